What follows belongs to an exercise in optimizing a design on an open flow for small area; a production flow would make more cautious choices.
At most, simulation tests tie the RTL to the original design; equivalence was not proved.
Runs are listed by start time; runs that overlapped did not see each other's results, and the first one shown may already differ from the original design.
Some runs may be left out. An edit can pass the tests and still lose a function that they never use.
Only the layout flow was run in runs 5 to 10; the RTL was not checked for function there.

===== flow/design.v =====
module  ultrasound_ctrl
#(
    parameter   CNT_10US_MAX    =   9'd500          ,
    parameter   CNT_100MS_MAX   =   23'd5000_000    
)
(
    input   wire                sys_clk             , 
    input   wire                sys_rst_n           ,
    input   wire                echo                , 
    output  reg                 trig                ,
    output  reg                 fall_flag_r1        , 
    output  reg     [12:0]      data_bin             
);
reg                 echo_r1             ;
reg                 echo_r2             ;
wire                raise_flag          ; 
wire                fall_flag           ; 
reg     [20:0]      cnt_pulse           ; 
reg     [20:0]      temp_pulse          ;
reg     [22:0]      cnt_100ms           ;
wire                cnt_100ms_flag      ;
assign raise_flag = ((~echo_r2) && (echo_r1)) ? 1'b1 : 1'b0 ;
assign fall_flag  = ((echo_r2) && (~echo_r1)) ? 1'b1 : 1'b0 ;
always @ (posedge sys_clk or negedge sys_rst_n) begin
    if(!sys_rst_n) begin
        echo_r1<=1'b0;
        echo_r2<=1'b0;
    end
    else begin
        echo_r1<=echo;
        echo_r2<=echo_r1;
    end
end
always @ (posedge sys_clk or negedge sys_rst_n) begin
    if(!sys_rst_n)
        cnt_pulse<=21'd0;
    else if(raise_flag)
        cnt_pulse<=21'd1; 
    else if(echo_r2)
        cnt_pulse<=cnt_pulse+1'b1;
    else
        cnt_pulse<=cnt_pulse; 
end
always @ (posedge sys_clk or negedge sys_rst_n ) begin
    if(!sys_rst_n)
        temp_pulse<=21'd0;
    else if(fall_flag)
        temp_pulse<=cnt_pulse;
    else
        temp_pulse<=temp_pulse;     
end
always @ (posedge sys_clk or negedge sys_rst_n ) begin
    if(!sys_rst_n)
        fall_flag_r1<=1'b0;
    else
        fall_flag_r1<=fall_flag;
end
always @ (posedge sys_clk or negedge sys_rst_n ) begin
    if(!sys_rst_n)
        data_bin<=1'b0;
    else if(fall_flag_r1)
        data_bin<=temp_pulse*34/10000;
    else
        data_bin<=data_bin;
end
assign  cnt_100ms_flag  =   cnt_100ms==CNT_100MS_MAX - 1'B1 ;
always @ (posedge sys_clk or negedge sys_rst_n) begin
    if(!sys_rst_n)
        cnt_100ms<=23'd0;
    else if(cnt_100ms_flag)
        cnt_100ms<=23'd0;
    else
        cnt_100ms<=cnt_100ms+1'b1;
end
always @ (posedge sys_clk or negedge sys_rst_n) begin
    if(!sys_rst_n)
        trig<=1'b0;
    else if(cnt_100ms<CNT_10US_MAX)
        trig<=1'b1;
    else
        trig<=1'b0;
end
endmodule
module  filter
(
    input   wire                sys_clk             ,
    input   wire                sys_rst_n           ,
    input   wire    [12:0]      data_bin            ,
    input   wire                fall_flag_r1        ,
    output  wire    [12:0]      data_ave             
);
reg     [12:0]      data_temp   [7:0]           ;
reg     [15:0]      data_sum                    ;
always @ (posedge sys_clk or negedge sys_rst_n) begin
    if(!sys_rst_n) begin
        data_temp[0]<=13'd0;
        data_temp[1]<=13'd0;
        data_temp[2]<=13'd0;
        data_temp[3]<=13'd0;
        data_temp[4]<=13'd0;
        data_temp[5]<=13'd0;
        data_temp[6]<=13'd0;
        data_temp[7]<=13'd0;
    end
    else if(fall_flag_r1) begin
        data_temp[0]<=data_bin  ;
        data_temp[1]<=data_temp[0] ;
        data_temp[2]<=data_temp[1] ;
        data_temp[3]<=data_temp[2] ;
        data_temp[4]<=data_temp[3] ;
        data_temp[5]<=data_temp[4] ;
        data_temp[6]<=data_temp[5] ;
        data_temp[7]<=data_temp[6] ;
    end
end
always @ (posedge sys_clk or negedge sys_rst_n ) begin
    if(!sys_rst_n)
        data_sum<=1'd0;
    else
        data_sum<=data_temp[0]+data_temp[1]+data_temp[2]+data_temp[3]+data_temp[4]+data_temp[5]+data_temp[6]+data_temp[7];
end
assign  data_ave    =   data_sum[15:3]      ; 
endmodule
module  beep_led_alarm
(
    input   wire                sys_clk             ,
    input   wire                sys_rst_n           ,
    input   wire    [12:0]      data_ave            , 
    output  reg                 beep_out            ,
    output  reg                 led_out              
);
parameter CNT_1KHZ_MAX  =   15'd25_000      ;
parameter CNT_500HZ_MAX =   16'd50_000      ;
reg     [14:0]          cnt_1khz            ;
wire                    cnt_1khz_flag       ;
reg     [15:0]          cnt_500hz           ;
wire                    cnt_500hz_flag      ;
reg                     beep_da             ; 
reg                     beep_di             ; 
always @ (posedge sys_clk or negedge sys_rst_n) begin
    if(!sys_rst_n) begin
        led_out<=1'b0;
        beep_out<=1'b0;
    end
    else if(data_ave<=13'd200) begin 
        led_out<=1'b1;
        if(data_ave<=13'd50) 
            beep_out<=beep_da ;
        else if(data_ave<=13'd30) 
            beep_out<=beep_di ;
    end
    else begin
        led_out<=1'b0;
        beep_out<=1'b0;
    end
end
assign  cnt_1khz_flag =cnt_1khz==CNT_1KHZ_MAX-1'B1;
always @ (posedge sys_clk or negedge sys_rst_n) begin
    if(!sys_rst_n)
        cnt_1khz<=15'd0;
    else if(cnt_1khz_flag)
        cnt_1khz<=15'd0;
    else
        cnt_1khz<=cnt_1khz+1'b1;
end
always @ (posedge sys_clk or negedge sys_rst_n) begin
    if(!sys_rst_n)
        beep_da<=1'b0;
    else if(cnt_1khz_flag)
        beep_da<=~beep_da;
    else
        beep_da<=beep_da;
end
assign cnt_500hz_flag=cnt_500hz==CNT_500HZ_MAX-1'B1;
always @ (posedge sys_clk or negedge sys_rst_n ) begin
    if(!sys_rst_n)
        cnt_500hz<=16'd0;
    else if(cnt_500hz_flag)
        cnt_500hz<=16'd0;
    else
        cnt_500hz<=cnt_500hz+1'b1;
end
always @ (posedge sys_clk or negedge sys_rst_n) begin
    if(!sys_rst_n)
        beep_di<=1'b0;
    else if(cnt_500hz_flag)
        beep_di<=~beep_di;
    else
        beep_di<=beep_di;
end
endmodule
module  bin_to_bcd
(
    input   wire                sys_clk             , 
    input   wire                sys_rst_n           ,
    input   wire    [12:0]      data_ave            ,
    output  reg     [15:0]      data_bcd             
);
parameter   SHIFT_CNT_MAX   =   5'd14       ; 
reg                 shift_flag              ;
reg     [4:0]       shift_cnt               ;
reg     [28:0]      data_shift              ;
wire                complete_flag           ;
always @ (posedge sys_clk or negedge sys_rst_n ) begin
    if(!sys_rst_n)
        shift_flag<=1'b0;
    else
        shift_flag<=~shift_flag;
end
wire                shift_cnt_flag          ;
assign  shift_cnt_flag  =   shift_cnt==SHIFT_CNT_MAX    ;
always @ (posedge sys_clk or negedge sys_rst_n) begin
    if(!sys_rst_n)
        shift_cnt<=5'd0;
    else if(shift_flag) begin
        if(shift_cnt_flag)
            shift_cnt<=5'd0;
        else
            shift_cnt<=shift_cnt+1'b1;
    end
    else
        shift_cnt<=shift_cnt        ;
end
always @ (posedge sys_clk or negedge sys_rst_n ) begin
    if(!sys_rst_n)
        data_shift<=29'd0;
    else if((!shift_cnt) && (shift_flag))
        data_shift<={16'b0,data_ave} ; 
    else if((shift_cnt>=1'b1)  && (shift_cnt<=5'd13)) begin
        if(!shift_flag) begin  
            data_shift[16:13]<=(data_shift[16:13] > 4'd4) ? (data_shift[16:13]+4'd3) : data_shift[16:13] ;
            data_shift[20:17]<=(data_shift[20:17] > 4'd4) ? (data_shift[20:17]+4'd3) : data_shift[20:17] ;
            data_shift[24:21]<=(data_shift[24:21] > 4'd4) ? (data_shift[24:21]+4'd3) : data_shift[24:21] ;
            data_shift[28:25]<=(data_shift[28:25] > 4'd4) ? (data_shift[28:25]+4'd3) : data_shift[28:25] ;
        end
        else begin 
            data_shift<=data_shift<<1'b1;
        end
    end
    else
        data_shift<=data_shift;
end
assign  complete_flag   =   (shift_cnt_flag && shift_flag) ? 1'b1: 1'b0 ;
always @(posedge sys_clk or negedge sys_rst_n) begin
    if(!sys_rst_n)
        data_bcd<=16'd0;
    else if(complete_flag)
        data_bcd<=data_shift[28:13] ;
    else
        data_bcd<=data_bcd;
end
endmodule
module  nixie_display
#(
    parameter   CNT_1MS_MAX     =   16'd50_000      
)
(
    input   wire                sys_clk             , 
    input   wire                sys_rst_n           ,
    input   wire    [15:0]      data_bcd            ,
    output  reg     [3:0]       nixie_cs            , 
    output  reg     [7:0]       nixie_seg             
);
localparam  _0 = 8'b0011_1111   ,
            _1 = 8'b0000_0110   ,
            _2 = 8'b0101_1011   ,
            _3 = 8'b0100_1111   ,
            _4 = 8'b0110_0110   ,
            _5 = 8'b0110_1101   ,
            _6 = 8'b0111_1101   ,
            _7 = 8'b0000_0111   ,
            _8 = 8'b0111_1111   ,
            _9 = 8'b0110_1111   ;
parameter   CNT_1S_MAX =   26'd50_000_000       ;
reg     [15:0]          cnt_1ms             ;
wire                    cnt_1ms_flag        ;
reg     [3:0]           disp_num            ; 
assign cnt_1ms_flag =  cnt_1ms==CNT_1MS_MAX-1'B1;
always @ (posedge sys_clk or negedge sys_rst_n) begin
    if(!sys_rst_n)
        cnt_1ms<=16'd0;
    else if(cnt_1ms_flag)
        cnt_1ms<=16'd0;
    else
        cnt_1ms<=cnt_1ms+1'b1;
end
always @ (posedge sys_clk or negedge sys_rst_n) begin
    if(!sys_rst_n)
        nixie_cs<=4'b0000; 
    else if(cnt_1ms_flag) begin
        if(nixie_cs==4'b0000)
            nixie_cs<=4'b0001;
        else
            nixie_cs<={nixie_cs[2:0],nixie_cs[3]};
    end
    else
        nixie_cs<=nixie_cs;
end
always @ (nixie_cs,data_bcd) begin
    case(nixie_cs)
        4'b0001:disp_num<=data_bcd[3:0];
        4'b0010:disp_num<=data_bcd[7:4];
        4'b0100:disp_num<=data_bcd[11:8];
        4'b1000:disp_num<=data_bcd[15:12];
        default:disp_num<=4'd0;
    endcase
end
always @ (disp_num) begin
    case(disp_num)
        4'd0:nixie_seg<=_0  ;
        4'd1:nixie_seg<=_1  ;
        4'd2:nixie_seg<=_2  ;
        4'd3:nixie_seg<=_3  ;
        4'd4:nixie_seg<=_4  ;
        4'd5:nixie_seg<=_5  ;
        4'd6:nixie_seg<=_6  ;
        4'd7:nixie_seg<=_7  ;
        4'd8:nixie_seg<=_8  ;
        4'd9:nixie_seg<=_9  ;
        default:nixie_seg<=_0;
    endcase
end
endmodule
module  distance_meter
(
    input   wire                sys_clk             ,
    input   wire                sys_rst_n           ,
    input   wire                echo                ,
    output  wire                trig                ,
    output  wire    [3:0]       nixie_cs            , 
    output  wire    [7:0]       nixie_seg           , 
    output  wire                led_out             ,
    output  wire                beep_out             
);
wire                fall_flag_r1            ;
wire    [12:0]      data_bin                ; 
wire    [12:0]      data_ave                ; 
wire    [15:0]      data_bcd                ; 
ultrasound_ctrl
#(
    . CNT_10US_MAX    (   9'd500        )  ,
    . CNT_100MS_MAX   (   23'd5000_000  )  
)
ultrasound_ctrl_inst_1
(
    . sys_clk         ( sys_clk      )    , 
    . sys_rst_n       ( sys_rst_n    )    ,
    . echo            ( echo         )    , 
    . trig            ( trig         )    ,
    . fall_flag_r1    ( fall_flag_r1 )    , 
    . data_bin        ( data_bin     )     
);
filter filter_inst_1
(
    . sys_clk        ( sys_clk      )     ,
    . sys_rst_n      ( sys_rst_n    )     ,
    . data_bin       ( data_bin     )     ,
    . fall_flag_r1   ( fall_flag_r1 )     ,
    . data_ave       ( data_ave     )      
);
beep_led_alarm beep_led_alarm_inst_1
(
    . sys_clk       ( sys_clk   )      ,
    . sys_rst_n     ( sys_rst_n )      ,
    . data_ave      ( data_ave  )      , 
    . beep_out      ( beep_out  )      ,
    . led_out       ( led_out   )       
);
bin_to_bcd bin_to_bcd_inst_1
(
    . sys_clk      ( sys_clk   )       , 
    . sys_rst_n    ( sys_rst_n )       ,
    . data_ave     ( data_ave  )       ,
    . data_bcd     ( data_bcd  )        
);
nixie_display
#(
    . CNT_1MS_MAX     (   16'd50_000      )
)
nixie_display_inst_1
(
    .  sys_clk       (sys_clk   )      , 
    .  sys_rst_n     (sys_rst_n )      ,
    .  data_bcd      (data_bcd  )      ,
    .  nixie_cs      (nixie_cs  )      , 
    .  nixie_seg     (nixie_seg )        
);
endmodule

===== flow/run.sh =====
#!/bin/bash
# synth_recipe.tcl (not shown) runs the flow's synth.tcl, then flattens the netlist and writes it again
# the make line also repeats each setting of config.mk as NAME=value (left out here)
make -C /OpenROAD-flow-scripts/flow DESIGN_CONFIG=/design/flow/config.mk WORK_HOME=/design/flow/orfs CLKGATE_MAP_FILE= SYNTH_SCRIPT=/design/flow/synth_recipe.tcl finish

===== flow/config.mk =====
export PLATFORM = sky130hd
export DESIGN_NAME = distance_meter
export DESIGN_NICKNAME = distance_meter
export VERILOG_FILES = /design/flow/design.v
export SDC_FILE = /design/flow/constraint.sdc
export NUM_CORES = 4
export LEC_CHECK = 0
export CAP_MARGIN = 20
export CORE_MARGIN = 2
export CORE_UTILIZATION = 40
export SLEW_MARGIN = 20

===== flow/constraint.sdc =====
create_clock -name core_clock -period 20.0 [get_ports {sys_clk}]
set_input_delay 4.0000 -clock core_clock [delete_from_list [all_inputs] [get_ports {sys_clk}]]
set_output_delay 4.0000 -clock core_clock [all_outputs]
set_load 0.01 [all_outputs]

==> impl_results.md, run 1 <==
* R2R cell count at 48
* RSZ-0062 raised after global routing: false
* Vias in the first global route at 15.7k
* Critical path's top delay family: compound AO/OA/AOI/OAI gates
* CP max stage cell: a311oi_2
* Via/cell ratio at 5.52
* Worst Path Buf+Inv at 1
* CP Max Fanout at 20
* Xor and xnor area share after synthesis at 0.0609
* Worst Skew at 0.0315 ns
* PortBufs at 16
* Post-route ant nets at 0
* Max-slew violation count at 0
* Worst path required time at 20.41 ns
* Post-synthesis sequential area ratio at 0.353
* Syn nets at 2,313
* Setup bufs post-CTS at 0
* CTS tree: done
* Sequential Area at 7210 um2
* Antenna violations before repair at 0
* HPWL Detailed at 30,900 um
* Status: timing/DRC/antenna clean
* Initial cell density of the core at 0.406
* Max clock buf depth at 3
* Simple logic cell fraction of the synthesized area at 0.167
* Slew Limit Headroom at 0.331
* Post-Syn Area at 20,400 um2
* Worst Path Arrival at 16.65 ns
* Row Count at 82
* Area after DPL at 21,100 um2
* Skew-Pair Late Insertion Delay at 0.55 ns
* Distinct cell type count after synthesis at 109
* GR Overflow Total at 0
* Layout area overhead at 9.73%
* Adder-cell share of the synthesized area at 0.120
* WL/cell at 15.0 um
* Post-synth EDFFs at 0
* All-Layer GR Usage at 0.164
* Fin crit period at 16.24 ns
* Slew @ Worst Pin at 1.00 ns
* Clk root buf: clkbuf_16
* Hold buffer count at cts at 0
* Clk slew on worst S/H paths at 0.06 ns
* CP peak stage delay at 0.84 ns
* Synthesis Warnings at 6
* Syn Area/Cell at 9.45 um2
* Synth Area in Compound Gates at 0.187
* Initial DRC count at 1,076
* Nets@finish at 2,297
* PostCTS Resize Cnt at 0
* H-tree Lvls at 2
* Critical path class: reg -> reg
* Final setup violation count at 0
* Ys flop type: dfrtp_1
* Largest family of logic cells by synthesized area: compound AO/OA/AOI/OAI gates
* # DRC at 0
* IO Count at 18
* Die Height at 230 um
* Fin crit share at 0.812
* Max cap viols at 0
* Crit start category: flip-flop
* Routability cong. at 0.861
* Fillers at 4,833
* HP Class: reg -> reg
* Synthesized flop and latch total at 288
* Diodes inserted at 0
* Hold Path Depth at 1
* Fin area at 22,400 um2
* Die area at 52,800 um2
* Total routed wirelength at 42,700 um
* Largest net degree at the start of global routing at 161
* Final-report hold violation count at 0
* Layout cell share with drive strength beyond 1 at 0.110
* CTS Buf Count at 36
* Levels on crit path at 48
* Fmax at 0.0616 GHz
* First-pass GRT wire length at 75,000 um
* Core area at 50,300 um2
* Fraction of registers with async set/reset at 1.00
* Chip Width at 230 um
* DR vias at 15.7k
* Synthesized netlist cell count at 2,159
* Mux share of post-synthesis cell area at 0.0730
* TritonRoute pass-1 iters at 5
* Fin Setup TNS at 0 ns
* CP endpoint kind: flip-flop
* Clock sink count at 288
* Most frequent CP cell: xnor2_1
* Area of the multi-input gates at 12,400 um2
-- final cells by class --
| cell class | count | share of cell area |
|---|---|---|
| clock buffer | 49 | 0.0461 |
| tap | 672 | 0.0376 |
| inverter | 119 | 0.0200 |
| clock inverter | 14 | 0.00861 |
| multi-input combinational | 1674 | 0.555 |
| timing repair buffer | 24 | 0.0106 |
| sequential | 288 | 0.322 |
-- layer usage --
metal / wire (um) / GRT usage / up-vias
met5: 0 / 0 / -
met4: 751 / 0.0423 / 0
met3: 1260 / 0.0238 / 61
met2: 20600 / 0.280 / 197
met1: 20100 / 0.220 / 7707
li1: - / - / 7723
-- state kept, by name, summed over array words and instances (netlist names) --
name,cells
filter_inst_1.data_temp,104
bin_to_bcd_inst_1.data_shift,29
ultrasound_ctrl_inst_1.cnt_100ms,23
ultrasound_ctrl_inst_1.cnt_pulse,21
ultrasound_ctrl_inst_1.temp_pulse,21
bin_to_bcd_inst_1.data_bcd,16
nixie_display_inst_1.cnt_1ms,16
beep_led_alarm_inst_1.cnt_1khz,15
filter_inst_1.data_sum,13
ultrasound_ctrl_inst_1.data_bin,13
bin_to_bcd_inst_1.shift_cnt,5
nixie_display_inst_1.nixie_cs,4
beep_led_alarm_inst_1.beep_da,1
beep_led_alarm_inst_1.beep_out,1
beep_led_alarm_inst_1.led_out,1
bin_to_bcd_inst_1.shift_flag,1
ultrasound_ctrl_inst_1.echo_r1,1
ultrasound_ctrl_inst_1.echo_r2,1
ultrasound_ctrl_inst_1.fall_flag_r1,1
ultrasound_ctrl_inst_1.trig,1
-- logic make-up after synthesis --
| family | after synthesis |
|---|---|
| AO/OA/AOI/OAI | 538 |
| XOR/XNOR | 140 |
| adder cells (fa/ha/maj) | 159 |
| buffers and inverters | 197 |
| flip-flops | 288 |
| multiplexers | 134 |
| other | 1 |
| AND/OR/NAND/NOR | 702 |
-- layout by cell type (no fill, tap or decap), types with 23 or more instances in the layout --
master,instances
dfrtp_1,287
nand2_1,212
nor2_1,164
o21ai_0,120
inv_1,119
mux2_2,113
a21oi_1,96
xnor2_1,89
ha_1,87
nand3_1,74
fa_1,64
nor3_1,57
xor2_1,49
clkbuf_16,37
a31oi_1,33
and2_1,29
o21a_1,27
nand4_1,26
o211ai_1,23
-- worst register-to-register path: cells and delay by family, from the launching register on --
kind,cells,cell delay [ns]
compound gates,26,9.30
simple gates,10,2.66
xor+xnor,6,2.38
fa+ha+maj,3,0.83
mux,2,0.49
flops,1,0.40
buf+inv,1,0.05
-- stage by stage --
stage,utilization,hold WS [ns],cells,worst slack (ns)
after floorplan,-,0.425,2159,7.13
after global placement,0.421,0.448,2777,4.66
after detailed placement,0.421,0.453,2777,3.98
after CTS,0.445,0.469,2840,3.89
after global routing,0.445,0.482,2840,2.29
final,0.445,0.472,2840,3.76
-- synthesized netlist by cell type, types with 13 or more instances --
master	count	area, um2
a211oi_1	13	97.6
a21o_1	20	150
a21oi_1	97	485
a31oi_1	33	206
and2_1	29	181
and3_1	19	119
buf_2	14	70.1
clkbuf_1	55	206
dfrtp_1	288	7210
fa_1	64	1280
ha_1	87	1090
inv_1	119	447
mux2_2	113	1270
mux2i_1	20	200
nand2_1	212	796
nand2b_1	19	119
nand3_1	74	370
nand4_1	26	163
nor2_1	164	616
nor2b_1	21	131
nor3_1	57	285
o211ai_1	23	173
o21a_1	27	203
o21ai_0	120	601
o22ai_1	14	87.6
o31ai_1	19	143
or3_1	14	87.6
xnor2_1	89	780
xor2_1	49	429
-- worst paths after layout --
path | start | end | slack (ns)
setup / recovery | ultrasound_ctrl_inst_1.temp_pulse[5]$_DFFE_PN0P_ | ultrasound_ctrl_inst_1.data_bin[0]$_DFFE_PN0P_ | 3.76
hold / removal | beep_led_alarm_inst_1.beep_da$_DFFE_PN0N_ | beep_led_alarm_inst_1.beep_da$_DFFE_PN0N_ | 0.47
setup reg to reg | ultrasound_ctrl_inst_1.temp_pulse[5]$_DFFE_PN0P_ | ultrasound_ctrl_inst_1.data_bin[0]$_DFFE_PN0P_ | 3.76
hold reg to reg | beep_led_alarm_inst_1.beep_da$_DFFE_PN0N_ | beep_led_alarm_inst_1.beep_da$_DFFE_PN0N_ | 0.47
max in group asynchronous | sys_rst_n | ultrasound_ctrl_inst_1.fall_flag_r1$_DFF_PN0_ | 14.86
min in group asynchronous | sys_rst_n | nixie_display_inst_1.nixie_cs[0]$_DFFE_PN0N_ | 3.54
Power of run 1 is not shown: the default activity estimate is doubtful for this run.
==> run 2: changes to the inputs <==
==> flow/design.v (replaced) <==
module distance_meter
(
    input  wire       sys_clk,
    input  wire       sys_rst_n,
    input  wire       echo,
    output reg        trig,
    output wire [3:0] nixie_cs,
    output wire [7:0] nixie_seg,
    output reg        led_out,
    output reg        beep_out
);
reg e1, e2, ff1, ff2;
wire rise = e1 & ~e2;
wire fall = e2 & ~e1;
always @(posedge sys_clk or negedge sys_rst_n)
    if (!sys_rst_n) begin
        e1 <= 1'b0; e2 <= 1'b0; ff1 <= 1'b0; ff2 <= 1'b0;
    end else begin
        e1 <= echo; e2 <= e1; ff1 <= fall; ff2 <= ff1;
    end
reg [12:0] d;
reg [8:0]  j;
reg [4:0]  s;
wire s_lo = ~|s[4:1];                                    
wire jt   = j[8] & j[5] & j[2] & (s_lo ? j[1] : j[0]);   
wire wrap = d[12] & d[11] & d[9] & d[8] & d[7] & d[6] & d[4] & d[3] & d[1]
          & j[6] & j[4] & j[3] & j[2];
always @(posedge sys_clk or negedge sys_rst_n)
    if (!sys_rst_n) begin
        d <= 13'd0; j <= 9'd0; s <= 5'd0;
    end else if (rise) begin
        d <= 13'd0; j <= 9'd1; s <= 5'd0;
    end else if (e1 & e2) begin
        if (wrap) begin
            d <= 13'd0; j <= 9'd0; s <= 5'd0;
        end else if (jt) begin
            d <= d + 13'd1; j <= 9'd0;
            s <= s_lo ? s + 5'd15 : s - 5'd2;
        end else
            j <= j + 9'd1;
    end
reg [4:0] c;                  
reg       nw, conv;
always @(posedge sys_clk or negedge sys_rst_n)
    if (!sys_rst_n) c <= 5'd0;
    else            c <= (c == 5'd29) ? 5'd0 : c + 5'd1;
reg  [3:0]  ph;               
reg         act;              
reg  [12:0] r0, r1, r2, r3, r4, r5, r6;
reg  [9:0]  acc;              
reg  [2:0]  cy;               
wire [12:0] nxt = {cy, acc};  
wire dbit = d[ph];
wire [3:0] tot = r0[0] + r1[0] + r2[0] + r3[0] + r4[0] + r5[0] + r6[0] + dbit
               + (act && ph != 4'd0 ? cy : 3'd0);
wire start = conv & (ph == 4'd12) & (c >= 5'd2) & (c <= 5'd14);
always @(posedge sys_clk or negedge sys_rst_n)
    if (!sys_rst_n) begin
        ph <= 4'd0; act <= 1'b0;
    end else begin
        ph  <= (ph == 4'd12) ? 4'd0 : ph + 4'd1;
        if (ph == 4'd12) act <= start;
    end
always @(posedge sys_clk or negedge sys_rst_n)
    if (!sys_rst_n) begin
        r0 <= 13'd0; r1 <= 13'd0; r2 <= 13'd0; r3 <= 13'd0;
        r4 <= 13'd0; r5 <= 13'd0; r6 <= 13'd0;
    end else if (act) begin
        r0 <= {dbit,  r0[12:1]};
        r1 <= {r0[0], r1[12:1]};
        r2 <= {r1[0], r2[12:1]};
        r3 <= {r2[0], r3[12:1]};
        r4 <= {r3[0], r4[12:1]};
        r5 <= {r4[0], r5[12:1]};
        r6 <= {r5[0], r6[12:1]};
    end else begin
        r0 <= {r0[0], r0[12:1]};
        r1 <= {r1[0], r1[12:1]};
        r2 <= {r2[0], r2[12:1]};
        r3 <= {r3[0], r3[12:1]};
        r4 <= {r4[0], r4[12:1]};
        r5 <= {r5[0], r5[12:1]};
        r6 <= {r6[0], r6[12:1]};
    end
always @(posedge sys_clk or negedge sys_rst_n)
    if (!sys_rst_n) begin
        acc <= 10'd0; cy <= 3'd0;
    end else if (act) begin
        acc <= {tot[0], acc[9:1]};
        cy  <= tot[3:1];
    end
reg gt200, gt50;
always @(posedge sys_clk or negedge sys_rst_n)
    if (!sys_rst_n) begin
        gt200 <= 1'b0; gt50 <= 1'b0;
    end else if (ff2) begin
        gt200 <= nxt > 13'd200;
        gt50  <= nxt > 13'd50;
    end
reg  [12:0] bin;
reg  [14:0] w;                
reg  [14:0] bcd;
function [3:0] add3(input [3:0] x);
    add3 = (x > 4'd4) ? x + 4'd3 : x;
endfunction
wire [14:0] wa = {w[14:12], add3(w[11:8]), add3(w[7:4]), add3(w[3:0])};
always @(posedge sys_clk or negedge sys_rst_n)
    if (!sys_rst_n) begin
        nw <= 1'b0; conv <= 1'b0;
    end else begin
        if (ff2) nw <= 1'b1;
        else if (c == 5'd1) nw <= 1'b0;
        if (c == 5'd1) conv <= nw;
        else if (c == 5'd29) conv <= 1'b0;
    end
always @(posedge sys_clk or negedge sys_rst_n)
    if (!sys_rst_n) begin
        bin <= 13'd0; w <= 15'd0;
    end else if (c == 5'd1) begin
        bin <= nxt; w <= 15'd0;
    end else if (c[0] && c >= 5'd3 && c <= 5'd27) begin
        bin <= {bin[11:0], 1'b0};
        w   <= {wa[13:0], bin[12]};
    end
always @(posedge sys_clk or negedge sys_rst_n)
    if (!sys_rst_n) bcd <= 15'd0;
    else if (c == 5'd29 && conv) bcd <= w;
reg [8:0] tb;                 
reg [5:0] ta;                 
reg       tt;                 
reg [6:0] tc;                 
wire bt = &{tb[8:4], tb[1:0]};           
wire at = ta[5] & ta[4] & ta[0];         
wire ct = tc[6] & tc[5] & tc[1] & tc[0]; 
wire tick = bt & at & tt;                
always @(posedge sys_clk or negedge sys_rst_n)
    if (!sys_rst_n) begin
        tb <= 9'd0; ta <= 6'd0; tt <= 1'b0; tc <= 7'd0; trig <= 1'b0;
    end else begin
        tb <= bt ? 9'd0 : tb + 9'd1;
        if (bt) ta <= at ? 6'd0 : ta + 6'd1;
        if (bt & at) tt <= ~tt;
        if (tick) tc <= ct ? 7'd0 : tc + 7'd1;
        trig <= ~|{tc, tt, ta};
    end
always @(posedge sys_clk or negedge sys_rst_n)
    if (!sys_rst_n) begin
        led_out <= 1'b0; beep_out <= 1'b0;
    end else if (!gt200) begin
        led_out <= 1'b1;
        if (!gt50) beep_out <= tt;
    end else begin
        led_out <= 1'b0; beep_out <= 1'b0;
    end
reg       on;
reg [1:0] pos;
always @(posedge sys_clk or negedge sys_rst_n)
    if (!sys_rst_n) begin
        on <= 1'b0; pos <= 2'd0;
    end else if (tick) begin
        on <= 1'b1;
        if (on) pos <= pos + 2'd1;
    end
assign nixie_cs = {on & (pos == 2'd3), on & (pos == 2'd2),
                   on & (pos == 2'd1), on & (pos == 2'd0)};
reg [3:0] dg;
always @(*)
    case (pos)
        2'd0: dg = bcd[3:0];
        2'd1: dg = bcd[7:4];
        2'd2: dg = bcd[11:8];
        default: dg = {1'b0, bcd[14:12]};
    endcase
wire [3:0] D = on ? dg : 4'd0;
assign nixie_seg[0] = D[3] | D[1] | ~(D[2] ^ D[0]);
assign nixie_seg[1] = ~D[2] | ~(D[1] ^ D[0]);
assign nixie_seg[2] = D[2] | ~D[1] | D[0];
assign nixie_seg[3] = D[3] | (~D[2] & ~D[0]) | (D[1] & ~D[0]) | (~D[2] & D[1])
                    | (D[2] & ~D[1] & D[0]);
assign nixie_seg[4] = (~D[2] & ~D[0]) | (D[1] & ~D[0]);
assign nixie_seg[5] = D[3] | (~D[1] & ~D[0]) | (D[2] & ~D[1]) | (D[2] & ~D[0]);
assign nixie_seg[6] = D[3] | (D[2] ^ D[1]) | (D[1] & ~D[0]);
assign nixie_seg[7] = 1'b0;
endmodule
==> impl_results.md, run 2 <==
* DR top layer: met4 (unchanged)
* Vias in the first global route at 5,715 (was 15.7k)
* Reg2reg setup slack at 16.25 ns (was 3.76 ns)
* Largest regs: bcd x15, w x15 (was filter_inst_1.data_temp x104, bin_to_bcd_inst_1.data_shift x29, ultrasound_ctrl_inst_1.cnt_100ms x23)
* Fraction of registers with async set/reset at 1.00 (unchanged)
* Xor and xnor area share after synthesis at 0.0179 (was 0.0609)
* Met2 WL at 7300 um (was 20,600 um)
* Ys flop type: dfrtp_1 (unchanged)
* Post-synth EDFFs at 0 (unchanged)
* Final setup violation count at 0 (unchanged)
* Via/cell ratio at 5.04 (was 5.52)
* Reg-to-Reg End: cy[0]$_DFFE_PN0P_ (was ultrasound_ctrl_inst_1.data_bin[0]$_DFFE_PN0P_)
* Layout cell share with drive strength beyond 1 at 0.113 (was 0.110)
* Most frequent cells in the layout: dfrtp_1 (221), nand2_1 (81), o21ai_0 (63) (was dfrtp_1 (287), nand2_1 (212), nor2_1 (164))
* Fin Setup TNS at 0 ns (unchanged)
* CP endpoint kind: primary output (was flip-flop)
* Post-route ant nets at 0 (unchanged)
* Fmax at 0.138 GHz (was 0.0616 GHz)
* Hold buffer count at cts at 0 (unchanged)
* Skew-Pair Late Insertion Delay at 0.52 ns (was 0.55 ns)
* Die area at 24,500 um2 (was 52,800 um2)
* Mux share of post-synthesis cell area at 0.0599 (was 0.0730)
* Clk slew on worst S/H paths at 0.06 ns (about the same)
* Largest net degree at the start of global routing at 101 (was 161)
* Diodes inserted at 0 (unchanged)
* PostCTS Resize Cnt at 0 (unchanged)
* Worst Hold End: r2[5]$_DFF_PN0_ (was beep_led_alarm_inst_1.beep_da$_DFFE_PN0N_)
* Synth top cells by count: dfrtp_1 (221), nand2_1 (81), o21ai_0 (63) (was dfrtp_1 (288), nand2_1 (212), nor2_1 (164))
* Commonest non-fill, non-tap cell in the layout: dfrtp_1 (unchanged)
* Post-synthesis sequential area ratio at 0.593 (was 0.353)
* M1 WL at 8240 um (was 20,100 um)
* R2R cell count at 8 (was 48)
* Setup bufs post-CTS at 0 (unchanged)
* HP Class: reg -> reg (unchanged)
* Chip Width at 157 um (was 230 um)
* Slew Limit Headroom at 0.370 (was 0.331)
* Synth area leader: dfrtp_1 (unchanged)
* Synth Area in Compound Gates at 0.116 (was 0.187)
* Critical path class: reg -> out (was reg -> reg)
* Syn nets at 843 (was 2,313)
* Share of the synthesized area in the top cell type at 0.593 (was 0.353)
* Total routed wirelength at 16,400 um (was 42,700 um)
* Distinct cell type count after synthesis at 73 (was 109)
* GR Overflow Total at 0 (unchanged)
* Fin crit share at 0.361 (was 0.812)
* TritonRoute pass-1 iters at 4 (was 5)
* Synthesized flop and latch total at 221 (was 288)
* Slew @ Worst Pin at 0.945 ns (was 1.00 ns)
* Crit start category: flip-flop (unchanged)
* HPWL Detailed at 10,300 um (was 30,900 um)
* DR vias at 5,783 (was 15.7k)
* Clk root buf: clkbuf_16 (unchanged)
* Count leader, synth: dfrtp_1 (unchanged)
* Die Height at 157 um (was 230 um)
* Adder-cell share of the synthesized area at 0.0591 (was 0.120)
* Max-slew violation count at 0 (unchanged)
* Layout area overhead at 13.7% (was 9.73%)
* Initial cell density of the core at 0.409 (was 0.406)
* CTS tree: done (unchanged)
* Met3 WL post-DR at 458 um (was 1260 um)
* Worst Skew at 0.0111 ns (was 0.0315 ns)
* Fin crit period at 7.23 ns (was 16.24 ns)
* RR Startpoint: act$_DFFE_PN0N_ (was ultrasound_ctrl_inst_1.temp_pulse[5]$_DFFE_PN0P_)
* Simple logic cell fraction of the synthesized area at 0.124 (was 0.167)
* Worst path required time at 16.00 ns (was 20.41 ns)
* IO Count at 18 (unchanged)
* Core area at 22,800 um2 (was 50,300 um2)
* Row Count at 55 (was 82)
* Post-Syn Area at 9320 um2 (was 20,400 um2)
* Hold Path Depth at 0 (was 1)
* Dominant cells by area after synthesis: dfrtp_1 (59%), ha_1 (4.8%), o21ai_0 (3.4%) (was dfrtp_1 (35%), fa_1 (6.3%), mux2_2 (6.2%))
* Hold wc startpoint: r2[6]$_DFF_PN0_ (was beep_led_alarm_inst_1.beep_da$_DFFE_PN0N_)
* PortBufs at 16 (unchanged)
* WL/cell at 14.3 um (was 15.0 um)
* Nets@finish at 860 (was 2,297)
* Worst Path Arrival at 3.23 ns (was 16.65 ns)
* CTS Buf Count at 24 (was 36)
* Antenna violations before repair at 0 (unchanged)
* Max cap viols at 0 (unchanged)
* Synthesis Warnings at 1 (was 6)
* All-Layer GR Usage at 0.141 (was 0.164)
* # DRC at 0 (unchanged)
* Clock sink count at 221 (was 288)
* Largest family of logic cells by synthesized area: simple AND/OR/NAND/NOR gates (was compound AO/OA/AOI/OAI gates)
* Routability cong. at 0.763 (was 0.861)
* Synthesized netlist cell count at 799 (was 2,159)
* RSZ-0062 raised after global routing: false (unchanged)
* CP Max Fanout at 5 (was 20)
* Syn Area/Cell at 11.7 um2 (was 9.45 um2)
* First-pass GRT wire length at 28,500 um (was 75,000 um)
* Initial DRC count at 339 (was 1,076)
* Final-report hold violation count at 0 (unchanged)
* H-tree Lvls at 1 (was 2)
* Max clock buf depth at 3 (unchanged)
* Status: timing/DRC/antenna clean (unchanged)
run 2: metrics by stage:
stage               instance area, um2  cells   util  worst slack, ns  hold WS [ns]
floorplan                         9320    799      -            13.96         0.331
global placement                  9770   1103  0.429            13.38         0.331
detailed placement                9780   1103  0.429            13.31         0.335
CTS                              10600   1147  0.465            12.76         0.346
global route                     10600   1147  0.465            12.65         0.348
finish                           10600   1147  0.465            12.77         0.344
run 2: per-layer routing:
layer,up-vias,GRT usage
met3,32,0.0227
met4,0,0.0424
met2,81,0.220
li1,2838,-
met1,2832,0.204
met5,-,0
run 2: worst max-delay path, cell delays in order, from the launching register on:
cell and delay (ns):
dfrtp_1 0.44, inv_1 0.09, ha_1 0.28, a222oi_1 0.37
o21ai_0 0.13, and2_1 0.21, ha_1 0.20, or4_1 0.51
clkdlybuf4s50_1 0.49
run 2: area by class of cell:
| type | count | area (um2) |
|---|---|---|
| sequential | 221 | 5530 |
| multi-input combinational | 510 | 3520 |
| timing repair buffer | 20 | 195 |
| clock inverter | 13 | 159 |
| inverter | 39 | 146 |
| tap | 313 | 392 |
| fill | 2080 | 12200 |
| clock buffer | 31 | 657 |
run 2: how the worst max path moves through the flow:
stage | startpoint | endpoint | cells after the start
after floorplan | pos[0]$_DFFE_PN0P_ | nixie_seg[3] | 9
after global placement | pos[0]$_DFFE_PN0P_ | nixie_seg[3] | 10
after detailed placement | pos[0]$_DFFE_PN0P_ | nixie_seg[5] | 8
after CTS | pos[0]$_DFFE_PN0P_ | nixie_seg[5] | 8
after global routing | pos[0]$_DFFE_PN0P_ | nixie_seg[3] | 10
final | pos[0]$_DFFE_PN0P_ | nixie_seg[5] | 8
run 2: logic make-up (layout without fill, tap and decap cells):
group           count (synthesis)  after routing
mux                            48             48
fa+ha+maj                      41             41
simple gates                  235            235
other cells                     1              1
compound gates                166            166
flops                         221            221
buf+inv                        68            103
xor+xnor                       19             19
Power of run 2 is not shown: the default activity estimate is doubtful for this run.
==> run 3: changes to the inputs <==
--- a/flow/design.v
+++ b/flow/design.v
@@ -26,8 +26,6 @@
 wire wrap = d[12] & d[11] & d[9] & d[8] & d[7] & d[6] & d[4] & d[3] & d[1]
           & j[6] & j[4] & j[3] & j[2];
-always @(posedge sys_clk or negedge sys_rst_n)
-    if (!sys_rst_n) begin
-        d <= 13'd0; j <= 9'd0; s <= 5'd0;
-    end else if (rise) begin
+always @(posedge sys_clk)
+    if (rise) begin
         d <= 13'd0; j <= 9'd1; s <= 5'd0;
     end else if (e1 & e2) begin
@@ -62,9 +60,10 @@
         if (ph == 4'd12) act <= start;
     end
+reg clr;
 always @(posedge sys_clk or negedge sys_rst_n)
-    if (!sys_rst_n) begin
-        r0 <= 13'd0; r1 <= 13'd0; r2 <= 13'd0; r3 <= 13'd0;
-        r4 <= 13'd0; r5 <= 13'd0; r6 <= 13'd0;
-    end else if (act) begin
+    if (!sys_rst_n)       clr <= 1'b0;
+    else if (ph == 4'd12) clr <= 1'b1;
+always @(posedge sys_clk)
+    if (act) begin
         r0 <= {dbit,  r0[12:1]};
         r1 <= {r0[0], r1[12:1]};
@@ -75,11 +74,11 @@
         r6 <= {r5[0], r6[12:1]};
     end else begin
-        r0 <= {r0[0], r0[12:1]};
-        r1 <= {r1[0], r1[12:1]};
-        r2 <= {r2[0], r2[12:1]};
-        r3 <= {r3[0], r3[12:1]};
-        r4 <= {r4[0], r4[12:1]};
-        r5 <= {r5[0], r5[12:1]};
-        r6 <= {r6[0], r6[12:1]};
+        r0 <= {r0[0] & clr, r0[12:1]};
+        r1 <= {r1[0] & clr, r1[12:1]};
+        r2 <= {r2[0] & clr, r2[12:1]};
+        r3 <= {r3[0] & clr, r3[12:1]};
+        r4 <= {r4[0] & clr, r4[12:1]};
+        r5 <= {r5[0] & clr, r5[12:1]};
+        r6 <= {r6[0] & clr, r6[12:1]};
     end
 always @(posedge sys_clk or negedge sys_rst_n)
@@ -114,8 +113,6 @@
         else if (c == 5'd29) conv <= 1'b0;
     end
-always @(posedge sys_clk or negedge sys_rst_n)
-    if (!sys_rst_n) begin
-        bin <= 13'd0; w <= 15'd0;
-    end else if (c == 5'd1) begin
+always @(posedge sys_clk)
+    if (c == 5'd1) begin
         bin <= nxt; w <= 15'd0;
     end else if (c[0] && c >= 5'd3 && c <= 5'd27) begin
@@ -130,5 +127,5 @@
 reg       tt;                 
 reg [6:0] tc;                 
-wire bt = &{tb[8:4], tb[1:0]};           
+wire bt = tb[0] & ~tb[1] & ~tb[2] & tb[3] & tb[4] & tb[6] & ~tb[7] & ~tb[8];
 wire at = ta[5] & ta[4] & ta[0];         
 wire ct = tc[6] & tc[5] & tc[1] & tc[0]; 
@@ -136,7 +133,7 @@
 always @(posedge sys_clk or negedge sys_rst_n)
     if (!sys_rst_n) begin
-        tb <= 9'd0; ta <= 6'd0; tt <= 1'b0; tc <= 7'd0; trig <= 1'b0;
+        tb <= 9'd178; ta <= 6'd0; tt <= 1'b0; tc <= 7'd0; trig <= 1'b0;
     end else begin
-        tb <= bt ? 9'd0 : tb + 9'd1;
+        tb <= {tb[7:6], tb[5] & ~bt, tb[4:0], ~(tb[8] ^ tb[4])};
         if (bt) ta <= at ? 6'd0 : ta + 6'd1;
         if (bt & at) tt <= ~tt;
==> impl_results.md, run 3 <==
* CTS Buf Count at 23 (was 24)
* CP cell instances: inv_1 > ha_1 > a222oi_1 > o21ai_0 > and2_1 > ha_1 > or2_2 > nor3_1 > o21ai_0 > clkdlybuf4s50_1 (was inv_1 > ha_1 > a222oi_1 > o21ai_0 > and2_1 > ha_1 > or4_1 > clkdlybuf4s50_1)
* HPWL Detailed at 9170 um (was 10,300 um)
* IO Count at 18 (unchanged)
* Row Count at 53 (was 55)
* Slew Limit Headroom at 0.344 (was 0.370)
* Chip Width at 150 um (was 157 um)
* Syn Area/Cell at 10.9 um2 (was 11.7 um2)
* Crit start category: flip-flop (unchanged)
* Xor and xnor area share after synthesis at 0.0215 (was 0.0179)
* Most frequent cells in the layout: dfxtp_1 (133), nand2_1 (87), dfrtp_1 (72) (was dfrtp_1 (221), nand2_1 (81), o21ai_0 (63))
* Largest net degree at the start of global routing at 77 (was 101)
* Synthesized flop and latch total at 222 (was 221)
* Total routed wirelength at 14,100 um (was 16,400 um)
* Die Height at 150 um (was 157 um)
* Worst path required time at 16.00 ns (about the same)
* Place WS at 13.40 ns (was 13.31 ns)
* CP Max Fanout at 5 (unchanged)
* Synthesized netlist cell count at 781 (was 799)
* Clk slew on worst S/H paths at 0.06 ns (about the same)
* Fin worst setup slack at 12.87 ns (was 12.77 ns)
* Skew-Pair Late Insertion Delay at 0.50 ns (was 0.52 ns)
* Fin crit period at 7.13 ns (was 7.23 ns)
* Final-report hold violation count at 0 (unchanged)
* # DRC at 0 (unchanged)
* Final setup violation count at 0 (unchanged)
* Fmax at 0.140 GHz (was 0.138 GHz)
* Synth area leader: dfxtp_1 (was dfrtp_1)
* Layout cell share with drive strength beyond 1 at 0.0936 (was 0.113)
* CP max stage cell: clkdlybuf4s50_1 (was or4_1)
* Antenna violations before repair at 0 (unchanged)
* Commonest non-fill, non-tap cell in the layout: dfxtp_1 (was dfrtp_1)
* Nets@finish at 839 (was 860)
* Diodes inserted at 0 (unchanged)
* Simple logic cell fraction of the synthesized area at 0.145 (was 0.124)
* RSZ-0062 raised after global routing: false (unchanged)
* Distinct cell type count after synthesis at 66 (was 73)
* Slew @ Worst Pin at 0.984 ns (was 0.945 ns)
* Count leader, synth: dfxtp_1 (was dfrtp_1)
* H-tree Lvls at 1 (unchanged)
* Synthesis Warnings at 1 (unchanged)
* Hold buffer count at cts at 0 (unchanged)
* Critical path's top delay family: simple AND/OR/NAND/NOR gates (unchanged)
* Fraction of registers with async set/reset at 0.342 (was 1.00)
* Adder-cell share of the synthesized area at 0.0630 (was 0.0591)
* TritonRoute pass-1 iters at 4 (unchanged)
* HP Class: reg -> reg (unchanged)
* Reg2reg setup slack at 16.21 ns (was 16.25 ns)
* CP peak stage delay at 0.48 ns (was 0.51 ns)
* PortBufs at 16 (unchanged)
* Mux share of post-synthesis cell area at 0.0527 (was 0.0599)
* Worst Skew at 0.00944 ns (was 0.0111 ns)
* Clk root buf: clkbuf_16 (unchanged)
* Via/cell ratio at 4.96 (was 5.04)
* Routability cong. at 0.770 (was 0.763)
* Post-synth EDFFs at 13 (was 0)
* Post-route ant nets at 0 (unchanged)
* Levels on crit path at 10 (was 8)
* Largest family of logic cells by synthesized area: simple AND/OR/NAND/NOR gates (unchanged)
* GR Overflow Total at 0 (unchanged)
* Syn nets at 824 (was 843)
* WL/cell at 13.0 um (was 14.3 um)
* CP endpoint kind: primary output (unchanged)
* Setup bufs post-CTS at 0 (unchanged)
* Max cap viols at 0 (unchanged)
* Fillers at 1,959 (was 2,080)
* Share of the synthesized area in the top cell type at 0.312 (was 0.593)
* Crit path capture: nixie_seg[3] (was nixie_seg[5])
* Post-Syn Area at 8540 um2 (was 9320 um2)
* Post-synthesis sequential area ratio at 0.581 (was 0.593)
* Max-slew violation count at 0 (unchanged)
* Status: timing/DRC/antenna clean (unchanged)
* Vias in the first global route at 5,262 (was 5,715)
* PostCTS Resize Cnt at 0 (unchanged)
* Critical path class: reg -> out (unchanged)
* Fin crit share at 0.357 (was 0.361)
* Fin Setup TNS at 0 ns (unchanged)
* Core area at 21,000 um2 (was 22,800 um2)
* Reg-to-Reg End: cy[1]$_DFFE_PN0P_ (was cy[0]$_DFFE_PN0P_)
* All-Layer GR Usage at 0.131 (was 0.141)
* Origin of the worst setup path: pos[0]$_DFFE_PN0P_ (unchanged)
* Die area at 22,500 um2 (was 24,500 um2)
* Layout area overhead at 13.8% (was 13.7%)
* Worst Path Buf+Inv at 2 (unchanged)
* Synth Area in Compound Gates at 0.102 (was 0.116)
* Ys flop type: dfxtp_1 (was dfrtp_1)
* Synth top cells by count: dfxtp_1 (133), nand2_1 (87), dfrtp_1 (72) (was dfrtp_1 (221), nand2_1 (81), o21ai_0 (63))
* R2R cell count at 8 (unchanged)
* CTS tree: done (unchanged)
* RR Startpoint: act$_DFFE_PN0N_ (unchanged)
* First-pass GRT wire length at 24,900 um (was 28,500 um)
* Max clock buf depth at 3 (unchanged)
* Dominant cells by area after synthesis: dfxtp_1 (31%), dfrtp_1 (21%), ha_1 (5.1%) (was dfrtp_1 (59%), ha_1 (4.8%), o21ai_0 (3.4%))
* Largest regs: bcd x15, w x15 (unchanged)
* DR vias at 5,391 (was 5,783)
* Initial cell density of the core at 0.406 (was 0.409)
* Clock sink count at 222 (was 221)
* Initial DRC count at 295 (was 339)
* Worst Path Arrival at 3.13 ns (was 3.23 ns)
run 3: cell type report:
| class | instances | area [um2] | share of cell area |
|---|---|---|---|
| clock buffers | 30 | 632 | 0.0650 |
| clock inverters | 11 | 110 | 0.0113 |
| inverters | 47 | 176 | 0.0182 |
| multi-input cells | 485 | 3330 | 0.342 |
| flip-flops and latches | 222 | 4960 | 0.510 |
| well taps | 275 | 344 | 0.0354 |
| repair buffers | 17 | 169 | 0.0174 |
run 3: stage by stage:
stage | area [um2] | cells | hold slack, ns | util
finish | 9720 | 1087 | 0.320 | 0.462
global route | 9720 | 1087 | 0.330 | 0.462
CTS | 9690 | 1087 | 0.325 | 0.461
detailed placement | 8950 | 1046 | 0.312 | 0.426
global placement | 8950 | 1046 | 0.310 | 0.426
floorplan | 8540 | 781 | 0.310 | -
run 3: worst register-to-register path, stage by stage (launching register included):
cell and delay, ns:
dfrtp_1 0.99, a21boi_0 0.40, nand2_1 0.12, fa_1 0.52, fa_1 0.44, fa_1 0.42
fa_1 0.40, xnor2_1 0.13, mux2_2 0.25
run 3: cell families (layout without fill, tap and decap cells):
| logic type | after synthesis | after routing |
|---|---|---|
| other | 1 | 1 |
| flip-flops | 222 | 222 |
| AND/OR/NAND/NOR | 244 | 244 |
| adder cells (fa/ha/maj) | 40 | 40 |
| buffers and inverters | 74 | 105 |
| XOR/XNOR | 21 | 21 |
| multiplexers | 40 | 40 |
| AO/OA/AOI/OAI | 139 | 139 |
run 3: worst min path at each step:
stage               endpoint  cells past startpoint           from
2_1_floorplan  r0[0]$_DFF_P_                      0  r0[1]$_DFF_P_
3_3_place_gp   r3[2]$_DFF_P_                      0  r3[3]$_DFF_P_
3_5_place_dp   r0[0]$_DFF_P_                      0  r0[1]$_DFF_P_
4_1_cts        r3[3]$_DFF_P_                      0  r3[4]$_DFF_P_
5_1_grt        r3[2]$_DFF_P_                      0  r3[3]$_DFF_P_
6_report       r5[1]$_DFF_P_                      0  r5[2]$_DFF_P_
run 3: metal layers:
metal	part of all wire	track usage	vias to the layer above
met2	0.44	0.210	61
met1	0.51	0.183	2561
li1	-	-	2742
met4	0.026	0.0401	0
met5	0	0	-
met3	0.032	0.0233	27
Power of run 3 is not shown: the default activity estimate is doubtful for this run.
==> run 4: changes to the inputs <==
--- a/flow/config.mk
+++ b/flow/config.mk
@@ -6,6 +6,8 @@
 export NUM_CORES = 4
 export LEC_CHECK = 0
+export ABC_AREA = 1
 export CAP_MARGIN = 20
 export CORE_MARGIN = 2
 export CORE_UTILIZATION = 40
+export CTS_BUF_LIST = sky130_fd_sc_hd__clkbuf_4
 export SLEW_MARGIN = 20
==> impl_results.md, run 4 <==
* Antenna violations before repair at 1 (was 0)
* Synthesis Warnings at 1 (unchanged)
* Synth top cells by count: nand2_1 (219), inv_1 (135), dfxtp_1 (133) (was dfxtp_1 (133), nand2_1 (87), dfrtp_1 (72))
* Largest net degree at the start of global routing at 77 (unchanged)
* Synthesized flop and latch total at 222 (unchanged)
* Slew @ Worst Pin at 0.830 ns (was 0.984 ns)
* Most frequent CP cell: inv_1
* PortBufs at 16 (unchanged)
* Worst Path Buf+Inv at 4 (was 2)
* Reg2reg setup slack at 16.24 ns (was 16.21 ns)
* TritonRoute pass-1 iters at 4 (unchanged)
* Row Count at 54 (was 53)
* Max cap viols at 0 (unchanged)
* Synth area leader: dfxtp_1 (unchanged)
* CTS Buf Count at 57 (was 23)
* Die area at 23,400 um2 (was 22,500 um2)
* Fin crit share at 0.359 (was 0.357)
* CTS tree: done (unchanged)
* Synthesized netlist cell count at 997 (was 781)
* Total routed wirelength at 15,600 um (was 14,100 um)
* Count leader, synth: nand2_1 (was dfxtp_1)
* Skew-Pair Late Insertion Delay at 0.68 ns (was 0.50 ns)
* GR Overflow Total at 0 (unchanged)
* Fraction of registers with async set/reset at 0.342 (unchanged)
* Syn Area/Cell at 8.89 um2 (was 10.9 um2)
* Initial cell density of the core at 0.407 (was 0.406)
* Max clock buf depth at 3 (unchanged)
* CP Max Fanout at 5 (unchanged)
* Hold buffer count at cts at 0 (unchanged)
* Largest regs: bcd x15, w x15 (unchanged)
* Clk root buf: clkbuf_4 (was clkbuf_16)
* CP cell instances: inv_1 > ha_1 > a22o_1 > inv_1 > a31oi_1 > inv_1 > ha_1 > or2_2 > nor2_1 > nand3_1 > clkdlybuf4s50_1 (was inv_1 > ha_1 > a222oi_1 > o21ai_0 > and2_1 > ha_1 > or2_2 > nor3_1 > o21ai_0 > clkdlybuf4s50_1)
* First-pass GRT wire length at 27,500 um (was 24,900 um)
* Status: timing/DRC/antenna clean (unchanged)
* IO Count at 18 (unchanged)
* All-Layer GR Usage at 0.138 (was 0.131)
* Fin crit period at 7.19 ns (was 7.13 ns)
* Max-slew violation count at 0 (unchanged)
* Post-synth EDFFs at 13 (unchanged)
* RSZ-0062 raised after global routing: false (unchanged)
* Fin Setup TNS at 0 ns (unchanged)
* Clock sink count at 222 (unchanged)
* Ys flop type: dfxtp_1 (unchanged)
* Layout area overhead at 13.2% (was 13.8%)
* Slew Limit Headroom at 0.445 (was 0.344)
* Final setup violation count at 0 (unchanged)
* DR vias at 6,403 (was 5,391)
* Distinct cell type count after synthesis at 45 (was 66)
* Crit start category: flip-flop (unchanged)
* Critical path's top delay family: buffers and inverters (was simple AND/OR/NAND/NOR gates)
* Clk slew on worst S/H paths at 0.07 ns (was 0.06 ns)
* Worst Path Arrival at 3.19 ns (was 3.13 ns)
* Core area at 21,800 um2 (was 21,000 um2)
* CP max stage cell: clkdlybuf4s50_1 (unchanged)
* Setup bufs post-CTS at 0 (unchanged)
* Post-route ant nets at 0 (unchanged)
* Routability cong. at 0.832 (was 0.770)
* WL/cell at 11.3 um (was 13.0 um)
* Worst path required time at 16.00 ns (about the same)
* Die Height at 153 um (was 150 um)
* HPWL Detailed at 10,100 um (was 9170 um)
* CP endpoint kind: primary output (unchanged)
* Fmax at 0.139 GHz (was 0.140 GHz)
* H-tree Lvls at 2 (was 1)
* Post-Syn Area at 8860 um2 (was 8540 um2)
* Chip Width at 153 um (was 150 um)
* Post-synthesis sequential area ratio at 0.560 (was 0.581)
* Vias in the first global route at 6,161 (was 5,262)
* Final-report hold violation count at 0 (unchanged)
* Fillers at 2,168 (was 1,959)
* Via/cell ratio at 4.64 (was 4.96)
* CP peak stage delay at 0.48 ns (about the same)
* Nets@finish at 1,096 (was 839)
* # DRC at 0 (unchanged)
* Most frequent cells in the layout: nand2_1 (219), inv_1 (135), dfxtp_1 (133) (was dfxtp_1 (133), nand2_1 (87), dfrtp_1 (72))
* Initial DRC count at 355 (was 295)
* Worst Skew at 0.0473 ns (was 0.00944 ns)
* Sequential Area at 4960 um2 (unchanged)
* Critical path class: reg -> out (unchanged)
* Area of the multi-input gates at 3260 um2 (was 3330 um2)
* Share of the synthesized area in the top cell type at 0.301 (was 0.312)
* Syn nets at 1,040 (was 824)
* HP Class: reg -> reg (unchanged)
* Layout cell share with drive strength beyond 1 at 0.115 (was 0.0936)
* Dominant cells by area after synthesis: dfxtp_1 (30%), dfrtp_1 (20%), nand2_1 (9.3%) (was dfxtp_1 (31%), dfrtp_1 (21%), ha_1 (5.1%))
* PostCTS Resize Cnt at 0 (unchanged)
* Commonest non-fill, non-tap cell in the layout: nand2_1 (was dfxtp_1)
-- run 4: final timing paths --
kind,from,endpoint,cells after the start
min,r0[3]$_DFF_P_,r0[2]$_DFF_P_,0
max reg2reg,act$_DFFE_PN0N_,cy[1]$_DFFE_PN0P_,9
max,pos[0]$_DFFE_PN0P_,nixie_seg[3],11
max in group asynchronous,sys_rst_n,tc[4]$_DFFE_PN0P_,1
min in group asynchronous,sys_rst_n,c[2]$_DFF_PN0_,1
min reg2reg,r0[3]$_DFF_P_,r0[2]$_DFF_P_,0
-- run 4: cell type report --
cell class / count / area share
flip-flops and latches: 222 / 0.495
multi-input cells: 614 / 0.325
clock buffers: 91 / 0.0681
inverters: 141 / 0.0528
well taps: 280 / 0.0349
repair buffers: 17 / 0.0168
clock inverters: 14 / 0.00749
diodes: 1 / 0.000250
-- run 4: logic make-up after synthesis --
logic type	synth area share
AOI/OAI and AO/OA	0.0725
DFF	0.560
adders and majority gates	0.0607
other	0.000423
and+or+nand+nor	0.219
xor gates and xnor gates	0.0148
buffers and inverters	0.0724
-- run 4: metal layers --
layer,up-vias,global-route usage,wire length [um]
met4,0,0.0547,347
met5,-,0,0
met1,2919,0.182,7660
met3,39,0.0369,673
li1,3333,-,-
met2,112,0.216,6950
-- run 4: worst register-to-register path, delay by kind of cell, from the launching register on --
family / cells / cell delay, ns
and+or+nand+nor: 1 / 0.11
AOI/OAI and AO/OA: 2 / 0.40
adders and majority gates: 4 / 1.79
xor gates and xnor gates: 1 / 0.17
DFF: 1 / 0.76
buffers and inverters: 1 / 0.39
-- run 4: through the flow --
stage          hold slack [ns]  setup slack [ns]  instance area (um2)  cells  utilization
2_1_floorplan            0.310             14.06                 8860    997            -
3_5_place_dp             0.312             13.46                 9260   1274        0.426
4_1_cts                  0.316             12.74                10000   1379        0.461
6_report                 0.314             12.81                10000   1380        0.461
5_1_grt                  0.327             12.57                10000   1380        0.461
3_3_place_gp             0.310             13.55                 9260   1274        0.426
Power of run 4 is not shown: the default activity estimate is doubtful for this run.
==> run 5: changes to the inputs <==
--- a/flow/design.v
+++ b/flow/design.v
@@ -97,5 +97,4 @@
         gt50  <= nxt > 13'd50;
     end
-reg  [12:0] bin;
 reg  [14:0] w;                
 reg  [14:0] bcd;
@@ -104,4 +103,6 @@
 endfunction
 wire [14:0] wa = {w[14:12], add3(w[11:8]), add3(w[7:4]), add3(w[3:0])};
+wire [3:0]  bi = ~c[3:0];     
+wire        nb = nxt[bi];
 always @(posedge sys_clk or negedge sys_rst_n)
     if (!sys_rst_n) begin
@@ -114,9 +115,9 @@
     end
 always @(posedge sys_clk)
-    if (c == 5'd1) begin
-        bin <= nxt; w <= 15'd0;
-    end else if (c[0] && c >= 5'd3 && c <= 5'd27) begin
-        bin <= {bin[11:0], 1'b0};
-        w   <= {wa[13:0], bin[12]};
+    if (!conv) begin
+        if (c == 5'd2)
+            w <= 15'd0;
+        else if (c >= 5'd3 && c <= 5'd15)
+            w <= {wa[13:0], nb};
     end
 always @(posedge sys_clk or negedge sys_rst_n)
--- a/flow/config.mk
+++ b/flow/config.mk
@@ -6,8 +6,8 @@
 export NUM_CORES = 4
 export LEC_CHECK = 0
-export ABC_AREA = 1
 export CAP_MARGIN = 20
 export CORE_MARGIN = 2
 export CORE_UTILIZATION = 40
-export CTS_BUF_LIST = sky130_fd_sc_hd__clkbuf_4
+export CTS_CLUSTER_DIAMETER = 100
+export CTS_CLUSTER_SIZE = 30
 export SLEW_MARGIN = 20
==> impl_results.md, run 5 <==
* Synthesized flop and latch total at 209 (was 222)
* Chip Width at 148 um (was 153 um)
* First-pass GRT wire length at 24,800 um (was 27,500 um)
* Synth top cells by count: dfxtp_1 (118), dfrtp_1 (72), nand2_1 (61) (was nand2_1 (219), inv_1 (135), dfxtp_1 (133))
* Clk slew on worst S/H paths at 0.11 ns (was 0.07 ns)
* Crit start category: flip-flop (unchanged)
* Worst Path Arrival at 3.15 ns (was 3.19 ns)
* HPWL Detailed at 9620 um (was 10,100 um)
* Syn Area/Cell at 11.3 um2 (was 8.89 um2)
* CP endpoint kind: primary output (unchanged)
* Hold WS at 0.319 ns (was 0.314 ns)
* Clock sink count at 209 (was 222)
* Skew-Pair Late Insertion Delay at 0.46 ns (was 0.68 ns)
* Commonest non-fill, non-tap cell in the layout: dfxtp_1 (was nand2_1)
* Post-synthesis sequential area ratio at 0.573 (was 0.560)
* RSZ-0062 raised after global routing: false (unchanged)
* Fillers at 1,876 (was 2,168)
* TritonRoute pass-1 iters at 4 (unchanged)
* # DRC at 0 (unchanged)
* Max clock buf depth at 3 (unchanged)
* Routability cong. at 0.836 (was 0.832)
* Via/cell ratio at 5.17 (was 4.64)
* WL/cell at 13.9 um (was 11.3 um)
* Layout cell share with drive strength beyond 1 at 0.0851 (was 0.115)
* Worst path required time at 16.00 ns (about the same)
* GR Overflow Total at 0 (unchanged)
* Share of the synthesized area in the top cell type at 0.287 (was 0.301)
* Syn nets at 770 (was 1,040)
* Slew Limit Headroom at 0.377 (was 0.445)
* Vias in the first global route at 5,194 (was 6,161)
* Worst Skew at 0.0154 ns (was 0.0473 ns)
* Initial DRC count at 315 (was 355)
* Largest regs: bcd x15, w x15 (unchanged)
* Most frequent cells in the layout: dfxtp_1 (118), dfrtp_1 (72), nand2_1 (61) (was nand2_1 (219), inv_1 (135), dfxtp_1 (133))
* PostCTS Resize Cnt at 0 (unchanged)
* Synthesized netlist cell count at 726 (was 997)
* Fin crit share at 0.357 (was 0.359)
* CTS Buf Count at 10 (was 57)
* Layout area overhead at 8.81% (was 13.2%)
* Post-route ant nets at 0 (unchanged)
* Fraction of registers with async set/reset at 0.364 (was 0.342)
* Antenna violations before repair at 0 (was 1)
* H-tree Lvls at 1 (was 2)
* Critical path class: reg -> out (unchanged)
* Synth area leader: dfxtp_1 (unchanged)
* Dominant cells by area after synthesis: dfxtp_1 (29%), dfrtp_1 (22%), edfxtp_1 (5.5%) (was dfxtp_1 (30%), dfrtp_1 (20%), nand2_1 (9.3%))
* HP Class: reg -> reg (unchanged)
* Clk root buf: clkbuf_16 (was clkbuf_4)
* Fin crit period at 7.15 ns (was 7.19 ns)
* Final setup violation count at 0 (unchanged)
* Post-Syn Area at 8240 um2 (was 8860 um2)
* Count leader, synth: dfxtp_1 (was nand2_1)
* CTS tree: done (unchanged)
* CP Max Fanout at 5 (unchanged)
* Distinct cell type count after synthesis at 70 (was 45)
* Diodes inserted at 0 (was 1)
* Nets@finish at 780 (was 1,096)
* Setup bufs post-CTS at 0 (unchanged)
* Fin Setup TNS at 0 ns (unchanged)
* Largest net degree at the start of global routing at 77 (unchanged)
* Synthesis Warnings at 1 (unchanged)
* IO Count at 18 (unchanged)
* Status: timing/DRC/antenna clean (unchanged)
* All-Layer GR Usage at 0.134 (was 0.138)
* Core area at 20,200 um2 (was 21,800 um2)
* Fmax at 0.140 GHz (was 0.139 GHz)
* Die Height at 148 um (was 153 um)
* Post-synth EDFFs at 15 (was 13)
* Die area at 21,800 um2 (was 23,400 um2)
* Initial cell density of the core at 0.407 (about the same)
* DR vias at 5,218 (was 6,403)
* Hold buffer count at cts at 0 (unchanged)
* Slew @ Worst Pin at 0.934 ns (was 0.830 ns)
* Total routed wirelength at 14,000 um (was 15,600 um)
* Final-report hold violation count at 0 (unchanged)
* Ys flop type: dfxtp_1 (unchanged)
* PortBufs at 16 (unchanged)
* Max cap viols at 0 (unchanged)
* Max-slew violation count at 0 (unchanged)
* Row Count at 52 (was 54)
run 5: cell count changes after synthesis, sizes merged, moves of 29 or more:
cell   change
mux2      +29
nand2    -163
o21ai     -34
nand3     -43
nor2      -68
inv       -96
run 5: critical path: stages, from the launching register on:
cell             delay [ns]
dfrtp_1                0.45
inv_1                  0.09
ha_1                   0.27
a222oi_1               0.30
o21ai_0                0.10
and2_1                 0.21
ha_1                   0.22
or2_2                  0.30
nor3_1                 0.15
o21ai_0                0.11
clkdlybuf4s50_1        0.49
run 5: cells by family after synthesis:
group,after synthesis,share of synthesized area
simple gates,217,0.137
flops,209,0.573
compound gates,131,0.107
buf+inv,65,0.0305
mux,49,0.0715
fa+ha+maj,41,0.0668
xor+xnor,13,0.0138
other cells,1,0.000455
run 5: layout make-up:
class,count,area (um2),area share
clock buffer,16,294,0.0328
inverter,44,165,0.0184
multi-input combinational,452,3270,0.365
sequential,209,4720,0.526
tap,270,338,0.0377
timing repair buffer,19,180,0.0201
run 5: routing by layer:
metal	global-route usage	wire length [um]	vias to the layer above
li1	-	-	2588
met1	0.184	6740	2532
met2	0.226	6640	80
met3	0.0176	429	18
met4	0.0317	222	0
met5	0	0	-
run 5: stage by stage:
stage / utilization / area, um2 / worst slack [ns] / std cells
after detailed placement: 0.429 / 8670 / 13.34 / 994
final: 0.443 / 8960 / 12.85 / 1010
after global routing: 0.443 / 8960 / 12.56 / 1010
after floorplan: - / 8240 / 13.96 / 726
after global placement: 0.429 / 8670 / 13.42 / 994
after CTS: 0.443 / 8960 / 12.83 / 1010
run 5: final timing paths:
check,from,endpoint,slack [ns],depth (start not counted)
max,pos[0]$_DFFE_PN0P_,nixie_seg[3],12.85,10
min,r0[5]$_DFF_P_,r0[4]$_DFF_P_,0.32,0
max reg2reg,act$_DFFE_PN0N_,cy[1]$_DFFE_PN0P_,16.11,10
min reg2reg,r0[5]$_DFF_P_,r0[4]$_DFF_P_,0.32,0
max in group asynchronous,sys_rst_n,acc[9]$_DFFE_PN0P_,15.72,1
min in group asynchronous,sys_rst_n,tc[5]$_DFFE_PN0P_,3.66,1
Power of run 5 is not shown: the default activity estimate is doubtful for this run.
==> run 6: changes to the inputs <==
--- a/flow/config.mk
+++ b/flow/config.mk
@@ -6,4 +6,5 @@
 export NUM_CORES = 4
 export LEC_CHECK = 0
+export ABC_AREA = 1
 export CAP_MARGIN = 20
 export CORE_MARGIN = 2
==> impl_results.md, run 6 <==
* Status: timing/DRC/antenna clean (unchanged)
* Slew @ Worst Pin at 0.931 ns (was 0.934 ns)
* Synthesized netlist cell count at 892 (was 726)
* # DRC at 0 (unchanged)
* Total routed wirelength at 13,600 um (was 14,000 um)
* Initial cell density of the core at 0.409 (was 0.407)
* Setup bufs post-CTS at 0 (unchanged)
* RSZ-0062 raised after global routing: false (unchanged)
* Diodes inserted at 0 (unchanged)
* Worst Path Buf+Inv at 4 (was 2)
* Fmax at 0.142 GHz (was 0.140 GHz)
* Post-Syn Area at 8300 um2 (was 8240 um2)
* Worst Path Arrival at 3.03 ns (was 3.15 ns)
* Vias in the first global route at 5,220 (was 5,194)
* Clk slew on worst S/H paths at 0.11 ns (about the same)
* Skew-Pair Late Insertion Delay at 0.47 ns (was 0.46 ns)
* WL/cell at 11.5 um (was 13.9 um)
* Hold buffer count at cts at 0 (unchanged)
* Worst Skew at 0.0210 ns (was 0.0154 ns)
* TritonRoute pass-1 iters at 4 (unchanged)
* CTS Buf Count at 11 (was 10)
* Distinct cell type count after synthesis at 47 (was 70)
* Count leader, synth: nand2_1 (was dfxtp_1)
* Chip Width at 148 um (about the same)
* Initial DRC count at 231 (was 315)
* Layout area overhead at 8.50% (was 8.81%)
* Post-synth EDFFs at 15 (unchanged)
* Max-slew violation count at 0 (unchanged)
* Critical path class: reg -> out (unchanged)
* Fraction of registers with async set/reset at 0.364 (unchanged)
* DR vias at 5,476 (was 5,218)
* Synth top cells by count: nand2_1 (161), inv_1 (128), dfxtp_1 (118) (was dfxtp_1 (118), dfrtp_1 (72), nand2_1 (61))
* PostCTS Resize Cnt at 0 (unchanged)
* HPWL Detailed at 9380 um (was 9620 um)
* CP max stage cell: clkdlybuf4s50_1 (unchanged)
* Dominant cells by area after synthesis: dfxtp_1 (28%), dfrtp_1 (22%), nand2_1 (7.3%) (was dfxtp_1 (29%), dfrtp_1 (22%), edfxtp_1 (5.5%))
* Final-report hold violation count at 0 (unchanged)
* Routability cong. at 0.828 (was 0.836)
* Most frequent cells in the layout: nand2_1 (161), inv_1 (128), dfxtp_1 (118) (was dfxtp_1 (118), dfrtp_1 (72), nand2_1 (61))
* Max cap viols at 0 (unchanged)
* First-pass GRT wire length at 24,200 um (was 24,800 um)
* IO Count at 18 (unchanged)
* CP Max Fanout at 5 (unchanged)
* Place WS at 13.46 ns (was 13.34 ns)
* Most frequent CP cell: inv_1
* Clock sink count at 209 (unchanged)
* Via/cell ratio at 4.65 (was 5.17)
* Worst Hold End: r2[8]$_DFF_P_ (was r0[4]$_DFF_P_)
* CP endpoint kind: primary output (unchanged)
* Critical path's top delay family: buffers and inverters (was simple AND/OR/NAND/NOR gates)
* Fin worst setup slack at 12.97 ns (was 12.85 ns)
* Ys flop type: dfxtp_1 (unchanged)
* Antenna violations before repair at 0 (unchanged)
* H-tree Lvls at 1 (unchanged)
* Die Height at 148 um (about the same)
* Largest regs: bcd x15, w x15 (unchanged)
* HP Class: reg -> reg (unchanged)
* Row Count at 52 (unchanged)
* Layout cell share with drive strength beyond 1 at 0.0485 (was 0.0851)
* Fin crit period at 7.03 ns (was 7.15 ns)
* Synthesis Warnings at 1 (unchanged)
* R2R cell count at 12 (was 10)
* Post-route ant nets at 0 (unchanged)
* Fin Setup TNS at 0 ns (unchanged)
* CP cell instances: inv_1 > ha_1 > a22o_1 > inv_1 > a31oi_1 > inv_1 > ha_1 > or2_2 > nor2_1 > nand3_1 > clkdlybuf4s50_1 (was inv_1 > ha_1 > a222oi_1 > o21ai_0 > and2_1 > ha_1 > or2_2 > nor3_1 > o21ai_0 > clkdlybuf4s50_1)
* Syn Area/Cell at 9.31 um2 (was 11.3 um2)
* Fin crit share at 0.352 (was 0.357)
* Hold Path Depth at 0 (unchanged)
* CP peak stage delay at 0.48 ns (was 0.49 ns)
* Core area at 20,300 um2 (was 20,200 um2)
* PortBufs at 16 (unchanged)
* Hold WS at 0.319 ns (about the same)
* All-Layer GR Usage at 0.130 (was 0.134)
* Final setup violation count at 0 (unchanged)
* Syn nets at 936 (was 770)
* Hold wc startpoint: r2[9]$_DFF_P_ (was r0[5]$_DFF_P_)
* Largest net degree at the start of global routing at 77 (unchanged)
* Nets@finish at 949 (was 780)
* Crit start category: flip-flop (unchanged)
* GR Overflow Total at 0 (unchanged)
* CTS tree: done (unchanged)
* Worst path required time at 16.00 ns (about the same)
* Slew Limit Headroom at 0.380 (was 0.377)
* RR Startpoint: ph[0]$_DFF_PN0_ (was act$_DFFE_PN0N_)
* Reg-to-Reg End: cy[1]$_DFFE_PN0P_ (unchanged)
* Commonest non-fill, non-tap cell in the layout: nand2_1 (was dfxtp_1)
* Post-synthesis sequential area ratio at 0.569 (was 0.573)
* Share of the synthesized area in the top cell type at 0.285 (was 0.287)
* Synth area leader: dfxtp_1 (unchanged)
* Reg2reg setup slack at 16.39 ns (was 16.11 ns)
* Clk root buf: clkbuf_16 (unchanged)
* Die area at 21,900 um2 (was 21,800 um2)
* Max clock buf depth at 3 (unchanged)
* Synthesized flop and latch total at 209 (unchanged)
## run 6: changes by cell type after synthesis, sizes merged, moves of 11 or more
cell,before,now
nand2,61,170
inv,44,131
o21ai,36,79
nor2,38,74
nand3,24,57
mux2,29,3
mux2i,15,0
nand2b,14,0
and2,14,2
nand4,11,22
## run 6: cells by family after synthesis
kind of cell	synth area share
compound gates	0.0846
xor+xnor	0.0200
fa+ha+maj	0.0663
buf+inv	0.0742
flops	0.569
mux	0.00407
other cells	0.000452
simple gates	0.182
## run 6: per-stage QoR
| stage | std cells | cell area (um2) | util |
|---|---|---|---|
| floorplan | 892 | 8300 | - |
| global placement | 1162 | 8690 | 0.428 |
| detailed placement | 1162 | 8690 | 0.428 |
| CTS | 1178 | 9010 | 0.444 |
| global route | 1178 | 9010 | 0.444 |
| finish | 1178 | 9010 | 0.444 |
## run 6: routing by layer
| layer | share of wire | track usage |
|---|---|---|
| met1 | 0.51 | 0.186 |
| met2 | 0.44 | 0.208 |
| met3 | 0.032 | 0.0196 |
| met4 | 0.012 | 0.0329 |
| met5 | 0 | 0 |
## run 6: final cells by class
cell class                      instances  area [um2]
Clock buffer                           13         283
Inverter                              133         499
Timing Repair Buffer                   17         165
Sequential cell                       209        4720
Tap cell                              270         338
Clock inverter                          3        36.3
Multi-Input combinational cell        533        2970
Fill cell                            2027       11300
## run 6: worst max-delay path by stage
stage,start,cells past startpoint,to,slack (ns)
floorplan,pos[0]$_DFFE_PN0P_,10,nixie_seg[3],14.06
detailed placement,pos[0]$_DFFE_PN0P_,11,nixie_seg[3],13.46
global placement,pos[0]$_DFFE_PN0P_,11,nixie_seg[3],13.54
global route,pos[0]$_DFFE_PN0P_,11,nixie_seg[3],12.71
finish,pos[0]$_DFFE_PN0P_,11,nixie_seg[3],12.97
CTS,pos[0]$_DFFE_PN0P_,11,nixie_seg[3],12.93
Power of run 6 is not shown: the default activity estimate is doubtful for this run.
==> run 7: changes to the inputs <==
--- a/flow/design.v
+++ b/flow/design.v
@@ -63,5 +63,5 @@
 always @(posedge sys_clk or negedge sys_rst_n)
     if (!sys_rst_n)       clr <= 1'b0;
-    else if (ph == 4'd12) clr <= 1'b1;
+    else if (c == 5'd29)  clr <= 1'b1;
 always @(posedge sys_clk)
     if (act) begin
@@ -121,7 +121,6 @@
             w <= {wa[13:0], nb};
     end
-always @(posedge sys_clk or negedge sys_rst_n)
-    if (!sys_rst_n) bcd <= 15'd0;
-    else if (c == 5'd29 && conv) bcd <= w;
+always @(posedge sys_clk)
+    if (c == 5'd29 && (conv || !clr)) bcd <= w;
 reg [8:0] tb;                 
 reg [5:0] ta;                 
==> flow/flow/run.sh (new file) <==
#!/bin/bash
# Standard layout, with two changes: the clock tree is built without dummy
# loads and with larger sink clusters, and the ports get the smallest buffer.
set -euo pipefail
export CTS_ARGS="-sink_clustering_enable -repair_clock_nets -dont_use_dummy_load -sink_clustering_size 30 -sink_clustering_max_diameter 100"
export BUFFER_PORTS_ARGS="-buffer_cell sky130_fd_sc_hd__buf_1"
bash standard.sh > standard.log 2>&1
==> flow/standard.sh (new file) <==
#!/bin/bash
# synth_recipe.tcl (not shown) runs the flow's synth.tcl, then flattens the netlist and writes it again
# the make line also repeats each setting of config.mk as NAME=value (left out here)
make -C /OpenROAD-flow-scripts/flow DESIGN_CONFIG=/design/flow/config.mk WORK_HOME=/design/flow/orfs CLKGATE_MAP_FILE= SYNTH_SCRIPT=/design/flow/synth_recipe.tcl "${@:-finish}"
--- a/flow/config.mk
+++ b/flow/config.mk
@@ -6,9 +6,6 @@
 export NUM_CORES = 4
 export LEC_CHECK = 0
-export ABC_AREA = 1
 export CAP_MARGIN = 20
 export CORE_MARGIN = 2
 export CORE_UTILIZATION = 40
-export CTS_CLUSTER_DIAMETER = 100
-export CTS_CLUSTER_SIZE = 30
 export SLEW_MARGIN = 20
removed: flow/run.sh
==> impl_results.md, run 7 <==
* Fmax at 0.146 GHz (was 0.142 GHz)
* Worst Skew at 0.0648 ns (was 0.0210 ns)
* Max clock buf depth at 3 (unchanged)
* Clock sink count at 209 (unchanged)
* Core area at 19,500 um2 (was 20,300 um2)
* DP Cell Count at 951 (was 1,162)
* Total routed wirelength at 13,000 um (was 13,600 um)
* Initial cell density of the core at 0.409 (about the same)
* Status: timing/DRC/antenna clean (unchanged)
* TritonRoute pass-1 iters at 5 (was 4)
* Slew Limit Headroom at 0.312 (was 0.380)
* Ys flop type: dfxtp_1 (unchanged)
* Final-report hold violation count at 0 (unchanged)
* IO Count at 18 (unchanged)
* HP Class: reg -> reg (unchanged)
* All-Layer GR Usage at 0.127 (was 0.130)
* Met3 Usage GRT at 0.0201 (was 0.0196)
* Routability cong. at 0.779 (was 0.828)
* Fraction of registers with async set/reset at 0.292 (was 0.364)
* Synth top cells by count: dfxtp_1 (118), dfrtp_1 (57), nor2_1 (54) (was nand2_1 (161), inv_1 (128), dfxtp_1 (118))
* CP Max Fanout at 5 (unchanged)
* Setup bufs post-CTS at 0 (unchanged)
* Chip Width at 145 um (was 148 um)
* Hold wc startpoint: r6[11]$_DFF_P_ (was r2[9]$_DFF_P_)
* Vias in the first global route at 4,875 (was 5,220)
* PortBufs at 16 (unchanged)
* Met1 Use GR at 0.177 (was 0.186)
* Final setup violation count at 0 (unchanged)
* Area of the multi-input gates at 2960 um2 (was 2970 um2)
* Simple logic cell fraction of the synthesized area at 0.137 (was 0.182)
* Fin crit period at 6.86 ns (was 7.03 ns)
* Top Usage Layer GRT: met2 (unchanged)
* RR Startpoint: act$_DFFE_PN0N_ (was ph[0]$_DFF_PN0_)
* Hold Path Depth at 0 (unchanged)
* Reg-to-Reg End: cy[1]$_DFFE_PN0P_ (unchanged)
* GR Overflow Total at 0 (unchanged)
* Met2 usage at 0.208 (about the same)
* Fin crit share at 0.343 (was 0.352)
* Mux share of post-synthesis cell area at 0.0426 (was 0.00407)
* WL/cell at 13.5 um (was 11.5 um)
* Xor and xnor area share after synthesis at 0.0220 (was 0.0200)
* Initial DRC count at 307 (was 231)
* Post-route ant nets at 0 (unchanged)
* Largest regs: bcd x15, w x15 (unchanged)
* Sequential Area at 4790 um2 (was 4720 um2)
* Hold buffer count at cts at 0 (unchanged)
* Most frequent cells in the layout: dfxtp_1 (118), dfrtp_1 (57), nor2_1 (54) (was nand2_1 (161), inv_1 (128), dfxtp_1 (118))
* PostCTS Resize Cnt at 0 (unchanged)
* Diodes inserted at 0 (unchanged)
* CTS tree: done (unchanged)
* Slew @ Worst Pin at 1.01 ns (was 0.931 ns)
* Synthesis Warnings at 1 (unchanged)
* Crit start category: flip-flop (unchanged)
* Place WS at 13.63 ns (was 13.46 ns)
* RSZ-0062 raised after global routing: false (unchanged)
* Row Count at 51 (was 52)
* Max cap viols at 0 (unchanged)
* Layout area overhead at 7.98% (was 8.50%)
* Critical path class: reg -> out (unchanged)
* Syn Area/Cell at 11.6 um2 (was 9.31 um2)
* Worst path required time at 16.00 ns (about the same)
* Finished Layout Cells at 962 (was 1,178)
* H-tree Lvls at 1 (unchanged)
* Reg2reg setup slack at 16.09 ns (was 16.39 ns)
* Worst Path Arrival at 2.86 ns (was 3.03 ns)
* Share of the synthesized area in the top cell type at 0.297 (was 0.285)
* Nets@finish at 743 (was 949)
* Via/cell ratio at 5.13 (was 4.65)
* Max-slew violation count at 0 (unchanged)
* Post-synthesis sequential area ratio at 0.603 (was 0.569)
* Post-synth EDFFs at 30 (was 15)
* Clk root buf: clkbuf_16 (unchanged)
* Synthesized flop and latch total at 209 (unchanged)
* Fin Setup TNS at 0 ns (unchanged)
* Largest family of logic cells by synthesized area: simple AND/OR/NAND/NOR gates (unchanged)
* DR vias at 4,933 (was 5,476)
* Util after Layout at 0.441 (was 0.444)
* # DRC at 0 (unchanged)
* First-pass GRT wire length at 23,000 um (was 24,200 um)
* Synth area leader: dfxtp_1 (unchanged)
* CP endpoint kind: primary output (unchanged)
* R2R cell count at 10 (was 12)
* Layout cell share with drive strength beyond 1 at 0.0775 (was 0.0485)
* Antenna violations before repair at 0 (unchanged)
* Worst Hold End: r6[10]$_DFF_P_ (was r2[8]$_DFF_P_)
* Dominant cells by area after synthesis: dfxtp_1 (30%), dfrtp_1 (18%), edfxtp_1 (11%) (was dfxtp_1 (28%), dfrtp_1 (22%), nand2_1 (7.3%))
* Syn nets at 727 (was 936)
* Synth Area in Compound Gates at 0.0994 (was 0.0846)
* Die Height at 145 um (was 148 um)
* Fillers at 1,767 (was 2,027)
* Fin worst setup slack at 13.14 ns (was 12.97 ns)
* Origin of the worst setup path: pos[0]$_DFFE_PN0P_ (unchanged)
* Synthesized netlist cell count at 683 (was 892)
* Die area at 21,000 um2 (was 21,900 um2)
* Skew-Pair Late Insertion Delay at 0.46 ns (was 0.47 ns)
* Commonest non-fill, non-tap cell in the layout: dfxtp_1 (was nand2_1)
* Count leader, synth: dfxtp_1 (was nand2_1)
* HPWL Detailed at 8900 um (was 9380 um)
* Adder-cell share of the synthesized area at 0.0692 (was 0.0663)
* Distinct cell type count after synthesis at 71 (was 47)
* CTS Buf Count at 11 (unchanged)
* Largest net degree at the start of global routing at 62 (was 77)
* Post-Syn Area at 7950 um2 (was 8300 um2)
* Clk slew on worst S/H paths at 0.11 ns (about the same)
[run 7: worst max path at each step]
stage          depth (start not counted)  slack, ns      endpoint
6_report                              10      13.14  nixie_seg[3]
5_1_grt                               10      12.94  nixie_seg[3]
3_5_place_dp                          10      13.63  nixie_seg[3]
2_1_floorplan                          9      13.96  nixie_seg[3]
4_1_cts                               10      13.11  nixie_seg[3]
3_3_place_gp                          10      13.80  nixie_seg[3]
[run 7: per-stage QoR]
step / area, um2 / hold WS [ns]
5_1_grt: 8590 / 0.286
6_report: 8590 / 0.301
3_3_place_gp: 8310 / 0.310
4_1_cts: 8580 / 0.290
3_5_place_dp: 8310 / 0.312
2_1_floorplan: 7950 / 0.310
[run 7: kinds of logic after synthesis]
logic type                 Yosys count
other                                1
muxes                               24
DFF                                209
and+or+nand+nor                    211
adders and majority gates           41
AOI/OAI and AO/OA                  123
buffers and inverters               54
xor gates and xnor gates            20
[run 7: area by class of cell]
| class | count | share of cell area |
|---|---|---|
| sequential | 209 | 0.558 |
| multi-input combinational | 420 | 0.345 |
| tap | 265 | 0.0386 |
| clock buffer | 11 | 0.0321 |
| inverter | 38 | 0.0166 |
| timing repair buffer | 19 | 0.00976 |
[run 7: layer usage]
layer | vias up | routed length [um]
li1 | 2436 | -
met1 | 2392 | 6190
met2 | 92 | 6080
met3 | 13 | 476
met4 | 0 | 225
met5 | - | 0
[run 7: worst max-delay path, cell delays in order, from the launching register on]
cell      delay (ns)
dfrtp_1         0.45
inv_1           0.09
ha_1            0.27
a222oi_1        0.31
o21ai_0         0.11
and2_1          0.21
ha_1            0.23
or2_2           0.29
nor3_1          0.16
o21ai_0         0.14
buf_1           0.15
Power of run 7 is not shown: the default activity estimate is doubtful for this run.
==> run 8: changes to the inputs <==
==> flow/run.sh (new file) <==
#!/bin/bash
# synth_recipe.tcl (not shown) runs the flow's synth.tcl, then flattens the netlist and writes it again
# the make line also repeats each setting of config.mk as NAME=value (left out here)
make -C /OpenROAD-flow-scripts/flow DESIGN_CONFIG=/design/flow/config.mk WORK_HOME=/design/flow/orfs CLKGATE_MAP_FILE= SYNTH_SCRIPT=/design/flow/synth_recipe.tcl finish
--- a/flow/config.mk
+++ b/flow/config.mk
@@ -9,3 +9,5 @@
 export CORE_MARGIN = 2
 export CORE_UTILIZATION = 40
+export CTS_CLUSTER_DIAMETER = 100
+export CTS_CLUSTER_SIZE = 30
 export SLEW_MARGIN = 20
removed: flow/flow/run.sh
removed: flow/standard.sh
==> impl_results.md, run 8 <==
* Worst Skew at 0.0314 ns (was 0.0648 ns)
* PortBufs at 16 (unchanged)
* Synth area leader: dfxtp_1 (unchanged)
* Commonest non-fill, non-tap cell in the layout: dfxtp_1 (unchanged)
* Via/cell ratio at 5.12 (was 5.13)
* Slew @ Worst Pin at 0.972 ns (was 1.01 ns)
* # DRC at 0 (unchanged)
* DR vias at 4,953 (was 4,933)
* Fin crit share at 0.358 (was 0.343)
* First-pass GRT wire length at 23,000 um (about the same)
* Most frequent cells in the layout: dfxtp_1 (118), dfrtp_1 (57), nor2_1 (54) (unchanged)
* GR Overflow Total at 0 (unchanged)
* IO Count at 18 (unchanged)
* Hold buffer count at cts at 0 (unchanged)
* Chip Width at 145 um (unchanged)
* CTS Buf Count at 11 (unchanged)
* Max cap viols at 0 (unchanged)
* Met2 usage at 0.221 (was 0.208)
* Count leader, synth: dfxtp_1 (unchanged)
* WL/cell at 13.7 um (was 13.5 um)
* Initial DRC count at 236 (was 307)
* Largest regs: bcd x15, w x15 (unchanged)
* CP max stage cell: clkdlybuf4s50_1 (was dfrtp_1)
* Die Height at 145 um (unchanged)
* Fin Setup TNS at 0 ns (unchanged)
* CTS tree: done (unchanged)
* Layout cell share with drive strength beyond 1 at 0.0812 (was 0.0775)
* TritonRoute pass-1 iters at 4 (was 5)
* CP cell instances: inv_1 > ha_1 > a222oi_1 > o21ai_0 > and2_1 > ha_1 > or2_2 > nor3_1 > o21ai_0 > clkdlybuf4s50_1 (was inv_1 > ha_1 > a222oi_1 > o21ai_0 > and2_1 > ha_1 > or2_2 > nor3_1 > o21ai_0 > buf_1)
* All-Layer GR Usage at 0.127 (about the same)
* PostCTS Resize Cnt at 0 (unchanged)
* Post-Syn Area at 7950 um2 (unchanged)
* CP peak stage delay at 0.49 ns (was 0.45 ns)
* Fraction of registers with async set/reset at 0.292 (unchanged)
* Die area at 21,000 um2 (unchanged)
* Vias in the first global route at 4,838 (was 4,875)
* Top Usage Layer GRT: met2 (unchanged)
* Met3 Usage GRT at 0.0179 (was 0.0201)
* Distinct cell type count after synthesis at 71 (unchanged)
* Max clock buf depth at 3 (unchanged)
* CP endpoint kind: primary output (unchanged)
* Area of the multi-input gates at 2960 um2 (unchanged)
* Final setup violation count at 0 (unchanged)
* Fin crit period at 7.16 ns (was 6.86 ns)
* Setup bufs post-CTS at 0 (unchanged)
* Clk root buf: clkbuf_16 (unchanged)
* Initial cell density of the core at 0.409 (unchanged)
* Total routed wirelength at 13,200 um (was 13,000 um)
* Routability cong. at 0.757 (was 0.779)
* Syn Area/Cell at 11.6 um2 (unchanged)
* Skew-Pair Late Insertion Delay at 0.46 ns (about the same)
* Post-synth EDFFs at 30 (unchanged)
* Row Count at 51 (unchanged)
* Synthesized flop and latch total at 209 (unchanged)
* Max-slew violation count at 0 (unchanged)
* Fillers at 1,787 (was 1,767)
* Synth top cells by count: dfxtp_1 (118), dfrtp_1 (57), nor2_1 (54) (unchanged)
* CP Max Fanout at 5 (unchanged)
* Crit start category: flip-flop (unchanged)
* Sequential Area at 4790 um2 (unchanged)
* Worst path required time at 16.00 ns (about the same)
* Post-route ant nets at 0 (unchanged)
* Core area at 19,500 um2 (unchanged)
* Synthesis Warnings at 1 (unchanged)
* Post-synthesis sequential area ratio at 0.603 (unchanged)
* Clk slew on worst S/H paths at 0.11 ns (about the same)
* Worst Path Arrival at 3.16 ns (was 2.86 ns)
* Ys flop type: dfxtp_1 (unchanged)
* Status: timing/DRC/antenna clean (unchanged)
* H-tree Lvls at 1 (unchanged)
* Critical path class: reg -> out (unchanged)
* Largest net degree at the start of global routing at 62 (unchanged)
* Slew Limit Headroom at 0.339 (was 0.312)
* Final-report hold violation count at 0 (unchanged)
* Fin area at 8770 um2 (was 8590 um2)
* Layout area overhead at 10.3% (was 7.98%)
* Dominant cells by area after synthesis: dfxtp_1 (30%), dfrtp_1 (18%), edfxtp_1 (11%) (unchanged)
* Fmax at 0.140 GHz (was 0.146 GHz)
* HP Class: reg -> reg (unchanged)
* Area after DPL at 8400 um2 (was 8310 um2)
* Met1 Use GR at 0.167 (was 0.177)
* Syn nets at 727 (unchanged)
* RSZ-0062 raised after global routing: false (unchanged)
* Nets@finish at 743 (unchanged)
* HPWL Detailed at 9100 um (was 8900 um)
* Antenna violations before repair at 0 (unchanged)
* Clock sink count at 209 (unchanged)
* Synthesized netlist cell count at 683 (unchanged)
* Share of the synthesized area in the top cell type at 0.297 (unchanged)
* Diodes inserted at 0 (unchanged)
## run 8: cell counts after synthesis
Identical to the previous run, type by type.
## run 8: cells by family after synthesis
family                   share of synthesized area
multiplexers                                0.0426
flip-flops                                   0.603
XOR/XNOR                                    0.0220
adder cells (fa/ha/maj)                     0.0692
other                                     0.000472
AND/OR/NAND/NOR                              0.137
AO/OA/AOI/OAI                               0.0994
buffers and inverters                       0.0264
## run 8: cell type report
| class | instances | share of cell area |
|---|---|---|
| Clock buffer | 14 | 0.0351 |
| Clock inverter | 2 | 0.00685 |
| Inverter | 38 | 0.0163 |
| Multi-Input combinational cell | 420 | 0.337 |
| Sequential cell | 209 | 0.546 |
| Tap cell | 265 | 0.0378 |
| Timing Repair Buffer | 19 | 0.0203 |
## run 8: metal layers
metal	vias up	part of all wire
met4	0	0.020
met3	19	0.028
met2	58	0.48
met1	2439	0.47
li1	2437	-
met5	-	0
## run 8: worst max-delay path: cells and delay by family (launching register included)
kind | cells | cell delay (ns)
DFF | 1 | 0.45
adders and majority gates | 2 | 0.50
buffers and inverters | 2 | 0.58
AOI/OAI and AO/OA | 3 | 0.54
and+or+nand+nor | 3 | 0.62
## run 8: final timing paths
path / slack, ns / end / cells past startpoint / start
worst min register to register: 0.32 / r2[2]$_DFF_P_ / 0 / r2[3]$_DFF_P_
min in group asynchronous: 3.68 / ta[2]$_DFFE_PN0P_ / 2 / sys_rst_n
worst max register to register: 16.13 / cy[1]$_DFFE_PN0P_ / 10 / act$_DFFE_PN0N_
max in group asynchronous: 15.81 / acc[9]$_DFFE_PN0P_ / 2 / sys_rst_n
worst max-delay path: 12.84 / nixie_seg[3] / 10 / pos[0]$_DFFE_PN0P_
worst min-delay path: 0.32 / r2[2]$_DFF_P_ / 0 / r2[3]$_DFF_P_
## run 8: stage by stage
step	util	hold slack [ns]	std cells	setup slack, ns
floorplan	-	0.310	683	13.96
global placement	0.432	0.310	951	13.45
detailed placement	0.432	0.312	951	13.33
CTS	0.450	0.328	967	12.82
global route	0.451	0.331	967	12.65
finish	0.451	0.320	967	12.84
Power of run 8 is not shown: the default activity estimate is doubtful for this run.
==> run 9: changes to the inputs <==
--- a/flow/design.v
+++ b/flow/design.v
@@ -10,4 +10,15 @@
     output reg        beep_out
 );
+function [15:0] inc(input [15:0] x);
+    integer i;
+    reg     cy;
+    begin
+        cy = 1'b1;
+        for (i = 0; i < 16; i = i + 1) begin
+            inc[i] = x[i] ^ cy;
+            cy     = cy & x[i];
+        end
+    end
+endfunction
 reg e1, e2, ff1, ff2;
 wire rise = e1 & ~e2;
@@ -19,22 +30,24 @@
         e1 <= echo; e2 <= e1; ff1 <= fall; ff2 <= ff1;
     end
+localparam [8:0] J0 = 9'd46, J1 = 9'd93;
 reg [12:0] d;
 reg [8:0]  j;
 reg [4:0]  s;
 wire s_lo = ~|s[4:1];                                    
-wire jt   = j[8] & j[5] & j[2] & (s_lo ? j[1] : j[0]);   
+wire jt   = s_lo ? ((j & 9'b010110111) == 9'b010010101)    
+                 : ((j & 9'b101011011) == 9'b001001010);   
 wire wrap = d[12] & d[11] & d[9] & d[8] & d[7] & d[6] & d[4] & d[3] & d[1]
-          & j[6] & j[4] & j[3] & j[2];
+          & ((j & 9'b100001011) == 9'b100001011);
 always @(posedge sys_clk)
     if (rise) begin
-        d <= 13'd0; j <= 9'd1; s <= 5'd0;
+        d <= 13'd0; j <= J1; s <= 5'd0;
     end else if (e1 & e2) begin
         if (wrap) begin
-            d <= 13'd0; j <= 9'd0; s <= 5'd0;
+            d <= 13'd0; j <= J0; s <= 5'd0;
         end else if (jt) begin
-            d <= d + 13'd1; j <= 9'd0;
+            d <= inc(d); j <= J0;
             s <= s_lo ? s + 5'd15 : s - 5'd2;
         end else
-            j <= j + 9'd1;
+            j <= {j[7:0], ~(j[8] ^ j[4])};
     end
 reg [4:0] c;                  
@@ -42,5 +55,5 @@
 always @(posedge sys_clk or negedge sys_rst_n)
     if (!sys_rst_n) c <= 5'd0;
-    else            c <= (c == 5'd29) ? 5'd0 : c + 5'd1;
+    else            c <= (c == 5'd29) ? 5'd0 : inc(c);
 reg  [3:0]  ph;               
 reg         act;              
@@ -57,5 +70,5 @@
         ph <= 4'd0; act <= 1'b0;
     end else begin
-        ph  <= (ph == 4'd12) ? 4'd0 : ph + 4'd1;
+        ph  <= (ph == 4'd12) ? 4'd0 : inc(ph);
         if (ph == 4'd12) act <= start;
     end
@@ -136,7 +149,7 @@
     end else begin
         tb <= {tb[7:6], tb[5] & ~bt, tb[4:0], ~(tb[8] ^ tb[4])};
-        if (bt) ta <= at ? 6'd0 : ta + 6'd1;
+        if (bt) ta <= at ? 6'd0 : inc(ta);
         if (bt & at) tt <= ~tt;
-        if (tick) tc <= ct ? 7'd0 : tc + 7'd1;
+        if (tick) tc <= ct ? 7'd0 : inc(tc);
         trig <= ~|{tc, tt, ta};
     end
==> flow/flow/run.sh (new file) <==
#!/bin/bash
# Standard layout, with two changes: the clock tree is built without dummy
# loads and with larger sink clusters, and the ports get the smallest buffer.
set -euo pipefail
export CTS_ARGS="-sink_clustering_enable -repair_clock_nets -dont_use_dummy_load -sink_clustering_size 30 -sink_clustering_max_diameter 100"
export BUFFER_PORTS_ARGS="-buffer_cell sky130_fd_sc_hd__buf_1"
bash standard.sh > standard.log 2>&1
==> flow/standard.sh (new file) <==
#!/bin/bash
# synth_recipe.tcl (not shown) runs the flow's synth.tcl, then flattens the netlist and writes it again
# the make line also repeats each setting of config.mk as NAME=value (left out here)
make -C /OpenROAD-flow-scripts/flow DESIGN_CONFIG=/design/flow/config.mk WORK_HOME=/design/flow/orfs CLKGATE_MAP_FILE= SYNTH_SCRIPT=/design/flow/synth_recipe.tcl "${@:-finish}"
--- a/flow/config.mk
+++ b/flow/config.mk
@@ -8,6 +8,5 @@
 export CAP_MARGIN = 20
 export CORE_MARGIN = 2
-export CORE_UTILIZATION = 40
-export CTS_CLUSTER_DIAMETER = 100
-export CTS_CLUSTER_SIZE = 30
+export CORE_UTILIZATION = 65
+export PLACE_DENSITY = 0.8
 export SLEW_MARGIN = 20
removed: flow/run.sh
==> impl_results.md, run 9 <==
* Status: timing/DRC/antenna clean (unchanged)
* Clock sink count at 209 (unchanged)
* Area after DPL at 8000 um2 (was 8400 um2)
* Total routed wirelength at 12,100 um (was 13,200 um)
* CP endpoint kind: primary output (unchanged)
* All-Layer GR Usage at 0.198 (was 0.127)
* Util after Layout at 0.696 (was 0.451)
* First-pass GRT wire length at 21,000 um (was 23,000 um)
* Fmax at 0.149 GHz (was 0.140 GHz)
* Die Height at 114 um (was 145 um)
* Max-slew violation count at 0 (unchanged)
* Distinct cell type count after synthesis at 67 (was 71)
* Layout area overhead at 5.71% (was 10.3%)
* Core area at 11,900 um2 (was 19,500 um2)
* PortBufs at 16 (unchanged)
* CTS tree: done (unchanged)
* Hold wc startpoint: r5[7]$_DFF_P_ (was r2[3]$_DFF_P_)
* Count leader, synth: dfxtp_1 (unchanged)
* Skew-Pair Late Insertion Delay at 0.45 ns (was 0.46 ns)
* Slew Limit Headroom at 0.413 (was 0.339)
* IO Count at 18 (unchanged)
* Fillers at 818 (was 1,787)
* Post-synth EDFFs at 30 (unchanged)
* Largest net degree at the start of global routing at 47 (was 62)
* HPWL Detailed at 8430 um (was 9100 um)
* Max clock buf depth at 3 (unchanged)
* Hold Path Depth at 0 (unchanged)
* # DRC at 0 (unchanged)
* Worst Path Arrival at 2.73 ns (was 3.16 ns)
* Setup bufs post-CTS at 0 (unchanged)
* Layout cell share with drive strength beyond 1 at 0.0775 (was 0.0812)
* Worst Hold End: r5[6]$_DFF_P_ (was r2[2]$_DFF_P_)
* Fin worst setup slack at 13.27 ns (was 12.84 ns)
* TritonRoute pass-1 iters at 5 (was 4)
* Worst Skew at 0.0112 ns (was 0.0314 ns)
* Clk root buf: clkbuf_16 (unchanged)
* Share of the synthesized area in the top cell type at 0.303 (was 0.297)
* Synth area leader: dfxtp_1 (unchanged)
* Place WS at 13.76 ns (was 13.33 ns)
* Diodes inserted at 0 (unchanged)
* WL/cell at 15.5 um (was 13.7 um)
* Final setup violation count at 0 (unchanged)
* Synthesis Warnings at 1 (unchanged)
* Fin Setup TNS at 0 ns (unchanged)
* Reg-to-Reg End: cy[2]$_DFFE_PN0P_ (was cy[1]$_DFFE_PN0P_)
* Slew @ Worst Pin at 0.880 ns (was 0.972 ns)
* Commonest non-fill, non-tap cell in the layout: dfxtp_1 (unchanged)
* Largest regs: bcd x15, w x15 (unchanged)
* Synthesized flop and latch total at 209 (unchanged)
* Post-route ant nets at 0 (unchanged)
* Final-report hold violation count at 0 (unchanged)
* Vias in the first global route at 4,442 (was 4,838)
* DR vias at 4,519 (was 4,953)
* Chip Width at 114 um (was 145 um)
* Critical path class: reg -> out (unchanged)
* Synth top cells by count: dfxtp_1 (118), dfrtp_1 (57), ha_1 (53) (was dfxtp_1 (118), dfrtp_1 (57), nor2_1 (54))
* Area of the multi-input gates at 2810 um2 (was 2960 um2)
* HP Class: reg -> reg (unchanged)
* Synthesized netlist cell count at 619 (was 683)
* Dominant cells by area after synthesis: dfxtp_1 (30%), dfrtp_1 (18%), edfxtp_1 (12%) (was dfxtp_1 (30%), dfrtp_1 (18%), edfxtp_1 (11%))
* Clk slew on worst S/H paths at 0.11 ns (about the same)
* Fraction of registers with async set/reset at 0.292 (unchanged)
* Row Count at 40 (was 51)
* Antenna violations before repair at 0 (unchanged)
* Post-Syn Area at 7810 um2 (was 7950 um2)
* Fin area at 8250 um2 (was 8770 um2)
* H-tree Lvls at 1 (unchanged)
* GR Overflow Total at 0 (unchanged)
* Syn nets at 680 (was 727)
* Most frequent cells in the layout: dfxtp_1 (118), dfrtp_1 (57), ha_1 (53) (was dfxtp_1 (118), dfrtp_1 (57), nor2_1 (54))
* Initial cell density of the core at 0.658 (was 0.409)
* Worst path required time at 16.00 ns (about the same)
* RR Startpoint: act$_DFFE_PN0N_ (unchanged)
* RSZ-0062 raised after global routing: false (unchanged)
* Ys flop type: dfxtp_1 (unchanged)
* Routability cong. at 0.807 (was 0.757)
* Initial DRC count at 297 (was 236)
* PostCTS Resize Cnt at 0 (unchanged)
* Crit start category: flip-flop (unchanged)
* R2R cell count at 10 (unchanged)
* Post-synthesis sequential area ratio at 0.614 (was 0.603)
* Fin crit period at 6.73 ns (was 7.16 ns)
* CP Max Fanout at 5 (unchanged)
* Syn Area/Cell at 12.6 um2 (was 11.6 um2)
* Die area at 12,900 um2 (was 21,000 um2)
* Nets@finish at 695 (was 743)
* CTS Buf Count at 10 (was 11)
* Fin crit share at 0.336 (was 0.358)
* Sequential Area at 4790 um2 (unchanged)
* Max cap viols at 0 (unchanged)
* Hold buffer count at cts at 0 (unchanged)
* Reg2reg setup slack at 16.27 ns (was 16.13 ns)
* Via/cell ratio at 5.80 (was 5.12)
-- run 9: changes by cell type after synthesis, moves of 6 or more --
cell / previous run / this run
a21oi_1: 31 / 22
a22o_1: 4 / 19
a31oi_1: 3 / 10
ha_1: 36 / 53
nand2_1: 51 / 40
nand3_1: 21 / 10
nor2_1: 54 / 41
o211ai_1: 6 / 0
o21ai_0: 39 / 17
o21ai_1: 0 / 11
xor2_1: 8 / 1
-- run 9: layer usage --
metal,GRT usage,share of wire,routed length [um],vias up
met5,0,0,0,-
met2,0.338,0.49,5980,60
met4,0.0390,0.013,155,0
met1,0.279,0.46,5600,2235
li1,-,-,-,2209
met3,0.0244,0.029,353,15
-- run 9: cell type report --
type | count | area share
Clock buffer | 10 | 0.0303
Inverter | 35 | 0.0159
Multi-Input combinational cell | 359 | 0.340
Sequential cell | 209 | 0.581
Tap cell | 147 | 0.0223
Timing Repair Buffer | 19 | 0.0102
-- run 9: kinds of logic (layout without fill, tap and decap cells) --
kind of cell             after synthesis  count (layout)  share of synthesized area
flip-flops                           209             209                      0.614
AND/OR/NAND/NOR                      158             158                      0.107
AO/OA/AOI/OAI                        107             107                     0.0963
adder cells (fa/ha/maj)               58              58                     0.0978
buffers and inverters                 51              64                     0.0276
multiplexers                          22              22                     0.0417
XOR/XNOR                              13              13                     0.0146
other                                  1               1                   0.000480
-- run 9: worst max path at each step --
stage / startpoint / end / slack [ns]
floorplan: pos[0]$_DFFE_PN0P_ / nixie_seg[3] / 13.96
global placement: pos[0]$_DFFE_PN0P_ / nixie_seg[5] / 13.83
detailed placement: pos[0]$_DFFE_PN0P_ / nixie_seg[3] / 13.76
CTS: pos[0]$_DFFE_PN0P_ / nixie_seg[3] / 13.27
global route: pos[0]$_DFFE_PN0P_ / nixie_seg[5] / 13.06
finish: pos[0]$_DFFE_PN0P_ / nixie_seg[6] / 13.27
-- run 9: stage by stage --
step / hold WS, ns / std cells
floorplan: 0.310 / 619
global placement: 0.310 / 769
detailed placement: 0.312 / 769
CTS: 0.334 / 779
global route: 0.340 / 779
finish: 0.327 / 779
-- run 9: critical path: stages, from the launching register on --
cell and delay, ns:
dfrtp_1 0.44, inv_1 0.09, ha_1 0.26, a222oi_1 0.32
o21ai_0 0.11, and2_1 0.21, ha_1 0.28, or3b_2 0.44
buf_1 0.14
Power of run 9 is not shown: the default activity estimate is doubtful for this run.
==> run 10: changes to the inputs <==
--- a/flow/design.v
+++ b/flow/design.v
@@ -30,25 +30,46 @@
         e1 <= echo; e2 <= e1; ff1 <= fall; ff2 <= ff1;
     end
+reg  [3:0]  ph;               
 localparam [8:0] J0 = 9'd46, J1 = 9'd93;
-reg [12:0] d;
+reg [12:0] dr;                
 reg [8:0]  j;
 reg [4:0]  s;
+reg        pend, dcy;         
+reg        zreq, zact;        
+reg        eqa, is7130;       
 wire s_lo = ~|s[4:1];                                    
 wire jt   = s_lo ? ((j & 9'b010110111) == 9'b010010101)    
                  : ((j & 9'b101011011) == 9'b001001010);   
-wire wrap = d[12] & d[11] & d[9] & d[8] & d[7] & d[6] & d[4] & d[3] & d[1]
-          & ((j & 9'b100001011) == 9'b100001011);
+wire wrap = is7130 & ((j & 9'b100001011) == 9'b100001011);
+wire hi   = e1 & e2;
 always @(posedge sys_clk)
     if (rise) begin
-        d <= 13'd0; j <= J1; s <= 5'd0;
-    end else if (e1 & e2) begin
+        j <= J1; s <= 5'd0;
+    end else if (hi) begin
         if (wrap) begin
-            d <= 13'd0; j <= J0; s <= 5'd0;
+            j <= J0; s <= 5'd0;
         end else if (jt) begin
-            d <= inc(d); j <= J0;
+            j <= J0;
             s <= s_lo ? s + 5'd15 : s - 5'd2;
         end else
             j <= {j[7:0], ~(j[8] ^ j[4])};
     end
+wire ph0  = (ph == 4'd0);
+wire ph12 = (ph == 4'd12);
+wire cin  = ph0 ? pend : dcy;
+wire dbit = ~zact & (dr[0] ^ cin);       
+wire k7130 = (ph == 4'd1) | (ph == 4'd3) | (ph == 4'd4) | (ph == 4'd6)
+           | (ph == 4'd7) | (ph == 4'd8) | (ph == 4'd9) | (ph == 4'd11)
+           | ph12;
+wire eqn  = (ph0 | eqa) & (dbit | ~k7130);
+always @(posedge sys_clk) begin
+    dr   <= {dbit, dr[12:1]};
+    dcy  <= cin & dr[0];
+    pend <= (hi & jt & ~wrap & ~rise) | (pend & ~ph0 & ~rise);
+    zreq <= rise | (hi & wrap) | (zreq & ~ph12);
+    if (ph12) zact <= zreq;
+    eqa  <= eqn;
+    if (ph12) is7130 <= eqn;
+end
 reg [4:0] c;                  
 reg       nw, conv;
@@ -56,5 +77,4 @@
     if (!sys_rst_n) c <= 5'd0;
     else            c <= (c == 5'd29) ? 5'd0 : inc(c);
-reg  [3:0]  ph;               
 reg         act;              
 reg  [12:0] r0, r1, r2, r3, r4, r5, r6;
@@ -62,7 +82,16 @@
 reg  [2:0]  cy;               
 wire [12:0] nxt = {cy, acc};  
-wire dbit = d[ph];
-wire [3:0] tot = r0[0] + r1[0] + r2[0] + r3[0] + r4[0] + r5[0] + r6[0] + dbit
-               + (act && ph != 4'd0 ? cy : 3'd0);
+function [1:0] fa(input a, input b, input c);    
+    fa = {(a & b) | (a & c) | (b & c), a ^ b ^ c};
+endfunction
+wire [2:0] cyi = (act && ph != 4'd0) ? cy : 3'd0;
+wire [1:0] f1 = fa(r0[0], r1[0], r2[0]);
+wire [1:0] f2 = fa(r3[0], r4[0], r5[0]);
+wire [1:0] f3 = fa(r6[0], dbit, cyi[0]);
+wire [1:0] f4 = fa(f1[0], f2[0], f3[0]);
+wire [1:0] f5 = fa(f1[1], f2[1], f3[1]);
+wire [1:0] f6 = fa(f5[0], f4[1], cyi[1]);
+wire [1:0] f7 = fa(f5[1], f6[1], cyi[2]);
+wire [3:0] tot = {f7[1], f7[0], f6[0], f4[0]};
 wire start = conv & (ph == 4'd12) & (c >= 5'd2) & (c <= 5'd14);
 always @(posedge sys_clk or negedge sys_rst_n)
@@ -113,5 +142,8 @@
 reg  [14:0] bcd;
 function [3:0] add3(input [3:0] x);
-    add3 = (x > 4'd4) ? x + 4'd3 : x;
+    add3 = {x[3] | (x[2] & x[0]) | (x[2] & x[1]),
+            (x[2] & ~x[1] & ~x[0]) | (x[3] & x[0]),
+            (x[1] & ~x[2]) | (x[1] & x[0]) | (x[3] & ~x[0]),
+            (~x[3] & ~x[2] & x[0]) | (x[2] & x[1] & ~x[0]) | (x[3] & ~x[0])};
 endfunction
 wire [14:0] wa = {w[14:12], add3(w[11:8]), add3(w[7:4]), add3(w[3:0])};
==> flow/flow/run.sh (replaced) <==
#!/bin/bash
# Standard layout, with two changes: the clock tree is built without dummy
# loads and with chosen clusters and buffers, and the ports get the smallest buffer.
set -euo pipefail
export CTS_ARGS="-sink_clustering_enable -repair_clock_nets -dont_use_dummy_load -buf_list sky130_fd_sc_hd__clkbuf_8 -sink_clustering_size 20 -sink_clustering_max_diameter 80"
export BUFFER_PORTS_ARGS="-buffer_cell sky130_fd_sc_hd__buf_1"
bash standard.sh > standard.log 2>&1
--- a/flow/config.mk
+++ b/flow/config.mk
@@ -8,5 +8,4 @@
 export CAP_MARGIN = 20
 export CORE_MARGIN = 2
-export CORE_UTILIZATION = 65
-export PLACE_DENSITY = 0.8
+export CORE_UTILIZATION = 50
 export SLEW_MARGIN = 20
==> impl_results.md, run 10 <==
* Status: timing/DRC/antenna clean (unchanged)
* First-pass GRT wire length at 19,100 um (was 21,000 um)
* All-Layer GR Usage at 0.143 (was 0.198)
* Row Count at 44 (was 40)
* GR Overflow Total at 0 (unchanged)
* Commonest non-fill, non-tap cell in the layout: dfxtp_1 (unchanged)
* Setup bufs post-CTS at 0 (unchanged)
* H-tree Lvls at 1 (unchanged)
* Fin worst setup slack at 13.21 ns (was 13.27 ns)
* Fin crit share at 0.340 (was 0.336)
* Syn Area/Cell at 12.9 um2 (was 12.6 um2)
* Diodes inserted at 0 (unchanged)
* DR top layer: met4 (unchanged)
* IO Count at 18 (unchanged)
* M1 WL at 5400 um (was 5600 um)
* Core area at 14,500 um2 (was 11,900 um2)
* Post-synthesis sequential area ratio at 0.663 (was 0.614)
* HP Class: reg -> reg (unchanged)
* Met3 WL post-DR at 338 um (was 353 um)
* WL/cell at 13.9 um (was 15.5 um)
* Layout cell share with drive strength beyond 1 at 0.0889 (was 0.0775)
* Synthesis Warnings at 1 (unchanged)
* CP endpoint kind: primary output (unchanged)
* Place WS at 13.71 ns (was 13.76 ns)
* Area of the multi-input gates at 2260 um2 (was 2810 um2)
* CTS tree: done (unchanged)
* Initial cell density of the core at 0.512 (was 0.658)
* Sequential Area at 4930 um2 (was 4790 um2)
* Fin Setup TNS at 0 ns (unchanged)
* Syn nets at 620 (was 680)
* TritonRoute pass-1 iters at 4 (was 5)
* Reg-to-Reg End: cy[1]$_DFFE_PN0P_ (was cy[2]$_DFFE_PN0P_)
* Slew Limit Headroom at 0.415 (was 0.413)
* Fillers at 1,235 (was 818)
* Initial DRC count at 297 (unchanged)
* RSZ-0062 raised after global routing: false (unchanged)
* Clk slew on worst S/H paths at 0.11 ns (about the same)
* Count leader, synth: dfxtp_1 (unchanged)
* Largest regs: bcd x15, w x15 (unchanged)
* Routability cong. at 0.774 (was 0.807)
* R2R cell count at 15 (was 10)
* Chip Width at 126 um (was 114 um)
* CTS Buf Count at 14 (was 10)
* RR Startpoint: ph[0]$_DFF_PN0_ (was act$_DFFE_PN0N_)
* Final-report hold violation count at 0 (unchanged)
* HPWL Detailed at 7200 um (was 8430 um)
* Max clock buf depth at 3 (unchanged)
* Via/cell ratio at 5.21 (was 5.80)
* Layout area overhead at 5.95% (was 5.71%)
* Largest net degree at the start of global routing at 62 (was 47)
* Total routed wirelength at 10,900 um (was 12,100 um)
* Crit start category: flip-flop (unchanged)
* Skew-Pair Late Insertion Delay at 0.48 ns (was 0.45 ns)
* Share of the synthesized area in the top cell type at 0.328 (was 0.303)
* Slew @ Worst Pin at 0.878 ns (was 0.880 ns)
* Dominant cells by area after synthesis: dfxtp_1 (33%), dfrtp_1 (19%), edfxtp_1 (13%) (was dfxtp_1 (30%), dfrtp_1 (18%), edfxtp_1 (12%))
* Antenna violations before repair at 0 (unchanged)
* Max-slew violation count at 0 (unchanged)
* PortBufs at 16 (unchanged)
* PostCTS Resize Cnt at 0 (unchanged)
* Clock sink count at 215 (was 209)
* Fin crit period at 6.79 ns (was 6.73 ns)
* Met2 WL at 4850 um (was 5980 um)
* Reg2reg setup slack at 15.60 ns (was 16.27 ns)
* Distinct cell type count after synthesis at 63 (was 67)
* Clk root buf: clkbuf_8 (was clkbuf_16)
* Post-synth EDFFs at 32 (was 30)
* Ys flop type: dfxtp_1 (unchanged)
* Final setup violation count at 0 (unchanged)
* Synthesized netlist cell count at 576 (was 619)
* Synthesized flop and latch total at 215 (was 209)
* Critical path class: reg -> out (unchanged)
* Post-Syn Area at 7450 um2 (was 7810 um2)
* Synth area leader: dfxtp_1 (unchanged)
* Die Height at 126 um (was 114 um)
* Worst Skew at 0.0294 ns (was 0.0112 ns)
* Worst Hold End: r5[5]$_DFF_P_ (was r5[6]$_DFF_P_)
* Most frequent cells in the layout: dfxtp_1 (122), dfrtp_1 (57), inv_1 (47) (was dfxtp_1 (118), dfrtp_1 (57), ha_1 (53))
* # DRC at 0 (unchanged)
* Hold buffer count at cts at 0 (unchanged)
* Synth top cells by count: dfxtp_1 (122), dfrtp_1 (57), inv_1 (47) (was dfxtp_1 (118), dfrtp_1 (57), ha_1 (53))
* Worst Path Arrival at 2.79 ns (was 2.73 ns)
* Fmax at 0.147 GHz (was 0.149 GHz)
* Hold WS at 0.315 ns (was 0.327 ns)
* Vias in the first global route at 4,039 (was 4,442)
* Post-route ant nets at 0 (unchanged)
* Hold Path Depth at 0 (unchanged)
* Nets@finish at 642 (was 695)
* Max cap viols at 0 (unchanged)
* Die area at 15,900 um2 (was 12,900 um2)
* DR vias at 4,064 (was 4,519)
* Hold wc startpoint: r5[6]$_DFF_P_ (was r5[7]$_DFF_P_)
* Fraction of registers with async set/reset at 0.284 (was 0.292)
* CP Max Fanout at 5 (unchanged)
* Worst path required time at 16.00 ns (about the same)
-- run 10: cell types whose count changed after synthesis, moves of 9 or more --
cell and change:
o21ai_0 +14, o21ai_1 -11, a22o_1 -10, nand2_1 -9, nor2_1 -14, ha_1 -19
inv_1 +12
-- run 10: worst max-delay path by stage --
stage | startpoint | endpoint
after detailed placement | pos[0]$_DFFE_PN0P_ | nixie_seg[5]
after CTS | pos[0]$_DFFE_PN0P_ | nixie_seg[5]
after global placement | pos[0]$_DFFE_PN0P_ | nixie_seg[5]
after global routing | pos[0]$_DFFE_PN0P_ | nixie_seg[5]
final | pos[0]$_DFFE_PN0P_ | nixie_seg[5]
after floorplan | pos[0]$_DFFE_PN0P_ | nixie_seg[3]
-- run 10: logic make-up after synthesis --
| kind of cell | share of synthesized area |
|---|---|
| adders and majority gates | 0.0760 |
| other | 0.000504 |
| and+or+nand+nor | 0.0976 |
| DFF | 0.663 |
| muxes | 0.0346 |
| buffers and inverters | 0.0339 |
| AOI/OAI and AO/OA | 0.0840 |
| xor gates and xnor gates | 0.0106 |
-- run 10: per-stage QoR --
step,instances,utilization,area [um2]
5_1_grt,780,0.543,7890
3_3_place_gp,766,0.530,7700
6_report,780,0.543,7890
2_1_floorplan,576,-,7450
3_5_place_dp,766,0.530,7700
4_1_cts,780,0.543,7890
-- run 10: worst max-delay path: stages, from the launching register on --
cell and delay [ns]:
dfrtp_1 0.45, inv_1 0.09, ha_1 0.26, a222oi_1 0.31, o21ai_0 0.13, and2_1 0.21, ha_1 0.21, or4_1 0.52
buf_1 0.14
-- run 10: cell type report --
type                       count  share of cell area
sequential                   215               0.626
inverter                      47              0.0224
multi-input combinational    300               0.287
timing repair buffer          20              0.0116
tap                          184              0.0292
clock buffer                  14              0.0244
-- run 10: metal layers --
layer,track usage,vias up
li1,-,2015
met1,0.207,1975
met2,0.225,55
met3,0.0212,19
met4,0.0433,0
met5,0,-
Power of run 10 is not shown: the default activity estimate is doubtful for this run.
==> run 11: changes to the inputs <==
--- a/flow/design.v
+++ b/flow/design.v
@@ -30,5 +30,7 @@
         e1 <= echo; e2 <= e1; ff1 <= fall; ff2 <= ff1;
     end
-reg  [3:0]  ph;               
+reg  [3:0]  ph;
+wire ph0  = ~|ph[2:0];                    
+wire ph12 = ph[3] & ~ph[2] & ~ph[0];      
 localparam [8:0] J0 = 9'd46, J1 = 9'd93;
 reg [12:0] dr;                
@@ -55,11 +57,7 @@
             j <= {j[7:0], ~(j[8] ^ j[4])};
     end
-wire ph0  = (ph == 4'd0);
-wire ph12 = (ph == 4'd12);
 wire cin  = ph0 ? pend : dcy;
 wire dbit = ~zact & (dr[0] ^ cin);       
-wire k7130 = (ph == 4'd1) | (ph == 4'd3) | (ph == 4'd4) | (ph == 4'd6)
-           | (ph == 4'd7) | (ph == 4'd8) | (ph == 4'd9) | (ph == 4'd11)
-           | ph12;
+wire k7130 = ~((ph == 4'd0) | (ph == 4'd3) | (ph == 4'd13) | (ph == 4'd2));
 wire eqn  = (ph0 | eqa) & (dbit | ~k7130);
 always @(posedge sys_clk) begin
@@ -85,5 +83,5 @@
     fa = {(a & b) | (a & c) | (b & c), a ^ b ^ c};
 endfunction
-wire [2:0] cyi = (act && ph != 4'd0) ? cy : 3'd0;
+wire [2:0] cyi = (act && !ph0) ? cy : 3'd0;
 wire [1:0] f1 = fa(r0[0], r1[0], r2[0]);
 wire [1:0] f2 = fa(r3[0], r4[0], r5[0]);
@@ -94,11 +92,11 @@
 wire [1:0] f7 = fa(f5[1], f6[1], cyi[2]);
 wire [3:0] tot = {f7[1], f7[0], f6[0], f4[0]};
-wire start = conv & (ph == 4'd12) & (c >= 5'd2) & (c <= 5'd14);
+wire start = conv & ph12 & (c >= 5'd2) & (c <= 5'd14);
 always @(posedge sys_clk or negedge sys_rst_n)
     if (!sys_rst_n) begin
         ph <= 4'd0; act <= 1'b0;
     end else begin
-        ph  <= (ph == 4'd12) ? 4'd0 : inc(ph);
-        if (ph == 4'd12) act <= start;
+        ph  <= {ph[2], ph[1] & ~ph12, ph[0], ~(ph[3] ^ ph[2])};
+        if (ph12) act <= start;
     end
 reg clr;
==> impl_results.md, run 11 <==
* Origin of the worst setup path: pos[0]$_DFFE_PN0P_ (unchanged)
* Fin Setup TNS at 0 ns (unchanged)
* Simple logic cell fraction of the synthesized area at 0.103 (was 0.0976)
* Final setup violation count at 0 (unchanged)
* CTS tree: done (unchanged)
* Hold wc startpoint: r6[1]$_DFF_P_ (was r5[6]$_DFF_P_)
* Post-synthesis sequential area ratio at 0.660 (was 0.663)
* First-pass GRT wire length at 19,400 um (was 19,100 um)
* Final-report hold violation count at 0 (unchanged)
* Chip Width at 126 um (about the same)
* RR Startpoint: ph[0]$_DFF_PN0_ (unchanged)
* Share of the synthesized area in the top cell type at 0.327 (was 0.328)
* Post-route ant nets at 0 (unchanged)
* Largest regs: bcd x15, w x15 (unchanged)
* Crit path capture: nixie_seg[3] (was nixie_seg[5])
* Util after Layout at 0.542 (was 0.543)
* HPWL Detailed at 7270 um (was 7200 um)
* R2R cell count at 12 (was 15)
* Status: timing/DRC/antenna clean (unchanged)
* Post-Syn Area at 7470 um2 (was 7450 um2)
* CP endpoint kind: primary output (unchanged)
* Routability cong. at 0.761 (was 0.774)
* IO Count at 18 (unchanged)
* Core area at 14,600 um2 (was 14,500 um2)
* Synth Area in Compound Gates at 0.0851 (was 0.0840)
* TritonRoute pass-1 iters at 4 (unchanged)
* Xor and xnor area share after synthesis at 0.00938 (was 0.0106)
* Crit start category: flip-flop (unchanged)
* Worst Path Arrival at 2.85 ns (was 2.79 ns)
* Layout cell share with drive strength beyond 1 at 0.0941 (was 0.0889)
* Most frequent cells in the layout: dfxtp_1 (122), dfrtp_1 (57), inv_1 (45) (was dfxtp_1 (122), dfrtp_1 (57), inv_1 (47))
* Count leader, synth: dfxtp_1 (unchanged)
* Diodes inserted at 0 (unchanged)
* Max-slew violation count at 0 (unchanged)
* Distinct cell type count after synthesis at 66 (was 63)
* Max clock buf depth at 3 (unchanged)
* Vias in the first global route at 4,048 (was 4,039)
* Clk root buf: clkbuf_8 (unchanged)
* Synthesis Warnings at 1 (unchanged)
* Critical path class: reg -> out (unchanged)
* Via/cell ratio at 5.24 (was 5.21)
* Largest net degree at the start of global routing at 62 (unchanged)
* Worst path required time at 16.00 ns (about the same)
* Fmax at 0.146 GHz (was 0.147 GHz)
* Clk slew on worst S/H paths at 0.12 ns (was 0.11 ns)
* Hold buffer count at cts at 0 (unchanged)
* Nets@finish at 639 (was 642)
* Syn Area/Cell at 13.0 um2 (was 12.9 um2)
* Synthesized netlist cell count at 576 (unchanged)
* DR vias at 4,079 (was 4,064)
* Dominant cells by area after synthesis: dfxtp_1 (33%), dfrtp_1 (19%), edfxtp_1 (13%) (unchanged)
* Setup bufs post-CTS at 0 (unchanged)
* Adder-cell share of the synthesized area at 0.0723 (was 0.0760)
* PostCTS Resize Cnt at 0 (unchanged)
* H-tree Lvls at 1 (unchanged)
* Largest family of logic cells by synthesized area: simple AND/OR/NAND/NOR gates (unchanged)
* Fraction of registers with async set/reset at 0.284 (unchanged)
* Ys flop type: dfxtp_1 (unchanged)
* Slew Limit Headroom at 0.395 (was 0.415)
* Synthesized flop and latch total at 215 (unchanged)
* Layout area overhead at 5.91% (was 5.95%)
* Die Height at 126 um (about the same)
* Fin crit share at 0.342 (was 0.340)
* Hold Path Depth at 0 (unchanged)
* Die area at 15,900 um2 (about the same)
* WL/cell at 14.2 um (was 13.9 um)
* CP Max Fanout at 5 (unchanged)
* Initial cell density of the core at 0.512 (about the same)
* Syn nets at 618 (was 620)
* GR Overflow Total at 0 (unchanged)
* Max cap viols at 0 (unchanged)
* Slew @ Worst Pin at 0.908 ns (was 0.878 ns)
* All-Layer GR Usage at 0.145 (was 0.143)
* PortBufs at 16 (unchanged)
* Skew-Pair Late Insertion Delay at 0.49 ns (was 0.48 ns)
* Initial DRC count at 200 (was 297)
* Fin crit period at 6.85 ns (was 6.79 ns)
* Worst Skew at 0.0248 ns (was 0.0294 ns)
* Synth area leader: dfxtp_1 (unchanged)
* Reg-to-Reg End: cy[1]$_DFFE_PN0P_ (unchanged)
* Post-synth EDFFs at 32 (unchanged)
* Clock sink count at 215 (unchanged)
* Antenna violations before repair at 0 (unchanged)
* Synth top cells by count: dfxtp_1 (122), dfrtp_1 (57), inv_1 (45) (was dfxtp_1 (122), dfrtp_1 (57), inv_1 (47))
* Commonest non-fill, non-tap cell in the layout: dfxtp_1 (unchanged)
* RSZ-0062 raised after global routing: false (unchanged)
* Row Count at 44 (unchanged)
* Reg2reg setup slack at 16.30 ns (was 15.60 ns)
* Total routed wirelength at 11,100 um (was 10,900 um)
* HP Class: reg -> reg (unchanged)
* # DRC at 0 (unchanged)
* CTS Buf Count at 14 (unchanged)
* Mux share of post-synthesis cell area at 0.0358 (was 0.0346)
-- run 11: cell count changes in the layout (fill, tap and decap cells not counted), moves of 3 or more --
| cell | before | now |
|---|---|---|
| nand4_1 | 4 | 8 |
| xnor2_1 | 7 | 4 |
| a21oi_1 | 19 | 22 |
| or3_1 | 2 | 5 |
| o2bb2ai_1 | 0 | 3 |
| nor3b_1 | 4 | 1 |
| nand2_1 | 31 | 26 |
-- run 11: per-stage QoR --
step | instances | setup WS [ns] | hold WS (ns) | area, um2
after detailed placement | 764 | 13.68 | 0.312 | 7710
after floorplan | 576 | 13.96 | 0.310 | 7470
final | 779 | 13.15 | 0.319 | 7910
after global routing | 779 | 12.85 | 0.320 | 7910
after CTS | 778 | 13.12 | 0.318 | 7900
after global placement | 764 | 13.82 | 0.312 | 7710
-- run 11: worst max-delay path, stage by stage (launching register included) --
cell	delay, ns
dfrtp_1	0.46
inv_1	0.10
ha_1	0.27
a222oi_1	0.33
o21ai_0	0.11
and2_1	0.21
ha_1	0.22
or2_2	0.29
nor3_1	0.14
o21ai_0	0.11
buf_1	0.13
-- run 11: cell families (layout without fill, tap and decap cells) --
group                    count (synthesis)  in the layout
AO/OA/AOI/OAI                           95             95
XOR/XNOR                                 8              8
adder cells (fa/ha/maj)                 39             39
buffers and inverters                   60             79
flip-flops                             215            215
multiplexers                            20             20
other                                    1              1
AND/OR/NAND/NOR                        138            138
-- run 11: how the worst min path moves through the flow --
stage | to
global route | r6[0]$_DFF_P_
global placement | r2[0]$_DFF_P_
finish | r6[0]$_DFF_P_
floorplan | dr[0]$_DFF_P_
CTS | r6[0]$_DFF_P_
detailed placement | dr[9]$_DFF_P_
-- run 11: final cells by class --
type                       instances  area (um2)
timing repair buffer              20        88.8
multi-input combinational        301        2300
tap                              184         230
fill                            1237        6680
inverter                          45         169
sequential                       215        4930
clock buffer                      14         193
-- run 11: routing by layer --
| layer | vias up | GRT usage | wire length, um |
|---|---|---|---|
| met5 | - | 0 | 0 |
| met3 | 19 | 0.0229 | 351 |
| met1 | 1970 | 0.206 | 5430 |
| met2 | 61 | 0.235 | 5060 |
| met4 | 0 | 0.0356 | 227 |
| li1 | 2029 | - | - |
Power of run 11 is not shown: the default activity estimate is doubtful for this run.
==> run 12: changes to the inputs <==
==> flow/flow/run.sh (replaced) <==
#!/bin/bash
# Standard layout, with two changes: the clock tree is built without dummy
# loads and with chosen clusters and buffers, and the ports get the smallest buffer.
set -euo pipefail
export CTS_ARGS="-sink_clustering_enable -repair_clock_nets -dont_use_dummy_load -buf_list sky130_fd_sc_hd__clkbuf_4 -sink_clustering_size 10 -sink_clustering_max_diameter 50"
export BUFFER_PORTS_ARGS="-buffer_cell sky130_fd_sc_hd__buf_1"
bash standard.sh > standard.log 2>&1
==> impl_results.md, run 12 <==
* Max cap viols at 0 (unchanged)
* Fin crit period at 6.93 ns (was 6.85 ns)
* Fin crit share at 0.347 (was 0.342)
* Synthesized netlist cell count at 576 (unchanged)
* Status: timing/DRC/antenna clean (unchanged)
* Final setup violation count at 0 (unchanged)
* Core area at 14,600 um2 (unchanged)
* Routability cong. at 0.761 (unchanged)
* Initial DRC count at 207 (was 200)
* Synthesis Warnings at 1 (unchanged)
* HPWL Detailed at 7270 um (unchanged)
* Slew Limit Headroom at 0.400 (was 0.395)
* Clk slew on worst S/H paths at 0.11 ns (was 0.12 ns)
* Hold buffer count at cts at 0 (unchanged)
* Total routed wirelength at 11,200 um (was 11,100 um)
* First-pass GRT wire length at 19,800 um (was 19,400 um)
* Nets@finish at 650 (was 639)
* Clk root buf: clkbuf_4 (was clkbuf_8)
* Fin worst setup slack at 13.07 ns (was 13.15 ns)
* Place WS at 13.68 ns (unchanged)
* Synthesized flop and latch total at 215 (unchanged)
* Post-route ant nets at 0 (unchanged)
* Distinct cell type count after synthesis at 66 (unchanged)
* Critical path class: reg -> out (unchanged)
* DR vias at 4,150 (was 4,079)
* Worst Skew at 0.0594 ns (was 0.0248 ns)
* Largest net degree at the start of global routing at 62 (unchanged)
* Layout area overhead at 5.88% (was 5.91%)
* Share of the synthesized area in the top cell type at 0.327 (unchanged)
* Crit start category: flip-flop (unchanged)
* CP endpoint kind: primary output (unchanged)
* Area of the multi-input gates at 2300 um2 (unchanged)
* Layout cell share with drive strength beyond 1 at 0.111 (was 0.0941)
* Chip Width at 126 um (unchanged)
* HP Class: reg -> reg (unchanged)
* Clock sink count at 215 (unchanged)
* CTS Buf Count at 25 (was 14)
* Post-Syn Area at 7470 um2 (unchanged)
* Skew-Pair Late Insertion Delay at 0.63 ns (was 0.49 ns)
* Slew @ Worst Pin at 0.900 ns (was 0.908 ns)
* Post-synth EDFFs at 32 (unchanged)
* Hold Path Depth at 0 (unchanged)
* Worst Path Arrival at 2.93 ns (was 2.85 ns)
* Vias in the first global route at 4,165 (was 4,048)
* Worst path required time at 16.00 ns (about the same)
* DP Cell Count at 764 (unchanged)
* Synth area leader: dfxtp_1 (unchanged)
* Fmax at 0.144 GHz (was 0.146 GHz)
* Hold WS at 0.302 ns (was 0.319 ns)
* GR Overflow Total at 0 (unchanged)
* RR Startpoint: ph[0]$_DFF_PN0_ (unchanged)
* Syn nets at 618 (unchanged)
* Setup bufs post-CTS at 0 (unchanged)
* # DRC at 0 (unchanged)
* Fraction of registers with async set/reset at 0.284 (unchanged)
* Die area at 15,900 um2 (unchanged)
* Die Height at 126 um (unchanged)
* Most frequent cells in the layout: dfxtp_1 (122), dfrtp_1 (57), inv_1 (45) (unchanged)
* WL/cell at 14.2 um (about the same)
* Dominant cells by area after synthesis: dfxtp_1 (33%), dfrtp_1 (19%), edfxtp_1 (13%) (unchanged)
* Final-report hold violation count at 0 (unchanged)
* Commonest non-fill, non-tap cell in the layout: dfxtp_1 (unchanged)
* CP Max Fanout at 5 (unchanged)
* Max clock buf depth at 3 (unchanged)
* All-Layer GR Usage at 0.148 (was 0.145)
* Max-slew violation count at 0 (unchanged)
* H-tree Lvls at 1 (unchanged)
* PortBufs at 16 (unchanged)
* RSZ-0062 raised after global routing: false (unchanged)
* Synth top cells by count: dfxtp_1 (122), dfrtp_1 (57), inv_1 (45) (unchanged)
* Ys flop type: dfxtp_1 (unchanged)
* Reg-to-Reg End: cy[1]$_DFFE_PN0P_ (unchanged)
* Finished Layout Cells at 791 (was 779)
* Initial cell density of the core at 0.512 (unchanged)
* Hold wc startpoint: r4[10]$_DFF_P_ (was r6[1]$_DFF_P_)
* Fin Setup TNS at 0 ns (unchanged)
* R2R cell count at 12 (unchanged)
* CTS tree: done (unchanged)
* Via/cell ratio at 5.25 (was 5.24)
* Worst Hold End: r4[9]$_DFF_P_ (was r6[0]$_DFF_P_)
* Reg2reg setup slack at 16.29 ns (was 16.30 ns)
* Syn Area/Cell at 13.0 um2 (unchanged)
* TritonRoute pass-1 iters at 4 (unchanged)
* IO Count at 18 (unchanged)
* Post-synthesis sequential area ratio at 0.660 (unchanged)
* PostCTS Resize Cnt at 0 (unchanged)
* Count leader, synth: dfxtp_1 (unchanged)
* Fillers at 1,248 (was 1,237)
* Row Count at 44 (unchanged)
* Antenna violations before repair at 1 (was 0)
* Largest regs: bcd x15, w x15 (unchanged)
* Sequential Area at 4930 um2 (unchanged)
run 12: cell type report:
cell class,count,area share
timing repair buffer,20,0.0112
tap,184,0.0291
antenna,1,0.000316
clock buffer,25,0.0237
sequential,215,0.624
inverter,45,0.0214
multi-input combinational,301,0.291
run 12: per-layer routing:
| metal | wire length (um) | track usage |
|---|---|---|
| met1 | 5420 | 0.205 |
| met4 | 244 | 0.0478 |
| met2 | 5170 | 0.237 |
| met3 | 393 | 0.0302 |
| met5 | 0 | 0 |
run 12: cells by family after synthesis:
kind of cell | count (synthesis) | share of synthesized area
AO/OA/AOI/OAI | 95 | 0.0851
XOR/XNOR | 8 | 0.00938
adder cells (fa/ha/maj) | 39 | 0.0723
buffers and inverters | 60 | 0.0335
flip-flops | 215 | 0.660
multiplexers | 20 | 0.0358
other | 1 | 0.000502
AND/OR/NAND/NOR | 138 | 0.103
run 12: critical path, cell delays in order (launching register included):
cell      delay (ns)
dfrtp_1         0.46
inv_1           0.10
ha_1            0.27
a222oi_1        0.32
o21ai_0         0.11
and2_1          0.21
ha_1            0.22
or2_2           0.29
nor3_1          0.14
o21ai_0         0.11
buf_1           0.13
run 12: how the worst max path moves through the flow:
stage,startpoint,endpoint,slack [ns],cells past startpoint
3_5_place_dp,pos[0]$_DFFE_PN0P_,nixie_seg[3],13.68,10
6_report,pos[0]$_DFFE_PN0P_,nixie_seg[3],13.07,10
4_1_cts,pos[0]$_DFFE_PN0P_,nixie_seg[3],13.00,10
2_1_floorplan,pos[0]$_DFFE_PN0P_,nixie_seg[3],13.96,9
5_1_grt,pos[0]$_DFFE_PN0P_,nixie_seg[3],12.71,10
3_3_place_gp,pos[0]$_DFFE_PN0P_,nixie_seg[5],13.82,8
run 12: metrics by stage:
stage	cell area, um2	util
CTS	7900	0.541
detailed placement	7710	0.528
global route	7910	0.542
global placement	7710	0.528
floorplan	7470	-
finish	7910	0.542
Power of run 12 is not shown: the default activity estimate is doubtful for this run.
==> run 13: changes to the inputs <==
==> flow/flow/run.sh (replaced) <==
#!/bin/bash
# The standard layout (standard.sh), with three changes:
# - synthesis maps no half or full adder cells (ADDER_MAP_FILE empty), so ABC
#   maps the adders as plain gates; registers are the same as the standard's;
# - the clock tree uses clkbuf_8 and larger sink clusters, with no dummy loads;
# - the ports are buffered with the smallest buffer.
set -euo pipefail
export CTS_ARGS="-sink_clustering_enable -repair_clock_nets -dont_use_dummy_load -buf_list sky130_fd_sc_hd__clkbuf_8 -sink_clustering_size 20 -sink_clustering_max_diameter 80"
export BUFFER_PORTS_ARGS="-buffer_cell sky130_fd_sc_hd__buf_1"
bash standard.sh ADDER_MAP_FILE= finish > standard.log 2>&1
==> impl_results.md, run 13 <==
* First-pass GRT wire length at 19,200 um (was 19,800 um)
* Skew-Pair Late Insertion Delay at 0.48 ns (was 0.63 ns)
* Post-synthesis sequential area ratio at 0.682 (was 0.660)
* Synth area leader: dfxtp_1 (unchanged)
* Die Height at 124 um (was 126 um)
* Worst path required time at 16.00 ns (about the same)
* IO Count at 18 (unchanged)
* # DRC at 0 (unchanged)
* PortBufs at 16 (unchanged)
* Diodes inserted at 0 (was 1)
* Clock sink count at 215 (unchanged)
* Core area at 14,000 um2 (was 14,600 um2)
* Distinct cell type count after synthesis at 65 (was 66)
* H-tree Lvls at 1 (unchanged)
* Routability cong. at 0.828 (was 0.761)
* Largest net degree at the start of global routing at 62 (unchanged)
* Met1 Use GR at 0.202 (was 0.205)
* Worst Path Arrival at 2.55 ns (was 2.93 ns)
* Slew @ Worst Pin at 1.02 ns (was 0.900 ns)
* Commonest non-fill, non-tap cell in the layout: dfxtp_1 (unchanged)
* Chip Width at 124 um (was 126 um)
* Fraction of registers with async set/reset at 0.284 (unchanged)
* Synthesized netlist cell count at 606 (was 576)
* Critical path class: reg -> out (unchanged)
* Final setup violation count at 0 (unchanged)
* GR Overflow Total at 0 (unchanged)
* Max cap viols at 0 (unchanged)
* Nets@finish at 622 (was 650)
* Max clock buf depth at 3 (unchanged)
* TritonRoute pass-1 iters at 4 (unchanged)
* Fin crit period at 6.55 ns (was 6.93 ns)
* CTS Buf Count at 14 (was 25)
* Post-route ant nets at 0 (unchanged)
* Crit start category: flip-flop (unchanged)
* Status: timing/DRC/antenna clean (unchanged)
* Clk root buf: clkbuf_8 (was clkbuf_4)
* Clk slew on worst S/H paths at 0.12 ns (was 0.11 ns)
* Final-report hold violation count at 0 (unchanged)
* All-Layer GR Usage at 0.145 (was 0.148)
* Syn nets at 609 (was 618)
* Antenna violations before repair at 0 (was 1)
* Met3 Usage GRT at 0.0241 (was 0.0302)
* Synthesis Warnings at 1 (unchanged)
* Vias in the first global route at 4,118 (was 4,165)
* Fin Setup TNS at 0 ns (unchanged)
* Dominant cells by area after synthesis: dfxtp_1 (34%), dfrtp_1 (20%), edfxtp_1 (13%) (was dfxtp_1 (33%), dfrtp_1 (19%), edfxtp_1 (13%))
* Post-synth EDFFs at 32 (unchanged)
* Share of the synthesized area in the top cell type at 0.338 (was 0.327)
* CTS tree: done (unchanged)
* Total routed wirelength at 10,900 um (was 11,200 um)
* Most frequent cells in the layout: dfxtp_1 (122), nand2_1 (65), dfrtp_1 (57) (was dfxtp_1 (122), dfrtp_1 (57), inv_1 (45))
* Fmax at 0.153 GHz (was 0.144 GHz)
* PostCTS Resize Cnt at 0 (unchanged)
* Initial cell density of the core at 0.517 (was 0.512)
* Row Count at 43 (was 44)
* Post-Syn Area at 7230 um2 (was 7470 um2)
* Count leader, synth: dfxtp_1 (unchanged)
* WL/cell at 13.7 um (was 14.2 um)
* Initial DRC count at 237 (was 207)
* Worst Skew at 0.0190 ns (was 0.0594 ns)
* Synth top cells by count: dfxtp_1 (122), nand2_1 (65), dfrtp_1 (57) (was dfxtp_1 (122), dfrtp_1 (57), inv_1 (45))
* Layout area overhead at 5.83% (was 5.88%)
* CP endpoint kind: primary output (unchanged)
* Hold buffer count at cts at 0 (unchanged)
* Via/cell ratio at 5.31 (was 5.25)
* Layout cell share with drive strength beyond 1 at 0.0729 (was 0.111)
* Max-slew violation count at 0 (unchanged)
* Top Usage Layer GRT: met2 (unchanged)
* Setup bufs post-CTS at 0 (unchanged)
* Slew Limit Headroom at 0.318 (was 0.400)
* HP Class: reg -> reg (unchanged)
* DR vias at 4,230 (was 4,150)
* Syn Area/Cell at 11.9 um2 (was 13.0 um2)
* Fin crit share at 0.327 (was 0.347)
* Ys flop type: dfxtp_1 (unchanged)
* Met2 usage at 0.237 (about the same)
* Synthesized flop and latch total at 215 (unchanged)
* Die area at 15,400 um2 (was 15,900 um2)
* RSZ-0062 raised after global routing: false (unchanged)
* HPWL Detailed at 7060 um (was 7270 um)
* Largest regs: bcd x15, w x15 (unchanged)
* CP Max Fanout at 11 (was 5)
==> run 13: cell types whose count changed after synthesis, sizes merged, moves of 14 or more <==
| cell | previous run | this run |
|---|---|---|
| nand2 | 26 | 65 |
| ha | 32 | 0 |
| inv | 45 | 19 |
| o21ai | 30 | 47 |
| nor2 | 27 | 41 |
| xnor2 | 4 | 18 |
==> run 13: final timing paths <==
| kind | from | end | slack, ns | depth (start not counted) |
|---|---|---|---|---|
| max | pos[0]$_DFFE_PN0P_ | nixie_seg[3] | 13.45 | 6 |
| max reg2reg | act$_DFFE_PN0P_ | cy[2]$_DFFE_PN0P_ | 17.24 | 7 |
| min | r5[6]$_DFF_P_ | r5[5]$_DFF_P_ | 0.33 | 0 |
| min reg2reg | r5[6]$_DFF_P_ | r5[5]$_DFF_P_ | 0.33 | 0 |
| min in group asynchronous | sys_rst_n | ta[5]$_DFFE_PN0P_ | 3.68 | 2 |
| max in group asynchronous | sys_rst_n | e2$_DFF_PN0_ | 15.81 | 2 |
==> run 13: per-layer routing <==
metal / up-vias / share of wire
li1: 2121 / -
met1: 2048 / 0.50
met2: 47 / 0.45
met3: 14 / 0.028
met4: 0 / 0.019
met5: - / 0
==> run 13: cell type report <==
| type | count | area [um2] |
|---|---|---|
| multi-input cells | 351 | 2150 |
| clock buffers | 14 | 193 |
| fillers | 1210 | 6330 |
| inverters | 19 | 71.3 |
| flip-flops and latches | 215 | 4930 |
| well taps | 180 | 225 |
| repair buffers | 18 | 76.3 |
==> run 13: metrics by stage <==
step	hold WS (ns)	cells	cell area, um2	util	setup WS [ns]
floorplan	0.310	606	7230	-	14.10
global placement	0.312	783	7460	0.533	14.05
detailed placement	0.312	783	7460	0.533	13.94
CTS	0.329	797	7650	0.547	13.40
global route	0.335	797	7650	0.547	13.26
finish	0.331	797	7650	0.547	13.45
==> run 13: cell families after synthesis <==
group / Yosys count / share of synthesized area
multiplexers: 19 / 0.0368
XOR/XNOR: 24 / 0.0301
AO/OA/AOI/OAI: 119 / 0.101
other: 1 / 0.000518
adder cells (fa/ha/maj): 1 / 0.00156
buffers and inverters: 40 / 0.0214
AND/OR/NAND/NOR: 187 / 0.126
flip-flops: 215 / 0.682
==> run 13: critical path: stages, from the launching register on <==
cell     delay (ns)
dfrtp_1        0.60
mux4_2         0.58
and2_0         0.25
nor2_1         0.23
nor3b_1        0.08
o21ai_0        0.17
buf_1          0.17
Power of run 13 is not shown: the default activity estimate is doubtful for this run.
==> run 14: changes to the inputs <==
--- a/flow/design.v
+++ b/flow/design.v
@@ -31,4 +31,6 @@
     end
 reg  [3:0]  ph;
+reg         act;              
+reg         clr;              
 wire ph0  = ~|ph[2:0];                    
 wire ph12 = ph[3] & ~ph[2] & ~ph[0];      
@@ -38,5 +40,5 @@
 reg [4:0]  s;
 reg        pend, dcy;         
-reg        zreq, zact;        
+reg        dz;                
 reg        eqa, is7130;       
 wire s_lo = ~|s[4:1];                                    
@@ -58,13 +60,12 @@
     end
 wire cin  = ph0 ? pend : dcy;
-wire dbit = ~zact & (dr[0] ^ cin);       
+wire dbit = (dr[0] & ~dz) ^ cin;         
 wire k7130 = ~((ph == 4'd0) | (ph == 4'd3) | (ph == 4'd13) | (ph == 4'd2));
 wire eqn  = (ph0 | eqa) & (dbit | ~k7130);
 always @(posedge sys_clk) begin
-    dr   <= {dbit, dr[12:1]};
-    dcy  <= cin & dr[0];
-    pend <= (hi & jt & ~wrap & ~rise) | (pend & ~ph0 & ~rise);
-    zreq <= rise | (hi & wrap) | (zreq & ~ph12);
-    if (ph12) zact <= zreq;
+    dr   <= {dbit & clr & ~act, dr[12:1]};
+    dcy  <= cin & dr[0] & ~dz;
+    pend <= (hi & jt & ~wrap) | (pend & ~ph0);
+    dz   <= (hi & wrap) | (dz & ~(ph0 & pend));
     eqa  <= eqn;
     if (ph12) is7130 <= eqn;
@@ -75,11 +76,10 @@
     if (!sys_rst_n) c <= 5'd0;
     else            c <= (c == 5'd29) ? 5'd0 : inc(c);
-reg         act;              
 reg  [12:0] r0, r1, r2, r3, r4, r5, r6;
 reg  [9:0]  acc;              
 reg  [2:0]  cy;               
 wire [12:0] nxt = {cy, acc};  
-function [1:0] fa(input a, input b, input c);    
-    fa = {(a & b) | (a & c) | (b & c), a ^ b ^ c};
+function [1:0] fa(input a, input b, input ci);   
+    fa = {(a & b) | (a & ci) | (b & ci), a ^ b ^ ci};
 endfunction
 wire [2:0] cyi = (act && !ph0) ? cy : 3'd0;
@@ -100,5 +100,4 @@
         if (ph12) act <= start;
     end
-reg clr;
 always @(posedge sys_clk or negedge sys_rst_n)
     if (!sys_rst_n)       clr <= 1'b0;
@@ -166,21 +165,20 @@
 always @(posedge sys_clk)
     if (c == 5'd29 && (conv || !clr)) bcd <= w;
-reg [8:0] tb;                 
-reg [5:0] ta;                 
-reg       tt;                 
-reg [6:0] tc;                 
-wire bt = tb[0] & ~tb[1] & ~tb[2] & tb[3] & tb[4] & tb[6] & ~tb[7] & ~tb[8];
-wire at = ta[5] & ta[4] & ta[0];         
-wire ct = tc[6] & tc[5] & tc[1] & tc[0]; 
-wire tick = bt & at & tt;                
-always @(posedge sys_clk or negedge sys_rst_n)
-    if (!sys_rst_n) begin
-        tb <= 9'd178; ta <= 6'd0; tt <= 1'b0; tc <= 7'd0; trig <= 1'b0;
-    end else begin
-        tb <= {tb[7:6], tb[5] & ~bt, tb[4:0], ~(tb[8] ^ tb[4])};
-        if (bt) ta <= at ? 6'd0 : inc(ta);
-        if (bt & at) tt <= ~tt;
+reg [14:0] tb;
+reg        tt;
+reg [6:0]  tc;
+wire bt  = (tb & 15'b110111111101111) == 15'b100010010100000;   
+wire b0  = (tb & 15'b111101111111111) == 15'b000100101100000;   
+wire b500 = (tb & 15'b000000110001111) == 15'b000000110001011;  
+wire ct  = tc[6] & tc[5] & tc[1] & tc[0]; 
+wire tick = bt & tt;                     
+always @(posedge sys_clk or negedge sys_rst_n)
+    if (!sys_rst_n) begin
+        tb <= 15'b000100101100000; tt <= 1'b0; tc <= 7'd0; trig <= 1'b0;
+    end else begin
+        tb <= {tb[13:5], tb[4] | bt, tb[3:0], ~(tb[14] ^ tb[13])};
+        if (bt) tt <= ~tt;
         if (tick) tc <= ct ? 7'd0 : inc(tc);
-        trig <= ~|{tc, tt, ta};
+        trig <= (b0 & ~tt & ~|tc) | (trig & ~b500);
     end
 always @(posedge sys_clk or negedge sys_rst_n)
==> flow/flow/run.sh (replaced) <==
#!/bin/bash
# The standard layout (standard.sh), with three changes:
# - the half-adder cell is kept out (added to the platform's don't-use list),
#   so synthesis maps only full adders to cells and ABC maps the rest as
#   plain gates; the registers are the same as the standard synthesis's;
# - the clock tree uses clkbuf_8 and larger sink clusters, with no dummy loads;
# - the ports are buffered with the smallest buffer.
set -euo pipefail
export CTS_ARGS="-sink_clustering_enable -repair_clock_nets -dont_use_dummy_load -buf_list sky130_fd_sc_hd__clkbuf_8 -sink_clustering_size 20 -sink_clustering_max_diameter 80"
export BUFFER_PORTS_ARGS="-buffer_cell sky130_fd_sc_hd__buf_1"
DONT_USE="sky130_fd_sc_hd__probe_p_8 sky130_fd_sc_hd__probec_p_8 sky130_fd_sc_hd__lpflow_bleeder_1 sky130_fd_sc_hd__lpflow_clkbufkapwr_1 sky130_fd_sc_hd__lpflow_clkbufkapwr_16 sky130_fd_sc_hd__lpflow_clkbufkapwr_2 sky130_fd_sc_hd__lpflow_clkbufkapwr_4 sky130_fd_sc_hd__lpflow_clkbufkapwr_8 sky130_fd_sc_hd__lpflow_clkinvkapwr_1 sky130_fd_sc_hd__lpflow_clkinvkapwr_16 sky130_fd_sc_hd__lpflow_clkinvkapwr_2 sky130_fd_sc_hd__lpflow_clkinvkapwr_4 sky130_fd_sc_hd__lpflow_clkinvkapwr_8 sky130_fd_sc_hd__lpflow_decapkapwr_12 sky130_fd_sc_hd__lpflow_decapkapwr_3 sky130_fd_sc_hd__lpflow_decapkapwr_4 sky130_fd_sc_hd__lpflow_decapkapwr_6 sky130_fd_sc_hd__lpflow_decapkapwr_8 sky130_fd_sc_hd__lpflow_inputiso0n_1 sky130_fd_sc_hd__lpflow_inputiso0p_1 sky130_fd_sc_hd__lpflow_inputiso1n_1 sky130_fd_sc_hd__lpflow_inputiso1p_1 sky130_fd_sc_hd__lpflow_inputisolatch_1 sky130_fd_sc_hd__lpflow_isobufsrc_1 sky130_fd_sc_hd__lpflow_isobufsrc_16 sky130_fd_sc_hd__lpflow_isobufsrc_2 sky130_fd_sc_hd__lpflow_isobufsrc_4 sky130_fd_sc_hd__lpflow_isobufsrc_8 sky130_fd_sc_hd__lpflow_isobufsrckapwr_16 sky130_fd_sc_hd__lpflow_lsbuf_lh_hl_isowell_tap_1 sky130_fd_sc_hd__lpflow_lsbuf_lh_hl_isowell_tap_2 sky130_fd_sc_hd__lpflow_lsbuf_lh_hl_isowell_tap_4 sky130_fd_sc_hd__lpflow_lsbuf_lh_isowell_4 sky130_fd_sc_hd__lpflow_lsbuf_lh_isowell_tap_1 sky130_fd_sc_hd__lpflow_lsbuf_lh_isowell_tap_2 sky130_fd_sc_hd__lpflow_lsbuf_lh_isowell_tap_4  sky130_fd_sc_hd__ha_1"
bash standard.sh "DONT_USE_CELLS=$DONT_USE" finish > standard.log 2>&1
==> impl_results.md, run 14 <==
* Commonest non-fill, non-tap cell in the layout: dfxtp_1 (unchanged)
* Critical path class: reg -> out (unchanged)
* H-tree Lvls at 1 (unchanged)
* Die area at 15,300 um2 (was 15,400 um2)
* Reg-to-Reg End: cy[1]$_DFFE_PN0P_ (was cy[2]$_DFFE_PN0P_)
* Most frequent cells in the layout: dfxtp_1 (122), dfrtp_1 (57), nand2_1 (31), edfxtp_1 (31), nor2_1 (30) (was dfxtp_1 (122), nand2_1 (65), dfrtp_1 (57))
* Synthesis Warnings at 1 (unchanged)
* Final setup violation count at 0 (unchanged)
* Crit start category: flip-flop (unchanged)
* HP Class: reg -> reg (unchanged)
* Count leader, synth: dfxtp_1 (unchanged)
* WL/cell at 14.7 um (was 13.7 um)
* PostCTS Resize Cnt at 0 (unchanged)
* Slew Limit Headroom at 0.391 (was 0.318)
* Skew-Pair Late Insertion Delay at 0.49 ns (was 0.48 ns)
* Post-synthesis sequential area ratio at 0.687 (was 0.682)
* DP Cell Count at 726 (was 783)
* Hold buffer count at cts at 0 (unchanged)
* Initial cell density of the core at 0.512 (was 0.517)
* Vias in the first global route at 3,856 (was 4,118)
* Max-slew violation count at 0 (unchanged)
* Routability cong. at 0.809 (was 0.828)
* Hold wc startpoint: dr[10]$_DFF_P_ (was r5[6]$_DFF_P_)
* Max clock buf depth at 3 (unchanged)
* Largest regs: bcd x15, tb x15, w x15 (was bcd x15, w x15)
* Dominant cells by area after synthesis: dfxtp_1 (34%), dfrtp_1 (20%), edfxtp_1 (13%) (unchanged)
* CP Max Fanout at 10 (was 11)
* Ys flop type: dfxtp_1 (unchanged)
* CTS Buf Count at 14 (unchanged)
* Hold WS at 0.327 ns (was 0.331 ns)
* Fin crit period at 6.37 ns (was 6.55 ns)
* Final-report hold violation count at 0 (unchanged)
* Diodes inserted at 0 (unchanged)
* Fin Setup TNS at 0 ns (unchanged)
* Worst path required time at 16.00 ns (about the same)
* Max cap viols at 0 (unchanged)
* CTS tree: done (unchanged)
* CP endpoint kind: primary output (unchanged)
* GR Overflow Total at 0 (unchanged)
* Post-synth EDFFs at 31 (was 32)
* Worst Hold End: dr[9]$_DFF_P_ (was r5[5]$_DFF_P_)
* Via/cell ratio at 5.28 (was 5.31)
* DR vias at 3,909 (was 4,230)
* Synthesized flop and latch total at 214 (was 215)
* # DRC at 0 (unchanged)
* Post-route ant nets at 0 (unchanged)
* Clk slew on worst S/H paths at 0.12 ns (about the same)
* Post-Syn Area at 7140 um2 (was 7230 um2)
* Row Count at 43 (unchanged)
* Status: timing/DRC/antenna clean (unchanged)
* R2R cell count at 9 (was 7)
* Share of the synthesized area in the top cell type at 0.342 (was 0.338)
* Worst Skew at 0.0263 ns (was 0.0190 ns)
* Chip Width at 124 um (about the same)
* RSZ-0062 raised after global routing: false (unchanged)
* Synthesized netlist cell count at 545 (was 606)
* Clk root buf: clkbuf_8 (unchanged)
* Slew @ Worst Pin at 0.913 ns (was 1.02 ns)
* Synth top cells by count: dfxtp_1 (122), dfrtp_1 (57), edfxtp_1 (31), nand2_1 (31), nor2_1 (30) (was dfxtp_1 (122), nand2_1 (65), dfrtp_1 (57))
* Syn Area/Cell at 13.1 um2 (was 11.9 um2)
* Clock sink count at 214 (was 215)
* Core area at 13,900 um2 (was 14,000 um2)
* Total routed wirelength at 10,900 um (about the same)
* IO Count at 18 (unchanged)
* Fmax at 0.157 GHz (was 0.153 GHz)
* Fillers at 1,191 (was 1,210)
* Distinct cell type count after synthesis at 73 (was 65)
* Worst Path Arrival at 2.37 ns (was 2.55 ns)
* Layout cell share with drive strength beyond 1 at 0.0893 (was 0.0729)
* Reg2reg setup slack at 16.45 ns (was 17.24 ns)
* Largest net degree at the start of global routing at 62 (unchanged)
* HPWL Detailed at 7110 um (was 7060 um)
* Setup bufs post-CTS at 0 (unchanged)
* TritonRoute pass-1 iters at 6 (was 4)
* Util after Layout at 0.544 (was 0.547)
* PortBufs at 16 (unchanged)
* Initial DRC count at 189 (was 237)
* Synth area leader: dfxtp_1 (unchanged)
* RR Startpoint: ph[2]$_DFF_PN0_ (was act$_DFFE_PN0P_)
* Nets@finish at 572 (was 622)
* Hold Path Depth at 0 (unchanged)
* Syn nets at 555 (was 609)
* Fraction of registers with async set/reset at 0.285 (was 0.284)
* Die Height at 124 um (about the same)
* All-Layer GR Usage at 0.151 (was 0.145)
* Finished Layout Cells at 740 (was 797)
* Fin crit share at 0.318 (was 0.327)
* Antenna violations before repair at 0 (unchanged)
* First-pass GRT wire length at 18,400 um (was 19,200 um)
* Layout area overhead at 6.10% (was 5.83%)
## run 14: cell count changes in the layout (fill, tap and decap cells not counted), sizes merged, moves of 8 or more
| cell | delta |
|---|---|
| a21oi | -8 |
| a31oi | -8 |
| xnor2 | -12 |
| nand2 | -34 |
| nor2 | -11 |
| o21ai | -23 |
| inv | +10 |
## run 14: metrics by stage
stage / area, um2 / worst slack (ns)
after detailed placement: 7380 / 14.14
after CTS: 7570 / 13.58
after floorplan: 7140 / 14.37
after global routing: 7580 / 13.45
final: 7580 / 13.63
after global placement: 7380 / 14.19
## run 14: critical path: stages (launching register included)
cell	delay, ns
dfrtp_1	0.59
mux4_2	0.64
xnor2_1	0.18
or3b_1	0.34
buf_1	0.13
## run 14: how the worst max path moves through the flow
stage,start,to
after CTS,pos[0]$_DFFE_PN0P_,nixie_seg[0]
after detailed placement,pos[0]$_DFFE_PN0P_,nixie_seg[0]
after global placement,pos[0]$_DFFE_PN0P_,nixie_seg[0]
after floorplan,pos[0]$_DFFE_PN0P_,nixie_seg[0]
after global routing,pos[0]$_DFFE_PN0P_,nixie_seg[0]
final,pos[0]$_DFFE_PN0P_,nixie_seg[0]
## run 14: final cells by class
type | instances | area, um2 | area share
sequential | 214 | 4900 | 0.647
clock buffer | 14 | 193 | 0.0254
multi-input combinational | 284 | 2060 | 0.272
inverter | 29 | 109 | 0.0144
timing repair buffer | 19 | 83.8 | 0.0111
tap | 180 | 225 | 0.0297
## run 14: cell families after synthesis
| kind of cell | Yosys count | synth area share |
|---|---|---|
| adders and majority gates | 8 | 0.0210 |
| muxes | 20 | 0.0407 |
| other | 1 | 0.000525 |
| buffers and inverters | 47 | 0.0261 |
| DFF | 214 | 0.687 |
| AOI/OAI and AO/OA | 94 | 0.0876 |
| xor gates and xnor gates | 11 | 0.0135 |
| and+or+nand+nor | 150 | 0.124 |
## run 14: routing by layer
metal  wire length, um  up-vias  global-route usage
met3               359       14              0.0277
met2              5080       46               0.249
met4               187        0              0.0412
li1                  -     1945                   -
met1              5230     1904               0.206
met5                 0        -                   0
Power of run 14 is not shown: the default activity estimate is doubtful for this run.
==> run 15: changes to the inputs <==
--- a/flow/flow/run.sh
+++ b/flow/flow/run.sh
@@ -7,5 +7,5 @@
 # - the ports are buffered with the smallest buffer.
 set -euo pipefail
-export CTS_ARGS="-sink_clustering_enable -repair_clock_nets -dont_use_dummy_load -buf_list sky130_fd_sc_hd__clkbuf_8 -sink_clustering_size 20 -sink_clustering_max_diameter 80"
+export CTS_ARGS="-sink_clustering_enable -repair_clock_nets -dont_use_dummy_load -buf_list sky130_fd_sc_hd__clkbuf_4 -sink_clustering_size 11 -sink_clustering_max_diameter 55"
 export BUFFER_PORTS_ARGS="-buffer_cell sky130_fd_sc_hd__buf_1"
 DONT_USE="sky130_fd_sc_hd__probe_p_8 sky130_fd_sc_hd__probec_p_8 sky130_fd_sc_hd__lpflow_bleeder_1 sky130_fd_sc_hd__lpflow_clkbufkapwr_1 sky130_fd_sc_hd__lpflow_clkbufkapwr_16 sky130_fd_sc_hd__lpflow_clkbufkapwr_2 sky130_fd_sc_hd__lpflow_clkbufkapwr_4 sky130_fd_sc_hd__lpflow_clkbufkapwr_8 sky130_fd_sc_hd__lpflow_clkinvkapwr_1 sky130_fd_sc_hd__lpflow_clkinvkapwr_16 sky130_fd_sc_hd__lpflow_clkinvkapwr_2 sky130_fd_sc_hd__lpflow_clkinvkapwr_4 sky130_fd_sc_hd__lpflow_clkinvkapwr_8 sky130_fd_sc_hd__lpflow_decapkapwr_12 sky130_fd_sc_hd__lpflow_decapkapwr_3 sky130_fd_sc_hd__lpflow_decapkapwr_4 sky130_fd_sc_hd__lpflow_decapkapwr_6 sky130_fd_sc_hd__lpflow_decapkapwr_8 sky130_fd_sc_hd__lpflow_inputiso0n_1 sky130_fd_sc_hd__lpflow_inputiso0p_1 sky130_fd_sc_hd__lpflow_inputiso1n_1 sky130_fd_sc_hd__lpflow_inputiso1p_1 sky130_fd_sc_hd__lpflow_inputisolatch_1 sky130_fd_sc_hd__lpflow_isobufsrc_1 sky130_fd_sc_hd__lpflow_isobufsrc_16 sky130_fd_sc_hd__lpflow_isobufsrc_2 sky130_fd_sc_hd__lpflow_isobufsrc_4 sky130_fd_sc_hd__lpflow_isobufsrc_8 sky130_fd_sc_hd__lpflow_isobufsrckapwr_16 sky130_fd_sc_hd__lpflow_lsbuf_lh_hl_isowell_tap_1 sky130_fd_sc_hd__lpflow_lsbuf_lh_hl_isowell_tap_2 sky130_fd_sc_hd__lpflow_lsbuf_lh_hl_isowell_tap_4 sky130_fd_sc_hd__lpflow_lsbuf_lh_isowell_4 sky130_fd_sc_hd__lpflow_lsbuf_lh_isowell_tap_1 sky130_fd_sc_hd__lpflow_lsbuf_lh_isowell_tap_2 sky130_fd_sc_hd__lpflow_lsbuf_lh_isowell_tap_4  sky130_fd_sc_hd__ha_1"
==> impl_results.md, run 15 <==
* Distinct cell type count after synthesis at 73 (unchanged)
* Total routed wirelength at 10,900 um (about the same)
* WL/cell at 14.6 um (was 14.7 um)
* Routability cong. at 0.809 (unchanged)
* Syn nets at 555 (unchanged)
* Initial DRC count at 204 (was 189)
* RR Startpoint: ph[2]$_DFF_PN0_ (unchanged)
* Final-report hold violation count at 0 (unchanged)
* Fin crit share at 0.322 (was 0.318)
* Largest regs: bcd x15, tb x15, w x15 (unchanged)
* Crit start category: flip-flop (unchanged)
* Post-synthesis sequential area ratio at 0.687 (unchanged)
* Core area at 13,900 um2 (unchanged)
* Fin crit period at 6.45 ns (was 6.37 ns)
* Hold buffer count at cts at 0 (unchanged)
* Fin area at 7560 um2 (was 7580 um2)
* Die area at 15,300 um2 (unchanged)
* Largest net degree at the start of global routing at 62 (unchanged)
* CP peak stage delay at 0.64 ns (about the same)
* Fmax at 0.155 GHz (was 0.157 GHz)
* Dominant cells by area after synthesis: dfxtp_1 (34%), dfrtp_1 (20%), edfxtp_1 (13%) (unchanged)
* GR Overflow Total at 0 (unchanged)
* Fin Setup TNS at 0 ns (unchanged)
* CP endpoint kind: primary output (unchanged)
* H-tree Lvls at 1 (unchanged)
* HPWL Detailed at 7110 um (unchanged)
* Die Height at 124 um (unchanged)
* Max cap viols at 0 (unchanged)
* Nets@finish at 581 (was 572)
* PortBufs at 16 (unchanged)
* Slew Limit Headroom at 0.398 (was 0.391)
* Max clock buf depth at 3 (unchanged)
* CTS tree: done (unchanged)
* IO Count at 18 (unchanged)
* Worst Path Arrival at 2.45 ns (was 2.37 ns)
* Clk root buf: clkbuf_4 (was clkbuf_8)
* PostCTS Resize Cnt at 0 (unchanged)
* Layout cell share with drive strength beyond 1 at 0.104 (was 0.0893)
* Synth area leader: dfxtp_1 (unchanged)
* Worst path required time at 16.00 ns (about the same)
* Row Count at 43 (unchanged)
* Final setup violation count at 0 (unchanged)
* Hold wc startpoint: r1[3]$_DFF_P_ (was dr[10]$_DFF_P_)
* RSZ-0062 raised after global routing: false (unchanged)
* Origin of the worst setup path: pos[0]$_DFFE_PN0P_ (unchanged)
* Synth top cells by count: dfxtp_1 (122), dfrtp_1 (57), edfxtp_1 (31), nand2_1 (31), nor2_1 (30) (unchanged)
* Syn Area/Cell at 13.1 um2 (unchanged)
* CP Max Fanout at 10 (unchanged)
* Antenna violations before repair at 0 (unchanged)
* Commonest non-fill, non-tap cell in the layout: dfxtp_1 (unchanged)
* Clk slew on worst S/H paths at 0.12 ns (about the same)
* Chip Width at 124 um (unchanged)
* All-Layer GR Usage at 0.154 (was 0.151)
* HP Class: reg -> reg (unchanged)
* Share of the synthesized area in the top cell type at 0.342 (unchanged)
* Post-synth EDFFs at 31 (unchanged)
* Via/cell ratio at 5.27 (was 5.28)
* Hold WS at 0.317 ns (was 0.327 ns)
* Fillers at 1,191 (unchanged)
* CP cell instances: mux4_2 > xnor2_1 > or3b_1 > buf_1 (unchanged)
* Area after DPL at 7380 um2 (unchanged)
* Status: timing/DRC/antenna clean (unchanged)
* CTS Buf Count at 23 (was 14)
* Synthesized flop and latch total at 214 (unchanged)
* Count leader, synth: dfxtp_1 (unchanged)
* Synthesis Warnings at 1 (unchanged)
* Skew-Pair Late Insertion Delay at 0.62 ns (was 0.49 ns)
* Initial cell density of the core at 0.512 (unchanged)
* First-pass GRT wire length at 18,600 um (was 18,400 um)
* TritonRoute pass-1 iters at 4 (was 6)
* Slew @ Worst Pin at 0.903 ns (was 0.913 ns)
* DR vias at 3,946 (was 3,909)
* Fraction of registers with async set/reset at 0.285 (unchanged)
* # DRC at 0 (unchanged)
* Most frequent cells in the layout: dfxtp_1 (122), dfrtp_1 (57), nand2_1 (31), edfxtp_1 (31), nor2_1 (30) (unchanged)
* Setup bufs post-CTS at 0 (unchanged)
* Clock sink count at 214 (unchanged)
* Critical path class: reg -> out (unchanged)
* Layout area overhead at 5.82% (was 6.10%)
* Synthesized netlist cell count at 545 (unchanged)
* Diodes inserted at 0 (unchanged)
* Ys flop type: dfxtp_1 (unchanged)
* CP max stage cell: mux4_2 (unchanged)
* Post-Syn Area at 7140 um2 (unchanged)
* Worst Skew at 0.0519 ns (was 0.0263 ns)
* Util after Layout at 0.542 (was 0.544)
* Post-route ant nets at 0 (unchanged)
* Vias in the first global route at 3,930 (was 3,856)
* Max-slew violation count at 0 (unchanged)
-- run 15: cell counts after synthesis --
No cell type changed its count.
-- run 15: metal layers --
| layer | GRT usage | share of wire | up-vias |
|---|---|---|---|
| met5 | 0 | 0 | - |
| met4 | 0.0497 | 0.019 | 0 |
| met3 | 0.0304 | 0.041 | 17 |
| met2 | 0.251 | 0.47 | 60 |
| met1 | 0.207 | 0.47 | 1896 |
| li1 | - | - | 1973 |
-- run 15: cell families (layout without fill, tap and decap cells) --
kind of cell	Yosys count	count (layout)	synth area share
adder cells (fa/ha/maj)	8	8	0.0210
XOR/XNOR	11	11	0.0135
flip-flops	214	214	0.687
other	1	1	0.000525
multiplexers	20	20	0.0407
buffers and inverters	47	71	0.0261
AND/OR/NAND/NOR	150	150	0.124
AO/OA/AOI/OAI	94	94	0.0876
-- run 15: worst paths after layout --
kind                            slack (ns)  cells after the start                 to
worst max-delay path                 13.55                      4       nixie_seg[0]
worst min-delay path                  0.32                      0      r1[2]$_DFF_P_
worst max register to register       16.51                      9  cy[1]$_DFFE_PN0P_
worst min register to register        0.32                      0      r1[2]$_DFF_P_
max in group asynchronous            15.90                      2    tb[7]$_DFF_PN0_
min in group asynchronous             3.56                      2     c[2]$_DFF_PN0_
-- run 15: through the flow --
| stage | cells | setup WS (ns) |
|---|---|---|
| final | 749 | 13.55 |
| after global routing | 749 | 13.34 |
| after CTS | 749 | 13.48 |
| after detailed placement | 726 | 14.14 |
| after global placement | 726 | 14.19 |
| after floorplan | 545 | 14.37 |
-- run 15: cell type report --
type                            instances  area (um2)  area share
Inverter                               29         109      0.0144
Timing Repair Buffer                   19        83.8      0.0111
Clock buffer                           23         173      0.0229
Tap cell                              180         225      0.0298
Multi-Input combinational cell        284        2060       0.273
Sequential cell                       214        4900       0.649
-- run 15: critical path, delay by kind of cell, from the launching register on --
family	cells	cell delay, ns
xor+xnor	1	0.18
flops	1	0.58
buf+inv	1	0.13
simple gates	1	0.34
mux	1	0.64
Power of run 15 is not shown: the default activity estimate is doubtful for this run.
==> run 16: changes to the inputs <==
--- a/flow/flow/run.sh
+++ b/flow/flow/run.sh
@@ -7,5 +7,5 @@
 # - the ports are buffered with the smallest buffer.
 set -euo pipefail
-export CTS_ARGS="-sink_clustering_enable -repair_clock_nets -dont_use_dummy_load -buf_list sky130_fd_sc_hd__clkbuf_4 -sink_clustering_size 11 -sink_clustering_max_diameter 55"
+export CTS_ARGS="-sink_clustering_enable -repair_clock_nets -dont_use_dummy_load -buf_list \"sky130_fd_sc_hd__clkbuf_4 sky130_fd_sc_hd__clkbuf_8\" -sink_clustering_size 20 -sink_clustering_max_diameter 80"
 export BUFFER_PORTS_ARGS="-buffer_cell sky130_fd_sc_hd__buf_1"
 DONT_USE="sky130_fd_sc_hd__probe_p_8 sky130_fd_sc_hd__probec_p_8 sky130_fd_sc_hd__lpflow_bleeder_1 sky130_fd_sc_hd__lpflow_clkbufkapwr_1 sky130_fd_sc_hd__lpflow_clkbufkapwr_16 sky130_fd_sc_hd__lpflow_clkbufkapwr_2 sky130_fd_sc_hd__lpflow_clkbufkapwr_4 sky130_fd_sc_hd__lpflow_clkbufkapwr_8 sky130_fd_sc_hd__lpflow_clkinvkapwr_1 sky130_fd_sc_hd__lpflow_clkinvkapwr_16 sky130_fd_sc_hd__lpflow_clkinvkapwr_2 sky130_fd_sc_hd__lpflow_clkinvkapwr_4 sky130_fd_sc_hd__lpflow_clkinvkapwr_8 sky130_fd_sc_hd__lpflow_decapkapwr_12 sky130_fd_sc_hd__lpflow_decapkapwr_3 sky130_fd_sc_hd__lpflow_decapkapwr_4 sky130_fd_sc_hd__lpflow_decapkapwr_6 sky130_fd_sc_hd__lpflow_decapkapwr_8 sky130_fd_sc_hd__lpflow_inputiso0n_1 sky130_fd_sc_hd__lpflow_inputiso0p_1 sky130_fd_sc_hd__lpflow_inputiso1n_1 sky130_fd_sc_hd__lpflow_inputiso1p_1 sky130_fd_sc_hd__lpflow_inputisolatch_1 sky130_fd_sc_hd__lpflow_isobufsrc_1 sky130_fd_sc_hd__lpflow_isobufsrc_16 sky130_fd_sc_hd__lpflow_isobufsrc_2 sky130_fd_sc_hd__lpflow_isobufsrc_4 sky130_fd_sc_hd__lpflow_isobufsrc_8 sky130_fd_sc_hd__lpflow_isobufsrckapwr_16 sky130_fd_sc_hd__lpflow_lsbuf_lh_hl_isowell_tap_1 sky130_fd_sc_hd__lpflow_lsbuf_lh_hl_isowell_tap_2 sky130_fd_sc_hd__lpflow_lsbuf_lh_hl_isowell_tap_4 sky130_fd_sc_hd__lpflow_lsbuf_lh_isowell_4 sky130_fd_sc_hd__lpflow_lsbuf_lh_isowell_tap_1 sky130_fd_sc_hd__lpflow_lsbuf_lh_isowell_tap_2 sky130_fd_sc_hd__lpflow_lsbuf_lh_isowell_tap_4  sky130_fd_sc_hd__ha_1"
==> impl_results.md, run 16 <==
* Crit start category: flip-flop (unchanged)
* Slew @ Worst Pin at 0.913 ns (was 0.903 ns)
* Layout area overhead at 6.10% (was 5.82%)
* Vias in the first global route at 3,856 (was 3,930)
* Synthesized netlist cell count at 545 (unchanged)
* Core area at 13,900 um2 (unchanged)
* Fraction of registers with async set/reset at 0.285 (unchanged)
* Worst Skew at 0.0263 ns (was 0.0519 ns)
* Die Height at 124 um (unchanged)
* Fmax at 0.157 GHz (was 0.155 GHz)
* Skew-Pair Late Insertion Delay at 0.49 ns (was 0.62 ns)
* CP Max Fanout at 10 (unchanged)
* PortBufs at 16 (unchanged)
* Clk root buf: clkbuf_8 (was clkbuf_4)
* Worst Path Arrival at 2.37 ns (was 2.45 ns)
* Initial DRC count at 189 (was 204)
* Critical path's top delay family: multiplexers (unchanged)
* Fin Setup TNS at 0 ns (unchanged)
* Post-synthesis sequential area ratio at 0.687 (unchanged)
* Final setup violation count at 0 (unchanged)
* HP Class: reg -> reg (unchanged)
* # DRC at 0 (unchanged)
* Layout cell share with drive strength beyond 1 at 0.0893 (was 0.104)
* Syn Area/Cell at 13.1 um2 (unchanged)
* IO Count at 18 (unchanged)
* Nets@finish at 572 (was 581)
* Max cap viols at 0 (unchanged)
* First-pass GRT wire length at 18,400 um (was 18,600 um)
* Max clock buf depth at 3 (unchanged)
* CTS tree: done (unchanged)
* Antenna violations before repair at 0 (unchanged)
* Die area at 15,300 um2 (unchanged)
* Slew Limit Headroom at 0.391 (was 0.398)
* Synthesized flop and latch total at 214 (unchanged)
* HPWL Detailed at 7110 um (unchanged)
* All-Layer GR Usage at 0.151 (was 0.154)
* Dominant cells by area after synthesis: dfxtp_1 (34%), dfrtp_1 (20%), edfxtp_1 (13%) (unchanged)
* Fin crit share at 0.318 (was 0.322)
* Post-Syn Area at 7140 um2 (unchanged)
* Clk slew on worst S/H paths at 0.12 ns (about the same)
* Largest net degree at the start of global routing at 62 (unchanged)
* Total routed wirelength at 10,900 um (about the same)
* TritonRoute pass-1 iters at 6 (was 4)
* WL/cell at 14.7 um (was 14.6 um)
* Ys flop type: dfxtp_1 (unchanged)
* Share of the synthesized area in the top cell type at 0.342 (unchanged)
* Final-report hold violation count at 0 (unchanged)
* Synth top cells by count: dfxtp_1 (122), dfrtp_1 (57), edfxtp_1 (31), nand2_1 (31), nor2_1 (30) (unchanged)
* Syn nets at 555 (unchanged)
* PostCTS Resize Cnt at 0 (unchanged)
* H-tree Lvls at 1 (unchanged)
* Diodes inserted at 0 (unchanged)
* Initial cell density of the core at 0.512 (unchanged)
* Distinct cell type count after synthesis at 73 (unchanged)
* Commonest non-fill, non-tap cell in the layout: dfxtp_1 (unchanged)
* Fin crit period at 6.37 ns (was 6.45 ns)
* Worst path required time at 16.00 ns (about the same)
* Row Count at 43 (unchanged)
* CP max stage cell: mux4_2 (unchanged)
* Routability cong. at 0.809 (unchanged)
* Post-synth EDFFs at 31 (unchanged)
* DR vias at 3,909 (was 3,946)
* Largest regs: bcd x15, tb x15, w x15 (unchanged)
* Chip Width at 124 um (unchanged)
* Synth area leader: dfxtp_1 (unchanged)
* Hold buffer count at cts at 0 (unchanged)
* Clock sink count at 214 (unchanged)
* CTS Buf Count at 14 (was 23)
* CP peak stage delay at 0.64 ns (about the same)
* Setup bufs post-CTS at 0 (unchanged)
* Worst Path Buf+Inv at 1 (unchanged)
* GR Overflow Total at 0 (unchanged)
* Max-slew violation count at 0 (unchanged)
* RSZ-0062 raised after global routing: false (unchanged)
* Synthesis Warnings at 1 (unchanged)
* Most frequent cells in the layout: dfxtp_1 (122), dfrtp_1 (57), nand2_1 (31), edfxtp_1 (31), nor2_1 (30) (unchanged)
* CP endpoint kind: primary output (unchanged)
* Status: timing/DRC/antenna clean (unchanged)
* Critical path class: reg -> out (unchanged)
* Via/cell ratio at 5.28 (was 5.27)
* CP cell instances: mux4_2 > xnor2_1 > or3b_1 > buf_1 (unchanged)
* Post-route ant nets at 0 (unchanged)
* Count leader, synth: dfxtp_1 (unchanged)
==> run 16: final timing paths <==
path,endpoint,cells past startpoint,start,slack (ns)
worst max-delay path,nixie_seg[0],4,pos[0]$_DFFE_PN0P_,13.63
worst min-delay path,dr[9]$_DFF_P_,0,dr[10]$_DFF_P_,0.33
worst max register to register,cy[1]$_DFFE_PN0P_,9,ph[2]$_DFF_PN0_,16.45
worst min register to register,dr[9]$_DFF_P_,0,dr[10]$_DFF_P_,0.33
max in group asynchronous,acc[4]$_DFFE_PN0P_,2,sys_rst_n,15.80
min in group asynchronous,tc[4]$_DFFE_PN0P_,2,sys_rst_n,3.66
==> run 16: worst register-to-register path, cell delays in order, from the launching register on <==
cell	delay, ns
dfrtp_1	0.47
or4b_1	0.60
a21o_1	0.24
nand2_1	0.14
fa_1	0.45
fa_1	0.41
fa_1	0.39
inv_1	0.08
fa_1	0.40
mux2_2	0.27
==> run 16: cell type report <==
| cell class | instances | area (um2) |
|---|---|---|
| multi-input cells | 284 | 2060 |
| inverters | 29 | 109 |
| clock buffers | 14 | 193 |
| flip-flops and latches | 214 | 4900 |
| well taps | 180 | 225 |
| fillers | 1191 | 6360 |
| repair buffers | 19 | 83.8 |
==> run 16: cells by family (layout without fill, tap and decap cells) <==
kind of cell               count (synthesis)  in the layout  synth area share
adders and majority gates                  8              8            0.0210
buffers and inverters                     47             62            0.0261
xor gates and xnor gates                  11             11            0.0135
AOI/OAI and AO/OA                         94             94            0.0876
other                                      1              1          0.000525
and+or+nand+nor                          150            150             0.124
DFF                                      214            214             0.687
muxes                                     20             20            0.0407
==> run 16: metal layers <==
layer | track usage | vias up | routed length [um] | part of all wire
li1 | - | 1945 | - | -
met1 | 0.206 | 1904 | 5230 | 0.48
met2 | 0.249 | 46 | 5080 | 0.47
met3 | 0.0277 | 14 | 359 | 0.033
met4 | 0.0412 | 0 | 187 | 0.017
met5 | 0 | - | 0 | 0
==> run 16: stage by stage <==
stage	cell area, um2	worst slack [ns]	hold slack [ns]	instances	utilization
4_1_cts	7570	13.58	0.332	740	0.543
6_report	7580	13.63	0.327	740	0.544
3_3_place_gp	7380	14.19	0.311	726	0.529
5_1_grt	7580	13.45	0.337	740	0.544
2_1_floorplan	7140	14.37	0.310	545	-
3_5_place_dp	7380	14.14	0.312	726	0.529
Power of run 16 is not shown: the default activity estimate is doubtful for this run.
==> run 17: changes to the inputs <==
--- a/flow/design.v
+++ b/flow/design.v
@@ -171,14 +171,15 @@
 wire b0  = (tb & 15'b111101111111111) == 15'b000100101100000;   
 wire b500 = (tb & 15'b000000110001111) == 15'b000000110001011;  
-wire ct  = tc[6] & tc[5] & tc[1] & tc[0]; 
+wire ct  = (tc & 7'b0111011) == 7'b0110010;    
+wire c0  = (tc & 7'b0111110) == 7'b0100100;    
 wire tick = bt & tt;                     
 always @(posedge sys_clk or negedge sys_rst_n)
     if (!sys_rst_n) begin
-        tb <= 15'b000100101100000; tt <= 1'b0; tc <= 7'd0; trig <= 1'b0;
+        tb <= 15'b000100101100000; tt <= 1'b0; tc <= 7'b1100101; trig <= 1'b0;
     end else begin
         tb <= {tb[13:5], tb[4] | bt, tb[3:0], ~(tb[14] ^ tb[13])};
         if (bt) tt <= ~tt;
-        if (tick) tc <= ct ? 7'd0 : inc(tc);
-        trig <= (b0 & ~tt & ~|tc) | (trig & ~b500);
+        if (tick) tc <= {tc[5:3], tc[2] & ~ct, tc[1:0], ~(tc[6] ^ tc[5])};
+        trig <= (b0 & ~tt & c0) | (trig & ~b500);
     end
 always @(posedge sys_clk or negedge sys_rst_n)
@@ -191,24 +192,12 @@
         led_out <= 1'b0; beep_out <= 1'b0;
     end
-reg       on;
-reg [1:0] pos;
-always @(posedge sys_clk or negedge sys_rst_n)
-    if (!sys_rst_n) begin
-        on <= 1'b0; pos <= 2'd0;
-    end else if (tick) begin
-        on <= 1'b1;
-        if (on) pos <= pos + 2'd1;
-    end
-assign nixie_cs = {on & (pos == 2'd3), on & (pos == 2'd2),
-                   on & (pos == 2'd1), on & (pos == 2'd0)};
-reg [3:0] dg;
-always @(*)
-    case (pos)
-        2'd0: dg = bcd[3:0];
-        2'd1: dg = bcd[7:4];
-        2'd2: dg = bcd[11:8];
-        default: dg = {1'b0, bcd[14:12]};
-    endcase
-wire [3:0] D = on ? dg : 4'd0;
+reg [3:0] cs;                 
+always @(posedge sys_clk or negedge sys_rst_n)
+    if (!sys_rst_n)  cs <= 4'b0000;
+    else if (tick)   cs <= {cs[2:0], cs[3] | ~|cs};
+assign nixie_cs = cs;
+wire on = |cs;
+wire [3:0] D = ({4{cs[0]}} & bcd[3:0]) | ({4{cs[1]}} & bcd[7:4])
+             | ({4{cs[2]}} & bcd[11:8]) | ({4{cs[3]}} & {1'b0, bcd[14:12]});
 assign nixie_seg[0] = D[3] | D[1] | ~(D[2] ^ D[0]);
 assign nixie_seg[1] = ~D[2] | ~(D[1] ^ D[0]);
--- a/flow/flow/run.sh
+++ b/flow/flow/run.sh
@@ -7,5 +7,5 @@
 # - the ports are buffered with the smallest buffer.
 set -euo pipefail
-export CTS_ARGS="-sink_clustering_enable -repair_clock_nets -dont_use_dummy_load -buf_list \"sky130_fd_sc_hd__clkbuf_4 sky130_fd_sc_hd__clkbuf_8\" -sink_clustering_size 20 -sink_clustering_max_diameter 80"
+export CTS_ARGS="-sink_clustering_enable -repair_clock_nets -dont_use_dummy_load -buf_list sky130_fd_sc_hd__clkbuf_8 -sink_clustering_size 20 -sink_clustering_max_diameter 80"
 export BUFFER_PORTS_ARGS="-buffer_cell sky130_fd_sc_hd__buf_1"
 DONT_USE="sky130_fd_sc_hd__probe_p_8 sky130_fd_sc_hd__probec_p_8 sky130_fd_sc_hd__lpflow_bleeder_1 sky130_fd_sc_hd__lpflow_clkbufkapwr_1 sky130_fd_sc_hd__lpflow_clkbufkapwr_16 sky130_fd_sc_hd__lpflow_clkbufkapwr_2 sky130_fd_sc_hd__lpflow_clkbufkapwr_4 sky130_fd_sc_hd__lpflow_clkbufkapwr_8 sky130_fd_sc_hd__lpflow_clkinvkapwr_1 sky130_fd_sc_hd__lpflow_clkinvkapwr_16 sky130_fd_sc_hd__lpflow_clkinvkapwr_2 sky130_fd_sc_hd__lpflow_clkinvkapwr_4 sky130_fd_sc_hd__lpflow_clkinvkapwr_8 sky130_fd_sc_hd__lpflow_decapkapwr_12 sky130_fd_sc_hd__lpflow_decapkapwr_3 sky130_fd_sc_hd__lpflow_decapkapwr_4 sky130_fd_sc_hd__lpflow_decapkapwr_6 sky130_fd_sc_hd__lpflow_decapkapwr_8 sky130_fd_sc_hd__lpflow_inputiso0n_1 sky130_fd_sc_hd__lpflow_inputiso0p_1 sky130_fd_sc_hd__lpflow_inputiso1n_1 sky130_fd_sc_hd__lpflow_inputiso1p_1 sky130_fd_sc_hd__lpflow_inputisolatch_1 sky130_fd_sc_hd__lpflow_isobufsrc_1 sky130_fd_sc_hd__lpflow_isobufsrc_16 sky130_fd_sc_hd__lpflow_isobufsrc_2 sky130_fd_sc_hd__lpflow_isobufsrc_4 sky130_fd_sc_hd__lpflow_isobufsrc_8 sky130_fd_sc_hd__lpflow_isobufsrckapwr_16 sky130_fd_sc_hd__lpflow_lsbuf_lh_hl_isowell_tap_1 sky130_fd_sc_hd__lpflow_lsbuf_lh_hl_isowell_tap_2 sky130_fd_sc_hd__lpflow_lsbuf_lh_hl_isowell_tap_4 sky130_fd_sc_hd__lpflow_lsbuf_lh_isowell_4 sky130_fd_sc_hd__lpflow_lsbuf_lh_isowell_tap_1 sky130_fd_sc_hd__lpflow_lsbuf_lh_isowell_tap_2 sky130_fd_sc_hd__lpflow_lsbuf_lh_isowell_tap_4  sky130_fd_sc_hd__ha_1"
==> impl_results.md, run 17 <==
* Status: timing/DRC/antenna clean (unchanged)
* Distinct cell type count after synthesis at 67 (was 73)
* Fin crit period at 6.01 ns (was 6.37 ns)
* Hold WS at 0.328 ns (was 0.327 ns)
* CP peak stage delay at 0.48 ns (was 0.64 ns)
* First-pass GRT wire length at 17,800 um (was 18,400 um)
* Ys flop type: dfxtp_1 (unchanged)
* H-tree Lvls at 1 (unchanged)
* Layout area overhead at 6.37% (was 6.10%)
* Routability cong. at 0.846 (was 0.809)
* Synth area leader: dfxtp_1 (unchanged)
* Core area at 13,700 um2 (was 13,900 um2)
* Largest regs: bcd x15, tb x15, w x15 (unchanged)
* Most frequent cells in the layout: dfxtp_1 (122), dfrtp_1 (54), edfxtp_1 (31) (was dfxtp_1 (122), dfrtp_1 (57), nand2_1 (31), edfxtp_1 (31), nor2_1 (30))
* PostCTS Resize Cnt at 0 (unchanged)
* HPWL Detailed at 6660 um (was 7110 um)
* Die Height at 122 um (was 124 um)
* Post-synth EDFFs at 31 (unchanged)
* Met2 usage at 0.242 (was 0.249)
* Synthesized netlist cell count at 512 (was 545)
* Dominant cells by area after synthesis: dfxtp_1 (35%), dfrtp_1 (19%), edfxtp_1 (13%) (was dfxtp_1 (34%), dfrtp_1 (20%), edfxtp_1 (13%))
* Util after Layout at 0.539 (was 0.544)
* RSZ-0062 raised after global routing: false (unchanged)
* Largest net degree at the start of global routing at 63 (was 62)
* Final setup violation count at 0 (unchanged)
* Synth top cells by count: dfxtp_1 (122), dfrtp_1 (54), edfxtp_1 (31) (was dfxtp_1 (122), dfrtp_1 (57), edfxtp_1 (31), nand2_1 (31), nor2_1 (30))
* CTS Buf Count at 14 (unchanged)
* WL/cell at 14.4 um (was 14.7 um)
* Fillers at 1,182 (was 1,191)
* Initial DRC count at 224 (was 189)
* CP Max Fanout at 8 (was 10)
* Post-Syn Area at 6950 um2 (was 7140 um2)
* Crit start category: flip-flop (unchanged)
* Via/cell ratio at 5.21 (was 5.28)
* Count leader, synth: dfxtp_1 (unchanged)
* Initial cell density of the core at 0.507 (was 0.512)
* Met3 Usage GRT at 0.0239 (was 0.0277)
* Fin crit share at 0.300 (was 0.318)
* Syn nets at 522 (was 555)
* Synthesis Warnings at 1 (unchanged)
* Layout cell share with drive strength beyond 1 at 0.113 (was 0.0893)
* Chip Width at 122 um (was 124 um)
* IO Count at 18 (unchanged)
* Fmax at 0.166 GHz (was 0.157 GHz)
* Post-synthesis sequential area ratio at 0.710 (was 0.687)
* Vias in the first global route at 3,754 (was 3,856)
* Worst Skew at 0.0374 ns (was 0.0263 ns)
* Top Usage Layer GRT: met2 (unchanged)
* Critical path class: reg -> out (unchanged)
* HP Class: reg -> reg (unchanged)
* DP Cell Count at 698 (was 726)
* Max cap viols at 0 (unchanged)
* # DRC at 0 (unchanged)
* Fraction of registers with async set/reset at 0.288 (was 0.285)
* Skew-Pair Late Insertion Delay at 0.48 ns (was 0.49 ns)
* Slew Limit Headroom at 0.397 (was 0.391)
* TritonRoute pass-1 iters at 5 (was 6)
* Met1 Use GR at 0.202 (was 0.206)
* All-Layer GR Usage at 0.146 (was 0.151)
* Diodes inserted at 0 (unchanged)
* CP endpoint kind: primary output (unchanged)
* Clock sink count at 215 (was 214)
* Nets@finish at 544 (was 572)
* Max clock buf depth at 3 (unchanged)
* Fin Setup TNS at 0 ns (unchanged)
* GR Overflow Total at 0 (unchanged)
* Worst path required time at 16.00 ns (about the same)
* Share of the synthesized area in the top cell type at 0.351 (was 0.342)
* Row Count at 43 (unchanged)
* Post-route ant nets at 0 (unchanged)
* Total routed wirelength at 10,300 um (was 10,900 um)
* Clk slew on worst S/H paths at 0.12 ns (about the same)
* Antenna violations before repair at 0 (unchanged)
* Finished Layout Cells at 712 (was 740)
* CP max stage cell: dfrtp_1 (was mux4_2)
* CTS tree: done (unchanged)
* Slew @ Worst Pin at 0.905 ns (was 0.913 ns)
* Die area at 14,900 um2 (was 15,300 um2)
* Synthesized flop and latch total at 215 (was 214)
* Setup bufs post-CTS at 0 (unchanged)
* PortBufs at 16 (unchanged)
* Syn Area/Cell at 13.6 um2 (was 13.1 um2)
* Final-report hold violation count at 0 (unchanged)
* DR vias at 3,708 (was 3,909)
* Commonest non-fill, non-tap cell in the layout: dfxtp_1 (unchanged)
* CP cell instances: a22oi_1 > and2_0 > xnor2_1 > mux2i_1 > nand2_1 > buf_1 (was mux4_2 > xnor2_1 > or3b_1 > buf_1)
* Clk root buf: clkbuf_8 (unchanged)
* Worst Path Arrival at 2.01 ns (was 2.37 ns)
* Max-slew violation count at 0 (unchanged)
* Hold buffer count at cts at 0 (unchanged)
-- run 17: cell count changes after synthesis, moves of 4 or more --
cell | before | now
a22o_1 | 6 | 10
mux2_2 | 10 | 14
nand2_1 | 31 | 27
inv_1 | 29 | 24
dfstp_2 | 4 | 8
nand2b_1 | 9 | 3
mux2_4 | 0 | 4
o41ai_1 | 6 | 1
o22ai_1 | 4 | 0
nor2_1 | 30 | 25
buf_2 | 5 | 0
a22oi_1 | 0 | 6
-- run 17: metal layers --
metal | wire length (um) | share of wire
met5 | 0 | 0
met4 | 163 | 0.016
met3 | 253 | 0.025
met2 | 4840 | 0.47
met1 | 5020 | 0.49
-- run 17: kinds of logic (layout without fill, tap and decap cells) --
family	Yosys count	after routing	share of synthesized area
simple gates	126	126	0.0981
xor+xnor	9	9	0.0113
buf+inv	37	57	0.0239
mux	24	24	0.0471
fa+ha+maj	7	7	0.0202
other cells	1	1	0.000539
flops	215	215	0.710
compound gates	93	93	0.0891
-- run 17: area by class of cell --
cell class	count	area, um2	area share
inverters	24	90.1	0.0122
multi-input cells	260	1870	0.253
flip-flops and latches	215	4930	0.667
repair buffers	19	83.8	0.0113
well taps	180	225	0.0305
clock buffers	14	193	0.0261
-- run 17: worst paths after layout --
| kind | start | end | slack, ns | depth (start not counted) |
|---|---|---|---|---|
| min reg2reg | dr[11]$_DFF_P_ | dr[10]$_DFF_P_ | 0.33 | 0 |
| max reg2reg | ph[2]$_DFF_PN0_ | cy[1]$_DFFE_PN0P_ | 16.21 | 10 |
| min in group asynchronous | sys_rst_n | acc[5]$_DFFE_PN0P_ | 3.69 | 2 |
| min | dr[11]$_DFF_P_ | dr[10]$_DFF_P_ | 0.33 | 0 |
| max in group asynchronous | sys_rst_n | c[0]$_DFF_PN0_ | 15.78 | 2 |
| max | cs[2]$_DFFE_PN0P_ | nixie_seg[3] | 13.99 | 6 |
-- run 17: critical path: cells and delay by family, from the launching register on --
| kind | cells | cell delay [ns] |
|---|---|---|
| xor+xnor | 1 | 0.19 |
| flops | 1 | 0.48 |
| simple gates | 2 | 0.37 |
| buf+inv | 1 | 0.15 |
| mux | 1 | 0.12 |
| compound gates | 1 | 0.24 |
-- run 17: stage by stage --
stage               setup WS, ns  area [um2]
floorplan                  14.74        6950
global placement           14.59        7200
detailed placement         14.50        7200
CTS                        13.97        7400
global route               13.81        7400
finish                     13.99        7400
Power of run 17 is not shown: the default activity estimate is doubtful for this run.
==> run 18: changes to the inputs <==
--- a/flow/flow/run.sh
+++ b/flow/flow/run.sh
@@ -7,5 +7,5 @@
 # - the ports are buffered with the smallest buffer.
 set -euo pipefail
-export CTS_ARGS="-sink_clustering_enable -repair_clock_nets -dont_use_dummy_load -buf_list sky130_fd_sc_hd__clkbuf_8 -sink_clustering_size 20 -sink_clustering_max_diameter 80"
+export CTS_ARGS="-sink_clustering_enable -repair_clock_nets -dont_use_dummy_load -buf_list sky130_fd_sc_hd__clkbuf_8 -sink_clustering_size 20 -sink_clustering_max_diameter 80 -distance_between_buffers 1000 -branching_point_buffers_distance 1000"
 export BUFFER_PORTS_ARGS="-buffer_cell sky130_fd_sc_hd__buf_1"
 DONT_USE="sky130_fd_sc_hd__probe_p_8 sky130_fd_sc_hd__probec_p_8 sky130_fd_sc_hd__lpflow_bleeder_1 sky130_fd_sc_hd__lpflow_clkbufkapwr_1 sky130_fd_sc_hd__lpflow_clkbufkapwr_16 sky130_fd_sc_hd__lpflow_clkbufkapwr_2 sky130_fd_sc_hd__lpflow_clkbufkapwr_4 sky130_fd_sc_hd__lpflow_clkbufkapwr_8 sky130_fd_sc_hd__lpflow_clkinvkapwr_1 sky130_fd_sc_hd__lpflow_clkinvkapwr_16 sky130_fd_sc_hd__lpflow_clkinvkapwr_2 sky130_fd_sc_hd__lpflow_clkinvkapwr_4 sky130_fd_sc_hd__lpflow_clkinvkapwr_8 sky130_fd_sc_hd__lpflow_decapkapwr_12 sky130_fd_sc_hd__lpflow_decapkapwr_3 sky130_fd_sc_hd__lpflow_decapkapwr_4 sky130_fd_sc_hd__lpflow_decapkapwr_6 sky130_fd_sc_hd__lpflow_decapkapwr_8 sky130_fd_sc_hd__lpflow_inputiso0n_1 sky130_fd_sc_hd__lpflow_inputiso0p_1 sky130_fd_sc_hd__lpflow_inputiso1n_1 sky130_fd_sc_hd__lpflow_inputiso1p_1 sky130_fd_sc_hd__lpflow_inputisolatch_1 sky130_fd_sc_hd__lpflow_isobufsrc_1 sky130_fd_sc_hd__lpflow_isobufsrc_16 sky130_fd_sc_hd__lpflow_isobufsrc_2 sky130_fd_sc_hd__lpflow_isobufsrc_4 sky130_fd_sc_hd__lpflow_isobufsrc_8 sky130_fd_sc_hd__lpflow_isobufsrckapwr_16 sky130_fd_sc_hd__lpflow_lsbuf_lh_hl_isowell_tap_1 sky130_fd_sc_hd__lpflow_lsbuf_lh_hl_isowell_tap_2 sky130_fd_sc_hd__lpflow_lsbuf_lh_hl_isowell_tap_4 sky130_fd_sc_hd__lpflow_lsbuf_lh_isowell_4 sky130_fd_sc_hd__lpflow_lsbuf_lh_isowell_tap_1 sky130_fd_sc_hd__lpflow_lsbuf_lh_isowell_tap_2 sky130_fd_sc_hd__lpflow_lsbuf_lh_isowell_tap_4  sky130_fd_sc_hd__ha_1"
==> impl_results.md, run 18 <==
* Setup bufs post-CTS at 0 (unchanged)
* CP max stage cell: dfrtp_1 (unchanged)
* Distinct cell type count after synthesis at 67 (unchanged)
* Worst Path Arrival at 2.01 ns (about the same)
* Fraction of registers with async set/reset at 0.288 (unchanged)
* Die area at 14,900 um2 (unchanged)
* IO Count at 18 (unchanged)
* Critical path class: reg -> out (unchanged)
* DR top layer: met4 (unchanged)
* Share of the synthesized area in the top cell type at 0.351 (unchanged)
* Largest regs: bcd x15, tb x15, w x15 (unchanged)
* Hold Path Depth at 0 (unchanged)
* Synthesized flop and latch total at 215 (unchanged)
* TritonRoute pass-1 iters at 5 (unchanged)
* Syn Area/Cell at 13.6 um2 (unchanged)
* CP Max Fanout at 8 (unchanged)
* Via/cell ratio at 5.21 (unchanged)
* Xor and xnor area share after synthesis at 0.0113 (unchanged)
* All-Layer GR Usage at 0.146 (unchanged)
* Fillers at 1,182 (unchanged)
* Slew @ Worst Pin at 0.905 ns (unchanged)
* Max clock buf depth at 3 (unchanged)
* PortBufs at 16 (unchanged)
* HP Class: reg -> reg (unchanged)
* H-tree Lvls at 1 (unchanged)
* Count leader, synth: dfxtp_1 (unchanged)
* Synth Area in Compound Gates at 0.0891 (unchanged)
* Mux share of post-synthesis cell area at 0.0471 (unchanged)
* Vias in the first global route at 3,754 (unchanged)
* Synthesis Warnings at 1 (unchanged)
* Final-report hold violation count at 0 (unchanged)
* Worst Hold End: dr[10]$_DFF_P_ (unchanged)
* Initial DRC count at 224 (unchanged)
* Synth area leader: dfxtp_1 (unchanged)
* Status: timing/DRC/antenna clean (unchanged)
* First-pass GRT wire length at 17,800 um (unchanged)
* Routability cong. at 0.846 (unchanged)
* Total routed wirelength at 10,300 um (unchanged)
* Worst Skew at 0.0374 ns (unchanged)
* CTS Buf Count at 14 (unchanged)
* Fin crit share at 0.300 (unchanged)
* Max-slew violation count at 0 (unchanged)
* Chip Width at 122 um (unchanged)
* Crit start category: flip-flop (unchanged)
* Layout cell share with drive strength beyond 1 at 0.113 (unchanged)
* Worst path required time at 16.00 ns (about the same)
* CP peak stage delay at 0.48 ns (about the same)
* Post-route ant nets at 0 (unchanged)
* Row Count at 43 (unchanged)
* Post-Syn Area at 6950 um2 (unchanged)
* Synthesized netlist cell count at 512 (unchanged)
* Largest family of logic cells by synthesized area: simple AND/OR/NAND/NOR gates (unchanged)
* Ys flop type: dfxtp_1 (unchanged)
* Clk slew on worst S/H paths at 0.12 ns (about the same)
* Final setup violation count at 0 (unchanged)
* Reg2reg setup slack at 16.21 ns (about the same)
* Met3 WL post-DR at 253 um (unchanged)
* CP endpoint kind: primary output (unchanged)
* Syn nets at 522 (unchanged)
* Synth top cells by count: dfxtp_1 (122), dfrtp_1 (54), edfxtp_1 (31) (unchanged)
* Simple logic cell fraction of the synthesized area at 0.0981 (unchanged)
* Adder-cell share of the synthesized area at 0.0202 (unchanged)
* RSZ-0062 raised after global routing: false (unchanged)
* DR vias at 3,708 (unchanged)
* Most frequent cells in the layout: dfxtp_1 (122), dfrtp_1 (54), edfxtp_1 (31) (unchanged)
* M1 WL at 5020 um (unchanged)
* Commonest non-fill, non-tap cell in the layout: dfxtp_1 (unchanged)
* WL/cell at 14.4 um (unchanged)
* Nets@finish at 544 (unchanged)
* Fin Setup TNS at 0 ns (unchanged)
* GR Overflow Total at 0 (unchanged)
* RR Startpoint: ph[2]$_DFF_PN0_ (unchanged)
* Hold buffer count at cts at 0 (unchanged)
* Reg-to-Reg End: cy[1]$_DFFE_PN0P_ (unchanged)
* Hold wc startpoint: dr[11]$_DFF_P_ (unchanged)
* Skew-Pair Late Insertion Delay at 0.48 ns (about the same)
* # DRC at 0 (unchanged)
* DP Cell Count at 698 (unchanged)
* PostCTS Resize Cnt at 0 (unchanged)
* Post-synthesis sequential area ratio at 0.710 (unchanged)
* Layout area overhead at 6.37% (unchanged)
* Slew Limit Headroom at 0.397 (unchanged)
* Antenna violations before repair at 0 (unchanged)
* Critical path's top delay family: flip-flops (unchanged)
* R2R cell count at 10 (unchanged)
* Fmax at 0.166 GHz (unchanged)
* Initial cell density of the core at 0.507 (unchanged)
* CP cell instances: a22oi_1 > and2_0 > xnor2_1 > mux2i_1 > nand2_1 > buf_1 (unchanged)
* Core area at 13,700 um2 (unchanged)
* Met2 WL at 4840 um (unchanged)
* Dominant cells by area after synthesis: dfxtp_1 (35%), dfrtp_1 (19%), edfxtp_1 (13%) (unchanged)
* Largest net degree at the start of global routing at 63 (unchanged)
* Clk root buf: clkbuf_8 (unchanged)
* Worst Path Buf+Inv at 1 (unchanged)
* Finished Layout Cells at 712 (unchanged)
* Clock sink count at 215 (unchanged)
* Diodes inserted at 0 (unchanged)
* HPWL Detailed at 6660 um (unchanged)
* Post-synth EDFFs at 31 (unchanged)
* Fin crit period at 6.01 ns (unchanged)
* Die Height at 122 um (unchanged)
* Max cap viols at 0 (unchanged)
* CTS tree: done (unchanged)
-- run 18: cell counts in the layout (fill, tap and decap cells not counted) --
Identical to the previous run, type by type.
-- run 18: area by class of cell --
cell class,instances,area (um2),area share
clock buffers,14,193,0.0261
repair buffers,19,83.8,0.0113
multi-input cells,260,1870,0.253
flip-flops and latches,215,4930,0.667
well taps,180,225,0.0305
inverters,24,90.1,0.0122
-- run 18: worst max-delay path by stage --
stage	from	end	slack, ns	depth (start not counted)
6_report	cs[2]$_DFFE_PN0P_	nixie_seg[3]	13.99	6
5_1_grt	cs[0]$_DFFE_PN0P_	nixie_seg[3]	13.81	6
4_1_cts	cs[2]$_DFFE_PN0P_	nixie_seg[3]	13.97	6
3_5_place_dp	cs[2]$_DFFE_PN0P_	nixie_seg[3]	14.50	6
3_3_place_gp	cs[0]$_DFFE_PN0P_	nixie_seg[3]	14.59	6
2_1_floorplan	cs[0]$_DFFE_PN0P_	nixie_seg[3]	14.74	5
-- run 18: cell families (layout without fill, tap and decap cells) --
| kind of cell | after synthesis | after routing |
|---|---|---|
| adders and majority gates | 7 | 7 |
| AOI/OAI and AO/OA | 93 | 93 |
| other | 1 | 1 |
| buffers and inverters | 37 | 57 |
| muxes | 24 | 24 |
| DFF | 215 | 215 |
| and+or+nand+nor | 126 | 126 |
| xor gates and xnor gates | 9 | 9 |
-- run 18: worst reg2reg max path, stage by stage (launching register included) --
cell	delay, ns
dfrtp_1	0.48
or4b_2	0.73
nand2_1	0.10
xnor2_1	0.19
inv_1	0.14
fa_1	0.49
fa_1	0.41
fa_1	0.39
inv_1	0.08
fa_1	0.40
mux2_2	0.27
-- run 18: metrics by stage --
step	utilization	setup WS [ns]	hold WS [ns]	instance area, um2
2_1_floorplan	-	14.74	0.310	6950
3_3_place_gp	0.525	14.59	0.311	7200
3_5_place_dp	0.525	14.50	0.312	7200
4_1_cts	0.539	13.97	0.333	7400
5_1_grt	0.539	13.81	0.332	7400
6_report	0.539	13.99	0.328	7400
-- run 18: per-layer routing --
metal | vias to the layer above | global-route usage
li1 | 1833 | -
met1 | 1821 | 0.202
met2 | 43 | 0.242
met3 | 11 | 0.0239
met4 | 0 | 0.0381
met5 | - | 0
Power of run 18 is not shown: the default activity estimate is doubtful for this run.
==> run 19: changes to the inputs <==
--- a/flow/flow/run.sh
+++ b/flow/flow/run.sh
@@ -7,5 +7,5 @@
 # - the ports are buffered with the smallest buffer.
 set -euo pipefail
-export CTS_ARGS="-sink_clustering_enable -repair_clock_nets -dont_use_dummy_load -buf_list sky130_fd_sc_hd__clkbuf_8 -sink_clustering_size 20 -sink_clustering_max_diameter 80 -distance_between_buffers 1000 -branching_point_buffers_distance 1000"
+export CTS_ARGS="-sink_clustering_enable -repair_clock_nets -dont_use_dummy_load -buf_list sky130_fd_sc_hd__clkbuf_8 -root_buf sky130_fd_sc_hd__clkbuf_16 -sink_clustering_size 20 -sink_clustering_max_diameter 80 -sink_clustering_levels 1"
 export BUFFER_PORTS_ARGS="-buffer_cell sky130_fd_sc_hd__buf_1"
 DONT_USE="sky130_fd_sc_hd__probe_p_8 sky130_fd_sc_hd__probec_p_8 sky130_fd_sc_hd__lpflow_bleeder_1 sky130_fd_sc_hd__lpflow_clkbufkapwr_1 sky130_fd_sc_hd__lpflow_clkbufkapwr_16 sky130_fd_sc_hd__lpflow_clkbufkapwr_2 sky130_fd_sc_hd__lpflow_clkbufkapwr_4 sky130_fd_sc_hd__lpflow_clkbufkapwr_8 sky130_fd_sc_hd__lpflow_clkinvkapwr_1 sky130_fd_sc_hd__lpflow_clkinvkapwr_16 sky130_fd_sc_hd__lpflow_clkinvkapwr_2 sky130_fd_sc_hd__lpflow_clkinvkapwr_4 sky130_fd_sc_hd__lpflow_clkinvkapwr_8 sky130_fd_sc_hd__lpflow_decapkapwr_12 sky130_fd_sc_hd__lpflow_decapkapwr_3 sky130_fd_sc_hd__lpflow_decapkapwr_4 sky130_fd_sc_hd__lpflow_decapkapwr_6 sky130_fd_sc_hd__lpflow_decapkapwr_8 sky130_fd_sc_hd__lpflow_inputiso0n_1 sky130_fd_sc_hd__lpflow_inputiso0p_1 sky130_fd_sc_hd__lpflow_inputiso1n_1 sky130_fd_sc_hd__lpflow_inputiso1p_1 sky130_fd_sc_hd__lpflow_inputisolatch_1 sky130_fd_sc_hd__lpflow_isobufsrc_1 sky130_fd_sc_hd__lpflow_isobufsrc_16 sky130_fd_sc_hd__lpflow_isobufsrc_2 sky130_fd_sc_hd__lpflow_isobufsrc_4 sky130_fd_sc_hd__lpflow_isobufsrc_8 sky130_fd_sc_hd__lpflow_isobufsrckapwr_16 sky130_fd_sc_hd__lpflow_lsbuf_lh_hl_isowell_tap_1 sky130_fd_sc_hd__lpflow_lsbuf_lh_hl_isowell_tap_2 sky130_fd_sc_hd__lpflow_lsbuf_lh_hl_isowell_tap_4 sky130_fd_sc_hd__lpflow_lsbuf_lh_isowell_4 sky130_fd_sc_hd__lpflow_lsbuf_lh_isowell_tap_1 sky130_fd_sc_hd__lpflow_lsbuf_lh_isowell_tap_2 sky130_fd_sc_hd__lpflow_lsbuf_lh_isowell_tap_4  sky130_fd_sc_hd__ha_1"
==> impl_results.md, run 19 <==
* WL/cell at 14.5 um (was 14.4 um)
* CTS tree: done (unchanged)
* Crit start category: flip-flop (unchanged)
* Initial cell density of the core at 0.507 (unchanged)
* # DRC at 0 (unchanged)
* Setup bufs post-CTS at 0 (unchanged)
* CP cell instances: a22oi_1 > and2_0 > xnor2_1 > mux2i_1 > nand2_1 > buf_1 (unchanged)
* Max cap viols at 0 (unchanged)
* Status: timing/DRC/antenna clean (unchanged)
* First-pass GRT wire length at 17,900 um (was 17,800 um)
* DR vias at 3,719 (was 3,708)
* HPWL Detailed at 6660 um (unchanged)
* GR Overflow Total at 0 (unchanged)
* Post-Syn Area at 6950 um2 (unchanged)
* Fin crit share at 0.299 (was 0.300)
* Worst Skew at 0.0347 ns (was 0.0374 ns)
* Final-report hold violation count at 0 (unchanged)
* Mux share of post-synthesis cell area at 0.0471 (unchanged)
* H-tree Lvls at 1 (unchanged)
* Adder-cell share of the synthesized area at 0.0202 (unchanged)
* CP max stage cell: dfrtp_1 (unchanged)
* Fin crit period at 5.99 ns (was 6.01 ns)
* Vias in the first global route at 3,734 (was 3,754)
* Diodes inserted at 0 (unchanged)
* Largest regs: bcd x15, tb x15, w x15 (unchanged)
* Ys flop type: dfxtp_1 (unchanged)
* Die Height at 122 um (unchanged)
* Distinct cell type count after synthesis at 67 (unchanged)
* Final setup violation count at 0 (unchanged)
* Synth top cells by count: dfxtp_1 (122), dfrtp_1 (54), edfxtp_1 (31) (unchanged)
* Most frequent cells in the layout: dfxtp_1 (122), dfrtp_1 (54), edfxtp_1 (31) (unchanged)
* Core area at 13,700 um2 (unchanged)
* Routability cong. at 0.846 (unchanged)
* Synthesized netlist cell count at 512 (unchanged)
* Simple logic cell fraction of the synthesized area at 0.0981 (unchanged)
* Xor and xnor area share after synthesis at 0.0113 (unchanged)
* IO Count at 18 (unchanged)
* Layout cell share with drive strength beyond 1 at 0.113 (unchanged)
* Slew @ Worst Pin at 0.915 ns (was 0.905 ns)
* Max clock buf depth at 3 (unchanged)
* Synth area leader: dfxtp_1 (unchanged)
* Skew-Pair Late Insertion Delay at 0.46 ns (was 0.48 ns)
* Syn Area/Cell at 13.6 um2 (unchanged)
* Worst path required time at 16.00 ns (about the same)
* Synthesized flop and latch total at 215 (unchanged)
* Fmax at 0.167 GHz (was 0.166 GHz)
* PortBufs at 16 (unchanged)
* Worst Path Arrival at 1.99 ns (was 2.01 ns)
* Via/cell ratio at 5.22 (was 5.21)
* Fin Setup TNS at 0 ns (unchanged)
* Row Count at 43 (unchanged)
* Share of the synthesized area in the top cell type at 0.351 (unchanged)
* Synthesis Warnings at 1 (unchanged)
* Initial DRC count at 185 (was 224)
* Largest net degree at the start of global routing at 63 (unchanged)
* Sequential Area at 4930 um2 (unchanged)
* TritonRoute pass-1 iters at 4 (was 5)
* Critical path class: reg -> out (unchanged)
* Total routed wirelength at 10,400 um (was 10,300 um)
* Hold buffer count at cts at 0 (unchanged)
* Post-synth EDFFs at 31 (unchanged)
* Die area at 14,900 um2 (unchanged)
* Largest family of logic cells by synthesized area: simple AND/OR/NAND/NOR gates (unchanged)
* Synth Area in Compound Gates at 0.0891 (unchanged)
* Clk slew on worst S/H paths at 0.12 ns (about the same)
* Post-route ant nets at 0 (unchanged)
* Layout area overhead at 6.86% (was 6.37%)
* Slew Limit Headroom at 0.390 (was 0.397)
* Post-synthesis sequential area ratio at 0.710 (unchanged)
* Worst Path Buf+Inv at 1 (unchanged)
* CTS Buf Count at 14 (unchanged)
* All-Layer GR Usage at 0.146 (about the same)
* Nets@finish at 544 (unchanged)
* Clock sink count at 215 (unchanged)
* PostCTS Resize Cnt at 0 (unchanged)
* CP endpoint kind: primary output (unchanged)
* CP Max Fanout at 8 (unchanged)
* Syn nets at 522 (unchanged)
* Critical path's top delay family: flip-flops (unchanged)
* Commonest non-fill, non-tap cell in the layout: dfxtp_1 (unchanged)
* Clk root buf: clkbuf_16 (was clkbuf_8)
* HP Class: reg -> reg (unchanged)
* Util after Layout at 0.542 (was 0.539)
* Area of the multi-input gates at 1870 um2 (unchanged)
* CP peak stage delay at 0.48 ns (about the same)
* Chip Width at 122 um (unchanged)
* Fillers at 1,175 (was 1,182)
* Antenna violations before repair at 0 (unchanged)
* Dominant cells by area after synthesis: dfxtp_1 (35%), dfrtp_1 (19%), edfxtp_1 (13%) (unchanged)
* Count leader, synth: dfxtp_1 (unchanged)
* Max-slew violation count at 0 (unchanged)
* RSZ-0062 raised after global routing: false (unchanged)
* Fraction of registers with async set/reset at 0.288 (unchanged)
-- run 19: changes by cell type in the layout (fill, tap and decap cells not counted) --
cell,change
clkbuf_16,+3
clkbuf_8,-3
-- run 19: worst paths after layout --
path | end | slack [ns] | depth (start not counted) | start
max in group asynchronous | acc[2]$_DFFE_PN0P_ | 15.74 | 2 | sys_rst_n
worst max register to register | cy[1]$_DFFE_PN0P_ | 16.18 | 10 | ph[2]$_DFF_PN0_
worst min register to register | dr[10]$_DFF_P_ | 0.32 | 0 | dr[11]$_DFF_P_
worst max-delay path | nixie_seg[3] | 14.01 | 6 | cs[2]$_DFFE_PN0P_
min in group asynchronous | acc[5]$_DFFE_PN0P_ | 3.73 | 2 | sys_rst_n
worst min-delay path | dr[10]$_DFF_P_ | 0.32 | 0 | dr[11]$_DFF_P_
-- run 19: layout make-up --
type	instances	share of cell area
well taps	180	0.0303
flip-flops and latches	215	0.664
inverters	24	0.0121
clock buffers	14	0.0305
multi-input cells	260	0.252
repair buffers	19	0.0113
-- run 19: metal layers --
metal / vias up / track usage / wire length (um)
li1: 1837 / - / -
met1: 1825 / 0.207 / 5120
met2: 44 / 0.240 / 4790
met3: 13 / 0.0220 / 263
met4: 0 / 0.0366 / 184
met5: - / 0 / 0
-- run 19: logic make-up (layout without fill, tap and decap cells) --
kind of cell | Yosys count | after routing
compound gates | 93 | 93
xor+xnor | 9 | 9
fa+ha+maj | 7 | 7
buf+inv | 37 | 57
flops | 215 | 215
mux | 24 | 24
other cells | 1 | 1
simple gates | 126 | 126
-- run 19: per-stage QoR --
stage | cells | setup slack (ns) | instance area (um2) | hold slack (ns)
finish | 712 | 14.01 | 7430 | 0.324
global route | 712 | 13.83 | 7430 | 0.342
CTS | 712 | 14.00 | 7430 | 0.334
detailed placement | 698 | 14.50 | 7200 | 0.312
global placement | 698 | 14.59 | 7200 | 0.311
floorplan | 512 | 14.74 | 6950 | 0.310
Power of run 19 is not shown: the default activity estimate is doubtful for this run.
==> run 20: changes to the inputs <==
--- a/flow/flow/run.sh
+++ b/flow/flow/run.sh
@@ -7,5 +7,5 @@
 # - the ports are buffered with the smallest buffer.
 set -euo pipefail
-export CTS_ARGS="-sink_clustering_enable -repair_clock_nets -dont_use_dummy_load -buf_list sky130_fd_sc_hd__clkbuf_8 -root_buf sky130_fd_sc_hd__clkbuf_16 -sink_clustering_size 20 -sink_clustering_max_diameter 80 -sink_clustering_levels 1"
+export CTS_ARGS="-sink_clustering_enable -repair_clock_nets -dont_use_dummy_load -buf_list sky130_fd_sc_hd__clkbuf_8 -sink_clustering_size 20 -sink_clustering_max_diameter 80"
 export BUFFER_PORTS_ARGS="-buffer_cell sky130_fd_sc_hd__buf_1"
 DONT_USE="sky130_fd_sc_hd__probe_p_8 sky130_fd_sc_hd__probec_p_8 sky130_fd_sc_hd__lpflow_bleeder_1 sky130_fd_sc_hd__lpflow_clkbufkapwr_1 sky130_fd_sc_hd__lpflow_clkbufkapwr_16 sky130_fd_sc_hd__lpflow_clkbufkapwr_2 sky130_fd_sc_hd__lpflow_clkbufkapwr_4 sky130_fd_sc_hd__lpflow_clkbufkapwr_8 sky130_fd_sc_hd__lpflow_clkinvkapwr_1 sky130_fd_sc_hd__lpflow_clkinvkapwr_16 sky130_fd_sc_hd__lpflow_clkinvkapwr_2 sky130_fd_sc_hd__lpflow_clkinvkapwr_4 sky130_fd_sc_hd__lpflow_clkinvkapwr_8 sky130_fd_sc_hd__lpflow_decapkapwr_12 sky130_fd_sc_hd__lpflow_decapkapwr_3 sky130_fd_sc_hd__lpflow_decapkapwr_4 sky130_fd_sc_hd__lpflow_decapkapwr_6 sky130_fd_sc_hd__lpflow_decapkapwr_8 sky130_fd_sc_hd__lpflow_inputiso0n_1 sky130_fd_sc_hd__lpflow_inputiso0p_1 sky130_fd_sc_hd__lpflow_inputiso1n_1 sky130_fd_sc_hd__lpflow_inputiso1p_1 sky130_fd_sc_hd__lpflow_inputisolatch_1 sky130_fd_sc_hd__lpflow_isobufsrc_1 sky130_fd_sc_hd__lpflow_isobufsrc_16 sky130_fd_sc_hd__lpflow_isobufsrc_2 sky130_fd_sc_hd__lpflow_isobufsrc_4 sky130_fd_sc_hd__lpflow_isobufsrc_8 sky130_fd_sc_hd__lpflow_isobufsrckapwr_16 sky130_fd_sc_hd__lpflow_lsbuf_lh_hl_isowell_tap_1 sky130_fd_sc_hd__lpflow_lsbuf_lh_hl_isowell_tap_2 sky130_fd_sc_hd__lpflow_lsbuf_lh_hl_isowell_tap_4 sky130_fd_sc_hd__lpflow_lsbuf_lh_isowell_4 sky130_fd_sc_hd__lpflow_lsbuf_lh_isowell_tap_1 sky130_fd_sc_hd__lpflow_lsbuf_lh_isowell_tap_2 sky130_fd_sc_hd__lpflow_lsbuf_lh_isowell_tap_4  sky130_fd_sc_hd__ha_1"
--- a/flow/config.mk
+++ b/flow/config.mk
@@ -9,3 +9,5 @@
 export CORE_MARGIN = 2
 export CORE_UTILIZATION = 50
+export GPL_ROUTABILITY_DRIVEN = 0
+export GPL_TIMING_DRIVEN = 0
 export SLEW_MARGIN = 20
==> impl_results.md, run 20 <==
* Finished Layout Cells at 725 (was 712)
* Vias in the first global route at 3,666 (was 3,734)
* Worst Skew at 0.0222 ns (was 0.0347 ns)
* Met2 usage at 0.224 (was 0.240)
* Final setup violation count at 0 (unchanged)
* Synthesized netlist cell count at 512 (unchanged)
* Core area at 13,700 um2 (unchanged)
* Slew Limit Headroom at 0.367 (was 0.390)
* Layout cell share with drive strength beyond 1 at 0.116 (was 0.113)
* Critical path's top delay family: flip-flops (unchanged)
* TritonRoute pass-1 iters at 4 (unchanged)
* Area after DPL at 7300 um2 (was 7200 um2)
* PostCTS Resize Cnt at 0 (unchanged)
* RSZ-0062 raised after global routing: false (unchanged)
* Worst Path Arrival at 2.01 ns (was 1.99 ns)
* Fmax at 0.166 GHz (was 0.167 GHz)
* H-tree Lvls at 1 (unchanged)
* Max-slew violation count at 0 (unchanged)
* Synth top cells by count: dfxtp_1 (122), dfrtp_1 (54), edfxtp_1 (31) (unchanged)
* CP Max Fanout at 8 (unchanged)
* DP Cell Count at 711 (was 698)
* Nets@finish at 557 (was 544)
* CTS tree: done (unchanged)
* Sequential Area at 4930 um2 (unchanged)
* Util after Layout at 0.546 (was 0.542)
* IO Count at 18 (unchanged)
* Synthesis Warnings at 1 (unchanged)
* Count leader, synth: dfxtp_1 (unchanged)
* PortBufs at 16 (unchanged)
* Crit start category: flip-flop (unchanged)
* Setup bufs post-CTS at 0 (unchanged)
* Slew @ Worst Pin at 0.941 ns (was 0.915 ns)
* Worst path required time at 16.00 ns (about the same)
* Fin area at 7500 um2 (was 7430 um2)
* Max clock buf depth at 3 (unchanged)
* Clk root buf: clkbuf_8 (was clkbuf_16)
* Met3 Usage GRT at 0.0248 (was 0.0220)
* DR vias at 3,791 (was 3,719)
* Post-route ant nets at 0 (unchanged)
* Commonest non-fill, non-tap cell in the layout: dfxtp_1 (unchanged)
* Most frequent cells in the layout: dfxtp_1 (122), dfrtp_1 (54), edfxtp_1 (31) (unchanged)
* Syn Area/Cell at 13.6 um2 (unchanged)
* Area of the multi-input gates at 1860 um2 (was 1870 um2)
* Antenna violations before repair at 0 (unchanged)
* All-Layer GR Usage at 0.146 (about the same)
* CP peak stage delay at 0.48 ns (about the same)
* CP max stage cell: dfrtp_1 (unchanged)
* GR Overflow Total at 0 (unchanged)
* Status: timing/DRC/antenna clean (unchanged)
* Largest net degree at the start of global routing at 33 (was 63)
* Post-synthesis sequential area ratio at 0.710 (unchanged)
* HPWL Detailed at 6990 um (was 6660 um)
* CP cell instances: a22oi_1 > and2_0 > xnor2_1 > mux2i_1 > nand2_1 > buf_1 (unchanged)
* Via/cell ratio at 5.23 (was 5.22)
* Diodes inserted at 0 (unchanged)
* Dominant cells by area after synthesis: dfxtp_1 (35%), dfrtp_1 (19%), edfxtp_1 (13%) (unchanged)
* Synth area leader: dfxtp_1 (unchanged)
* Fillers at 1,190 (was 1,175)
* Die Height at 122 um (unchanged)
* Top Usage Layer GRT: met2 (unchanged)
* First-pass GRT wire length at 17,600 um (was 17,900 um)
* # DRC at 0 (unchanged)
* Hold Path Depth at 0 (unchanged)
* HP Class: reg -> reg (unchanged)
* Syn nets at 522 (unchanged)
* Distinct cell type count after synthesis at 67 (unchanged)
* Max cap viols at 0 (unchanged)
* Clock sink count at 215 (unchanged)
* Reg2reg setup slack at 16.18 ns (about the same)
* Post-synth EDFFs at 31 (unchanged)
* Skew-Pair Late Insertion Delay at 0.49 ns (was 0.46 ns)
* CP endpoint kind: primary output (unchanged)
* WL/cell at 14.2 um (was 14.5 um)
* Die area at 14,900 um2 (unchanged)
* Fin Setup TNS at 0 ns (unchanged)
* R2R cell count at 10 (unchanged)
* Ys flop type: dfxtp_1 (unchanged)
* Initial DRC count at 207 (was 185)
* CTS Buf Count at 14 (unchanged)
* Fin crit period at 6.01 ns (was 5.99 ns)
* Met1 Use GR at 0.216 (was 0.207)
* Largest regs: bcd x15, tb x15, w x15 (unchanged)
* Critical path class: reg -> out (unchanged)
* Fraction of registers with async set/reset at 0.288 (unchanged)
* Hold buffer count at cts at 0 (unchanged)
* Clk slew on worst S/H paths at 0.11 ns (was 0.12 ns)
* Levels on crit path at 6 (unchanged)
* Total routed wirelength at 10,300 um (was 10,400 um)
* Share of the synthesized area in the top cell type at 0.351 (unchanged)
* Post-Syn Area at 6950 um2 (unchanged)
* Fin crit share at 0.301 (was 0.299)
* Worst Path Buf+Inv at 1 (unchanged)
* Initial cell density of the core at 0.507 (unchanged)
* Final-report hold violation count at 0 (unchanged)
* Synthesized flop and latch total at 215 (unchanged)
* Chip Width at 122 um (unchanged)
* Row Count at 43 (unchanged)
* Layout area overhead at 7.81% (was 6.86%)
[run 20: through the flow]
stage | hold WS, ns | setup WS [ns]
CTS | 0.328 | 13.95
finish | 0.331 | 13.99
global route | 0.334 | 13.79
global placement | 0.312 | 12.83
detailed placement | 0.312 | 14.50
floorplan | 0.310 | 14.74
[run 20: cells by family after synthesis]
family / share of synthesized area
adders and majority gates: 0.0202
DFF: 0.710
other: 0.000539
muxes: 0.0471
AOI/OAI and AO/OA: 0.0891
buffers and inverters: 0.0239
xor gates and xnor gates: 0.0113
and+or+nand+nor: 0.0981
[run 20: worst paths after layout]
path,end,start
worst max-delay path,nixie_seg[3],cs[2]$_DFFE_PN0P_
worst max register to register,cy[1]$_DFFE_PN0P_,ph[2]$_DFF_PN0_
min in group asynchronous,tb[3]$_DFF_PN0_,sys_rst_n
worst min register to register,r0[6]$_DFF_P_,r0[7]$_DFF_P_
max in group asynchronous,cy[2]$_DFFE_PN0P_,sys_rst_n
worst min-delay path,r0[6]$_DFF_P_,r0[7]$_DFF_P_
[run 20: layout make-up]
type                       instances  area share
inverter                          24      0.0120
timing repair buffer              19      0.0155
multi-input combinational        260       0.248
buffer                            13      0.0102
clock buffer                      14      0.0257
sequential                       215       0.658
tap                              180      0.0300
[run 20: routing by layer]
layer | part of all wire | wire, um
met2 | 0.44 | 4520
met1 | 0.50 | 5180
met4 | 0.022 | 226
met5 | 0 | 0
met3 | 0.036 | 372
Power of run 20 is not shown: the default activity estimate is doubtful for this run.
==> run 21: changes to the inputs <==
--- a/flow/config.mk
+++ b/flow/config.mk
@@ -6,8 +6,6 @@
 export NUM_CORES = 4
 export LEC_CHECK = 0
-export CAP_MARGIN = 20
+export CAP_MARGIN = 0
 export CORE_MARGIN = 2
 export CORE_UTILIZATION = 50
-export GPL_ROUTABILITY_DRIVEN = 0
-export GPL_TIMING_DRIVEN = 0
-export SLEW_MARGIN = 20
+export SLEW_MARGIN = 0
==> impl_results.md, run 21 <==
* Routability cong. at 0.846
* Max-slew violation count at 0 (unchanged)
* Fmax at 0.166 GHz (about the same)
* All-Layer GR Usage at 0.145 (was 0.146)
* Synth top cells by count: dfxtp_1 (122), dfrtp_1 (54), edfxtp_1 (31) (unchanged)
* Fin Setup TNS at 0 ns (unchanged)
* Hold buffer count at cts at 0 (unchanged)
* Dominant cells by area after synthesis: dfxtp_1 (35%), dfrtp_1 (19%), edfxtp_1 (13%) (unchanged)
* WL/cell at 14.4 um (was 14.2 um)
* IO Count at 18 (unchanged)
* Synthesis Warnings at 1 (unchanged)
* First-pass GRT wire length at 17,700 um (was 17,600 um)
* H-tree Lvls at 1 (unchanged)
* Status: timing/DRC/antenna clean (unchanged)
* CP cell instances: a22oi_1 > and2_0 > xnor2_1 > mux2i_1 > nand2_1 > buf_1 (unchanged)
* Antenna violations before repair at 0 (unchanged)
* Layout area overhead at 6.28% (was 7.81%)
* Core area at 13,700 um2 (unchanged)
* CP max stage cell: dfrtp_1 (unchanged)
* Distinct cell type count after synthesis at 67 (unchanged)
* Post-Syn Area at 6950 um2 (unchanged)
* Clk root buf: clkbuf_8 (unchanged)
* Finished Layout Cells at 712 (was 725)
* Post-synthesis sequential area ratio at 0.710 (unchanged)
* Vias in the first global route at 3,744 (was 3,666)
* Ys flop type: dfxtp_1 (unchanged)
* Most frequent cells in the layout: dfxtp_1 (122), dfrtp_1 (54), edfxtp_1 (31) (unchanged)
* Skew-Pair Late Insertion Delay at 0.48 ns (was 0.49 ns)
* Worst Path Arrival at 2.01 ns (about the same)
* CP Max Fanout at 8 (unchanged)
* Fraction of registers with async set/reset at 0.288 (unchanged)
* Via/cell ratio at 5.25 (was 5.23)
* Clk slew on worst S/H paths at 0.11 ns (about the same)
* CTS Buf Count at 14 (unchanged)
* Total routed wirelength at 10,300 um (about the same)
* Synthesized netlist cell count at 512 (unchanged)
* Fillers at 1,187 (was 1,190)
* Crit start category: flip-flop (unchanged)
* Hold WS at 0.332 ns (was 0.331 ns)
* Syn nets at 522 (unchanged)
* Worst Skew at 0.0313 ns (was 0.0222 ns)
* Final-report hold violation count at 0 (unchanged)
* Setup bufs post-CTS at 0 (unchanged)
* Largest net degree at the start of global routing at 63 (was 33)
* Slew Limit Headroom at 0.215 (was 0.367)
* Worst path required time at 16.00 ns (about the same)
* Critical path's top delay family: flip-flops (unchanged)
* Critical path class: reg -> out (unchanged)
* Max clock buf depth at 3 (unchanged)
* Nets@finish at 544 (was 557)
* CP peak stage delay at 0.48 ns (about the same)
* Chip Width at 122 um (unchanged)
* TritonRoute pass-1 iters at 4 (unchanged)
* Die Height at 122 um (unchanged)
* Initial cell density of the core at 0.507 (unchanged)
* HP Class: reg -> reg (unchanged)
* Die area at 14,900 um2 (unchanged)
* Count leader, synth: dfxtp_1 (unchanged)
* Fin area at 7390 um2 (was 7500 um2)
* GR Overflow Total at 0 (unchanged)
* PortBufs at 16 (unchanged)
* RSZ-0062 raised after global routing: false (unchanged)
* Row Count at 43 (unchanged)
* Clock sink count at 215 (unchanged)
* Final setup violation count at 0 (unchanged)
* Largest regs: bcd x15, tb x15, w x15 (unchanged)
* Slew @ Worst Pin at 1.17 ns (was 0.941 ns)
* Initial DRC count at 195 (was 207)
* DP Cell Count at 698 (was 711)
* Post-route ant nets at 0 (unchanged)
* Diodes inserted at 0 (unchanged)
* Post-synth EDFFs at 31 (unchanged)
* # DRC at 0 (unchanged)
* Area after DPL at 7200 um2 (was 7300 um2)
* Synth area leader: dfxtp_1 (unchanged)
* Commonest non-fill, non-tap cell in the layout: dfxtp_1 (unchanged)
* HPWL Detailed at 6650 um (was 6990 um)
* Syn Area/Cell at 13.6 um2 (unchanged)
* Synthesized flop and latch total at 215 (unchanged)
* DR vias at 3,735 (was 3,791)
* CTS tree: done (unchanged)
* Max cap viols at 0 (unchanged)
* Fin crit share at 0.301 (about the same)
* Worst Path Buf+Inv at 1 (unchanged)
* PostCTS Resize Cnt at 0 (unchanged)
* CP endpoint kind: primary output (unchanged)
* Layout cell share with drive strength beyond 1 at 0.113 (was 0.116)
* Share of the synthesized area in the top cell type at 0.351 (unchanged)
* Fin crit period at 6.01 ns (about the same)
-- run 21: cells by family after synthesis --
kind of cell,after synthesis,synth area share
adder cells (fa/ha/maj),7,0.0202
buffers and inverters,37,0.0239
other,1,0.000539
XOR/XNOR,9,0.0113
AND/OR/NAND/NOR,126,0.0981
AO/OA/AOI/OAI,93,0.0891
multiplexers,24,0.0471
flip-flops,215,0.710
-- run 21: per-layer routing --
layer,wire [um],track usage,vias up
met5,0,0,-
met4,188,0.0338,0
met3,306,0.0257,13
met2,4800,0.238,57
met1,4970,0.202,1821
li1,-,-,1844
-- run 21: worst register-to-register path: stages, from the launching register on --
cell and delay, ns:
dfrtp_1 0.48, or4b_2 0.74, nand2_1 0.10, xnor2_1 0.19
inv_1 0.14, fa_1 0.48, fa_1 0.40, fa_1 0.39
inv_1 0.08, fa_1 0.41, mux2_2 0.27
-- run 21: path summary, 6_finish.rpt --
| path | slack, ns | cells after the start | startpoint | endpoint |
|---|---|---|---|---|
| min reg2reg | 0.33 | 0 | dr[11]$_DFF_P_ | dr[10]$_DFF_P_ |
| max in group asynchronous | 15.79 | 2 | sys_rst_n | acc[7]$_DFFE_PN0P_ |
| min in group asynchronous | 3.69 | 2 | sys_rst_n | c[4]$_DFF_PN0_ |
| max reg2reg | 16.22 | 10 | ph[2]$_DFF_PN0_ | cy[1]$_DFFE_PN0P_ |
| min | 0.33 | 0 | dr[11]$_DFF_P_ | dr[10]$_DFF_P_ |
| max | 13.99 | 6 | cs[2]$_DFFE_PN0P_ | nixie_seg[3] |
-- run 21: layout make-up --
| type | instances | area, um2 | share of cell area |
|---|---|---|---|
| timing repair buffer | 19 | 83.8 | 0.0113 |
| clock buffer | 14 | 193 | 0.0261 |
| tap | 180 | 225 | 0.0305 |
| inverter | 24 | 90.1 | 0.0122 |
| multi-input combinational | 260 | 1860 | 0.252 |
| sequential | 215 | 4930 | 0.668 |
-- run 21: per-stage QoR --
| stage | utilization | worst slack (ns) |
|---|---|---|
| after floorplan | - | 14.74 |
| after global placement | 0.525 | 14.59 |
| after detailed placement | 0.525 | 14.50 |
| after CTS | 0.539 | 13.97 |
| after global routing | 0.539 | 13.79 |
| final | 0.539 | 13.99 |
Power of run 21 is not shown: the default activity estimate is doubtful for this run.
==> run 22: changes to the inputs <==
--- a/flow/config.mk
+++ b/flow/config.mk
@@ -6,6 +6,6 @@
 export NUM_CORES = 4
 export LEC_CHECK = 0
-export CAP_MARGIN = 0
+export CAP_MARGIN = 20
 export CORE_MARGIN = 2
-export CORE_UTILIZATION = 50
-export SLEW_MARGIN = 0
+export CORE_UTILIZATION = 60
+export SLEW_MARGIN = 20
==> impl_results.md, run 22 <==
* Layout area overhead at 5.72% (was 6.28%)
* All-Layer GR Usage at 0.169 (was 0.145)
* Worst Skew at 0.0278 ns (was 0.0313 ns)
* Critical path class: reg -> out (unchanged)
* Fillers at 878 (was 1,187)
* CP endpoint kind: primary output (unchanged)
* Syn Area/Cell at 13.6 um2 (unchanged)
* Routability cong. at 0.891 (was 0.846)
* Setup bufs post-CTS at 0 (unchanged)
* Top Usage Layer GRT: met2 (unchanged)
* Worst Hold End: r4[4]$_DFF_P_ (was dr[10]$_DFF_P_)
* Slew @ Worst Pin at 0.951 ns (was 1.17 ns)
* PostCTS Resize Cnt at 0 (unchanged)
* Fin worst setup slack at 13.99 ns (about the same)
* Area of the multi-input gates at 1880 um2 (was 1860 um2)
* Met2 usage at 0.275 (was 0.238)
* Count leader, synth: dfxtp_1 (unchanged)
* Row Count at 39 (was 43)
* DP Cell Count at 660 (was 698)
* R2R cell count at 10 (unchanged)
* CTS Buf Count at 14 (unchanged)
* Sequential Area at 4930 um2 (unchanged)
* Share of the synthesized area in the top cell type at 0.351 (unchanged)
* Most frequent cells in the layout: dfxtp_1 (122), dfrtp_1 (54), edfxtp_1 (31) (unchanged)
* Reg-to-Reg End: cy[1]$_DFFE_PN0P_ (unchanged)
* GR Overflow Total at 0 (unchanged)
* Antenna violations before repair at 0 (unchanged)
* CTS tree: done (unchanged)
* Crit start category: flip-flop (unchanged)
* Final-report hold violation count at 0 (unchanged)
* Total routed wirelength at 10,100 um (was 10,300 um)
* Distinct cell type count after synthesis at 67 (unchanged)
* Synthesized flop and latch total at 215 (unchanged)
* Final setup violation count at 0 (unchanged)
* Largest regs: bcd x15, tb x15, w x15 (unchanged)
* Slew Limit Headroom at 0.366 (was 0.215)
* PortBufs at 16 (unchanged)
* RR Startpoint: ph[2]$_DFF_PN0_ (unchanged)
* Worst Path Arrival at 2.01 ns (about the same)
* First-pass GRT wire length at 17,400 um (was 17,700 um)
* Syn nets at 522 (unchanged)
* Synth area leader: dfxtp_1 (unchanged)
* DR vias at 3,735 (unchanged)
* Met3 Usage GRT at 0.0278 (was 0.0257)
* WL/cell at 15.0 um (was 14.4 um)
* Diodes inserted at 0 (unchanged)
* Post-Syn Area at 6950 um2 (unchanged)
* Initial DRC count at 259 (was 195)
* H-tree Lvls at 1 (unchanged)
* TritonRoute pass-1 iters at 6 (was 4)
* Clk root buf: clkbuf_8 (unchanged)
* RSZ-0062 raised after global routing: false (unchanged)
* Max cap viols at 0 (unchanged)
* Synthesized netlist cell count at 512 (unchanged)
* Clock sink count at 215 (unchanged)
* Place WS at 14.52 ns (was 14.50 ns)
* HP Class: reg -> reg (unchanged)
* Fin crit period at 6.01 ns (about the same)
* Post-synthesis sequential area ratio at 0.710 (unchanged)
* Initial cell density of the core at 0.612 (was 0.507)
* Met1 Use GR at 0.237 (was 0.202)
* IO Count at 18 (unchanged)
* Max clock buf depth at 3 (unchanged)
* Post-route ant nets at 0 (unchanged)
* Die Height at 112 um (was 122 um)
* Layout cell share with drive strength beyond 1 at 0.111 (was 0.113)
* Max-slew violation count at 0 (unchanged)
* Ys flop type: dfxtp_1 (unchanged)
* Fmax at 0.166 GHz (about the same)
* Fraction of registers with async set/reset at 0.288 (unchanged)
* Post-synth EDFFs at 31 (unchanged)
* Chip Width at 112 um (was 122 um)
* Via/cell ratio at 5.54 (was 5.25)
* Hold WS at 0.329 ns (was 0.332 ns)
* HPWL Detailed at 6600 um (was 6650 um)
* Status: timing/DRC/antenna clean (unchanged)
* Clk slew on worst S/H paths at 0.11 ns (about the same)
* Finished Layout Cells at 674 (was 712)
* Reg2reg setup slack at 16.15 ns (was 16.22 ns)
* Hold Path Depth at 0 (unchanged)
* Vias in the first global route at 3,660 (was 3,744)
* CP Max Fanout at 8 (unchanged)
* Commonest non-fill, non-tap cell in the layout: dfxtp_1 (unchanged)
* Hold wc startpoint: r4[5]$_DFF_P_ (was dr[11]$_DFF_P_)
* Skew-Pair Late Insertion Delay at 0.47 ns (was 0.48 ns)
* Synth top cells by count: dfxtp_1 (122), dfrtp_1 (54), edfxtp_1 (31) (unchanged)
* Core area at 11,400 um2 (was 13,700 um2)
* Hold buffer count at cts at 0 (unchanged)
* Synthesis Warnings at 1 (unchanged)
* Dominant cells by area after synthesis: dfxtp_1 (35%), dfrtp_1 (19%), edfxtp_1 (13%) (unchanged)
* # DRC at 0 (unchanged)
* Fin Setup TNS at 0 ns (unchanged)
* Fin crit share at 0.300 (was 0.301)
* Worst path required time at 16.00 ns (about the same)
* Largest net degree at the start of global routing at 63 (unchanged)
* Nets@finish at 543 (was 544)
* Die area at 12,500 um2 (was 14,900 um2)
-- run 22: cell counts after synthesis --
No cell type changed its count.
-- run 22: area by class of cell --
class	instances	share of cell area
clock buffer	14	0.0262
inverter	24	0.0123
multi-input combinational	260	0.255
sequential	215	0.671
tap	143	0.0243
timing repair buffer	18	0.0104
-- run 22: worst max path at each step --
stage	startpoint	depth (start not counted)	endpoint	slack (ns)
after global routing	cs[0]$_DFFE_PN0P_	6	nixie_seg[3]	13.80
final	cs[0]$_DFFE_PN0P_	6	nixie_seg[3]	13.99
after detailed placement	cs[0]$_DFFE_PN0P_	6	nixie_seg[3]	14.52
after global placement	cs[0]$_DFFE_PN0P_	6	nixie_seg[3]	14.58
after floorplan	cs[0]$_DFFE_PN0P_	5	nixie_seg[3]	14.74
after CTS	cs[0]$_DFFE_PN0P_	6	nixie_seg[3]	13.97
-- run 22: kinds of logic after synthesis --
kind of cell               synth area share
DFF                                   0.710
and+or+nand+nor                      0.0981
AOI/OAI and AO/OA                    0.0891
buffers and inverters                0.0239
muxes                                0.0471
xor gates and xnor gates             0.0113
adders and majority gates            0.0202
other                              0.000539
-- run 22: stage by stage --
stage                     utilization  cell area [um2]
after floorplan                     -             6950
after global placement          0.628             7140
after detailed placement        0.630             7160
after CTS                       0.647             7350
after global routing            0.647             7350
final                           0.647             7350
-- run 22: metal layers --
metal / vias to the layer above / share of wire
li1: 1835 / -
met1: 1832 / 0.48
met2: 50 / 0.48
met3: 18 / 0.029
met4: 0 / 0.016
met5: - / 0
-- run 22: worst max-delay path, cell delays in order, from the launching register on --
cell	delay [ns]
dfrtp_1	0.47
a22oi_1	0.25
nand2_1	0.22
xnor2_1	0.26
mux2i_1	0.11
nand2_1	0.08
buf_1	0.15
Power of run 22 is not shown: the default activity estimate is doubtful for this run.
==> run 23: changes to the inputs <==
--- a/flow/config.mk
+++ b/flow/config.mk
@@ -8,4 +8,4 @@
 export CAP_MARGIN = 20
 export CORE_MARGIN = 2
-export CORE_UTILIZATION = 60
+export CORE_UTILIZATION = 35
 export SLEW_MARGIN = 20
==> impl_results.md, run 23 <==
* Worst Skew at 0.0265 ns (was 0.0278 ns)
* Worst Path Buf+Inv at 1 (unchanged)
* Fmax at 0.167 GHz (was 0.166 GHz)
* H-tree Lvls at 1 (unchanged)
* DP Cell Count at 783 (was 660)
* IO Count at 18 (unchanged)
* Layout cell share with drive strength beyond 1 at 0.113 (was 0.111)
* Core area at 19,500 um2 (was 11,400 um2)
* CP cell instances: a22oi_1 > and2_0 > xnor2_1 > mux2i_1 > nand2_1 > buf_1 (was a22oi_1 > nand2_1 > xnor2_1 > mux2i_1 > nand2_1 > buf_1)
* Chip Width at 145 um (was 112 um)
* RSZ-0062 raised after global routing: false (unchanged)
* Routability cong. at 0.802 (was 0.891)
* Via/cell ratio at 4.67 (was 5.54)
* Count leader, synth: dfxtp_1 (unchanged)
* Distinct cell type count after synthesis at 67 (unchanged)
* Skew-Pair Late Insertion Delay at 0.48 ns (was 0.47 ns)
* Nets@finish at 544 (was 543)
* Total routed wirelength at 10,400 um (was 10,100 um)
* CP peak stage delay at 0.49 ns (was 0.47 ns)
* Syn nets at 522 (unchanged)
* Area after DPL at 7300 um2 (was 7160 um2)
* Initial cell density of the core at 0.357 (was 0.612)
* Share of the synthesized area in the top cell type at 0.351 (unchanged)
* PortBufs at 16 (unchanged)
* Fraction of registers with async set/reset at 0.288 (unchanged)
* Ys flop type: dfxtp_1 (unchanged)
* All-Layer GR Usage at 0.101 (was 0.169)
* Reg2reg setup slack at 16.19 ns (was 16.15 ns)
* Synthesized netlist cell count at 512 (unchanged)
* Util after Layout at 0.385 (was 0.647)
* Vias in the first global route at 3,621 (was 3,660)
* Final setup violation count at 0 (unchanged)
* WL/cell at 13.1 um (was 15.0 um)
* Synthesis Warnings at 1 (unchanged)
* Synthesized flop and latch total at 215 (unchanged)
* Clk root buf: clkbuf_8 (unchanged)
* Commonest non-fill, non-tap cell in the layout: dfxtp_1 (unchanged)
* Synth area leader: dfxtp_1 (unchanged)
* Dominant cells by area after synthesis: dfxtp_1 (35%), dfrtp_1 (19%), edfxtp_1 (13%) (unchanged)
* Status: timing/DRC/antenna clean (unchanged)
* DR vias at 3,723 (was 3,735)
* Max-slew violation count at 0 (unchanged)
* Layout area overhead at 7.86% (was 5.72%)
* Fin crit period at 5.98 ns (was 6.01 ns)
* Antenna violations before repair at 0 (unchanged)
* Slew Limit Headroom at 0.373 (was 0.366)
* RR Startpoint: ph[2]$_DFF_PN0_ (unchanged)
* Hold wc startpoint: dr[1]$_DFF_P_ (was r4[5]$_DFF_P_)
* Row Count at 51 (was 39)
* Final-report hold violation count at 0 (unchanged)
* HPWL Detailed at 6770 um (was 6600 um)
* Most frequent cells in the layout: dfxtp_1 (122), dfrtp_1 (54), edfxtp_1 (31) (unchanged)
* Fin Setup TNS at 0 ns (unchanged)
* Worst Hold End: dr[0]$_DFF_P_ (was r4[4]$_DFF_P_)
* TritonRoute pass-1 iters at 4 (was 6)
* Largest net degree at the start of global routing at 63 (unchanged)
* DR top layer: met4 (unchanged)
* Max cap viols at 0 (unchanged)
* CP endpoint kind: primary output (unchanged)
* Synth top cells by count: dfxtp_1 (122), dfrtp_1 (54), edfxtp_1 (31) (unchanged)
* Die Height at 145 um (was 112 um)
* M1 WL at 5290 um (was 4840 um)
* Critical path class: reg -> out (unchanged)
* Post-synthesis sequential area ratio at 0.710 (unchanged)
* First-pass GRT wire length at 18,000 um (was 17,400 um)
* Max clock buf depth at 3 (unchanged)
* Diodes inserted at 0 (unchanged)
* Die area at 21,000 um2 (was 12,500 um2)
* Finished Layout Cells at 797 (was 674)
* Hold Path Depth at 0 (unchanged)
* Met3 WL post-DR at 314 um (was 293 um)
* Met2 WL at 4580 um (was 4800 um)
* Post-route ant nets at 0 (unchanged)
* Critical path's top delay family: flip-flops (unchanged)
* Setup bufs post-CTS at 0 (unchanged)
* GR Overflow Total at 0 (unchanged)
* Reg-to-Reg End: cy[1]$_DFFE_PN0P_ (unchanged)
* Initial DRC count at 199 (was 259)
* Worst path required time at 16.00 ns (about the same)
* Fin crit share at 0.299 (was 0.300)
* Post-synth EDFFs at 31 (unchanged)
* R2R cell count at 10 (unchanged)
* CP max stage cell: dfrtp_1 (unchanged)
* CTS Buf Count at 14 (unchanged)
* CP Max Fanout at 8 (unchanged)
* Hold buffer count at cts at 0 (unchanged)
* Crit start category: flip-flop (unchanged)
* Clock sink count at 215 (unchanged)
* Slew @ Worst Pin at 0.941 ns (was 0.951 ns)
* Largest regs: bcd x15, tb x15, w x15 (unchanged)
* Fin area at 7500 um2 (was 7350 um2)
* Clk slew on worst S/H paths at 0.12 ns (was 0.11 ns)
* Origin of the worst setup path: cs[0]$_DFFE_PN0P_ (unchanged)
* HP Class: reg -> reg (unchanged)
* CTS tree: done (unchanged)
* Syn Area/Cell at 13.6 um2 (unchanged)
* PostCTS Resize Cnt at 0 (unchanged)
* # DRC at 0 (unchanged)
* Post-Syn Area at 6950 um2 (unchanged)
* Worst Path Arrival at 1.98 ns (was 2.01 ns)
run 23: cell counts after synthesis:
Identical to the previous run, type by type.
run 23: final cells by class:
cell class	instances	area (um2)
fill	1818	12000
timing repair buffer	19	81.3
clock buffer	14	193
tap	265	332
sequential	215	4930
multi-input combinational	260	1870
inverter	24	90.1
run 23: cells by family (layout without fill, tap and decap cells):
family                   after synthesis  in the layout  share of synthesized area
multiplexers                          24             24                     0.0471
flip-flops                           215            215                      0.710
AO/OA/AOI/OAI                         93             93                     0.0891
AND/OR/NAND/NOR                      126            126                     0.0981
XOR/XNOR                               9              9                     0.0113
other                                  1              1                   0.000539
buffers and inverters                 37             57                     0.0239
adder cells (fa/ha/maj)                7              7                     0.0202
run 23: per-stage QoR:
stage,hold slack (ns),setup WS [ns]
after floorplan,0.310,14.74
after global placement,0.311,14.60
after detailed placement,0.312,14.55
after CTS,0.316,14.01
after global routing,0.315,13.84
final,0.309,14.02
run 23: how the worst max path moves through the flow:
stage	endpoint	cells after the start	slack [ns]
4_1_cts	nixie_seg[3]	6	14.01
3_5_place_dp	nixie_seg[3]	6	14.55
2_1_floorplan	nixie_seg[3]	5	14.74
5_1_grt	nixie_seg[3]	6	13.84
3_3_place_gp	nixie_seg[3]	6	14.60
6_report	nixie_seg[3]	6	14.02
run 23: metal layers:
| layer | global-route usage | up-vias |
|---|---|---|
| li1 | - | 1833 |
| met2 | 0.151 | 53 |
| met3 | 0.0182 | 19 |
| met1 | 0.147 | 1818 |
| met4 | 0.0342 | 0 |
| met5 | 0 | - |
Power of run 23 is not shown: the default activity estimate is doubtful for this run.
==> run 24: changes to the inputs <==
--- a/flow/design.v
+++ b/flow/design.v
@@ -197,5 +197,5 @@
     else if (tick)   cs <= {cs[2:0], cs[3] | ~|cs};
 assign nixie_cs = cs;
-wire on = |cs;
+wire on = |cs;                
 wire [3:0] D = ({4{cs[0]}} & bcd[3:0]) | ({4{cs[1]}} & bcd[7:4])
              | ({4{cs[2]}} & bcd[11:8]) | ({4{cs[3]}} & {1'b0, bcd[14:12]});
--- a/flow/config.mk
+++ b/flow/config.mk
@@ -8,4 +8,4 @@
 export CAP_MARGIN = 20
 export CORE_MARGIN = 2
-export CORE_UTILIZATION = 35
+export CORE_UTILIZATION = 50
 export SLEW_MARGIN = 20
==> impl_results.md, run 24 <==
* Initial DRC count at 224 (was 199)
* Skew-Pair Late Insertion Delay at 0.48 ns (about the same)
* Worst Skew at 0.0374 ns (was 0.0265 ns)
* Critical path class: reg -> out (unchanged)
* Die area at 14,900 um2 (was 21,000 um2)
* RR Startpoint: ph[2]$_DFF_PN0_ (unchanged)
* All-Layer GR Usage at 0.146 (was 0.101)
* Fraction of registers with async set/reset at 0.288 (unchanged)
* Antenna violations before repair at 0 (unchanged)
* Status: timing/DRC/antenna clean (unchanged)
* Clk root buf: clkbuf_8 (unchanged)
* Worst path required time at 16.00 ns (about the same)
* Hold wc startpoint: dr[11]$_DFF_P_ (was dr[1]$_DFF_P_)
* Distinct cell type count after synthesis at 67 (unchanged)
* CP Max Fanout at 8 (unchanged)
* Via/cell ratio at 5.21 (was 4.67)
* Slew Limit Headroom at 0.397 (was 0.373)
* Final setup violation count at 0 (unchanged)
* Routability cong. at 0.846 (was 0.802)
* Fmax at 0.166 GHz (was 0.167 GHz)
* Fin crit period at 6.01 ns (was 5.98 ns)
* Setup bufs post-CTS at 0 (unchanged)
* Max cap viols at 0 (unchanged)
* CTS tree: done (unchanged)
* Post-synth EDFFs at 31 (unchanged)
* Largest regs: bcd x15, tb x15, w x15 (unchanged)
* Post-Syn Area at 6950 um2 (unchanged)
* Hold buffer count at cts at 0 (unchanged)
* First-pass GRT wire length at 17,800 um (was 18,000 um)
* Chip Width at 122 um (was 145 um)
* Syn nets at 522 (unchanged)
* RSZ-0062 raised after global routing: false (unchanged)
* Vias in the first global route at 3,754 (was 3,621)
* Total routed wirelength at 10,300 um (was 10,400 um)
* Synthesized netlist cell count at 512 (unchanged)
* HPWL Detailed at 6660 um (was 6770 um)
* Nets@finish at 544 (unchanged)
* IO Count at 18 (unchanged)
* CP endpoint kind: primary output (unchanged)
* Syn Area/Cell at 13.6 um2 (unchanged)
* Dominant cells by area after synthesis: dfxtp_1 (35%), dfrtp_1 (19%), edfxtp_1 (13%) (unchanged)
* HP Class: reg -> reg (unchanged)
* DR vias at 3,708 (was 3,723)
* Layout cell share with drive strength beyond 1 at 0.113 (unchanged)
* WL/cell at 14.4 um (was 13.1 um)
* Synthesized flop and latch total at 215 (unchanged)
* Reg-to-Reg End: cy[1]$_DFFE_PN0P_ (unchanged)
* Max clock buf depth at 3 (unchanged)
* Diodes inserted at 0 (unchanged)
* Largest net degree at the start of global routing at 63 (unchanged)
* Final-report hold violation count at 0 (unchanged)
* Fin Setup TNS at 0 ns (unchanged)
* Die Height at 122 um (was 145 um)
* Core area at 13,700 um2 (was 19,500 um2)
* PortBufs at 16 (unchanged)
* Ys flop type: dfxtp_1 (unchanged)
* Hold Path Depth at 0 (unchanged)
* Clk slew on worst S/H paths at 0.12 ns (about the same)
* Reg2reg setup slack at 16.21 ns (was 16.19 ns)
* Layout area overhead at 6.37% (was 7.86%)
* Clock sink count at 215 (unchanged)
* PostCTS Resize Cnt at 0 (unchanged)
* TritonRoute pass-1 iters at 5 (was 4)
* Share of the synthesized area in the top cell type at 0.351 (unchanged)
* # DRC at 0 (unchanged)
* Commonest non-fill, non-tap cell in the layout: dfxtp_1 (unchanged)
* Worst Hold End: dr[10]$_DFF_P_ (was dr[0]$_DFF_P_)
* Max-slew violation count at 0 (unchanged)
* GR Overflow Total at 0 (unchanged)
* Slew @ Worst Pin at 0.905 ns (was 0.941 ns)
* Synth top cells by count: dfxtp_1 (122), dfrtp_1 (54), edfxtp_1 (31) (unchanged)
* Synthesis Warnings at 1 (unchanged)
* CTS Buf Count at 14 (unchanged)
* Synth area leader: dfxtp_1 (unchanged)
* Count leader, synth: dfxtp_1 (unchanged)
* H-tree Lvls at 1 (unchanged)
* Initial cell density of the core at 0.507 (was 0.357)
* Worst Path Arrival at 2.01 ns (was 1.98 ns)
* Crit start category: flip-flop (unchanged)
* R2R cell count at 10 (unchanged)
* Origin of the worst setup path: cs[2]$_DFFE_PN0P_ (was cs[0]$_DFFE_PN0P_)
* Most frequent cells in the layout: dfxtp_1 (122), dfrtp_1 (54), edfxtp_1 (31) (unchanged)
* Post-route ant nets at 0 (unchanged)
* Row Count at 43 (was 51)
* Post-synthesis sequential area ratio at 0.710 (unchanged)
* Fin crit share at 0.300 (was 0.299)
-- run 24: cell counts after synthesis --
No cell type changed its count.
-- run 24: layout make-up --
cell class	count	area [um2]
clock buffers	14	193
fillers	1182	6320
multi-input cells	260	1870
well taps	180	225
repair buffers	19	83.8
flip-flops and latches	215	4930
inverters	24	90.1
-- run 24: how the worst max path moves through the flow --
stage / slack (ns) / end
after CTS: 13.97 / nixie_seg[3]
after global routing: 13.81 / nixie_seg[3]
after detailed placement: 14.50 / nixie_seg[3]
final: 13.99 / nixie_seg[3]
after global placement: 14.59 / nixie_seg[3]
after floorplan: 14.74 / nixie_seg[3]
-- run 24: cells by family after synthesis --
family,Yosys count,synth area share
multiplexers,24,0.0471
buffers and inverters,37,0.0239
XOR/XNOR,9,0.0113
flip-flops,215,0.710
AO/OA/AOI/OAI,93,0.0891
other,1,0.000539
AND/OR/NAND/NOR,126,0.0981
adder cells (fa/ha/maj),7,0.0202
-- run 24: stage by stage --
step	util	cells	instance area [um2]	hold slack (ns)	setup WS, ns
4_1_cts	0.539	712	7400	0.333	13.97
5_1_grt	0.539	712	7400	0.332	13.81
6_report	0.539	712	7400	0.328	13.99
3_5_place_dp	0.525	698	7200	0.312	14.50
2_1_floorplan	-	512	6950	0.310	14.74
3_3_place_gp	0.525	698	7200	0.311	14.59
-- run 24: metal layers --
| layer | wire length [um] | share of wire | vias to the layer above | global-route usage |
|---|---|---|---|---|
| met1 | 5020 | 0.49 | 1821 | 0.202 |
| met4 | 163 | 0.016 | 0 | 0.0381 |
| met3 | 253 | 0.025 | 11 | 0.0239 |
| li1 | - | - | 1833 | - |
| met5 | 0 | 0 | - | 0 |
| met2 | 4840 | 0.47 | 43 | 0.242 |
-- run 24: critical path, stage by stage, from the launching register on --
cell,delay [ns]
dfrtp_1,0.48
a22oi_1,0.24
and2_0,0.29
xnor2_1,0.19
mux2i_1,0.12
nand2_1,0.08
buf_1,0.15
Power of run 24 is not shown: the default activity estimate is doubtful for this run.
==> run 25: changes to the inputs <==
==> flow/flow/run.sh (replaced) <==
#!/bin/bash
# The standard layout (standard.sh, standard synthesis unchanged), with two
# changes: the clock tree uses clkbuf_8 and larger sink clusters, with no
# dummy loads; and the ports are buffered with the smallest buffer.
set -euo pipefail
export CTS_ARGS="-sink_clustering_enable -repair_clock_nets -dont_use_dummy_load -buf_list sky130_fd_sc_hd__clkbuf_8 -sink_clustering_size 20 -sink_clustering_max_diameter 80"
export BUFFER_PORTS_ARGS="-buffer_cell sky130_fd_sc_hd__buf_1"
bash standard.sh finish > standard.log 2>&1
==> impl_results.md, run 25 <==
* Status: timing/DRC/antenna clean (unchanged)
* Worst Skew at 0.0273 ns (was 0.0374 ns)
* Setup bufs post-CTS at 0 (unchanged)
* Fmax at 0.150 GHz (was 0.166 GHz)
* Diodes inserted at 0 (unchanged)
* Antenna violations before repair at 0 (unchanged)
* Dominant cells by area after synthesis: dfxtp_1 (34%), dfrtp_1 (19%), edfxtp_1 (13%) (was dfxtp_1 (35%), dfrtp_1 (19%), edfxtp_1 (13%))
* Critical path class: reg -> out (unchanged)
* Reg2reg setup slack at 16.31 ns (was 16.21 ns)
* Synthesized flop and latch total at 215 (unchanged)
* RR Startpoint: ph[2]$_DFF_PN0_ (unchanged)
* Commonest non-fill, non-tap cell in the layout: dfxtp_1 (unchanged)
* Synthesized netlist cell count at 533 (was 512)
* IO Count at 18 (unchanged)
* Share of the synthesized area in the top cell type at 0.344 (was 0.351)
* Post-synth EDFFs at 31 (unchanged)
* Origin of the worst setup path: cs[0]$_DFFE_PN0P_ (was cs[2]$_DFFE_PN0P_)
* PortBufs at 16 (unchanged)
* Worst path required time at 16.00 ns (about the same)
* Skew-Pair Late Insertion Delay at 0.48 ns (about the same)
* CP endpoint kind: primary output (unchanged)
* RSZ-0062 raised after global routing: false (unchanged)
* HPWL Detailed at 6850 um (was 6660 um)
* Syn Area/Cell at 13.3 um2 (was 13.6 um2)
* Row Count at 43 (unchanged)
* Nets@finish at 584 (was 544)
* Fin Setup TNS at 0 ns (unchanged)
* Fin crit period at 6.64 ns (was 6.01 ns)
* Clock sink count at 215 (unchanged)
* CTS Buf Count at 14 (unchanged)
* Vias in the first global route at 3,769 (was 3,754)
* Crit start category: flip-flop (unchanged)
* CP Max Fanout at 7 (was 8)
* Die area at 15,200 um2 (was 14,900 um2)
* DR vias at 3,853 (was 3,708)
* Reg-to-Reg End: cy[1]$_DFFE_PN0P_ (unchanged)
* Worst Path Arrival at 2.64 ns (was 2.01 ns)
* R2R cell count at 9 (was 10)
* Worst Path Buf+Inv at 1 (unchanged)
* Syn nets at 560 (was 522)
* Crit path capture: nixie_seg[0] (was nixie_seg[3])
* CP cell instances: a22o_1 > a221oi_1 > ha_1 > or3_1 > buf_1 (was a22oi_1 > and2_0 > xnor2_1 > mux2i_1 > nand2_1 > buf_1)
* Fraction of registers with async set/reset at 0.288 (unchanged)
* Total routed wirelength at 10,300 um (about the same)
* Most frequent cells in the layout: dfxtp_1 (122), dfrtp_1 (54), inv_1 (37) (was dfxtp_1 (122), dfrtp_1 (54), edfxtp_1 (31))
* CTS tree: done (unchanged)
* GR Overflow Total at 0 (unchanged)
* HP Class: reg -> reg (unchanged)
* Fin crit share at 0.332 (was 0.300)
* Synthesis Warnings at 1 (unchanged)
* Layout area overhead at 6.38% (was 6.37%)
* Synth area leader: dfxtp_1 (unchanged)
* Routability cong. at 0.806 (was 0.846)
* Clk root buf: clkbuf_8 (unchanged)
* Initial DRC count at 160 (was 224)
* Post-synthesis sequential area ratio at 0.695 (was 0.710)
* TritonRoute pass-1 iters at 4 (was 5)
* Slew Limit Headroom at 0.378 (was 0.397)
* Post-Syn Area at 7100 um2 (was 6950 um2)
* PostCTS Resize Cnt at 0 (unchanged)
* Via/cell ratio at 5.24 (was 5.21)
* Post-route ant nets at 0 (unchanged)
* Final-report hold violation count at 0 (unchanged)
* First-pass GRT wire length at 17,800 um (about the same)
* Levels on crit path at 5 (was 6)
* Clk slew on worst S/H paths at 0.11 ns (was 0.12 ns)
* Critical path's top delay family: compound AO/OA/AOI/OAI gates (was flip-flops)
* Chip Width at 123 um (was 122 um)
* Fillers at 1,175 (was 1,182)
* Die Height at 123 um (was 122 um)
* WL/cell at 14.0 um (was 14.4 um)
* Distinct cell type count after synthesis at 61 (was 67)
* Ys flop type: dfxtp_1 (unchanged)
* Slew @ Worst Pin at 0.934 ns (was 0.905 ns)
* Synth top cells by count: dfxtp_1 (122), dfrtp_1 (54), inv_1 (37) (was dfxtp_1 (122), dfrtp_1 (54), edfxtp_1 (31))
* Layout cell share with drive strength beyond 1 at 0.0919 (was 0.113)
* Final setup violation count at 0 (unchanged)
* Max clock buf depth at 3 (unchanged)
* All-Layer GR Usage at 0.144 (was 0.146)
* CP peak stage delay at 0.61 ns (was 0.48 ns)
* Core area at 13,900 um2 (was 13,700 um2)
* Largest net degree at the start of global routing at 63 (unchanged)
* Initial cell density of the core at 0.511 (was 0.507)
* Max-slew violation count at 0 (unchanged)
* # DRC at 0 (unchanged)
* H-tree Lvls at 1 (unchanged)
* CP max stage cell: a221oi_1 (was dfrtp_1)
* Largest regs: bcd x15, tb x15, w x15 (unchanged)
* Count leader, synth: dfxtp_1 (unchanged)
* Hold buffer count at cts at 0 (unchanged)
* Max cap viols at 0 (unchanged)
run 25: cells by family after synthesis:
logic type      count (synthesis)  share of synthesized area
simple gates                  126                     0.0931
compound gates                 90                     0.0851
buf+inv                        50                     0.0293
mux                            22                     0.0409
fa+ha+maj                      24                     0.0497
flops                         215                      0.695
other cells                     1                   0.000528
xor+xnor                        5                    0.00617
run 25: through the flow:
step	setup slack [ns]	hold WS (ns)	util	instance area, um2	std cells
2_1_floorplan	14.12	0.310	-	7100	533
3_3_place_gp	13.96	0.310	0.529	7350	720
3_5_place_dp	13.85	0.312	0.530	7360	721
4_1_cts	13.31	0.307	0.544	7550	735
5_1_grt	13.14	0.315	0.544	7550	735
6_report	13.36	0.309	0.544	7550	735
run 25: worst min path at each step:
stage             startpoint            end  slack [ns]  cells past startpoint
2_1_floorplan  dr[1]$_DFF_P_  dr[0]$_DFF_P_        0.31                      0
3_3_place_gp   r5[6]$_DFF_P_  r5[5]$_DFF_P_        0.31                      0
3_5_place_dp   r5[1]$_DFF_P_  r5[0]$_DFF_P_        0.31                      0
4_1_cts        r4[6]$_DFF_P_  r4[5]$_DFF_P_        0.31                      0
5_1_grt        r4[6]$_DFF_P_  r4[5]$_DFF_P_        0.31                      0
6_report       r4[6]$_DFF_P_  r4[5]$_DFF_P_        0.31                      0
run 25: cell type report:
type / count / area (um2) / share of cell area
multi-input combinational: 268 / 1960 / 0.260
clock buffer: 14 / 193 / 0.0255
inverter: 38 / 143 / 0.0189
timing repair buffer: 20 / 95.1 / 0.0126
tap: 180 / 225 / 0.0298
sequential: 215 / 4930 / 0.654
run 25: layer usage:
layer	vias to the layer above	GRT usage	share of wire
li1	1897	-	-
met1	1882	0.197	0.48
met2	61	0.240	0.47
met3	13	0.0240	0.036
met4	0	0.0405	0.021
met5	-	0	0
Power of run 25 is not shown: the default activity estimate is doubtful for this run.

==> separate check: timing with driven ports <==
The flow's constraints put no driver on any port. The routed layouts listed below were extracted and timed again, unchanged, in two steps. Step 1: set_driving_cell puts a clkbuf_16 on sys_clk and a buf_2 on each other input, an assumption about the parent block. Step 2 also shifts input and output timing later by t, the mid clock arrival at the registers, as if the neighbouring blocks saw the same clock. a / b / c = ideal ports / drivers / drivers and shift; a / b = the first two.
run	shift t [ns]	slack for setup (ns)	hold WS [ns]	worst setup path after step 2	pins driven straight from the clock port
run 1	0.593	3.759 / 3.759 / 3.759	0.472 / 0.472 / 0.472	register to register	1
run 2	0.557	12.774 / 12.730 / 13.288	0.344 / 0.344 / 0.344	register to output	1
run 3	0.536	12.869 / 12.826 / 13.361	0.320 / 0.320 / 0.320	register to output	1
run 4	0.696	12.813 / 12.775 / 13.471	0.314 / 0.314 / 0.314	register to output	1
run 5	0.494	12.852 / 12.810 / 13.304	0.319 / 0.319 / 0.319	register to output	1
run 6	0.497	12.966 / 12.924 / 13.421	0.319 / 0.319 / 0.319	register to output	1
run 7	0.471	13.135 / 13.092 / 13.562	0.301 / 0.301 / 0.301	register to output	1
run 8	0.484	12.835 / 12.795 / 13.279	0.320 / 0.320 / 0.320	register to output	1
run 9	0.479	13.272 / 13.235 / 13.715	0.327 / 0.327 / 0.327	register to output	1
run 10	0.506	13.209 / 13.173 / 13.679	0.315 / 0.315 / 0.315	register to output	1
run 11	0.511	13.154 / 13.122 / 13.633	0.319 / 0.319 / 0.319	register to output	1
run 12	0.627	13.066 / 13.034 / 13.661	0.302 / 0.302 / 0.302	register to output	1
run 13	0.505	13.451 / 13.416 / 13.921	0.331 / 0.331 / 0.331	register to output	1
run 14	0.510	13.632 / 13.599 / 14.109	0.327 / 0.327 / 0.327	register to output	1
run 15	0.617	13.554 / 13.523 / 14.139	0.317 / 0.317 / 0.317	register to output	1
run 16	0.510	13.632 / 13.599 / 14.109	0.327 / 0.327 / 0.327	register to output	1
run 17	0.498	13.993 / 13.959 / 14.457	0.328 / 0.328 / 0.328	register to output	1
run 18	0.498	13.993 / 13.959 / 14.457	0.328 / 0.328 / 0.328	register to output	1
run 19	0.478	14.013 / 13.973 / 14.451	0.324 / 0.324 / 0.324	register to output	1
run 20	0.510	13.988 / 13.956 / 14.467	0.331 / 0.331 / 0.331	register to output	1
run 21	0.494	13.989 / 13.957 / 14.452	0.332 / 0.332 / 0.332	register to output	1
run 22	0.495	13.994 / 13.960 / 14.455	0.329 / 0.329 / 0.329	register to output	1
run 23	0.500	14.018 / 13.984 / 14.484	0.309 / 0.309 / 0.309	register to output	1
run 24	0.498	13.993 / 13.959 / 14.457	0.328 / 0.328 / 0.328	register to output	1
run 25	0.503	13.355 / 13.320 / 13.823	0.309 / 0.309 / 0.309	register to output	1
After both steps every run listed still meets setup and hold.
